Background: an optimization exercise with open tools, aiming at small area. Do not read the settings as production practice.
At most, simulation tests tie the RTL to the original design; equivalence was not proved.
Order is by start time. A run may have started before the one above it ended, and the first run may already hold edits.
The series may have gaps, and a smaller design here may also do less where the tests do not look.
No functional check of the RTL was part of runs 2 to 6, 9 and 14.

`design/flow/design.v`:
```
package params_pkg;
  parameter int COEFF_WIDTH    = 16;  
  parameter int DATA_WIDTH     = 12;  
  parameter int OUTPUT_WIDTH   = 16;  
  parameter int PIPELINE_DEPTH = 5;   
  parameter int NUM_TAPS       = 16;  
  parameter int INPUT_FRAC     = 11;  
  parameter int COEFF_FRAC     = 14;  
  parameter int OUTPUT_FRAC    = 14;  
  parameter int ACC_WIDTH      = 32;  
  localparam int PROD_WIDTH = DATA_WIDTH + COEFF_WIDTH;  
  localparam int SHIFT_RIGHT = (INPUT_FRAC + COEFF_FRAC) - OUTPUT_FRAC;  
  typedef logic signed [DATA_WIDTH-1:0]    in_t;
  typedef logic signed [COEFF_WIDTH-1:0]  coeff_t;
  typedef logic signed [PROD_WIDTH-1:0]   prod_t;
  typedef logic signed [ACC_WIDTH-1:0]    acc_t;
  typedef logic signed [OUTPUT_WIDTH-1:0] out_t;
  localparam logic [NUM_TAPS*COEFF_WIDTH-1:0] COEFF_ROM = {
    -16'sd28,
    -16'sd1014,
    -16'sd1589,
    -16'sd1638,
    -16'sd1153,
    -16'sd261,
    16'sd790,
    16'sd1710,
    16'sd2177,
    16'sd2110,
    16'sd1594,
    16'sd845,
    16'sd184,
    -16'sd179,
    -16'sd226,
    -16'sd116
  };
endpackage
import params_pkg::*;
module algorithm_core (
  input  logic                 clk,
  input  logic                 rst_n,
  input  logic                 s_valid,
  output logic                 s_ready,
  input  params_pkg::in_t      s_data,
  output logic                 m_valid,
  input  logic                 m_ready,
  output params_pkg::out_t     m_data
);
  assign s_ready = 1'b1;
  logic signed [DATA_WIDTH-1:0] samples [0:NUM_TAPS-1];
  logic valid_pipe [0:PIPELINE_DEPTH];
  logic signed [PROD_WIDTH-1:0] prods_comb [0:NUM_TAPS-1];
  params_pkg::acc_t prod_ext_comb [0:NUM_TAPS-1];
  params_pkg::acc_t stage_prod_reg   [0:NUM_TAPS-1];  
  params_pkg::acc_t stage_sum8_reg   [0:8-1];        
  params_pkg::acc_t stage_sum4_reg   [0:4-1];        
  params_pkg::acc_t stage_sum2_reg   [0:2-1];        
  params_pkg::acc_t stage_final_reg;                 
  genvar i;
  generate
    for (i = 0; i < NUM_TAPS; i++) begin : PROD_COMB
      always_comb begin
        prods_comb[i] = $signed(samples[i]) * $signed(COEFF_ROM[i*COEFF_WIDTH +: COEFF_WIDTH]);
        prod_ext_comb[i] = $signed({{(ACC_WIDTH-PROD_WIDTH){prods_comb[i][PROD_WIDTH-1]}}, prods_comb[i]});
      end
    end
  endgenerate
  integer idx;
  always_ff @(posedge clk or negedge rst_n) begin
    if (!rst_n) begin
      for (idx = 0; idx < NUM_TAPS; idx = idx + 1) begin
        samples[idx] <= '0;
      end
      for (idx = 0; idx <= PIPELINE_DEPTH; idx = idx + 1) begin
        valid_pipe[idx] <= 1'b0;
      end
      for (idx = 0; idx < NUM_TAPS; idx = idx + 1) begin
        stage_prod_reg[idx] <= '0;
      end
      for (idx = 0; idx < 8; idx = idx + 1) begin
        stage_sum8_reg[idx] <= '0;
      end
      for (idx = 0; idx < 4; idx = idx + 1) begin
        stage_sum4_reg[idx] <= '0;
      end
      for (idx = 0; idx < 2; idx = idx + 1) begin
        stage_sum2_reg[idx] <= '0;
      end
      stage_final_reg <= '0;
    end else begin
      if (s_valid && s_ready) begin
        for (idx = NUM_TAPS-1; idx >= 1; idx = idx - 1) begin
          samples[idx] <= samples[idx-1];
        end
        samples[0] <= s_data;
      end
      valid_pipe[0] <= s_valid & s_ready;
      for (idx = 0; idx < PIPELINE_DEPTH; idx = idx + 1) begin
        valid_pipe[idx+1] <= valid_pipe[idx];
      end
      for (idx = 0; idx < NUM_TAPS; idx = idx + 1) begin
        stage_prod_reg[idx] <= prod_ext_comb[idx];
      end
      for (idx = 0; idx < 8; idx = idx + 1) begin
        stage_sum8_reg[idx] <= stage_prod_reg[2*idx] + stage_prod_reg[2*idx + 1];
      end
      for (idx = 0; idx < 4; idx = idx + 1) begin
        stage_sum4_reg[idx] <= stage_sum8_reg[2*idx] + stage_sum8_reg[2*idx + 1];
      end
      for (idx = 0; idx < 2; idx = idx + 1) begin
        stage_sum2_reg[idx] <= stage_sum4_reg[2*idx] + stage_sum4_reg[2*idx + 1];
      end
      stage_final_reg <= stage_sum2_reg[0] + stage_sum2_reg[1];
    end
  end
  logic signed [ACC_WIDTH-1:0] shifted_acc;
  always_comb begin
    if (SHIFT_RIGHT >= 0)
      shifted_acc = $signed(stage_final_reg) >>> SHIFT_RIGHT;
    else
      shifted_acc = $signed(stage_final_reg) <<< (-SHIFT_RIGHT);
  end
  assign m_data  = params_pkg::out_t'(shifted_acc[OUTPUT_WIDTH-1:0]);
  assign m_valid = valid_pipe[PIPELINE_DEPTH];
endmodule
import params_pkg::*;
module algorithm_top (
  input  logic                 clk,
  input  logic                 rst_n,
  input  logic                 s_valid,
  output logic                 s_ready,
  input  params_pkg::in_t      s_data,
  output logic                 m_valid,
  input  logic                 m_ready,
  output params_pkg::out_t     m_data
);
  algorithm_core u_core (
    .clk      (clk),
    .rst_n    (rst_n),
    .s_valid  (s_valid),
    .s_ready  (s_ready),
    .s_data   (s_data),
    .m_valid  (m_valid),
    .m_ready  (m_ready),
    .m_data   (m_data)
  );
endmodule
```
`design/flow/run.sh`:
```
#!/bin/bash
# synth_recipe.tcl (not shown) runs the flow's synth.tcl, then flattens the netlist and writes it again
# the make line also repeats each setting of config.mk as NAME=value (left out here)
make -C /OpenROAD-flow-scripts/flow DESIGN_CONFIG=/design/flow/config.mk WORK_HOME=/design/flow/orfs CLKGATE_MAP_FILE= SYNTH_SCRIPT=/design/flow/synth_recipe.tcl finish
```
`design/flow/config.mk`:
```
export PLATFORM = sky130hd
export DESIGN_NAME = algorithm_top
export DESIGN_NICKNAME = algorithm_top
export VERILOG_FILES = /design/flow/design.v
export SDC_FILE = /design/flow/constraint.sdc
export NUM_CORES = 4
export LEC_CHECK = 0
export CAP_MARGIN = 20
export CORE_MARGIN = 2
export CORE_UTILIZATION = 40
export SLEW_MARGIN = 20
```
`design/flow/constraint.sdc`:
```
create_clock -name core_clock -period 6.0 [get_ports {clk}]
set_input_delay 1.2000 -clock core_clock [delete_from_list [all_inputs] [get_ports {clk}]]
set_output_delay 1.2000 -clock core_clock [all_outputs]
set_load 0.01 [all_outputs]
```
==> impl_metrics.toml, run 1 <==
[route]
initialDrtViolationCount = 2177
wl_um = 170000
drc = 0
ant_nets = 0
num_vias = 51100
vias_per_cell = 4.99
post_drt_wl_per_cell_um = 16.6
dr.pass1.iters = 7

[global_routing]
antenna_found_initial = 12
grt_pass1_wl_um = 278000
grt.overflow.total = 0
grt_start_max_net_pins = 158
track_usage_pct = 17.6
grt_pass1_vias = 52600

[clock_network]
clockBufferDepth = 3
cts_root_buf = "clkbuf_16"
worstSkewPairLatency_ps = 760
numClockSinks = 909
cts_resized = 0
hold_buffers = 0
cts_setup_buffers = 0
numCtsBuffers = 107
cts_tree = "done"
htreeDepth = 3
path_clk_slew_ps = 60

[layout]
multi_input_area_um2 = 48900
ff_latch_area_um2 = 22700
stdcell_count = 10200
fin_nets = 9570
drive_gt1_share_pct = 4.45
layout_common_cells = "ha_1, inv_1, dfrtp_1, fa_1, xnor2_1"
fill_cells = 18200
largest_reg_flops = 348
syn2layout_area_growth_pct = 9.70
final_common_cell = "ha_1"
stdcell_area_um2 = 84500

[yosys]
seq_area_frac_synth_pct = 29.5
synthesis.area_um2 = 77100
synth_top_area_share_pct = 29.5
post-synth-top-area-cell = "dfrtp_1"
yosys-top-cells-area = "dfrtp_1, ha_1, fa_1, inv_1, xnor2_1"
syn_area_per_cell_um2 = 10.3
synthArstFlopShare_pct = 100
yosysWarnings = 9
ys_types = 90
ys_ff_latch = 909
synth_edf_count = 0
synth_top_flop_cell = "dfrtp_1"
synth_cells = 7508
syn_nets = 9467

[sta]
skew_ps = 53.2
grt_setup_unrepaired = "false"
setup_tns_ps = 0
tightestPinTransition_ps = 932
maxSlewHeadroom_pct = 37.9
drv_slew = 0
setup_violations = 0
timing.final.crit_share_pct = 91.5
hold_violations = 0
min_period_ps = 5490
fmax_ghz = 0.182

[place]
dp_hpwl_um = 137000
place_area_um2 = 80600
finalWeightedCongestion = 0.872
portBuffers = 31
dp_cells = 10000

[die]
std_cell_rows = 161
ios = 34
initial_core_util_pct = 40.1
fp.dieH_um = 443
die_w_um = 443
die_area_um2 = 196000
fp.coreArea_um2 = 192000

[worst_setup_path]
critical_path_required_ps = 6700
cp-start-kind = "flip-flop"
critPathMaxFanout = 6
path_class = "flip-flop to flip-flop"
critPathArrivalTime_ps = 6190
cp-end-kind = "flip-flop"

[min_path]
hold_path_class = "flip-flop to flip-flop"

[flow_run]
maxCapViolCount = 0

[run_status]
outcome = "complete, no violations"
==> through the flow <==
| stage | hold WS, ps | worst slack (ps) | util [%] |
|---|---|---|---|
| 2_1_floorplan | 331 | 813 | - |
| 3_3_place_gp | 332 | 520 | 42.0 |
| 3_5_place_dp | 335 | 515 | 42.0 |
| 4_1_cts | 344 | 492 | 44.0 |
| 5_1_grt | 349 | 213 | 44.0 |
| 6_report | 344 | 507 | 44.0 |
==> Yosys cell counts (69+ instances only) <==
cell type / number
ha_1: 1374
inv_1: 1372
nor2b_1: 81
fa_1: 569
dfrtp_1: 909
xnor2_1: 434
o21bai_1: 80
nor2_1: 294
xor2_1: 152
nor3_1: 96
nand3_1: 99
a21o_1: 191
o21ai_0: 318
a21oi_1: 392
mux2_2: 69
nand2_1: 347
==> layout make-up <==
class                           count  share of cell area (%)
Multi-Input combinational cell   5159                    57.9
Inverter                         1372                    6.09
Sequential cell                   909                    26.9
Antenna cell                        3                 0.00888
Clock inverter                     56                    1.06
Tap cell                         2526                    3.74
Timing Repair Buffer               62                   0.758
Clock buffer                      143                    3.59
==> routing by layer <==
metal  global-route usage, %  vias up  wire (µm)
li1                        -    25200          -
met1                    23.7    25100      79400
met2                    29.9      544      82000
met3                    1.97      202       4420
met4                    4.82        0       4430
met5                       0        -          0
==> worst paths after layout <==
kind	startpoint	end	slack [ps]	cells past startpoint
setup / recovery	u_core.samples[10][6]	u_core.stage_prod_reg[10][21]	510	18
hold / removal	u_core.valid_pipe[3]	u_core.valid_pipe[4]	340	0
setup reg to reg	u_core.samples[10][6]	u_core.stage_prod_reg[10][21]	510	18
hold reg to reg	u_core.valid_pipe[3]	u_core.valid_pipe[4]	340	0
max in group asynchronous	rst_n	u_core.stage_prod_reg[12][9]	4160	2
min in group asynchronous	rst_n	u_core.stage_prod_reg[0][16]	490	1
==> worst max-delay path, stage by stage, from the launching register on <==
cell,delay (ps)
dfrtp_1,460
inv_1,200
fa_1,570
inv_1,60
fa_1,550
fa_1,430
fa_1,490
inv_1,50
fa_1,470
inv_1,40
ha_1,320
a21o_1,180
a21o_1,180
a21o_1,180
and3_1,170
a221o_1,280
o41a_1,380
nor4b_1,280
a211o_1,140
==> kinds of logic after synthesis <==
family | Yosys count | synth area share (%)
buf+inv | 1440 | 7.02
compound gates | 1403 | 11.6
other cells | 1 | 0.00487
mux | 80 | 1.15
fa+ha+maj | 1943 | 37.1
simple gates | 1146 | 6.98
xor+xnor | 586 | 6.66
flops | 909 | 29.5
Power of run 1 is left out: the tool's default activity adds up to more than one toggle a clock period on the data nets, which glitch-free logic cannot reach.
--- run 2: outline of the changes from run 1 ---
design/flow/design.v: 146 -> 1664 lines; modules unchanged: 0
  algorithm_core: edited, 87 -> 1607 lines, shown in part
  algorithm_top: edited, 21 -> 21 lines
  code outside the modules changed too, not shown
==> module algorithm_core, changes in run 2, first 47 of 1690 lines <==
@@ -1,87 +1,1607 @@
 module algorithm_core (
-  input  logic                 clk,
-  input  logic                 rst_n,
-  input  logic                 s_valid,
-  output logic                 s_ready,
-  input  params_pkg::in_t      s_data,
-  output logic                 m_valid,
-  input  logic                 m_ready,
-  output params_pkg::out_t     m_data
+  input  logic        clk,
+  input  logic        rst_n,
+  input  logic        s_valid,
+  output logic        s_ready,
+  input  logic [11:0] s_data,
+  output logic        m_valid,
+  input  logic        m_ready,
+  output logic [15:0] m_data
 );
   assign s_ready = 1'b1;
-  logic signed [DATA_WIDTH-1:0] samples [0:NUM_TAPS-1];
-  logic valid_pipe [0:PIPELINE_DEPTH];
-  logic signed [PROD_WIDTH-1:0] prods_comb [0:NUM_TAPS-1];
-  params_pkg::acc_t prod_ext_comb [0:NUM_TAPS-1];
-  params_pkg::acc_t stage_prod_reg   [0:NUM_TAPS-1];  
-  params_pkg::acc_t stage_sum8_reg   [0:8-1];        
-  params_pkg::acc_t stage_sum4_reg   [0:4-1];        
-  params_pkg::acc_t stage_sum2_reg   [0:2-1];        
-  params_pkg::acc_t stage_final_reg;                 
-  genvar i;
-  generate
-    for (i = 0; i < NUM_TAPS; i++) begin : PROD_COMB
-      always_comb begin
-        prods_comb[i] = $signed(samples[i]) * $signed(COEFF_ROM[i*COEFF_WIDTH +: COEFF_WIDTH]);
-        prod_ext_comb[i] = $signed({{(ACC_WIDTH-PROD_WIDTH){prods_comb[i][PROD_WIDTH-1]}}, prods_comb[i]});
-      end
-    end
-  endgenerate
-  integer idx;
-  always_ff @(posedge clk or negedge rst_n) begin
-    if (!rst_n) begin
-      for (idx = 0; idx < NUM_TAPS; idx = idx + 1) begin
-        samples[idx] <= '0;
-      end
-      for (idx = 0; idx <= PIPELINE_DEPTH; idx = idx + 1) begin
-        valid_pipe[idx] <= 1'b0;
-      end
==> module algorithm_top as of run 2 <==
module algorithm_top (
  input  logic        clk,
  input  logic        rst_n,
  input  logic        s_valid,
  output logic        s_ready,
  input  logic [11:0] s_data,
  output logic        m_valid,
  input  logic        m_ready,
  output logic [15:0] m_data
);
  algorithm_core u_core (
    .clk      (clk),
    .rst_n    (rst_n),
    .s_valid  (s_valid),
    .s_ready  (s_ready),
    .s_data   (s_data),
    .m_valid  (m_valid),
    .m_ready  (m_ready),
    .m_data   (m_data)
  );
endmodule
==> impl_metrics.toml, run 2 <==
[yosys]
synth_edf_count = 12
synthMuxAreaShare_pct = 0
synth_cells = 2307
synth_top_family_by_area = "adder cells"
syn_area_per_cell_um2 = 10.8
yosysWarnings = 1
yosys-top-cells-area = "fa_1, dfxtp_1, inv_1, o22ai_1, nand2_1"
yosysMostFrequentCell = "inv_1"
synthArstFlopShare_pct = 1.42
synth_top_flop_cell = "dfxtp_1"
seq_area_frac_synth_pct = 17.6
post-synth-top-area-cell = "fa_1"
yosys.area_share.simple_pct = 2.88
syn_nets = 3074
ys_ff_latch = 211
ys_types = 25
synth_top_area_share_pct = 59.1
synthTopCellsByCount = "inv_1, fa_1, dfxtp_1, nand2_1, o22ai_1"
synthesis.area_um2 = 24800
synthAdderAreaFrac_pct = 60.0
synth_compound_area_share_pct = 4.45
synthXorXnorAreaFrac_pct = 0

[place]
dp_hpwl_um = 81000
portBuffers = 31
finalWeightedCongestion = 1.05

[clock_network]
numClockSinks = 211
htreeDepth = 1
cts_tree = "done"
worstSkewPairLatency_ps = 610
clockBufferDepth = 3
numCtsBuffers = 30
cts_root_buf = "clkbuf_16"
path_clk_slew_ps = 60

[worst_setup_path]
cp-start-kind = "flip-flop"
rr_startpoint = "u_core.h2[5]"
crit_buf_inv = 13
cp-end-kind = "flip-flop"
cp_common_cell = "fa_2"
r2r_cells = 39
path_class = "flip-flop to flip-flop"
critical-path-top-delay-family = "adder cells"
critical_path_required_ps = 6500
critPathArrivalTime_ps = 10280
r2r_slack_ps = -3770
critPathSlowestCell = "fa_1"
reg2reg_to = "u_core.y_q[14]"
cpPeakStageDelay_ps = 560
critPathMaxFanout = 3

[flow_run]
maxCapViolCount = 0

[die]
fp.dieH_um = 253
fp.coreArea_um2 = 61500
die_w_um = 253
initial_core_util_pct = 40.4
std_cell_rows = 91
ios = 34
die_area_um2 = 64100

[global_routing]
antenna_found_initial = 0
grt_pass1_vias = 19300
grt_pass1_wl_um = 133000
track_usage_pct = 30.4
grt.overflow.total = 0
grt_start_max_net_pins = 133

[min_path]
min_to = "u_core.v2_q"
hold_path_class = "flip-flop to flip-flop"
holdCritStartpoint = "u_core.v1_q"
hold_depth = 0

[sta]
min_period_ps = 9770
setup_slack_ps = -3770
maxSlewHeadroom_pct = 26.0
setup_tns_ps = -33220
skew_ps = 22.4
fmax_ghz = 0.102
tightestPinTransition_ps = 1110
hold_violations = 0
grt_setup_unrepaired = "true"
drv_slew = 0
setup_violations = 15
timing.final.crit_share_pct = 163

[layout]
drive_gt1_share_pct = 21.7
diodes = 0
fill_cells = 5702
fin_nets = 3465
largest_reg_flops = 16
final_common_cell = "inv_1"
syn2layout_area_growth_pct = 21.2
layout_common_cells = "inv_1, fa_1, buf_4, nand2_1, dfxtp_1"

[route]
post_drt_wl_per_cell_um = 25.9
top_layer_used = "met4"
ant_nets = 0
vias_per_cell = 4.81
initialDrtViolationCount = 1462
wl_met3_um = 7270
wl_met1_um = 35400
num_vias = 16900
wl_um = 91100
drc = 0
met2WireLength_um = 41900
dr.pass1.iters = 6

[run_status]
violations = "negative setup slack"
outcome = "failed layout checks"
-- run 2: kinds of logic (layout without fill, tap and decap cells) --
group	count (synthesis)	count (layout)
buffers and inverters	970	1385
adders and majority gates	752	752
DFF	211	211
AOI/OAI and AO/OA	188	188
and+or+nand+nor	185	185
other	1	1
-- run 2: worst max path at each step --
stage | start | to | slack [ps] | depth (start not counted)
floorplan | u_core.h4[2] | u_core.y_q[14] | -3330 | 39
global placement | u_core.h0[2] | u_core.y_q[14] | -3990 | 38
detailed placement | u_core.h0[2] | u_core.y_q[14] | -4000 | 38
CTS | u_core.h13[8] | u_core.y_q[14] | -3860 | 38
global route | u_core.h4[1] | u_core.y_q[14] | -4070 | 39
finish | u_core.h2[5] | u_core.y_q[14] | -3770 | 39
-- run 2: final cells by class --
type / instances / area (µm²) / area share, %
multi-input cells: 1126 / 16900 / 56.3
flip-flops and latches: 211 / 4470 / 14.8
clock buffers: 44 / 875 / 2.91
repair buffers: 414 / 3270 / 10.9
well taps: 790 / 988 / 3.28
inverters: 915 / 3440 / 11.4
clock inverters: 12 / 104 / 0.345
-- run 2: through the flow --
step                      setup WS [ps]  util [%]  cell area (µm²)  hold WS (ps)  instances
after floorplan                   -3330         -            25000           331       2307
after global placement            -3990      47.0            28900           334       3449
after detailed placement          -4000      47.0            28900           336       3449
after CTS                         -3860      48.8            30000           351       3508
after global routing              -4070      48.9            30100           364       3512
final                             -3770      48.9            30100           344       3512
-- run 2: timing repair --
item,4_1_cts,5_1_grt
setup endpoints to repair,15,15
setup buffers,3,5
resized for setup,54,30
hold buffers,0,0
pin swaps,15,11
-- run 2: metal layers --
metal,up-vias,GRT usage (%)
li1,7143,-
met2,680,48.2
met1,8866,39.9
met3,187,4.70
met5,-,0
met4,0,17.2
Power of run 2 is left out for the same reason.
==> run 3, diff against run 2 <==
==> design/flow/flow/run.sh (new file) <==
#!/bin/bash
set -e
bash standard.sh > standard.log 2>&1
==> design/flow/standard.sh (new file) <==
#!/bin/bash
# synth_recipe.tcl (not shown) runs the flow's synth.tcl, then flattens the netlist and writes it again
# the make line also repeats each setting of config.mk as NAME=value (left out here)
make -C /OpenROAD-flow-scripts/flow DESIGN_CONFIG=/design/flow/config.mk WORK_HOME=/design/flow/orfs CLKGATE_MAP_FILE= SYNTH_SCRIPT=/design/flow/synth_recipe.tcl "${@:-finish}"
removed: design/flow/run.sh
==> impl_metrics.toml, run 3 <==
[run_status]
outcome = "failed layout checks"
violations = "negative setup slack"

[yosys]
ys_types = 25
yosys-top-cells-area = "fa_1, dfxtp_1, inv_1, o22ai_1, nand2_1"
synthesis.area_um2 = 24800
syn_nets = 3074
syn_area_per_cell_um2 = 10.8
synth_top_flop_cell = "dfxtp_1"
synth_cells = 2307
seq_area_frac_synth_pct = 17.6
post-synth-top-area-cell = "fa_1"
synth_edf_count = 12
yosysWarnings = 1
yosysMostFrequentCell = "inv_1"
synthTopCellsByCount = "inv_1, fa_1, dfxtp_1, nand2_1, o22ai_1"
synth_top_area_share_pct = 59.1
synthArstFlopShare_pct = 1.42
ys_ff_latch = 211

[die]
fp.coreArea_um2 = 61500
die_w_um = 253
std_cell_rows = 91
die_area_um2 = 64100
fp.dieH_um = 253
ios = 34
initial_core_util_pct = 40.4

[route]
dr.pass1.iters = 6
ant_nets = 0
post_drt_wl_per_cell_um = 25.9
drc = 0
wl_um = 91100
initialDrtViolationCount = 1462
vias_per_cell = 4.81
num_vias = 16900

[worst_setup_path]
critPathArrivalTime_ps = 10280
critPathSlowestCell = "fa_1"
cp-end-kind = "flip-flop"
cp-start-kind = "flip-flop"
critical_path_required_ps = 6500
r2r_slack_ps = -3770
cpPeakStageDelay_ps = 560
cp_common_cell = "fa_2"
r2r_cells = 39
reg2reg_to = "u_core.y_q[14]"
critPathMaxFanout = 3
rr_startpoint = "u_core.h2[5]"
path_class = "flip-flop to flip-flop"

[layout]
largest_reg_flops = 16
drive_gt1_share_pct = 21.7
final_common_cell = "inv_1"
layout_common_cells = "inv_1, fa_1, buf_4, nand2_1, dfxtp_1"
diodes = 0
syn2layout_area_growth_pct = 21.2
fin_nets = 3465

[sta]
drv_slew = 0
grt_setup_unrepaired = "true"
hold_ws_ps = 344
fmax_ghz = 0.102
setup_violations = 15
timing.final.crit_share_pct = 163
maxSlewHeadroom_pct = 26.0
tightestPinTransition_ps = 1110
hold_violations = 0
setup_slack_ps = -3770
skew_ps = 22.4
min_period_ps = 9770

[global_routing]
track_usage_pct = 30.4
antenna_found_initial = 0
grt_start_max_net_pins = 133
grt_pass1_wl_um = 133000
grt.overflow.total = 0
grt_pass1_vias = 19300

[min_path]
min_to = "u_core.v2_q"
hold_path_class = "flip-flop to flip-flop"
hold_depth = 0
holdCritStartpoint = "u_core.v1_q"

[flow_run]
maxCapViolCount = 0

[place]
finalWeightedCongestion = 1.05
dp_hpwl_um = 81000
portBuffers = 31

[clock_network]
cts_root_buf = "clkbuf_16"
numClockSinks = 211
clockBufferDepth = 3
cts_tree = "done"
worstSkewPairLatency_ps = 610
htreeDepth = 1
path_clk_slew_ps = 60
numCtsBuffers = 30
-- run 3: worst max-delay path by stage --
stage               slack (ps)  cells after the start           from              to
finish                   -3770                     39   u_core.h2[5]  u_core.y_q[14]
global route             -4070                     39   u_core.h4[1]  u_core.y_q[14]
CTS                      -3860                     38  u_core.h13[8]  u_core.y_q[14]
detailed placement       -4000                     38   u_core.h0[2]  u_core.y_q[14]
global placement         -3990                     38   u_core.h0[2]  u_core.y_q[14]
floorplan                -3330                     39   u_core.h4[2]  u_core.y_q[14]
-- run 3: cells by family after synthesis --
family                     count (synthesis)  share of synthesized area, %
DFF                                      211                          17.6
buffers and inverters                    970                          15.0
and+or+nand+nor                          185                          2.88
other                                      1                        0.0151
AOI/OAI and AO/OA                        188                          4.45
adders and majority gates                752                          60.0
-- run 3: worst max-delay path, delay by kind of cell, from the launching register on --
kind                       cells  cell delay [ps]
and+or+nand+nor                1              230
adders and majority gates     24             8150
AOI/OAI and AO/OA              1              130
buffers and inverters         13              750
DFF                            1              370
-- run 3: cell type report --
| class | instances | area, µm² |
|---|---|---|
| timing repair buffer | 414 | 3270 |
| multi-input combinational | 1126 | 16900 |
| inverter | 915 | 3440 |
| fill | 5702 | 31400 |
| clock buffer | 44 | 875 |
| sequential | 211 | 4470 |
| tap | 790 | 988 |
| clock inverter | 12 | 104 |
-- run 3: metrics by stage --
step	setup WS [ps]	util, %	setup TNS [ps]	instance area, µm²	std cells
floorplan	-3330	-	-27160	25000	2307
global placement	-3990	47.0	-35510	28900	3449
detailed placement	-4000	47.0	-36080	28900	3449
CTS	-3860	48.8	-34190	30000	3508
global route	-4070	48.9	-36420	30100	3512
finish	-3770	48.9	-33220	30100	3512
-- run 3: repair_timing --
action | CTS | global route
resized for setup | 54 | 30
hold endpoints to repair | 0 | 0
hold buffers | 0 | 0
setup buffers | 3 | 5
pin swaps | 15 | 11
setup endpoints to repair | 15 | 15
-- run 3: layer usage --
metal	up-vias	wire [µm]	global-route usage, %
li1	7143	-	-
met1	8866	35400	39.9
met2	680	41900	48.2
met3	187	7270	4.70
met4	0	6500	17.2
met5	-	0	0
Power of run 3 is left out for the same reason.
## Run 4: large edit since run 3, in outline
design/flow/design.v: 1664 -> 1710 lines; modules unchanged: 1
  algorithm_core: edited, 1607 -> 1653 lines, shown in part
==> module algorithm_core, changes in run 4, first 37 of 2836 lines <==
@@ -58,126 +58,126 @@
   wire c4 = (h2[0] & h4[0]) | (h2[0] & h7[0]) | (h4[0] & h7[0]);
   wire s5 = h13[0] ^ s1 ^ ~s3;
   wire c6 = (h13[0] & s1) | (h13[0] & ~s3) | (s1 & ~s3);
-  wire s7 = 1'b0 ^ h1[0] ^ ~h2[1];
-  wire c8 = (1'b0 & h1[0]) | (1'b0 & ~h2[1]) | (h1[0] & ~h2[1]);
-  wire s9 = h4[1] ^ h5[0] ^ h7[1];
-  wire c10 = (h4[1] & h5[0]) | (h4[1] & h7[1]) | (h5[0] & h7[1]);
-  wire s11 = h6[0] ^ h8[0] ^ h9[0];
-  wire c12 = (h6[0] & h8[0]) | (h6[0] & h9[0]) | (h8[0] & h9[0]);
-  wire s13 = h10[1] ^ h11[1] ^ h13[1];
-  wire c14 = (h10[1] & h11[1]) | (h10[1] & h13[1]) | (h11[1] & h13[1]);
-  wire s15 = h12[0] ^ h14[0] ^ c4;
-  wire c16 = (h12[0] & h14[0]) | (h12[0] & c4) | (h14[0] & c4);
-  wire s17 = c2 ^ s7 ^ s11;
-  wire c18 = (c2 & s7) | (c2 & s11) | (s7 & s11);
-  wire s19 = s9 ^ ~s13 ^ s15;
-  wire c20 = (s9 & ~s13) | (s9 & s15) | (~s13 & s15);
-  wire s21 = c6 ^ s17 ^ ~s19;
-  wire c22 = (c6 & s17) | (c6 & ~s19) | (s17 & ~s19);
+  wire s7 = 1'b0 ^ h1[0] ^ h6[0];
+  wire c8 = (1'b0 & h1[0]) | (1'b0 & h6[0]) | (h1[0] & h6[0]);
+  wire s9 = h2[1] ^ h4[1] ^ h5[0];
+  wire c10 = (h2[1] & h4[1]) | (h2[1] & h5[0]) | (h4[1] & h5[0]);
+  wire s11 = h7[1] ^ h12[0] ^ h14[0];
+  wire c12 = (h7[1] & h12[0]) | (h7[1] & h14[0]) | (h12[0] & h14[0]);
+  wire s13 = h8[0] ^ h9[0] ^ h10[1];
+  wire c14 = (h8[0] & h9[0]) | (h8[0] & h10[1]) | (h9[0] & h10[1]);
+  wire s15 = h11[1] ^ h13[1] ^ c2;
+  wire c16 = (h11[1] & h13[1]) | (h11[1] & c2) | (h13[1] & c2);
+  wire s17 = c4 ^ s9 ^ s11;
+  wire c18 = (c4 & s9) | (c4 & s11) | (s9 & s11);
+  wire s19 = s7 ^ s13 ^ s15;
+  wire c20 = (s7 & s13) | (s7 & s15) | (s13 & s15);
+  wire s21 = c6 ^ ~s17 ^ s19;
+  wire c22 = (c6 & ~s17) | (c6 & s19) | (~s17 & s19);
   wire s23 = 1'b0 ^ h0[0] ^ h1[1];
removed: design/flow/flow/run.sh
removed: design/flow/standard.sh
==> design/flow/run.sh (new file) <==
#!/bin/bash
# synth_recipe.tcl (not shown) runs the flow's synth.tcl, then flattens the netlist and writes it again
# the make line also repeats each setting of config.mk as NAME=value (left out here)
make -C /OpenROAD-flow-scripts/flow DESIGN_CONFIG=/design/flow/config.mk WORK_HOME=/design/flow/orfs CLKGATE_MAP_FILE= SYNTH_SCRIPT=/design/flow/synth_recipe.tcl finish
==> impl_metrics.toml, run 4 <==
[run_status]
outcome = "failed layout checks"
violations = "negative setup slack"

[die]
std_cell_rows = 92
ios = 34
die_area_um2 = 65200
initial_core_util_pct = 40.3
fp.dieH_um = 255
fp.coreArea_um2 = 62700
die_w_um = 255

[worst_setup_path]
critical_path_required_ps = 6490
path_class = "flip-flop to flip-flop"
cp_common_cell = "fa_1"
r2r_slack_ps = -300
cp-start-kind = "flip-flop"
crit_chain = "fa_1, inv_1, fa_1, fa_1, fa_1, fa_1, fa_1, inv_2, fa_1, fa_2, fa_2, nand4b_1, a21oi_2, o31a_1, ha_2, inv_2, fa_1"
worstSetupEndpoint = "u_core.s871_q"
critPathMaxFanout = 3
r2r_cells = 17
cp-startpoint = "u_core.h13[4]"
rr_startpoint = "u_core.h13[4]"
critPathArrivalTime_ps = 6790
cp-end-kind = "flip-flop"
reg2reg_to = "u_core.s871_q"
critPathSlowestCell = "dfxtp_1"
cpPeakStageDelay_ps = 580

[place]
finalWeightedCongestion = 1.03
portBuffers = 31
place_area_um2 = 28700
dp_hpwl_um = 77500
dp_cells = 3481

[clock_network]
cts_tree = "done"
path_clk_slew_ps = 60
numCtsBuffers = 30
hold_buffers = 0
clockBufferDepth = 3
numClockSinks = 219
worstSkewPairLatency_ps = 620
cts_root_buf = "clkbuf_16"
htreeDepth = 1

[yosys]
synth_cells = 2368
synth_top_flop_cell = "dfxtp_1"
syn_nets = 3135
ys_types = 24
synthArstFlopShare_pct = 1.37
seq_area_frac_synth_pct = 17.9
post-synth-top-area-cell = "fa_1"
yosys-top-cells-area = "fa_1, dfxtp_1, inv_1, o22ai_1, nand2_1"
ys_ff_latch = 219
syn_area_per_cell_um2 = 10.7
yosysWarnings = 1
synthTopCellsByCount = "inv_1, fa_1, dfxtp_1, nand2_1, o22ai_1"
synth_top_area_share_pct = 58.1
synth_edf_count = 12
synthesis.area_um2 = 25300
yosysMostFrequentCell = "inv_1"

[layout]
syn2layout_area_growth_pct = 18.8
final_common_cell = "inv_1"
layout_common_cells = "inv_1, fa_1, buf_4, nand2_1, o22ai_1"
multi_input_area_um2 = 17000
drive_gt1_share_pct = 18.7
diodes = 0
fin_nets = 3440
stdcell_count = 3543
ff_latch_area_um2 = 4600
stdcell_area_um2 = 30000
fill_cells = 5862

[sta]
grt_setup_unrepaired = "true"
tightestPinTransition_ps = 1040
hold_violations = 0
timing.final.crit_share_pct = 105
skew_ps = 19.7
setup_violations = 3
drv_slew = 0
min_period_ps = 6300
fmax_ghz = 0.159
setup_tns_ps = -576
maxSlewHeadroom_pct = 30.7
hold_ws_ps = 346
setup_slack_ps = -296

[route]
post_drt_wl_per_cell_um = 25.0
wl_met1_um = 33900
dr.pass1.iters = 8
ant_nets = 0
top_layer_used = "met5"
num_vias = 17100
met2WireLength_um = 41500
wl_um = 88400
wl_met3_um = 7380
drc = 0
initialDrtViolationCount = 1589
vias_per_cell = 4.82

[global_routing]
grt_start_max_net_pins = 182
grt_pass1_vias = 19200
antenna_found_initial = 1
track_usage_pct = 29.0
grt.overflow.total = 0
grt_pass1_wl_um = 130000

[min_path]
holdCritStartpoint = "u_core.v1_q"
hold_path_class = "flip-flop to flip-flop"

[flow_run]
maxCapViolCount = 0
==> run 4: cell types whose count changed after synthesis, moves of 5 or more <==
cell / change
o22ai_1: +54
dfxtp_1: +8
o21ai_0: -49
inv_1: +38
buf_4: +8
buf_6: -5
buf_2: +7
o21ai_1: -7
==> run 4: kinds of logic (layout without fill, tap and decap cells) <==
| kind of cell | count (synthesis) | in the layout | share of synthesized area (%) |
|---|---|---|---|
| AOI/OAI and AO/OA | 185 | 185 | 4.60 |
| DFF | 219 | 219 | 17.9 |
| adders and majority gates | 753 | 753 | 59.1 |
| and+or+nand+nor | 188 | 188 | 2.84 |
| other | 1 | 1 | 0.0148 |
| buffers and inverters | 1022 | 1351 | 15.6 |
==> run 4: repair_timing <==
action,in CTS,in global routing
gates resized for setup,60,63
endpoints found under the setup margin,10,9
pin swaps,28,40
buffers inserted,3,3
==> run 4: critical path: cells and delay by family (launching register included) <==
kind | cells | cell delay, ps
adders and majority gates | 11 | 4970
DFF | 1 | 580
AOI/OAI and AO/OA | 2 | 310
buffers and inverters | 3 | 170
and+or+nand+nor | 1 | 140
==> run 4: how the worst min path moves through the flow <==
stage,to,slack (ps),cells after the start
after floorplan,u_core.v2_q,330,0
after global placement,u_core.v2_q,340,0
after detailed placement,u_core.v2_q,340,0
after CTS,u_core.v2_q,350,0
after global routing,u_core.v2_q,370,0
final,u_core.v2_q,350,0
==> run 4: cell type report <==
type | count | share of cell area, %
clock buffers | 39 | 2.75
inverters | 953 | 11.9
well taps | 846 | 3.53
clock inverters | 17 | 0.625
multi-input cells | 1127 | 56.7
flip-flops and latches | 219 | 15.3
repair buffers | 342 | 9.13
==> run 4: stage by stage <==
step / util (%) / setup slack [ps]
after floorplan: - / 10.5
after global placement: 45.8 / -438
after detailed placement: 45.8 / -436
after CTS: 47.6 / -312
after global routing: 47.8 / -429
final: 47.8 / -296
==> run 4: metal layers <==
layer  vias up  track usage (%)
met2       728             46.5
met1      8977             37.6
li1       7168                -
met4         2             15.1
met5         -                0
met3       196             5.58
Power of run 4 is left out for the same reason.
==> run 5, diff against run 4 <==
==> design/flow/flow/run.sh (new file) <==
#!/bin/bash
# Own layout flow: the standard synthesis, then a netlist clean-up that removes
# inverters around full adders (flow/netopt.py), then the standard layout steps.
set -euo pipefail
HERE=$(pwd)
R=$HERE/orfs/results/sky130hd/algorithm_top/base
bash standard.sh synth > synth_std.log 2>&1
cp $R/1_2_yosys.v $HERE/1_2_yosys.std.v
python3 flow/netopt.py $HERE/1_2_yosys.std.v $R/1_2_yosys.v > netopt.log 2>&1
rm -f $R/1_synth.odb $R/1_synth.sdc
bash standard.sh synth > synth_odb.log 2>&1
bash standard.sh > layout.log 2>&1
==> design/flow/flow/netopt.py (new file) <==
#!/usr/bin/env python3
"""Post-synthesis netlist clean-up for a yosys-written flat sky130hd netlist.

Full adders are self-dual: FA(~a,~b,~c) = ~FA(a,b,c) on both outputs.  Synthesis
leaves many inverters around the fa cells; this script chooses, for each fa cell,
whether to run it on the true or the complemented signals so that the number of
inverters needed is smallest, then rebuilds the inverters (at most one per signal).
Registers and ports are not touched."""
import re, sys, random
from collections import defaultdict

SA_STEPS = 3000000
INV = re.compile(r'sky130_fd_sc_hd__(inv|clkinv)_\d+$')
FA = re.compile(r'sky130_fd_sc_hd__fa_\d+$')
OUTPINS = {'X', 'Y', 'Q', 'Q_N', 'SUM', 'COUT', 'HI', 'LO'}

def parse(path):
    txt = open(path).read()
    m = re.search(r'^(.*?\);\n)(.*?)\nendmodule', txt, re.S)
    header, body = m.group(1), m.group(2)
    decls, cells, others = [], [], []
    # split body into statements ending in ';'
    for st in re.finditer(r'\s*(.*?;)', body, re.S):
        s = st.group(1).strip()
        if not s: continue
        if re.match(r'(input|output|inout|wire)\b', s):
            decls.append(s)
            continue
        mm = re.match(r'(sky130_fd_sc_hd__\w+)\s+(\\\S+\s|\S+)\s*\((.*)\)\s*;$', s, re.S)
        if mm:
            pins = {}
            for p in re.finditer(r'\.(\w+)\(\s*((?:\\\S+\s)|[^()\s]+)\s*\)', mm.group(3)):
                pins[p.group(1)] = p.group(2).strip()
            cells.append([mm.group(1), mm.group(2).strip(), pins])
        else:
            others.append(s)
    return header, decls, cells, others

def main(inp, outp, seed=1):
    header, decls, cells, others = parse(inp)
    if others:
        print("netopt: unhandled statements, leaving netlist unchanged:", others[:3], file=sys.stderr)
        open(outp, 'w').write(open(inp).read()); return
    driver = {}
    for ci, (t, n, pins) in enumerate(cells):
        for p, net in pins.items():
            if p in OUTPINS: driver[net] = (ci, p)
    # resolve inverter chains: net -> (base net, parity)
    base = {}
    def res(net):
        if net in base: return base[net]
        d = driver.get(net)
        if d and INV.match(cells[d[0]][0]):
            b, p = res(cells[d[0]][2]['A'])
            base[net] = (b, p ^ 1)
        else:
            base[net] = (net, 0)
        return base[net]
    ports_out = set()
    for s in decls:
        mm = re.match(r'output\s+(\[(\d+):(\d+)\]\s+)?(\S+);', s)
        if mm:
            if mm.group(1):
                for i in range(int(mm.group(3)), int(mm.group(2)) + 1): ports_out.add(f"{mm.group(4)}[{i}]")
            else: ports_out.add(mm.group(4))
    fa_ids = [ci for ci, c in enumerate(cells) if FA.match(c[0])]
    isfa = set(fa_ids)
    # consumers: list of (cell, pin, base, parity)
    uses = defaultdict(list)   # base -> list of (ci, pin, parity)
    for ci, (t, n, pins) in enumerate(cells):
        if INV.match(t): continue
        for p, net in pins.items():
            if p in OUTPINS: continue
            b, par = res(net)
            uses[b].append((ci, p, par))
    # output ports fed by inverters are consumers too
    port_use = {}
    for pn in ports_out:
        b, par = res(pn)
        if b != pn:
            uses[b].append((None, pn, par))
    # frozen fa: outputs that are ports
    frozen = set()
    for ci in fa_ids:
        for p in ('SUM', 'COUT'):
            if cells[ci][2].get(p) in ports_out: frozen.add(ci)
    flip = defaultdict(int)
    def dflip(b):
        d = driver.get(b)
        return flip[d[0]] if d and d[0] in isfa else 0
    def cost_base(b):
        fd = dflip(b)
        need = False
        for (ci, p, par) in uses[b]:
            fc = flip[ci] if ci in isfa else 0
            if fd ^ par ^ fc: return 1
        return 0
    # bases touching each fa
    touch = defaultdict(set)
    for b, us in uses.items():
        d = driver.get(b)
        if d and d[0] in isfa: touch[d[0]].add(b)
        for (ci, p, par) in us:
            if ci in isfa: touch[ci].add(b)
    def total():
        return sum(cost_base(b) for b in uses)
    c0 = total()
    rng = random.Random(seed)
    improved = True; it = 0
    while improved and it < 50:
        improved = False; it += 1
        order = fa_ids[:]; rng.shuffle(order)
        for ci in order:
            if ci in frozen: continue
            bs = touch[ci]
            before = sum(cost_base(b) for b in bs)
            flip[ci] ^= 1
            after = sum(cost_base(b) for b in bs)
            if after < before: improved = True
            elif after == before and rng.random() < 0.3: pass
            else: flip[ci] ^= 1
    # simulated annealing on top of the greedy result
    import math
    cur = total()
    best = cur; bestflip = dict(flip)
    movable = [ci for ci in fa_ids if ci not in frozen]
    steps = SA_STEPS
    for k in range(steps):
        T = 2.0 * (1 - k / steps) + 0.05
        ci = rng.choice(movable)
        bs = touch[ci]
        before = sum(cost_base(b) for b in bs)
        flip[ci] ^= 1
        after = sum(cost_base(b) for b in bs)
        dlt = after - before
        if dlt <= 0 or rng.random() < math.exp(-dlt / T):
            cur += dlt
            if cur < best: best = cur; bestflip = dict(flip)
        else:
            flip[ci] ^= 1
    flip.clear(); flip.update(bestflip)
    c1 = total()
    # rebuild
    new_cells = []
    invnet = {}
    extra_wires = []
    cnt = [0]
    def inverted(b):
        if b not in invnet:
            cnt[0] += 1
            nn = f"_netopt_inv{cnt[0]}_"
            extra_wires.append(nn)
            new_cells.append(['sky130_fd_sc_hd__inv_1', f"_netopt_i{cnt[0]}_", {'A': b, 'Y': nn}])
            invnet[b] = nn
        return invnet[b]
    for ci, (t, n, pins) in enumerate(cells):
        if INV.match(t):
            # keep inverters that drive an output port directly (rebuilt below)
            continue
        fc = flip[ci] if ci in isfa else 0
        np_ = {}
        for p, net in pins.items():
            if p in OUTPINS:
                np_[p] = net; continue
            b, par = res(net)
            if dflip(b) ^ par ^ fc: np_[p] = inverted(b)
            else: np_[p] = b
        new_cells.append([t, n, np_])
    # output ports that were driven by inverters
    for pn in ports_out:
        b, par = res(pn)
        if b == pn: continue
        if dflip(b) ^ par:
            cnt[0] += 1
            new_cells.append(['sky130_fd_sc_hd__inv_1', f"_netopt_i{cnt[0]}_", {'A': b, 'Y': pn}])
        else:
            cnt[0] += 1
            new_cells.append(['sky130_fd_sc_hd__buf_1', f"_netopt_b{cnt[0]}_", {'A': b, 'X': pn}])
    ninv_old = sum(1 for c in cells if INV.match(c[0]))
    ninv_new = sum(1 for c in new_cells if INV.match(c[0]))
    print(f"netopt: fa={len(fa_ids)} flipped={sum(flip[c] for c in fa_ids)} cost {c0}->{c1} inverters {ninv_old}->{ninv_new}", file=sys.stderr)
    used = set()
    for t, n, pins in new_cells:
        used.update(pins.values())
    out = [header.rstrip('\n')]
    for s in decls:
        mm = re.match(r'wire\s+(\[\d+:\d+\]\s+)?(\\\S+\s|\S+)\s*;', s)
        if mm and not mm.group(1):
            nm = mm.group(2).strip()
            if nm not in used and nm not in ports_out: continue
        out.append("  " + s)
    for w in extra_wires: out.append(f"  wire {w};")
    for t, n, pins in new_cells:
        pl = ",\n".join(f"    .{p}({v}{' ' if v.startswith(chr(92)) else ''})" for p, v in pins.items())
        nn = n + (' ' if n.startswith('\\') else '')
        out.append(f"  {t} {nn} (\n{pl}\n  );")
    out.append("endmodule")
    open(outp, 'w').write("\n".join(out) + "\n")

if __name__ == "__main__":
    main(sys.argv[1], sys.argv[2])
==> design/flow/standard.sh (new file) <==
#!/bin/bash
# synth_recipe.tcl (not shown) runs the flow's synth.tcl, then flattens the netlist and writes it again
# the make line also repeats each setting of config.mk as NAME=value (left out here)
make -C /OpenROAD-flow-scripts/flow DESIGN_CONFIG=/design/flow/config.mk WORK_HOME=/design/flow/orfs CLKGATE_MAP_FILE= SYNTH_SCRIPT=/design/flow/synth_recipe.tcl "${@:-finish}"
removed: design/flow/run.sh
==> impl_metrics.toml, run 5 <==
[worst_setup_path]
cp-start-kind = "flip-flop"
cp-end-kind = "flip-flop"
critPathMaxFanout = 4
critPathArrivalTime_ps = 6740
rr_startpoint = "u_core.h4[5]"
path_class = "flip-flop to flip-flop"
cp-startpoint = "u_core.h4[5]"
critical_path_required_ps = 6520
r2r_slack_ps = -220

[global_routing]
antenna_found_initial = 0
grt_pass1_wl_um = 117000
track_usage_pct = 28.8
use_met3_pct = 6.33
grt_start_max_net_pins = 151
grt_util_met1_pct = 36.7
met2_usage_pct = 44.0
grt_most_used_layer = "met2"
grt.overflow.total = 0
grt_pass1_vias = 16800

[sta]
timing.final.crit_share_pct = 104
min_period_ps = 6220
hold_violations = 0
setup_violations = 2
tightestPinTransition_ps = 1110
maxSlewHeadroom_pct = 26.1
setup_slack_ps = -222
fmax_ghz = 0.161
drv_slew = 0
skew_ps = 18.1
grt_setup_unrepaired = "true"

[clock_network]
path_clk_slew_ps = 60
numClockSinks = 219
cts_root_buf = "clkbuf_16"
hold_buffers = 0
htreeDepth = 1
cts_tree = "done"
numCtsBuffers = 28
clockBufferDepth = 3
worstSkewPairLatency_ps = 580

[layout]
fin_util_pct = 49.3
syn2layout_area_growth_pct = 22.3
diodes = 0
drive_gt1_share_pct = 29.6
layout_common_cells = "fa_1, buf_4, inv_1, nand2_1, o22ai_1"
fin_nets = 2782
final_common_cell = "fa_1"
stdcell_area_um2 = 27700

[die]
ios = 34
die_area_um2 = 58500
fp.coreArea_um2 = 56200
initial_core_util_pct = 40.3
die_w_um = 242
std_cell_rows = 87
fp.dieH_um = 242

[route]
ant_nets = 0
dr.pass1.iters = 8
drc = 0
vias_per_cell = 5.26
num_vias = 14700
initialDrtViolationCount = 1490
post_drt_wl_per_cell_um = 29.1
wl_um = 81200

[place]
pre_cts_ws_ps = -644
place_area_um2 = 26400
portBuffers = 31
dp_hpwl_um = 71600
finalWeightedCongestion = 1.11

[yosys]
synth_cells = 1672
syn_nets = 2439
synthesis.area_um2 = 22600
syn_area_per_cell_um2 = 13.5
yosysWarnings = 1

[min_path]
hold_path_class = "flip-flop to flip-flop"
holdCritStartpoint = "u_core.v1_q"

[run_status]
violations = "negative setup slack"
outcome = "failed layout checks"

[flow_run]
maxCapViolCount = 0
run 5: metal layers:
metal,part of all wire (%),routed length (µm),vias up
met5,0.15,122,-
met4,8.5,6940,2
met3,9.7,7880,230
met2,46,37100,806
met1,36,29200,7812
li1,-,-,5853
run 5: final cells by class:
type,count,area (µm²)
clock buffer,40,837
fill,4997,28500
timing repair buffer,384,3100
inverter,255,962
multi-input combinational,1127,17100
tap,756,946
sequential,219,4600
clock inverter,12,124
run 5: path summary, 6_finish.rpt:
kind	endpoint	cells after the start
setup / recovery	u_core.s871_q	16
max in group asynchronous	u_core.clr_q	1
setup reg to reg	u_core.s871_q	16
hold reg to reg	u_core.v2_q	0
hold / removal	u_core.v2_q	0
min in group asynchronous	u_core.v2_q	1
run 5: repair_timing:
item                                    CTS  global route
pin swaps                                32            15
gates resized for setup                 105            38
gates cloned                              0             0
setup buffers                             4             3
endpoints found under the setup margin   10             7
run 5: critical path: stages (launching register included):
cell and delay, ps:
dfxtp_2 390, buf_4 200, fa_1 470, fa_1 500, fa_1 580, fa_1 450, fa_1 500, fa_1 520
fa_1 430, fa_2 360, fa_2 580, nand4b_1 130, a21oi_2 130, o31a_1 250, ha_4 170, fa_1 420
inv_1 70
run 5: stage by stage:
stage,cells,hold slack (ps),setup TNS (ps)
2_1_floorplan,1672,331,0
3_3_place_gp,2734,339,-2330
3_5_place_dp,2734,341,-2330
4_1_cts,2790,354,-375
5_1_grt,2793,365,-787
6_report,2793,352,-402
Power of run 5 is left out for the same reason.
==> run 6, diff against run 5 <==
--- a/design/flow/config.mk
+++ b/design/flow/config.mk
@@ -8,4 +8,5 @@
 export CAP_MARGIN = 20
 export CORE_MARGIN = 2
 export CORE_UTILIZATION = 40
+export GPL_TIMING_DRIVEN = 0
 export SLEW_MARGIN = 20
==> impl_metrics.toml, run 6 <==
[die]
fp.dieH_um = 242
ios = 34
die_w_um = 242
die_area_um2 = 58500
fp.coreArea_um2 = 56200
initial_core_util_pct = 40.3
std_cell_rows = 87

[worst_setup_path]
cpPeakStageDelay_ps = 620
r2r_cells = 15
cp_common_cell = "fa_1"
critical_path_required_ps = 6560
reg2reg_to = "u_core.s871_q"
cp-startpoint = "u_core.h7[1]"
worstSetupEndpoint = "u_core.s871_q"
r2r_slack_ps = -490
critPathMaxFanout = 4
critPathArrivalTime_ps = 7050
cp-end-kind = "flip-flop"
rr_startpoint = "u_core.h7[1]"
cp-start-kind = "flip-flop"
path_class = "flip-flop to flip-flop"
critPathSlowestCell = "dfxtp_1"
crit_chain = "fa_1, fa_1, fa_1, fa_1, fa_1, fa_1, fa_1, fa_2, fa_2, nand4b_1, a21oi_1, o31a_2, ha_4, fa_1, inv_1"

[global_routing]
grt.overflow.total = 0
grt_pass1_wl_um = 158000
antenna_found_initial = 6
grt_pass1_vias = 16700
track_usage_pct = 42.0
grt_start_max_net_pins = 16

[clock_network]
cts_tree = "done"
cts_root_buf = "clkbuf_16"
clockBufferDepth = 3
htreeDepth = 1
path_clk_slew_ps = 70
numClockSinks = 219
numCtsBuffers = 29
worstSkewPairLatency_ps = 610

[sta]
setup_violations = 4
fmax_ghz = 0.154
grt_setup_unrepaired = "true"
timing.final.crit_share_pct = 108
drv_slew = 0
min_period_ps = 6490
setup_slack_ps = -486
tightestPinTransition_ps = 1300
setup_tns_ps = -980
hold_violations = 0
maxSlewHeadroom_pct = 13.4
skew_ps = 15.0

[place]
portBuffers = 31
pre_cts_ws_ps = -1250
finalWeightedCongestion = 1.06
dp_hpwl_um = 98900

[run_status]
outcome = "failed layout checks"
violations = "negative setup slack"

[route]
initialDrtViolationCount = 2157
wl_met3_um = 13200
drc = 0
num_vias = 15600
vias_per_cell = 5.93
wl_met1_um = 45400
ant_nets = 0
met2WireLength_um = 53400
post_drt_wl_per_cell_um = 45.8
top_layer_used = "met5"
wl_um = 121000
dr.pass1.iters = 6

[yosys]
syn_area_per_cell_um2 = 13.5
synth_cells = 1672
synthesis.area_um2 = 22600
yosysWarnings = 1
syn_nets = 2439

[layout]
drive_gt1_share_pct = 28.0
fill_cells = 5097
multi_input_area_um2 = 17100
final_common_cell = "fa_1"
fin_util_pct = 47.5
ff_latch_area_um2 = 4790
layout_common_cells = "fa_1, nand2_1, o22ai_1, inv_1, buf_4"
syn2layout_area_growth_pct = 17.8
fin_nets = 2621

[flow_run]
maxCapViolCount = 0

[min_path]
hold_path_class = "flip-flop to flip-flop"
hold_depth = 0
holdCritStartpoint = "u_core.v1_q"
[run 6: per-layer routing]
layer  up-vias  global-route usage, %
met1      8573                   55.1
met4         6                   22.8
met2      1170                   63.6
met3       327                   12.0
met5         -                      0
li1       5535                      -
[run 6: what timing repair did]
| item | 4_1_cts | 5_1_grt |
|---|---|---|
| setup buffers | 105 | 15 |
| hold buffers | 0 | 0 |
| pin swaps | 25 | 26 |
| endpoints found under the hold margin | 0 | 0 |
| endpoints found under the setup margin | 14 | 7 |
| resized for setup | 262 | 52 |
[run 6: layout make-up]
| class | instances | share of cell area [%] |
|---|---|---|
| Sequential cell | 219 | 18.0 |
| Multi-Input combinational cell | 1127 | 64.2 |
| Clock buffer | 42 | 3.13 |
| Tap cell | 756 | 3.54 |
| Buffer | 71 | 1.37 |
| Inverter | 255 | 4.32 |
| Timing Repair Buffer | 151 | 4.97 |
| Antenna cell | 2 | 0.0188 |
| Clock inverter | 11 | 0.474 |
[run 6: metrics by stage]
stage                     hold slack (ps)  instance area, µm²  std cells
after floorplan                       331               22700       1672
after global placement                334               24000       2459
after detailed placement              343               24000       2459
after CTS                             358               26400       2617
after global routing                  369               26700       2632
final                                 351               26700       2634
[run 6: worst min path at each step]
stage / to / slack [ps]
6_report: u_core.v2_q / 350
2_1_floorplan: u_core.v2_q / 330
4_1_cts: u_core.v2_q / 360
3_5_place_dp: u_core.v2_q / 340
3_3_place_gp: u_core.v2_q / 330
5_1_grt: u_core.v2_q / 370
[run 6: critical path, delay by kind of cell, from the launching register on]
kind	cells	cell delay [ps]
adders and majority gates	11	5150
DFF	1	620
AOI/OAI and AO/OA	2	450
and+or+nand+nor	1	130
buffers and inverters	1	60
Power of run 6 is left out for the same reason.
==> run 7: too many edits to list; what changed since run 6 <==
design/flow/design.v: 1710 -> 1750 lines; modules unchanged: 1
  algorithm_core: edited, 1653 -> 1693 lines, shown in part
==> module algorithm_core, changes in run 7, first 76 of 2246 lines <==
@@ -52,6 +52,68 @@
     h14 <= ({12{ld}} & h13) | ({12{hld}} & h14);
     h15 <= ({12{ld}} & h14) | ({12{hld}} & h15);
   end
+  logic c638_q;
+  logic s753_q;
+  logic c754_q;
+  logic s867_q;
+  logic c868_q;
+  logic s973_q;
+  logic c974_q;
+  logic s1069_q;
+  logic c1070_q;
+  logic s1155_q;
+  logic c1156_q;
+  logic s1233_q;
+  logic c1234_q;
+  logic s1301_q;
+  logic c1302_q;
+  logic s1357_q;
+  logic c1358_q;
+  logic s1403_q;
+  logic c1404_q;
+  logic s1439_q;
+  logic c1440_q;
+  logic s1467_q;
+  logic c1468_q;
+  logic s1487_q;
+  logic c1488_q;
+  logic s1495_q;
+  logic c1496_q;
+  logic s1499_q;
+  logic c1498_q;
+  logic c1500_q;
+  always_ff @(posedge clk) begin
+    c638_q <= c638;
+    s753_q <= s753;
+    c754_q <= c754;
+    s867_q <= s867;
+    c868_q <= c868;
+    s973_q <= s973;
+    c974_q <= c974;
+    s1069_q <= s1069;
+    c1070_q <= c1070;
+    s1155_q <= s1155;
+    c1156_q <= c1156;
+    s1233_q <= s1233;
+    c1234_q <= c1234;
+    s1301_q <= s1301;
+    c1302_q <= c1302;
+    s1357_q <= s1357;
+    c1358_q <= c1358;
+    s1403_q <= s1403;
+    c1404_q <= c1404;
+    s1439_q <= s1439;
+    c1440_q <= c1440;
+    s1467_q <= s1467;
+    c1468_q <= c1468;
+    s1487_q <= s1487;
+    c1488_q <= c1488;
+    s1495_q <= s1495;
+    c1496_q <= c1496;
+    s1499_q <= s1499;
+    c1498_q <= c1498;
+    c1500_q <= c1500;
+  end
   wire s1 = 1'b0 ^ h10[0] ^ h11[0];
   wire c2 = (1'b0 & h10[0]) | (1'b0 & h11[0]) | (h10[0] & h11[0]);
   wire s3 = h2[0] ^ h4[0] ^ h7[0];
@@ -70,10 +132,10 @@
   wire c16 = (h11[1] & h13[1]) | (h11[1] & c2) | (h13[1] & c2);
   wire s17 = c4 ^ s9 ^ s11;
   wire c18 = (c4 & s9) | (c4 & s11) | (s9 & s11);
-  wire s19 = s7 ^ s13 ^ s15;
-  wire c20 = (s7 & s13) | (s7 & s15) | (s13 & s15);
-  wire s21 = c6 ^ ~s17 ^ s19;
--- a/design/flow/flow/netopt.py
+++ b/design/flow/flow/netopt.py
@@ -18,7 +18,7 @@
     txt = open(path).read()
     m = re.search(r'^(.*?\);\n)(.*?)\nendmodule', txt, re.S)
     header, body = m.group(1), m.group(2)
-    decls, cells, others = [], [], []
+    decls, cells, others, assigns = [], [], [], []
     # split body into statements ending in ';'
     for st in re.finditer(r'\s*(.*?;)', body, re.S):
         s = st.group(1).strip()
@@ -33,11 +33,15 @@
                 pins[p.group(1)] = p.group(2).strip()
             cells.append([mm.group(1), mm.group(2).strip(), pins])
         else:
-            others.append(s)
-    return header, decls, cells, others
+            ma = re.match(r'assign\s+(\\\S+\s|[^=\s]+)\s*=\s*(\\\S+\s|[^;\s]+)\s*;$', s)
+            if ma:
+                assigns.append([ma.group(1).strip(), ma.group(2).strip()])
+            else:
+                others.append(s)
+    return header, decls, cells, others, assigns
 
 def main(inp, outp, seed=1):
-    header, decls, cells, others = parse(inp)
+    header, decls, cells, others, assigns = parse(inp)
     if others:
         print("netopt: unhandled statements, leaving netlist unchanged:", others[:3], file=sys.stderr)
         open(outp, 'w').write(open(inp).read()); return
@@ -79,8 +83,15 @@
         b, par = res(pn)
         if b != pn:
             uses[b].append((None, pn, par))
-    # frozen fa: outputs that are ports
+    for a_ in assigns:
+        b, par = res(a_[1])
+        uses[b].append((None, 'assign', par))
+    # frozen fa: outputs that are ports or assign sources
     frozen = set()
+    for a_ in assigns:
+        b, par = res(a_[1])
+        d = driver.get(b)
+        if d and d[0] in isfa: frozen.add(d[0])
     for ci in fa_ids:
         for p in ('SUM', 'COUT'):
             if cells[ci][2].get(p) in ports_out: frozen.add(ci)
@@ -176,12 +187,19 @@
         else:
             cnt[0] += 1
             new_cells.append(['sky130_fd_sc_hd__buf_1', f"_netopt_b{cnt[0]}_", {'A': b, 'X': pn}])
+    new_assigns = []
+    for lhs, rhs in assigns:
+        b, par = res(rhs)
+        if dflip(b) ^ par: new_assigns.append((lhs, inverted(b)))
+        else: new_assigns.append((lhs, b))
     ninv_old = sum(1 for c in cells if INV.match(c[0]))
     ninv_new = sum(1 for c in new_cells if INV.match(c[0]))
     print(f"netopt: fa={len(fa_ids)} flipped={sum(flip[c] for c in fa_ids)} cost {c0}->{c1} inverters {ninv_old}->{ninv_new}", file=sys.stderr)
     used = set()
     for t, n, pins in new_cells:
         used.update(pins.values())
+    for lhs, rhs in new_assigns:
+        used.add(lhs); used.add(rhs)
     out = [header.rstrip('\n')]
     for s in decls:
         mm = re.match(r'wire\s+(\[\d+:\d+\]\s+)?(\\\S+\s|\S+)\s*;', s)
@@ -194,6 +212,8 @@
         pl = ",\n".join(f"    .{p}({v}{' ' if v.startswith(chr(92)) else ''})" for p, v in pins.items())
         nn = n + (' ' if n.startswith('\\') else '')
         out.append(f"  {t} {nn} (\n{pl}\n  );")
+    for lhs, rhs in new_assigns:
+        out.append(f"  assign {lhs}{' ' if lhs.startswith(chr(92)) else ''} = {rhs}{' ' if rhs.startswith(chr(92)) else ''};")
     out.append("endmodule")
     open(outp, 'w').write("\n".join(out) + "\n")
 
==> impl_metrics.toml, run 7 <==
[global_routing]
grt_pass1_wl_um = 156000
antenna_found_initial = 2
track_usage_pct = 40.9
grt.overflow.total = 0
grt_pass1_vias = 16600
grt_start_max_net_pins = 17

[clock_network]
htreeDepth = 1
hold_buffers = 0
cts_root_buf = "clkbuf_16"
path_clk_slew_ps = 60
numClockSinks = 225
cts_tree = "done"
numCtsBuffers = 30
worstSkewPairLatency_ps = 630
clockBufferDepth = 3

[place]
portBuffers = 31
place_area_um2 = 24200
dp_cells = 2496
finalWeightedCongestion = 1.06
pre_cts_ws_ps = -846
dp_hpwl_um = 98500

[worst_setup_path]
cpPeakStageDelay_ps = 590
cp-start-kind = "flip-flop"
crit_chain = "inv_1, fa_1, fa_1, fa_1, fa_1, fa_1, fa_1, fa_1, fa_1, fa_2, inv_1, o211ai_1, a21oi_4"
crit_buf_inv = 2
cp-end-kind = "flip-flop"
path_class = "flip-flop to flip-flop"
critPathMaxFanout = 4
critical_path_required_ps = 6500
r2r_slack_ps = 70
critical-path-top-delay-family = "adder cells"
critPathSlowestCell = "fa_1"
cp_common_cell = "fa_1"
critPathArrivalTime_ps = 6430

[route]
dr.pass1.iters = 5
initialDrtViolationCount = 1931
drc = 0
ant_nets = 0
num_vias = 15400
vias_per_cell = 5.88
post_drt_wl_per_cell_um = 45.1
wl_um = 118000

[sta]
tightestPinTransition_ps = 1310
fmax_ghz = 0.169
drv_slew = 0
hold_violations = 0
timing.final.crit_share_pct = 98.8
maxSlewHeadroom_pct = 12.8
setup_tns_ps = 0
setup_slack_ps = 70.1
min_period_ps = 5930
setup_violations = 0
skew_ps = 27.0
grt_setup_unrepaired = "false"

[yosys]
syn_area_per_cell_um2 = 13.5
synth_cells = 1709
synthesis.area_um2 = 23000
syn_nets = 2481
yosysWarnings = 1

[die]
die_w_um = 244
die_area_um2 = 59400
fp.coreArea_um2 = 56600
fp.dieH_um = 244
initial_core_util_pct = 40.6
std_cell_rows = 87
ios = 34

[layout]
drive_gt1_share_pct = 14.0
diodes = 0
final_common_cell = "fa_1"
stdcell_count = 2612
syn2layout_area_growth_pct = 13.5
fin_nets = 2605
layout_common_cells = "fa_1, inv_1, nand2_1, o22ai_1, dfxtp_1"
stdcell_area_um2 = 26100

[min_path]
hold_path_class = "flip-flop to flip-flop"

[run_status]
outcome = "complete, no violations"

[flow_run]
maxCapViolCount = 0
run 7: timing repair:
item	4_1_cts	5_1_grt
gates resized for setup	107	50
endpoints found under the setup margin	8	6
pin swaps	0	4
buffers inserted	39	22
run 7: per-stage QoR:
step                hold slack (ps)  util [%]
floorplan                       331         -
global placement                334      42.8
detailed placement              337      42.8
CTS                             350      45.6
global route                    355      46.1
finish                          347      46.1
run 7: area by class of cell:
cell class,instances,area (µm²)
fillers,5229,30500
multi-input cells,1163,17100
flip-flops and latches,225,4810
inverters,247,1040
well taps,756,946
clock buffers,43,881
repair buffers,92,793
plain buffers,74,337
clock inverters,12,143
run 7: routing by layer:
layer  wire (µm)  GRT usage, %  up-vias  share of wire, %
met5          12             0        -             0.010
met4        8980          24.4        2               7.6
met2       51000          59.6      986                43
met3       12200          11.0      270                10
met1       45700          55.1     8537                39
li1            -             -     5560                 -
run 7: path summary, 6_finish.rpt:
path                                from            end  cells past startpoint
hold / removal               u_core.v1_q    u_core.v2_q                      0
setup / recovery           u_core.h12[5]  u_core.c638_q                     13
min in group asynchronous          rst_n    u_core.v1_q                      1
max in group asynchronous          rst_n   u_core.clr_q                      1
hold reg to reg              u_core.v1_q    u_core.v2_q                      0
setup reg to reg           u_core.h12[5]  u_core.c638_q                     13
Power of run 7 is left out for the same reason.
==> run 8, diff against run 7 <==
==> design/flow/flow/run.sh (replaced) <==
#!/bin/bash
# Own layout flow: the standard synthesis, then a netlist clean-up (flow/netopt.py:
# history-register input muxes as a22o cells, fewer inverters around full adders),
# then the standard layout steps with a leaner clock tree.
set -euo pipefail
HERE=$(pwd)
R=$HERE/orfs/results/sky130hd/algorithm_top/base
CTS="CTS_ARGS=-sink_clustering_enable -repair_clock_nets -dont_use_dummy_load -sink_clustering_size 20 -sink_clustering_max_diameter 40 -buf_list sky130_fd_sc_hd__clkbuf_8 -root_buf sky130_fd_sc_hd__clkbuf_16"
bash standard.sh synth > synth_std.log 2>&1
cp $R/1_2_yosys.v $HERE/1_2_yosys.std.v
python3 flow/netopt.py $HERE/1_2_yosys.std.v $R/1_2_yosys.v > netopt.log 2>&1
rm -f $R/1_synth.odb $R/1_synth.sdc
bash standard.sh synth > synth_odb.log 2>&1
bash standard.sh "$CTS" finish > layout.log 2>&1
--- a/design/flow/flow/netopt.py
+++ b/design/flow/flow/netopt.py
@@ -40,11 +40,78 @@
                 others.append(s)
     return header, decls, cells, others, assigns
 
+HMUX = True
+FLOP = re.compile(r'sky130_fd_sc_hd__(dfxtp|dfrtp|dfstp|edfxtp|dfxbp|dfrbp|dfsbp|sdf\w*|df\w*)_\d+$')
+
+def hmux(cells):
+    """Rebuild the input logic of history registers h1..h15 as a22o(ld, prev, hld, self)."""
+    byname = {n: ci for ci, (t, n, p) in enumerate(cells)}
+    hq = {}
+    for ci, (t, n, p) in enumerate(cells):
+        m = re.match(r'\\u_core\.h(\d+)\[(\d+)\]\$_DFF_P_$', n)
+        if m and t.startswith('sky130_fd_sc_hd__dfxtp'):
+            hq[(int(m.group(1)), int(m.group(2)))] = ci
+    clr = [ci for ci, (t, n, p) in enumerate(cells) if n.startswith('\\u_core.clr_q$')]
+    if len(hq) != 15 * 12 or len(clr) != 1:
+        print(f"netopt: hmux pattern not found ({len(hq)} regs, {len(clr)} clr), skipped", file=sys.stderr)
+        return cells
+    clrq = cells[clr[0]][2]['Q']
+    for i in range(16):
+        for j in range(12):
+            if i >= 1 and (i, j) not in hq: return cells
+    qn = {k: cells[ci][2]['Q'] for k, ci in hq.items()}
+    h0 = {}
+    for ci, (t, n, p) in enumerate(cells):
+        m = re.match(r'\\u_core\.h0\[(\d+)\]\$', n)
+        if m: h0[int(m.group(1))] = p['Q']
+    if len(h0) != 12:
+        print("netopt: h0 not found, hmux skipped", file=sys.stderr); return cells
+    for j in range(12): qn[(0, j)] = h0[j]
+    new = [list(c) for c in cells]
+    new.append(['sky130_fd_sc_hd__nor2b_1', '_hm_ld_', {'A': clrq, 'B_N': 's_valid', 'Y': '_hm_ld_n_'}])
+    new.append(['sky130_fd_sc_hd__inv_1', '_hm_hld_', {'A': 's_valid', 'Y': '_hm_hld_n_'}])
+    for (i, j), ci in hq.items():
+        d = f"_hm_d_{i}_{j}_"
+        new[ci][2] = dict(new[ci][2]); new[ci][2]['D'] = d
+        new.append(['sky130_fd_sc_hd__a22o_1', f"_hm_m_{i}_{j}_", {'A1': '_hm_ld_n_', 'A2': qn[(i - 1, j)], 'B1': '_hm_hld_n_', 'B2': qn[(i, j)], 'X': d}])
+    # dead-code elimination of combinational cells
+    ports = PORTS_OUT
+    while True:
+        used = set(ports)
+        for t, n, p in new:
+            for k, v in p.items():
+                if k not in OUTPINS: used.add(v)
+        keep = []
+        removed = 0
+        for c in new:
+            t, n, p = c
+            outs = [v for k, v in p.items() if k in OUTPINS]
+            if not FLOP.match(t) and outs and not any(o in used for o in outs) and not t.startswith('sky130_fd_sc_hd__conb'):
+                removed += 1; continue
+            keep.append(c)
+        new = keep
+        if not removed: break
+    print(f"netopt: hmux rebuilt {len(hq)} register inputs; cells {len(cells)} -> {len(new)}", file=sys.stderr)
+    return new
+
+PORTS_OUT = set()
+
 def main(inp, outp, seed=1):
     header, decls, cells, others, assigns = parse(inp)
     if others:
         print("netopt: unhandled statements, leaving netlist unchanged:", others[:3], file=sys.stderr)
         open(outp, 'w').write(open(inp).read()); return
+    global PORTS_OUT
+    po = set()
+    for s_ in decls:
+        mm = re.match(r'output\s+(\[(\d+):(\d+)\]\s+)?(\S+);', s_)
+        if mm:
+            if mm.group(1):
+                for i in range(int(mm.group(3)), int(mm.group(2)) + 1): po.add(f"{mm.group(4)}[{i}]")
+            else: po.add(mm.group(4))
+    PORTS_OUT = po | set(a_[1] for a_ in assigns)
+    if HMUX:
+        cells = hmux(cells)
     driver = {}
     for ci, (t, n, pins) in enumerate(cells):
         for p, net in pins.items():
==> impl_metrics.toml, run 8 <==
[run_status]
outcome = "complete, no violations"

[layout]
drive_gt1_share_pct = 8.55
stdcell_area_um2 = 24400
fill_cells = 4999
layout_common_cells = "fa_1, a22o_1, inv_1, dfxtp_1, dfxtp_2"
syn2layout_area_growth_pct = 9.44
diodes = 0
final_common_cell = "fa_1"
fin_nets = 2247

[worst_setup_path]
cp-startpoint = "u_core.h5[6]"
cp-end-kind = "flip-flop"
critPathMaxFanout = 7
path_class = "flip-flop to flip-flop"
critical_path_required_ps = 6380
cp-start-kind = "flip-flop"
critPathArrivalTime_ps = 6280
rr_startpoint = "u_core.h5[6]"

[sta]
tightestPinTransition_ps = 938
fmax_ghz = 0.170
drv_slew = 0
grt_setup_unrepaired = "false"
setup_violations = 0
hold_violations = 0
setup_slack_ps = 102
hold_ws_ps = 355
skew_ps = 68.4
maxSlewHeadroom_pct = 37.2
timing.final.crit_share_pct = 98.3
min_period_ps = 5900
setup_tns_ps = 0

[yosys]
syn_nets = 2167
syn_area_per_cell_um2 = 16.0
synthesis.area_um2 = 22300
synth_cells = 1395
yosysWarnings = 1

[die]
ios = 34
std_cell_rows = 86
fp.coreArea_um2 = 55100
initial_core_util_pct = 40.4
die_area_um2 = 57600
fp.dieH_um = 240
die_w_um = 240

[min_path]
hold_path_class = "flip-flop to flip-flop"
holdCritStartpoint = "u_core.v1_q"

[place]
portBuffers = 31
finalWeightedCongestion = 1.01
pre_cts_ws_ps = -200
place_area_um2 = 23700
dp_hpwl_um = 59900

[global_routing]
grt.overflow.total = 0
track_usage_pct = 27.3
grt_start_max_net_pins = 126
antenna_found_initial = 0
grt_pass1_wl_um = 105000
grt_pass1_vias = 14200

[clock_network]
worstSkewPairLatency_ps = 560
cts_tree = "done"
cts_root_buf = "clkbuf_16"
clockBufferDepth = 3
htreeDepth = 2
path_clk_slew_ps = 80
numClockSinks = 225
numCtsBuffers = 41

[route]
num_vias = 12500
vias_per_cell = 5.61
dr.pass1.iters = 5
drc = 0
ant_nets = 0
wl_um = 73700
initialDrtViolationCount = 1165
post_drt_wl_per_cell_um = 33.2

[flow_run]
maxCapViolCount = 0
run 8: changes by cell type in the layout (fill, tap and decap cells not counted), moves of 30 or more:
cell,before,now
o22ai_1,180,0
clkbuf_8,6,36
clkinvlp_4,33,0
nand2_1,185,5
clkbuf_1,60,4
buf_4,72,13
a22o_1,0,180
inv_1,216,167
run 8: stage by stage:
step | util [%] | cells
3_5_place_dp | 42.9 | 2180
5_1_grt | 44.2 | 2221
3_3_place_gp | 42.7 | 2174
2_1_floorplan | - | 1395
6_report | 44.2 | 2221
4_1_cts | 44.1 | 2221
run 8: path summary, 6_finish.rpt:
path,endpoint,slack [ps],cells past startpoint
max,u_core.s753_q,100,10
min,u_core.v2_q,350,0
max reg2reg,u_core.s753_q,100,10
min reg2reg,u_core.v2_q,350,0
max in group asynchronous,u_core.clr_q,4920,1
min in group asynchronous,u_core.v2_q,870,1
run 8: critical path: stages, from the launching register on:
cell	delay, ps
dfxtp_1	810
fa_1	550
fa_1	560
fa_1	440
fa_1	510
fa_1	590
fa_1	460
fa_1	470
fa_1	440
fa_1	430
fa_1	470
run 8: layer usage:
metal	up-vias	wire [µm]	track usage, %
met5	-	0	0
met3	184	5280	4.88
li1	4622	-	-
met1	7088	27400	35.0
met4	0	4390	14.2
met2	573	36700	44.8
run 8: repair_timing:
action,4_1_cts,5_1_grt
hold endpoints to repair,0,0
endpoints found under the setup margin,6,6
setup buffers,0,0
hold buffers,0,0
gates resized for setup,26,35
run 8: cell type report:
class,instances,area [µm²],area share (%)
Timing Repair Buffer,37,445,1.83
Buffer,18,124,0.508
Multi-Input combinational cell,984,16900,69.3
Sequential cell,225,4710,19.4
Tap cell,748,936,3.84
Clock buffer,41,621,2.55
Inverter,168,638,2.62
Power of run 8 is left out for the same reason.
==> run 9: too many edits to list; what changed since run 8 <==
design/flow/design.v: 1750 -> 1750 lines; modules unchanged: 1
  algorithm_core: edited, 1693 -> 1693 lines, shown in part
==> module algorithm_core, changes in run 9, first 52 of 1622 lines <==
@@ -62,7 +62,7 @@
   logic s1069_q;
   logic c1070_q;
   logic s1155_q;
-  logic c1156_q;
+  logic s1231_q;
   logic s1233_q;
   logic c1234_q;
   logic s1301_q;
@@ -93,7 +93,7 @@
     s1069_q <= s1069;
     c1070_q <= c1070;
     s1155_q <= s1155;
-    c1156_q <= c1156;
+    s1231_q <= s1231;
     s1233_q <= s1233;
     c1234_q <= c1234;
     s1301_q <= s1301;
@@ -156,14 +156,14 @@
   wire c40 = (s23 & s27) | (s23 & s31) | (s27 & s31);
   wire s41 = s25 ^ s29 ^ ~s33;
   wire c42 = (s25 & s29) | (s25 & ~s33) | (s29 & ~s33);
-  wire s43 = c16 ^ ~c18 ^ s35;
-  wire c44 = (c16 & ~c18) | (c16 & s35) | (~c18 & s35);
-  wire s45 = s37 ^ ~s39 ^ s41;
-  wire c46 = (s37 & ~s39) | (s37 & s41) | (~s39 & s41);
-  wire s47 = c20 ^ s43 ^ ~s45;
-  wire c48 = (c20 & s43) | (c20 & ~s45) | (s43 & ~s45);
-  wire s49 = c22 ^ s47;
-  wire c50 = ~(c22 | s47);
+  wire s43 = c16 ^ s35 ^ s39;
+  wire c44 = (c16 & s35) | (c16 & s39) | (s35 & s39);
+  wire s45 = c18 ^ s37 ^ s41;
+  wire c46 = (c18 & s37) | (c18 & s41) | (s37 & s41);
+  wire s47 = c20 ^ s43 ^ c22;
+  wire c48 = (c20 & s43) | (c20 & c22) | (s43 & c22);
+  wire s49 = s45 ^ s47;
+  wire c50 = s45 & ~s47;
   wire s51 = 1'b0 ^ h0[1] ^ h1[2];
   wire c52 = (1'b0 & h0[1]) | (1'b0 & h1[2]) | (h0[1] & h1[2]);
   wire s53 = h2[3] ^ h4[3] ^ h5[2];
@@ -198,10 +198,10 @@
   wire c82 = (s71 & s73) | (s71 & ~s75) | (s73 & ~s75);
   wire s83 = c44 ^ ~c46 ^ s77;
   wire c84 = (c44 & ~c46) | (c44 & s77) | (~c46 & s77);
-  wire s85 = s81 ^ c48 ^ s83;
-  wire c86 = (s81 & c48) | (s81 & s83) | (c48 & s83);
-  wire s87 = s79 ^ c50 ^ ~s85;
-  wire c88 = (s79 & c50) | (s79 & ~s85) | (c50 & ~s85);
+  wire s85 = ~s79 ^ s81 ^ s83;
+  wire c86 = (~s79 & s81) | (~s79 & s83) | (s81 & s83);
+  wire s87 = c48 ^ s85 ^ ~c50;
--- a/design/flow/flow/run.sh
+++ b/design/flow/flow/run.sh
@@ -5,7 +5,7 @@
 set -euo pipefail
 HERE=$(pwd)
 R=$HERE/orfs/results/sky130hd/algorithm_top/base
-CTS="CTS_ARGS=-sink_clustering_enable -repair_clock_nets -dont_use_dummy_load -sink_clustering_size 20 -sink_clustering_max_diameter 40 -buf_list sky130_fd_sc_hd__clkbuf_8 -root_buf sky130_fd_sc_hd__clkbuf_16"
+CTS="CTS_ARGS=-sink_clustering_enable -repair_clock_nets -dont_use_dummy_load -sink_clustering_size 16 -sink_clustering_max_diameter 60 -buf_list sky130_fd_sc_hd__clkbuf_8 -root_buf sky130_fd_sc_hd__clkbuf_16"
 bash standard.sh synth > synth_std.log 2>&1
 cp $R/1_2_yosys.v $HERE/1_2_yosys.std.v
 python3 flow/netopt.py $HERE/1_2_yosys.std.v $R/1_2_yosys.v > netopt.log 2>&1
==> impl_metrics.toml, run 9 <==
[layout]
drive_gt1_share_pct = 10.6
fin_nets = 2161
final_common_cell = "fa_1"
layout_common_cells = "fa_1, a22o_1, dfxtp_1, inv_1, dfxtp_2"
syn2layout_area_growth_pct = 9.16
diodes = 0
stdcell_count = 2087
fin_util_pct = 44.3

[global_routing]
grt.overflow.total = 0
grt_pass1_wl_um = 102000
antenna_found_initial = 0
grt_start_max_net_pins = 92
track_usage_pct = 26.5
grt_pass1_vias = 13900

[worst_setup_path]
critPathArrivalTime_ps = 6210
cpPeakStageDelay_ps = 620
critPathSlowestCell = "fa_1"
critical-path-top-delay-family = "adder cells"
path_class = "flip-flop to flip-flop"
critical_path_required_ps = 6370
cp_common_cell = "fa_1"
crit_buf_inv = 1
cp-end-kind = "flip-flop"
critPathMaxFanout = 7
cp-start-kind = "flip-flop"
crit_chain = "fa_1, fa_1, fa_1, fa_1, fa_1, fa_1, fa_1, fa_2, fa_2, fa_1, inv_1, fa_1"

[sta]
hold_violations = 0
fmax_ghz = 0.171
setup_slack_ps = 163
setup_violations = 0
setup_tns_ps = 0
skew_ps = 60.7
min_period_ps = 5840
timing.final.crit_share_pct = 97.3
tightestPinTransition_ps = 872
drv_slew = 0
maxSlewHeadroom_pct = 41.7

[yosys]
yosysWarnings = 1
syn_nets = 2085
synthesis.area_um2 = 21900
syn_area_per_cell_um2 = 16.6
synth_cells = 1317

[route]
num_vias = 12100
vias_per_cell = 5.79
ant_nets = 0
dr.pass1.iters = 5
post_drt_wl_per_cell_um = 33.7
drc = 0
wl_um = 70400
initialDrtViolationCount = 1196

[die]
std_cell_rows = 85
fp.dieH_um = 238
initial_core_util_pct = 40.5
ios = 34
die_area_um2 = 56600
fp.coreArea_um2 = 54000
die_w_um = 238

[clock_network]
numClockSinks = 225
worstSkewPairLatency_ps = 530
cts_tree = "done"
numCtsBuffers = 26
clockBufferDepth = 3
cts_root_buf = "clkbuf_16"
path_clk_slew_ps = 100
hold_buffers = 0
htreeDepth = 1

[place]
finalWeightedCongestion = 0.975
dp_hpwl_um = 56200
pre_cts_ws_ps = -500
dp_cells = 2051
portBuffers = 31

[flow_run]
maxCapViolCount = 0

[run_status]
outcome = "complete, no violations"

[min_path]
hold_path_class = "flip-flop to flip-flop"
==> run 9: cell count changes in the layout (fill, tap and decap cells not counted), sizes merged, moves of 3 or more <==
cell / previous run / this run
fa: 731 / 723
buf: 20 / 31
nand2: 5 / 2
clkbuf: 45 / 30
inv: 168 / 87
o21a: 0 / 3
ha: 25 / 29
xor2: 1 / 4
==> run 9: stage by stage <==
stage                     area (µm²)  hold slack, ps
after floorplan                21900             331
after global placement         23100             338
after detailed placement       23300             350
after CTS                      23800             385
after global routing           23900             399
final                          23900             380
==> run 9: layout make-up <==
class,instances,area [µm²]
plain buffers,18,113
clock buffers,26,392
fillers,4833,30100
inverters,87,334
multi-input cells,987,16900
flip-flops and latches,225,4790
well taps,696,871
repair buffers,48,553
==> run 9: worst paths after layout <==
kind	depth (start not counted)	endpoint	slack (ps)	from
worst max-delay path	12	u_core.s753_q	160	u_core.h9[1]
worst min-delay path	0	u_core.v2_q	380	u_core.v1_q
worst max register to register	12	u_core.s753_q	160	u_core.h9[1]
worst min register to register	0	u_core.v2_q	380	u_core.v1_q
max in group asynchronous	1	u_core.clr_q	4920	rst_n
min in group asynchronous	1	u_core.v2_q	820	rst_n
==> run 9: timing repair <==
| action | 4_1_cts | 5_1_grt |
|---|---|---|
| setup buffers | 1 | 9 |
| gates resized for setup | 90 | 18 |
| endpoints found under the setup margin | 14 | 4 |
| pin swaps | 4 | 3 |
==> run 9: worst register-to-register path, cell delays in order (launching register included) <==
cell and delay (ps):
dfxtp_2 610, fa_1 520, fa_1 490, fa_1 400, fa_1 440, fa_1 490, fa_1 620, fa_1 470
fa_2 360, fa_2 370, fa_1 410, inv_1 80, fa_1 410
==> run 9: per-layer routing <==
layer | wire [µm] | track usage (%) | part of all wire, %
met2 | 34000 | 42.3 | 48
met4 | 4650 | 13.6 | 6.6
met3 | 5370 | 4.47 | 7.6
met1 | 26300 | 35.2 | 37
met5 | 0 | 0 | 0
Power of run 9 is left out for the same reason.
## Run 10: large edit since run 9, in outline
design/flow/design.v: 1750 -> 1758 lines; modules unchanged: 1
  algorithm_core: edited, 1693 -> 1701 lines, shown in part
==> module algorithm_core, changes in run 10, first 91 of 2628 lines <==
@@ -52,67 +52,71 @@
     h14 <= ({12{ld}} & h13) | ({12{hld}} & h14);
     h15 <= ({12{ld}} & h14) | ({12{hld}} & h15);
   end
-  logic c638_q;
-  logic s753_q;
-  logic c754_q;
-  logic s867_q;
-  logic c868_q;
-  logic s973_q;
-  logic c974_q;
-  logic s1069_q;
-  logic c1070_q;
-  logic s1155_q;
+  logic c530_q;
+  logic s635_q;
+  logic c636_q;
+  logic s751_q;
+  logic c752_q;
+  logic s865_q;
+  logic c866_q;
+  logic s971_q;
+  logic c972_q;
+  logic s1067_q;
+  logic s1151_q;
+  logic s1153_q;
+  logic c1154_q;
   logic s1231_q;
-  logic s1233_q;
-  logic c1234_q;
-  logic s1301_q;
-  logic c1302_q;
-  logic s1357_q;
-  logic c1358_q;
-  logic s1403_q;
-  logic c1404_q;
-  logic s1439_q;
-  logic c1440_q;
-  logic s1467_q;
-  logic c1468_q;
-  logic s1487_q;
-  logic c1488_q;
-  logic s1495_q;
+  logic c1232_q;
+  logic s1299_q;
+  logic c1300_q;
+  logic s1355_q;
+  logic c1356_q;
+  logic s1401_q;
+  logic c1402_q;
+  logic s1437_q;
+  logic c1438_q;
+  logic s1465_q;
+  logic c1466_q;
+  logic s1485_q;
+  logic c1486_q;
+  logic s1493_q;
+  logic c1494_q;
+  logic s1497_q;
   logic c1496_q;
-  logic s1499_q;
   logic c1498_q;
-  logic c1500_q;
   always_ff @(posedge clk) begin
-    c638_q <= c638;
-    s753_q <= s753;
-    c754_q <= c754;
-    s867_q <= s867;
-    c868_q <= c868;
-    s973_q <= s973;
-    c974_q <= c974;
-    s1069_q <= s1069;
-    c1070_q <= c1070;
-    s1155_q <= s1155;
+    c530_q <= c530;
+    s635_q <= s635;
+    c636_q <= c636;
+    s751_q <= s751;
+    c752_q <= c752;
+    s865_q <= s865;
+    c866_q <= c866;
+    s971_q <= s971;
+    c972_q <= c972;
+    s1067_q <= s1067;
+    s1151_q <= s1151;
+    s1153_q <= s1153;
+    c1154_q <= c1154;
     s1231_q <= s1231;
-    s1233_q <= s1233;
-    c1234_q <= c1234;
-    s1301_q <= s1301;
==> impl_metrics.toml, run 10 <==
[worst_setup_path]
cp_num_cells = 11
crit_chain = "fa_1, fa_1, fa_1, fa_1, fa_1, fa_1, fa_1, fa_1, inv_1, fa_1, fa_1"
critPathArrivalTime_ps = 6330
critPathSlowestCell = "dfxtp_1"
critical_path_required_ps = 6390
cp_common_cell = "fa_1"
worstSetupEndpoint = "u_core.s1299_q"
critPathMaxFanout = 6
r2r_cells = 11
path_class = "flip-flop to flip-flop"
crit_buf_inv = 1
cp-startpoint = "u_core.h12[4]"
cpPeakStageDelay_ps = 740
rr_startpoint = "u_core.h12[4]"
cp-end-kind = "flip-flop"
reg2reg_to = "u_core.s1299_q"
cp-start-kind = "flip-flop"
r2r_slack_ps = 60
critical-path-top-delay-family = "adder cells"

[yosys]
synthesis.area_um2 = 22000
yosysWarnings = 1
syn_area_per_cell_um2 = 16.7
syn_nets = 2088
synth_cells = 1317

[global_routing]
grt_most_used_layer = "met2"
grt_util_met1_pct = 32.3
use_met3_pct = 8.13
grt_pass1_wl_um = 100000
grt_start_max_net_pins = 114
track_usage_pct = 26.0
met2_usage_pct = 41.0
antenna_found_initial = 1
grt_pass1_vias = 14000
grt.overflow.total = 0

[route]
drc = 0
wl_um = 69200
ant_nets = 0
dr.pass1.iters = 5
post_drt_wl_per_cell_um = 33.3
vias_per_cell = 5.76
initialDrtViolationCount = 1074
num_vias = 12000

[sta]
hold_violations = 0
skew_ps = 76.6
drv_slew = 0
min_period_ps = 5940
setup_violations = 0
tightestPinTransition_ps = 899
grt_setup_unrepaired = "false"
fmax_ghz = 0.168
maxSlewHeadroom_pct = 39.9
hold_ws_ps = 376
timing.final.crit_share_pct = 98.9

[place]
dp_hpwl_um = 55600
portBuffers = 31
finalWeightedCongestion = 0.992

[die]
fp.coreArea_um2 = 54100
die_area_um2 = 56900
initial_core_util_pct = 40.6
std_cell_rows = 85
ios = 34
die_w_um = 239
fp.dieH_um = 239

[run_status]
outcome = "complete, no violations"

[flow_run]
maxCapViolCount = 0

[clock_network]
cts_tree = "done"
numClockSinks = 227
worstSkewPairLatency_ps = 550
htreeDepth = 1
clockBufferDepth = 3
path_clk_slew_ps = 100
numCtsBuffers = 26
cts_root_buf = "clkbuf_16"

[layout]
syn2layout_area_growth_pct = 8.32
fin_nets = 2155
diodes = 0
layout_common_cells = "fa_1, a22o_1, dfxtp_1, inv_1, dfxtp_2"
final_common_cell = "fa_1"
drive_gt1_share_pct = 7.24

[min_path]
hold_path_class = "flip-flop to flip-flop"
run 10: worst min path at each step:
stage	end	depth (start not counted)	startpoint	slack (ps)
3_5_place_dp	u_core.v2_q	0	u_core.v1_q	360
5_1_grt	u_core.v2_q	0	u_core.v1_q	380
2_1_floorplan	u_core.v2_q	0	u_core.v1_q	330
3_3_place_gp	u_core.v2_q	0	u_core.v1_q	340
6_report	u_core.v2_q	0	u_core.v1_q	380
4_1_cts	u_core.v2_q	0	u_core.v1_q	380
run 10: area by class of cell:
cell class                 count  area (µm²)
inverter                      80         308
buffer                        20         131
multi-input combinational    990       16900
sequential                   227        4740
timing repair buffer          39         480
clock buffer                  26         392
fill                        4793       30300
tap                          696         871
run 10: stage by stage:
stage	TNS (ps)	worst slack (ps)	std cells	util (%)	area (µm²)
finish	0	63.3	2078	44.0	23800
global route	0	0.421	2078	44.0	23800
CTS	0	12.0	2078	43.9	23800
detailed placement	-195	-77.0	2051	43.2	23400
global placement	-407160	-2290	2044	42.8	23200
floorplan	0	599	1317	-	22000
run 10: per-layer routing:
metal / routed length (µm) / part of all wire [%] / up-vias
li1: - / - / 4456
met1: 24800 / 36 / 6709
met2: 32900 / 48 / 612
met3: 6950 / 10 / 187
met4: 4550 / 6.6 / 2
met5: 16 / 0.023 / -
run 10: timing repair:
action / in CTS / in global routing
hold endpoints to repair: 0 / 0
setup buffers: 1 / 0
gates resized for setup: 16 / 32
pin swaps: 0 / 0
hold buffers: 0 / 0
endpoints found under the setup margin: 8 / 14
Power of run 10 is left out for the same reason.
==> run 11, diff against run 10 <==
==> design/flow/flow/run.sh (replaced) <==
#!/bin/bash
# Own layout flow: the standard synthesis, then a netlist clean-up (flow/netopt.py:
# history-register input muxes as a22o cells, fewer inverters around full adders),
# then the standard layout steps with a leaner clock tree.
set -euo pipefail
HERE=$(pwd)
R=$HERE/orfs/results/sky130hd/algorithm_top/base
CTS="CTS_ARGS=-sink_clustering_enable -repair_clock_nets -dont_use_dummy_load -sink_clustering_size 10 -sink_clustering_max_diameter 50 -buf_list sky130_fd_sc_hd__clkbuf_4 -root_buf sky130_fd_sc_hd__clkbuf_16"
bash standard.sh synth > synth_std.log 2>&1
cp $R/1_2_yosys.v $HERE/1_2_yosys.std.v
python3 flow/netopt.py $HERE/1_2_yosys.std.v $R/1_2_yosys.v > netopt.log 2>&1
rm -f $R/1_synth.odb $R/1_synth.sdc
bash standard.sh synth > synth_odb.log 2>&1
bash standard.sh "$CTS" "BUFFER_PORTS_ARGS=-buffer_cell sky130_fd_sc_hd__buf_1" finish > layout.log 2>&1
--- a/design/flow/flow/netopt.py
+++ b/design/flow/flow/netopt.py
@@ -68,12 +68,15 @@
         print("netopt: h0 not found, hmux skipped", file=sys.stderr); return cells
     for j in range(12): qn[(0, j)] = h0[j]
     new = [list(c) for c in cells]
-    new.append(['sky130_fd_sc_hd__nor2b_1', '_hm_ld_', {'A': clrq, 'B_N': 's_valid', 'Y': '_hm_ld_n_'}])
-    new.append(['sky130_fd_sc_hd__inv_1', '_hm_hld_', {'A': 's_valid', 'Y': '_hm_hld_n_'}])
+    # one load/hold control pair per register stage (12 loads each) instead of two
+    # nets with 180 loads that placement would have to buffer
+    for i in range(1, 16):
+        new.append(['sky130_fd_sc_hd__nor2b_1', f'_hm_ld{i}_', {'A': clrq, 'B_N': 's_valid', 'Y': f'_hm_ld{i}_n_'}])
+        new.append(['sky130_fd_sc_hd__inv_1', f'_hm_hld{i}_', {'A': 's_valid', 'Y': f'_hm_hld{i}_n_'}])
     for (i, j), ci in hq.items():
         d = f"_hm_d_{i}_{j}_"
         new[ci][2] = dict(new[ci][2]); new[ci][2]['D'] = d
-        new.append(['sky130_fd_sc_hd__a22o_1', f"_hm_m_{i}_{j}_", {'A1': '_hm_ld_n_', 'A2': qn[(i - 1, j)], 'B1': '_hm_hld_n_', 'B2': qn[(i, j)], 'X': d}])
+        new.append(['sky130_fd_sc_hd__a22o_1', f"_hm_m_{i}_{j}_", {'A1': f'_hm_ld{i}_n_', 'A2': qn[(i - 1, j)], 'B1': f'_hm_hld{i}_n_', 'B2': qn[(i, j)], 'X': d}])
     # dead-code elimination of combinational cells
     ports = PORTS_OUT
     while True:
@@ -94,6 +97,29 @@
     print(f"netopt: hmux rebuilt {len(hq)} register inputs; cells {len(cells)} -> {len(new)}", file=sys.stderr)
     return new
 
+UNBUF = True
+BUF = re.compile(r'sky130_fd_sc_hd__(buf|clkbuf)_\d+$')
+
+def unbuffer(cells):
+    """Remove the buffers synthesis inserted (placement repairs fanout itself)."""
+    alias = {}
+    keep = []
+    for c in cells:
+        t, n, p = c
+        if BUF.match(t) and p.get('X') not in PORTS_OUT:
+            alias[p['X']] = p['A']
+        else:
+            keep.append(c)
+    def r(net):
+        seen = 0
+        while net in alias and seen < 100: net = alias[net]; seen += 1
+        return net
+    out = []
+    for t, n, p in keep:
+        out.append([t, n, {k: (v if k in OUTPINS else r(v)) for k, v in p.items()}])
+    print(f"netopt: removed {len(alias)} buffers", file=sys.stderr)
+    return out
+
 PORTS_OUT = set()
 
 def main(inp, outp, seed=1):
@@ -112,6 +138,8 @@
     PORTS_OUT = po | set(a_[1] for a_ in assigns)
     if HMUX:
         cells = hmux(cells)
+    if UNBUF:
+        cells = unbuffer(cells)
     driver = {}
     for ci, (t, n, pins) in enumerate(cells):
         for p, net in pins.items():
@@ -121,7 +149,7 @@
     def res(net):
         if net in base: return base[net]
         d = driver.get(net)
-        if d and INV.match(cells[d[0]][0]):
+        if d and INV.match(cells[d[0]][0]) and not cells[d[0]][1].startswith('_hm_'):
             b, p = res(cells[d[0]][2]['A'])
             base[net] = (b, p ^ 1)
         else:
@@ -139,7 +167,7 @@
     # consumers: list of (cell, pin, base, parity)
     uses = defaultdict(list)   # base -> list of (ci, pin, parity)
     for ci, (t, n, pins) in enumerate(cells):
-        if INV.match(t): continue
+        if INV.match(t) and not n.startswith('_hm_'): continue
         for p, net in pins.items():
             if p in OUTPINS: continue
             b, par = res(net)
@@ -232,8 +260,8 @@
             invnet[b] = nn
         return invnet[b]
     for ci, (t, n, pins) in enumerate(cells):
-        if INV.match(t):
-            # keep inverters that drive an output port directly (rebuilt below)
+        if INV.match(t) and not n.startswith('_hm_'):
+            # inverters are rebuilt below, at most one per signal
             continue
         fc = flip[ci] if ci in isfa else 0
         np_ = {}
==> impl_metrics.toml, run 11 <==
[route]
num_vias = 12500
post_drt_wl_per_cell_um = 35.4
dr.pass1.iters = 6
vias_per_cell = 5.93
wl_um = 74600
initialDrtViolationCount = 1402
drc = 0
ant_nets = 0

[worst_setup_path]
cpPeakStageDelay_ps = 650
critPathMaxFanout = 4
path_class = "flip-flop to flip-flop"
critPathArrivalTime_ps = 6240
critPathSlowestCell = "fa_1"
cp-end-kind = "flip-flop"
crit_buf_inv = 1
cp-start-kind = "flip-flop"
cp_common_cell = "fa_1"
crit_chain = "fa_1, fa_1, fa_1, fa_1, fa_1, fa_1, fa_1, fa_1, fa_1, inv_1, fa_1, fa_1"
critical_path_required_ps = 6380
critical-path-top-delay-family = "adder cells"

[clock_network]
numClockSinks = 227
cts_setup_buffers = 0
clockBufferDepth = 3
hold_buffers = 0
worstSkewPairLatency_ps = 540
cts_root_buf = "clkbuf_16"
path_clk_slew_ps = 110
htreeDepth = 2
cts_tree = "done"
numCtsBuffers = 35

[global_routing]
grt_pass1_vias = 14400
grt.overflow.total = 0
grt_start_max_net_pins = 35
antenna_found_initial = 0
grt_pass1_wl_um = 107000
track_usage_pct = 28.0

[sta]
setup_tns_ps = 0
grt_setup_unrepaired = "false"
tightestPinTransition_ps = 1050
maxSlewHeadroom_pct = 30.1
setup_violations = 0
fmax_ghz = 0.170
hold_violations = 0
skew_ps = 63.0
timing.final.crit_share_pct = 97.8
drv_slew = 0
min_period_ps = 5870
hold_ws_ps = 365

[die]
die_area_um2 = 57200
fp.dieH_um = 239
die_w_um = 239
initial_core_util_pct = 40.3
ios = 34
fp.coreArea_um2 = 54900
std_cell_rows = 86

[layout]
fill_cells = 4929
drive_gt1_share_pct = 8.81
layout_common_cells = "fa_1, a22o_1, dfxtp_1, inv_1, dfxtp_2"
stdcell_count = 2111
final_common_cell = "fa_1"
diodes = 0
fin_nets = 2180
stdcell_area_um2 = 23600
syn2layout_area_growth_pct = 6.62

[place]
place_area_um2 = 23100
portBuffers = 31
dp_cells = 2076
dp_hpwl_um = 59800
finalWeightedCongestion = 0.988

[yosys]
syn_nets = 2111
yosysWarnings = 1
synthesis.area_um2 = 22100
synth_cells = 1340
syn_area_per_cell_um2 = 16.5

[flow_run]
maxCapViolCount = 0

[run_status]
outcome = "complete, no violations"

[min_path]
hold_path_class = "flip-flop to flip-flop"
## run 11: cell types whose count changed in the layout (fill, tap and decap cells not counted), sizes merged
cell	before	now
buf	24	47
inv	80	93
clkinvlp	0	1
clkbuf	30	35
nor2b	3	17
clkdlybuf4s50	31	0
## run 11: metal layers
metal | vias to the layer above | global-route usage, % | wire [µm]
li1 | 4545 | - | -
met5 | - | 0 | 0
met3 | 240 | 7.44 | 7580
met2 | 770 | 42.5 | 34300
met4 | 0 | 17.6 | 5870
met1 | 6956 | 35.9 | 26900
## run 11: through the flow
step,setup WS (ps),utilization (%)
CTS,5.15,42.8
global route,3.66,43.0
global placement,-80.7,42.1
floorplan,599,-
finish,133,43.0
detailed placement,-88.3,42.2
## run 11: worst register-to-register path, stage by stage (launching register included)
cell and delay [ps]:
edfxtp_1 630, fa_1 500, fa_1 460, fa_1 460
fa_1 470, fa_1 390, fa_1 460, fa_1 390
fa_1 390, fa_1 650, inv_1 90, fa_1 380
fa_1 430
## run 11: area by class of cell
class	instances	area, µm²	area share (%)
multi-input combinational	1004	17000	72.0
sequential	227	4760	20.2
tap	704	881	3.74
inverter	94	357	1.51
clock buffer	35	350	1.49
timing repair buffer	32	138	0.584
buffer	15	105	0.446
## run 11: timing repair
action / 4_1_cts / 5_1_grt
pin swaps: 0 / 0
gates resized for setup: 25 / 44
setup endpoints to repair: 7 / 10
## run 11: path summary, 6_finish.rpt
check / startpoint / to / slack (ps) / depth (start not counted)
max in group asynchronous: rst_n / u_core.clr_q / 5320 / 1
max: u_core.h0[5] / u_core.s1299_q / 130 / 12
min in group asynchronous: rst_n / u_core.v1_q / 450 / 1
min reg2reg: u_core.v1_q / u_core.v2_q / 370 / 0
min: u_core.v1_q / u_core.v2_q / 370 / 0
max reg2reg: u_core.h0[5] / u_core.s1299_q / 130 / 12
Power of run 11 is left out for the same reason.
==> run 12, diff against run 11 <==
--- a/design/flow/flow/run.sh
+++ b/design/flow/flow/run.sh
@@ -5,7 +5,7 @@
 set -euo pipefail
 HERE=$(pwd)
 R=$HERE/orfs/results/sky130hd/algorithm_top/base
-CTS="CTS_ARGS=-sink_clustering_enable -repair_clock_nets -dont_use_dummy_load -sink_clustering_size 10 -sink_clustering_max_diameter 50 -buf_list sky130_fd_sc_hd__clkbuf_4 -root_buf sky130_fd_sc_hd__clkbuf_16"
+CTS="CTS_ARGS=-sink_clustering_enable -repair_clock_nets -dont_use_dummy_load -sink_clustering_size 16 -sink_clustering_max_diameter 60 -buf_list sky130_fd_sc_hd__clkbuf_8 -root_buf sky130_fd_sc_hd__clkbuf_16"
 bash standard.sh synth > synth_std.log 2>&1
 cp $R/1_2_yosys.v $HERE/1_2_yosys.std.v
 python3 flow/netopt.py $HERE/1_2_yosys.std.v $R/1_2_yosys.v > netopt.log 2>&1
==> impl_metrics.toml, run 12 <==
[run_status]
outcome = "complete, no violations"

[die]
fp.dieH_um = 239
std_cell_rows = 86
initial_core_util_pct = 40.3
ios = 34
die_w_um = 239
fp.coreArea_um2 = 54900
die_area_um2 = 57200

[clock_network]
cts_root_buf = "clkbuf_16"
hold_buffers = 0
clockBufferDepth = 3
cts_setup_buffers = 0
cts_tree = "done"
numClockSinks = 227
numCtsBuffers = 27
worstSkewPairLatency_ps = 560
path_clk_slew_ps = 100
htreeDepth = 1

[layout]
fin_nets = 2173
drive_gt1_share_pct = 7.64
syn2layout_area_growth_pct = 6.87
stdcell_area_um2 = 23600
layout_common_cells = "fa_1, a22o_1, dfxtp_1, inv_1, dfxtp_2"
final_common_cell = "fa_1"
fin_util_pct = 43.1

[route]
dr.pass1.iters = 5
wl_um = 74300
num_vias = 12400
ant_nets = 0
drc = 0
post_drt_wl_per_cell_um = 35.3
initialDrtViolationCount = 1247
vias_per_cell = 5.91

[place]
dp_hpwl_um = 60200
place_area_um2 = 23100
portBuffers = 31
finalWeightedCongestion = 1.00

[worst_setup_path]
r2r_slack_ps = 90
critical_path_required_ps = 6380
cp-start-kind = "flip-flop"
critPathMaxFanout = 7
cp-end-kind = "flip-flop"
path_class = "flip-flop to flip-flop"
critPathArrivalTime_ps = 6290

[global_routing]
grt.overflow.total = 0
grt_pass1_vias = 14600
antenna_found_initial = 0
track_usage_pct = 27.8
grt_start_max_net_pins = 26
grt_pass1_wl_um = 107000

[sta]
fmax_ghz = 0.169
hold_violations = 0
timing.final.crit_share_pct = 98.5
drv_slew = 0
maxSlewHeadroom_pct = 25.5
skew_ps = 78.6
tightestPinTransition_ps = 1110
setup_violations = 0
min_period_ps = 5910

[flow_run]
maxCapViolCount = 0

[yosys]
synthesis.area_um2 = 22100
yosysWarnings = 1
syn_area_per_cell_um2 = 16.5
synth_cells = 1340
syn_nets = 2111

[min_path]
hold_path_class = "flip-flop to flip-flop"
run 12: cell type report:
type / instances / area (µm²)
fill: 4961 / 31200
multi-input combinational: 1004 / 17000
sequential: 227 / 4750
tap: 704 / 881
clock buffer: 27 / 405
inverter: 94 / 353
timing repair buffer: 33 / 153
buffer: 15 / 105
antenna: 1 / 2.50
run 12: worst paths after layout:
path                          startpoint        endpoint  cells after the start
max in group asynchronous          rst_n    u_core.clr_q                      1
hold / removal               u_core.v1_q     u_core.v2_q                      0
setup / recovery           u_core.h12[9]  u_core.s1299_q                     12
setup reg to reg           u_core.h12[9]  u_core.s1299_q                     12
hold reg to reg              u_core.v1_q     u_core.v2_q                      0
min in group asynchronous          rst_n     u_core.v2_q                      1
run 12: per-layer routing:
layer / wire length [µm] / up-vias / track usage [%]
met5: 0 / - / 0
met4: 5300 / 0 / 16.0
met3: 7790 / 221 / 7.97
met2: 34100 / 751 / 42.8
met1: 27100 / 6972 / 35.4
li1: - / 4503 / -
run 12: timing repair:
| action | in CTS | in global routing |
|---|---|---|
| endpoints found under the hold margin | 0 | 0 |
| gates cloned | 0 | 0 |
| resized for setup | 20 | 39 |
| endpoints found under the setup margin | 9 | 14 |
run 12: critical path, stage by stage (launching register included):
cell and delay [ps]:
dfxtp_1 770, fa_1 560, fa_1 410, fa_1 400, fa_1 440, fa_1 400, fa_1 450, fa_1 390
fa_1 380, fa_1 650, inv_1 90, fa_1 380, fa_1 430
run 12: per-stage QoR:
step	hold slack, ps	cells	setup TNS (ps)	worst slack (ps)
4_1_cts	376	2103	0	0.804
5_1_grt	387	2104	-0.313	-0.313
6_report	369	2105	0	92.8
3_5_place_dp	341	2076	-159	-64.7
2_1_floorplan	331	1340	0	599
3_3_place_gp	336	2075	-168	-73.2
Power of run 12 is left out for the same reason.
==> run 13: too many edits to list; what changed since run 12 <==
design/flow/design.v: 1758 -> 1761 lines; modules unchanged: 1
  algorithm_core: edited, 1701 -> 1704 lines, shown in part
==> module algorithm_core, changes in run 13, first 73 of 2381 lines <==
@@ -9,7 +9,7 @@
   output logic [15:0] m_data
 );
   assign s_ready = 1'b1;
-  logic clr_q, v1_q, v2_q;
+  logic clr_q, v0_q, v1_q;
   logic [11:0] h0;
   logic [11:0] h1;
   logic [11:0] h2;
@@ -26,16 +26,16 @@
   logic [11:0] h13;
   logic [11:0] h14;
   logic [11:0] h15;
-  wire ld  = s_valid & ~clr_q;
-  wire hld = ~s_valid;
+  wire ld  = v0_q;
+  wire hld = ~(v0_q | clr_q);
   always_ff @(posedge clk or negedge rst_n)
     if (!rst_n) clr_q <= 1'b1;
-    else if (s_valid) clr_q <= 1'b0;
+    else if (v0_q) clr_q <= 1'b0;
   always_ff @(posedge clk or negedge rst_n)
-    if (!rst_n) begin v1_q <= 1'b0; v2_q <= 1'b0; end
-    else begin v1_q <= s_valid; v2_q <= v1_q; end
+    if (!rst_n) begin v0_q <= 1'b0; v1_q <= 1'b0; end
+    else begin v0_q <= s_valid; v1_q <= v0_q; end
   always_ff @(posedge clk) begin
-    h0 <= s_valid ? s_data : h0;
+    h0 <= s_data;
     h1 <= ({12{ld}} & h0) | ({12{hld}} & h1);
     h2 <= ({12{ld}} & h1) | ({12{hld}} & h2);
     h3 <= ({12{ld}} & h2) | ({12{hld}} & h3);
@@ -52,71 +52,75 @@
     h14 <= ({12{ld}} & h13) | ({12{hld}} & h14);
     h15 <= ({12{ld}} & h14) | ({12{hld}} & h15);
   end
-  logic c530_q;
-  logic s635_q;
-  logic c636_q;
-  logic s751_q;
-  logic c752_q;
-  logic s865_q;
-  logic c866_q;
-  logic s971_q;
-  logic c972_q;
-  logic s1067_q;
+  logic c430_q;
+  logic s527_q;
+  logic c528_q;
+  logic s633_q;
+  logic s747_q;
+  logic s749_q;
+  logic c750_q;
+  logic s863_q;
+  logic c864_q;
+  logic s969_q;
+  logic c970_q;
+  logic s1065_q;
+  logic c1066_q;
   logic s1151_q;
-  logic s1153_q;
-  logic c1154_q;
-  logic s1231_q;
-  logic c1232_q;
-  logic s1299_q;
-  logic c1300_q;
-  logic s1355_q;
-  logic c1356_q;
-  logic s1401_q;
-  logic c1402_q;
-  logic s1437_q;
-  logic c1438_q;
-  logic s1465_q;
--- a/design/flow/flow/netopt.py
+++ b/design/flow/flow/netopt.py
@@ -49,13 +49,15 @@
     hq = {}
     for ci, (t, n, p) in enumerate(cells):
         m = re.match(r'\\u_core\.h(\d+)\[(\d+)\]\$_DFF_P_$', n)
-        if m and t.startswith('sky130_fd_sc_hd__dfxtp'):
+        if m and t.startswith('sky130_fd_sc_hd__dfxtp') and int(m.group(1)) >= 1:
             hq[(int(m.group(1)), int(m.group(2)))] = ci
     clr = [ci for ci, (t, n, p) in enumerate(cells) if n.startswith('\\u_core.clr_q$')]
     if len(hq) != 15 * 12 or len(clr) != 1:
         print(f"netopt: hmux pattern not found ({len(hq)} regs, {len(clr)} clr), skipped", file=sys.stderr)
         return cells
     clrq = cells[clr[0]][2]['Q']
+    v0 = [ci for ci, (t, n, p) in enumerate(cells) if n.startswith('\\u_core.v0_q$')]
+    v0q = cells[v0[0]][2]['Q'] if len(v0) == 1 else None
     for i in range(16):
         for j in range(12):
             if i >= 1 and (i, j) not in hq: return cells
@@ -71,8 +73,13 @@
     # one load/hold control pair per register stage (12 loads each) instead of two
     # nets with 180 loads that placement would have to buffer
     for i in range(1, 16):
-        new.append(['sky130_fd_sc_hd__nor2b_1', f'_hm_ld{i}_', {'A': clrq, 'B_N': 's_valid', 'Y': f'_hm_ld{i}_n_'}])
-        new.append(['sky130_fd_sc_hd__inv_1', f'_hm_hld{i}_', {'A': 's_valid', 'Y': f'_hm_hld{i}_n_'}])
+        if v0q is not None:
+            # shift one cycle after acceptance: load = v0, hold = ~(v0 | clr)
+            new.append(['sky130_fd_sc_hd__buf_1', f'_hm_ld{i}_', {'A': v0q, 'X': f'_hm_ld{i}_n_'}])
+            new.append(['sky130_fd_sc_hd__nor2_1', f'_hm_hld{i}_', {'A': v0q, 'B': clrq, 'Y': f'_hm_hld{i}_n_'}])
+        else:
+            new.append(['sky130_fd_sc_hd__nor2b_1', f'_hm_ld{i}_', {'A': clrq, 'B_N': 's_valid', 'Y': f'_hm_ld{i}_n_'}])
+            new.append(['sky130_fd_sc_hd__inv_1', f'_hm_hld{i}_', {'A': 's_valid', 'Y': f'_hm_hld{i}_n_'}])
     for (i, j), ci in hq.items():
         d = f"_hm_d_{i}_{j}_"
         new[ci][2] = dict(new[ci][2]); new[ci][2]['D'] = d
@@ -106,7 +113,7 @@
     keep = []
     for c in cells:
         t, n, p = c
-        if BUF.match(t) and p.get('X') not in PORTS_OUT:
+        if BUF.match(t) and p.get('X') not in PORTS_OUT and not n.startswith('_hm_'):
             alias[p['X']] = p['A']
         else:
             keep.append(c)
==> impl_metrics.toml, run 13 <==
[run_status]
outcome = "complete, no violations"

[flow_run]
maxCapViolCount = 0

[worst_setup_path]
crit_chain = "fa_1, fa_1, fa_1, fa_1, fa_1, fa_1, fa_1, fa_1, fa_1, fa_1"
critical_path_required_ps = 6400
cp_common_cell = "fa_1"
cpPeakStageDelay_ps = 870
critical-path-top-delay-family = "adder cells"
cp-end-kind = "flip-flop"
crit_buf_inv = 0
r2r_slack_ps = 110
reg2reg_to = "u_core.s1297_q"
cp-start-kind = "flip-flop"
critPathSlowestCell = "dfxtp_1"
rr_startpoint = "u_core.h12[4]"
r2r_cells = 10
critPathMaxFanout = 6
path_class = "flip-flop to flip-flop"
critPathArrivalTime_ps = 6290

[place]
finalWeightedCongestion = 1.05
dp_cells = 2064
place_area_um2 = 23000
dp_hpwl_um = 62200
portBuffers = 31

[die]
ios = 34
std_cell_rows = 85
fp.dieH_um = 238
initial_core_util_pct = 40.7
die_w_um = 238
die_area_um2 = 56800
fp.coreArea_um2 = 54000

[route]
wl_um = 76500
vias_per_cell = 5.96
initialDrtViolationCount = 1468
post_drt_wl_per_cell_um = 36.5
num_vias = 12500
drc = 0
ant_nets = 0
dr.pass1.iters = 5

[layout]
layout_common_cells = "fa_1, dfxtp_1, a22o_1, inv_1, buf_1"
stdcell_count = 2093
fill_cells = 4876
drive_gt1_share_pct = 3.94
fin_nets = 2172
multi_input_area_um2 = 16900
syn2layout_area_growth_pct = 6.47
final_common_cell = "fa_1"
ff_latch_area_um2 = 4610
diodes = 0
stdcell_area_um2 = 23400

[global_routing]
grt_pass1_vias = 14600
grt_pass1_wl_um = 111000
antenna_found_initial = 0
track_usage_pct = 28.8
grt.overflow.total = 0
grt_start_max_net_pins = 33

[sta]
maxSlewHeadroom_pct = 25.7
fmax_ghz = 0.170
grt_setup_unrepaired = "false"
drv_slew = 0
setup_tns_ps = 0
min_period_ps = 5890
tightestPinTransition_ps = 1110
timing.final.crit_share_pct = 98.2
skew_ps = 58.0
setup_violations = 0
hold_violations = 0

[yosys]
syn_nets = 2110
yosysWarnings = 1
syn_area_per_cell_um2 = 16.4
synth_cells = 1337
synthesis.area_um2 = 22000

[clock_network]
cts_tree = "done"
htreeDepth = 1
numCtsBuffers = 26
path_clk_slew_ps = 90
numClockSinks = 229
hold_buffers = 0
worstSkewPairLatency_ps = 540
clockBufferDepth = 3
cts_root_buf = "clkbuf_16"

[min_path]
hold_path_class = "input port to async pin"
==> run 13: layout make-up <==
class | instances | share of cell area, %
Buffer | 31 | 0.706
Clock buffer | 26 | 1.67
Inverter | 80 | 1.30
Sequential cell | 229 | 19.7
Tap cell | 696 | 3.72
Timing Repair Buffer | 34 | 0.593
Multi-Input combinational cell | 997 | 72.3
==> run 13: worst max-delay path by stage <==
stage | end | startpoint | slack [ps] | depth (start not counted)
after floorplan | u_core.s1297_q | u_core.h4[3] | 850 | 10
after global placement | u_core.s863_q | u_core.h4[4] | 50 | 10
after detailed placement | u_core.s863_q | u_core.h4[4] | 70 | 10
after CTS | m_data[13] | u_core.s527_q | 40 | 14
after global routing | u_core.s1297_q | u_core.h12[7] | 20 | 10
final | u_core.s1297_q | u_core.h12[4] | 110 | 10
==> run 13: per-layer routing <==
layer | routed length [µm] | vias to the layer above | GRT usage (%)
li1 | - | 4484 | -
met1 | 28900 | 7032 | 37.8
met2 | 35300 | 745 | 44.6
met3 | 7520 | 223 | 7.20
met4 | 4770 | 0 | 14.6
met5 | 0 | - | 0
==> run 13: repair_timing <==
item	4_1_cts	5_1_grt
setup endpoints to repair	4	5
buffers inserted	2	1
gates resized for setup	1	5
==> run 13: per-stage QoR <==
step	setup slack, ps	hold WS (ps)	utilization, %
3_5_place_dp	69.3	538	42.5
3_3_place_gp	45.8	523	42.5
4_1_cts	43.0	463	43.3
6_report	110	488	43.3
2_1_floorplan	849	504	-
5_1_grt	22.0	489	43.3
Power of run 13 is left out for the same reason.
==> run 14: too many edits to list; what changed since run 13 <==
design/flow/design.v: 1761 -> 1754 lines; modules unchanged: 1
  algorithm_core: edited, 1704 -> 1697 lines, shown in part
==> module algorithm_core, changes in run 14, first 92 of 2430 lines <==
@@ -52,75 +52,71 @@
     h14 <= ({12{ld}} & h13) | ({12{hld}} & h14);
     h15 <= ({12{ld}} & h14) | ({12{hld}} & h15);
   end
-  logic c430_q;
-  logic s527_q;
-  logic c528_q;
-  logic s633_q;
-  logic s747_q;
-  logic s749_q;
-  logic c750_q;
-  logic s863_q;
-  logic c864_q;
-  logic s969_q;
-  logic c970_q;
-  logic s1065_q;
-  logic c1066_q;
-  logic s1151_q;
-  logic c1152_q;
+  logic c530_q;
+  logic s635_q;
+  logic c636_q;
+  logic s751_q;
+  logic c752_q;
+  logic s865_q;
+  logic c866_q;
+  logic s971_q;
+  logic c972_q;
+  logic s1067_q;
+  logic c1068_q;
+  logic s1153_q;
   logic s1229_q;
-  logic c1230_q;
-  logic s1297_q;
-  logic c1298_q;
-  logic s1353_q;
-  logic c1354_q;
-  logic s1399_q;
-  logic c1400_q;
-  logic s1435_q;
-  logic c1436_q;
-  logic s1463_q;
-  logic c1464_q;
-  logic s1483_q;
-  logic c1484_q;
-  logic s1491_q;
-  logic c1492_q;
-  logic s1495_q;
+  logic s1231_q;
+  logic c1232_q;
+  logic s1299_q;
+  logic c1300_q;
+  logic s1355_q;
+  logic c1356_q;
+  logic s1401_q;
+  logic c1402_q;
+  logic s1437_q;
+  logic c1438_q;
+  logic s1465_q;
+  logic c1466_q;
+  logic s1485_q;
+  logic c1486_q;
+  logic s1493_q;
   logic c1494_q;
+  logic s1497_q;
   logic c1496_q;
+  logic c1498_q;
   always_ff @(posedge clk) begin
-    c430_q <= c430;
-    s527_q <= s527;
-    c528_q <= c528;
-    s633_q <= s633;
-    s747_q <= s747;
-    s749_q <= s749;
-    c750_q <= c750;
-    s863_q <= s863;
-    c864_q <= c864;
-    s969_q <= s969;
-    c970_q <= c970;
-    s1065_q <= s1065;
-    c1066_q <= c1066;
-    s1151_q <= s1151;
-    c1152_q <= c1152;
+    c530_q <= c530;
+    s635_q <= s635;
+    c636_q <= c636;
+    s751_q <= s751;
+    c752_q <= c752;
+    s865_q <= s865;
+    c866_q <= c866;
+    s971_q <= s971;
+    c972_q <= c972;
==> impl_metrics.toml, run 14 <==
[sta]
grt_setup_unrepaired = "true"
timing.final.crit_share_pct = 98.1
fmax_ghz = 0.170
skew_ps = 77.4
setup_tns_ps = 0
min_period_ps = 5890
drv_slew = 0
setup_violations = 0
maxSlewHeadroom_pct = 23.4
hold_violations = 0
tightestPinTransition_ps = 1150

[route]
vias_per_cell = 5.96
wl_um = 75900
num_vias = 12600
dr.pass1.iters = 5
initialDrtViolationCount = 1330
post_drt_wl_per_cell_um = 36.0
ant_nets = 0
drc = 0

[global_routing]
grt_pass1_wl_um = 109000
track_usage_pct = 28.4
antenna_found_initial = 0
grt_start_max_net_pins = 33
grt_pass1_vias = 14500
grt.overflow.total = 0

[worst_setup_path]
critPathMaxFanout = 8
cp-start-kind = "flip-flop"
rr_startpoint = "u_core.h13[8]"
path_class = "flip-flop to flip-flop"
cp-startpoint = "u_core.h13[8]"
critPathArrivalTime_ps = 6280
critical_path_required_ps = 6390
cp-end-kind = "flip-flop"

[layout]
drive_gt1_share_pct = 6.52
fin_nets = 2184
syn2layout_area_growth_pct = 6.98
stdcell_area_um2 = 23500
layout_common_cells = "fa_1, dfxtp_1, a22o_1, inv_1, buf_1"
diodes = 0
final_common_cell = "fa_1"

[clock_network]
cts_tree = "done"
hold_buffers = 0
numCtsBuffers = 27
htreeDepth = 1
clockBufferDepth = 3
cts_root_buf = "clkbuf_16"
path_clk_slew_ps = 90
numClockSinks = 227
worstSkewPairLatency_ps = 550

[place]
portBuffers = 31
finalWeightedCongestion = 1.02
dp_hpwl_um = 61800
place_area_um2 = 23000

[die]
die_w_um = 238
die_area_um2 = 56800
initial_core_util_pct = 40.7
ios = 34
std_cell_rows = 85
fp.dieH_um = 238
fp.coreArea_um2 = 54000

[flow_run]
maxCapViolCount = 0

[yosys]
syn_area_per_cell_um2 = 16.4
synth_cells = 1343
synthesis.area_um2 = 22000
yosysWarnings = 1
syn_nets = 2115

[min_path]
hold_path_class = "input port to async pin"

[run_status]
outcome = "complete, no violations"
## run 14: cell count changes in the layout (fill, tap and decap cells not counted), moves of 3 or more
cell / before / now
fa_2: 1 / 4
dfxtp_1: 222 / 195
inv_1: 79 / 92
buf_4: 16 / 20
fa_1: 730 / 727
nand2_1: 3 / 6
dfxtp_2: 4 / 25
dfxtp_4: 0 / 4
## run 14: worst max-delay path: stages (launching register included)
cell	delay, ps
dfxtp_1	1010
fa_1	570
fa_1	490
fa_1	480
fa_1	480
fa_1	450
fa_1	510
fa_1	440
fa_1	480
fa_1	410
fa_1	430
## run 14: through the flow
step                      cells  hold WS (ps)  setup slack (ps)  utilization (%)
after detailed placement   2071           537              -332             42.5
after CTS                  2101           508              18.4             43.3
final                      2106           521               111             43.5
after global placement     2070           527              -355             42.5
after global routing       2106           526             -7.81             43.5
after floorplan            1343           504               622                -
## run 14: layer usage
layer	track usage, %	up-vias	share of wire, %
met2	43.6	789	45
met4	14.8	0	6.8
met3	6.86	250	9.9
met1	37.8	7026	38
met5	0	-	0
li1	-	4495	-
## run 14: worst paths after layout
| kind | endpoint | slack (ps) | cells past startpoint |
|---|---|---|---|
| worst min-delay path | u_core.v1_q | 520 | 1 |
| worst max-delay path | u_core.s1299_q | 110 | 10 |
| worst max register to register | u_core.s1299_q | 110 | 10 |
| min in group core_clock | u_core.h15[2] | 560 | 1 |
| max in group asynchronous | u_core.clr_q | 5260 | 1 |
| worst min register to register | u_core.h15[2] | 560 | 1 |
## run 14: final cells by class
class | instances | area [µm²]
Buffer | 28 | 150
Clock buffer | 27 | 405
Fill cell | 4824 | 30500
Inverter | 92 | 345
Multi-Input combinational cell | 996 | 16900
Sequential cell | 227 | 4610
Tap cell | 696 | 871
Timing Repair Buffer | 40 | 188
## run 14: repair_timing
item                                    4_1_cts  5_1_grt
setup buffers                                 3        5
gates resized for setup                      11       27
gates cloned                                  0        0
endpoints found under the setup margin        7        7
hold endpoints to repair                      0        0
pin swaps                                     1        1
Power of run 14 is left out for the same reason.
==> run 15, diff against run 14 <==
==> design/flow/design.v: back to that of run 13 <==
--- a/design/flow/flow/run.sh
+++ b/design/flow/flow/run.sh
@@ -5,7 +5,7 @@
 set -euo pipefail
 HERE=$(pwd)
 R=$HERE/orfs/results/sky130hd/algorithm_top/base
-CTS="CTS_ARGS=-sink_clustering_enable -repair_clock_nets -dont_use_dummy_load -sink_clustering_size 16 -sink_clustering_max_diameter 60 -buf_list sky130_fd_sc_hd__clkbuf_8 -root_buf sky130_fd_sc_hd__clkbuf_16"
+CTS="CTS_ARGS=-sink_clustering_enable -repair_clock_nets -dont_use_dummy_load -sink_clustering_size 20 -sink_clustering_max_diameter 60 -buf_list sky130_fd_sc_hd__clkbuf_8 -root_buf sky130_fd_sc_hd__clkbuf_16"
 bash standard.sh synth > synth_std.log 2>&1
 cp $R/1_2_yosys.v $HERE/1_2_yosys.std.v
 python3 flow/netopt.py $HERE/1_2_yosys.std.v $R/1_2_yosys.v > netopt.log 2>&1
--- a/design/flow/flow/netopt.py
+++ b/design/flow/flow/netopt.py
@@ -123,6 +123,8 @@
         return net
     out = []
     for t, n, p in keep:
+        if BUF.match(t) and p.get('X') in PORTS_OUT:
+            t = 'sky130_fd_sc_hd__buf_1'   # port buffers of their own come later
         out.append([t, n, {k: (v if k in OUTPINS else r(v)) for k, v in p.items()}])
     print(f"netopt: removed {len(alias)} buffers", file=sys.stderr)
     return out
==> impl_metrics.toml, run 15 <==
[layout]
final_common_cell = "fa_1"
diodes = 0
stdcell_count = 2094
fin_util_pct = 43.3
drive_gt1_share_pct = 3.93
fin_nets = 2173
syn2layout_area_growth_pct = 6.57
layout_common_cells = "fa_1, dfxtp_1, a22o_1, inv_1, buf_1"

[clock_network]
htreeDepth = 1
cts_tree = "done"
numCtsBuffers = 24
hold_buffers = 0
cts_root_buf = "clkbuf_16"
path_clk_slew_ps = 120
worstSkewPairLatency_ps = 560
clockBufferDepth = 3
numClockSinks = 229

[route]
drc = 0
ant_nets = 0
wl_um = 76300
dr.pass1.iters = 6
num_vias = 12500
initialDrtViolationCount = 1372
post_drt_wl_per_cell_um = 36.5
vias_per_cell = 5.98

[global_routing]
grt_pass1_vias = 14700
antenna_found_initial = 0
grt.overflow.total = 0
track_usage_pct = 28.5
grt_pass1_wl_um = 110000
grt_start_max_net_pins = 33

[sta]
grt_setup_unrepaired = "false"
fmax_ghz = 0.169
skew_ps = 78.3
hold_violations = 0
drv_slew = 0
maxSlewHeadroom_pct = 25.4
setup_violations = 0
timing.final.crit_share_pct = 98.6
tightestPinTransition_ps = 1120
min_period_ps = 5910
setup_tns_ps = 0

[flow_run]
maxCapViolCount = 0

[place]
dp_cells = 2065
finalWeightedCongestion = 0.998
dp_hpwl_um = 62200
portBuffers = 31

[yosys]
yosysWarnings = 1
synth_cells = 1337
synthesis.area_um2 = 21900
syn_area_per_cell_um2 = 16.4
syn_nets = 2110

[worst_setup_path]
r2r_cells = 10
critPathArrivalTime_ps = 6330
cp-start-kind = "flip-flop"
path_class = "flip-flop to flip-flop"
critical_path_required_ps = 6410
critPathMaxFanout = 8
cp-end-kind = "flip-flop"
rr_startpoint = "u_core.h13[7]"
cp-startpoint = "u_core.h13[7]"

[run_status]
outcome = "complete, no violations"

[die]
fp.coreArea_um2 = 54000
fp.dieH_um = 238
std_cell_rows = 85
die_w_um = 238
ios = 34
initial_core_util_pct = 40.6
die_area_um2 = 56700

[min_path]
hold_path_class = "input port to async pin"
## run 15: metrics by stage
| stage | hold slack (ps) | worst slack (ps) | cell area, µm² |
|---|---|---|---|
| after floorplan | 504 | 849 | 21900 |
| after global placement | 526 | 88.9 | 22900 |
| after detailed placement | 536 | 66.3 | 22900 |
| after CTS | 469 | 50.7 | 23300 |
| after global routing | 498 | 9.61 | 23400 |
| final | 494 | 85.8 | 23400 |
## run 15: path summary, 6_finish.rpt
check                           endpoint  slack, ps
setup / recovery           u_core.s863_q         90
hold / removal               u_core.v1_q        490
setup reg to reg           u_core.s863_q         90
hold reg to reg            u_core.h15[2]        550
max in group asynchronous   u_core.clr_q       5280
min in group core_clock    u_core.h15[2]        550
## run 15: metal layers
| layer | GRT usage (%) | wire [µm] | share of wire (%) |
|---|---|---|---|
| met2 | 44.5 | 35300 | 46 |
| met4 | 14.0 | 4750 | 6.2 |
| met3 | 6.84 | 8100 | 11 |
| met1 | 37.7 | 28200 | 37 |
| met5 | 0 | 0 | 0 |
## run 15: area by class of cell
class | instances | area (µm²)
flip-flops and latches | 229 | 4620
plain buffers | 31 | 116
clock buffers | 24 | 364
repair buffers | 37 | 165
fillers | 4841 | 30700
well taps | 696 | 871
multi-input cells | 997 | 16900
inverters | 80 | 304
## run 15: critical path, stage by stage, from the launching register on
cell and delay, ps:
dfxtp_1 1080, fa_1 580, fa_1 510, fa_1 430, fa_1 400, fa_1 490, fa_1 430, fa_1 490
fa_1 450, fa_1 440, fa_1 450
## run 15: timing repair
item	in CTS	in global routing
resized for setup	2	17
hold endpoints to repair	0	0
buffers inserted	1	4
setup endpoints to repair	3	9
Power of run 15 is left out for the same reason.
==> run 16, diff against run 15 <==
--- a/design/flow/flow/run.sh
+++ b/design/flow/flow/run.sh
@@ -5,7 +5,7 @@
 set -euo pipefail
 HERE=$(pwd)
 R=$HERE/orfs/results/sky130hd/algorithm_top/base
-CTS="CTS_ARGS=-sink_clustering_enable -repair_clock_nets -dont_use_dummy_load -sink_clustering_size 20 -sink_clustering_max_diameter 60 -buf_list sky130_fd_sc_hd__clkbuf_8 -root_buf sky130_fd_sc_hd__clkbuf_16"
+CTS="CTS_ARGS=-sink_clustering_enable -repair_clock_nets -dont_use_dummy_load -sink_clustering_size 16 -sink_clustering_max_diameter 60 -buf_list sky130_fd_sc_hd__clkbuf_8 -root_buf sky130_fd_sc_hd__clkbuf_16"
 bash standard.sh synth > synth_std.log 2>&1
 cp $R/1_2_yosys.v $HERE/1_2_yosys.std.v
 python3 flow/netopt.py $HERE/1_2_yosys.std.v $R/1_2_yosys.v > netopt.log 2>&1
==> impl_metrics.toml, run 16 <==
[sta]
hold_violations = 0
maxSlewHeadroom_pct = 28.0
setup_slack_ps = 62.3
skew_ps = 62.9
timing.final.crit_share_pct = 99.0
setup_violations = 0
drv_slew = 0
fmax_ghz = 0.168
hold_ws_ps = 483
tightestPinTransition_ps = 1080
setup_tns_ps = 0
min_period_ps = 5940
grt_setup_unrepaired = "false"

[die]
fp.coreArea_um2 = 54000
fp.dieH_um = 238
die_area_um2 = 56700
std_cell_rows = 85
initial_core_util_pct = 40.6
die_w_um = 238
ios = 34

[global_routing]
grt_pass1_vias = 14500
grt.overflow.total = 0
track_usage_pct = 28.4
grt_start_max_net_pins = 33
grt_pass1_wl_um = 109000
antenna_found_initial = 0

[yosys]
synth_cells = 1337
syn_area_per_cell_um2 = 16.4
syn_nets = 2110
yosysWarnings = 1
synthesis.area_um2 = 21900

[worst_setup_path]
cp-start-kind = "flip-flop"
r2r_cells = 10
critical_path_required_ps = 6400
critPathArrivalTime_ps = 6330
critPathMaxFanout = 8
cp-end-kind = "flip-flop"
path_class = "flip-flop to flip-flop"

[clock_network]
worstSkewPairLatency_ps = 550
path_clk_slew_ps = 80
numCtsBuffers = 27
cts_tree = "done"
htreeDepth = 1
clockBufferDepth = 3
numClockSinks = 229
cts_root_buf = "clkbuf_16"

[run_status]
outcome = "complete, no violations"

[route]
vias_per_cell = 5.96
post_drt_wl_per_cell_um = 36.3
wl_um = 76100
dr.pass1.iters = 5
num_vias = 12500
ant_nets = 0
initialDrtViolationCount = 1370
drc = 0

[layout]
fill_cells = 4838
multi_input_area_um2 = 16900
drive_gt1_share_pct = 3.92
diodes = 0
layout_common_cells = "fa_1, dfxtp_1, a22o_1, inv_1, buf_1"
final_common_cell = "fa_1"
ff_latch_area_um2 = 4610
syn2layout_area_growth_pct = 6.83
fin_nets = 2178

[place]
dp_hpwl_um = 62000
portBuffers = 31
finalWeightedCongestion = 1.05
pre_cts_ws_ps = 63.3

[min_path]
hold_path_class = "input port to async pin"

[flow_run]
maxCapViolCount = 0
-- run 16: per-stage QoR --
stage	util [%]	area (µm²)	cells
2_1_floorplan	-	21900	1337
3_3_place_gp	42.4	22900	2064
3_5_place_dp	42.4	22900	2064
4_1_cts	43.2	23300	2092
5_1_grt	43.4	23400	2099
6_report	43.4	23400	2099
-- run 16: layer usage --
metal,vias up,GRT usage [%],wire length [µm]
li1,4493,-,-
met1,6978,37.4,28700
met2,790,44.1,35100
met3,249,6.72,7260
met4,0,15.1,5070
met5,-,0,0
-- run 16: layout make-up --
type	count	area share, %
well taps	696	3.72
repair buffers	39	0.785
clock buffers	27	1.73
inverters	80	1.30
multi-input cells	997	72.3
flip-flops and latches	229	19.7
plain buffers	31	0.497
-- run 16: final timing paths --
kind | start | end | slack [ps]
worst max-delay path | u_core.h13[9] | u_core.s1297_q | 60
worst min-delay path | rst_n | u_core.v1_q | 480
worst max register to register | u_core.h13[9] | u_core.s1297_q | 60
worst min register to register | u_core.h15[2] | u_core.h15[2] | 560
max in group asynchronous | rst_n | u_core.clr_q | 5290
min in group core_clock | u_core.h15[2] | u_core.h15[2] | 560
-- run 16: worst max-delay path: stages (launching register included) --
cell	delay, ps
dfxtp_1	1010
fa_1	600
fa_1	490
fa_1	410
fa_1	480
fa_1	460
fa_1	530
fa_1	440
fa_1	470
fa_1	430
fa_1	470
-- run 16: what timing repair did --
action	4_1_cts	5_1_grt
buffers inserted	1	5
hold buffers	0	0
hold endpoints to repair	0	0
endpoints found under the setup margin	3	5
gates resized for setup	3	11
Power of run 16 is left out for the same reason.
==> run 17, diff against run 16 <==
--- a/design/flow/flow/netopt.py
+++ b/design/flow/flow/netopt.py
@@ -122,10 +122,26 @@
         while net in alias and seen < 100: net = alias[net]; seen += 1
         return net
     out = []
-    for t, n, p in keep:
+    # buffers between an internal cell output and an output port: drive the port
+    # net from the cell itself (placement adds its own port buffers)
+    drv = {}
+    for ci, (t, n, p) in enumerate(keep):
+        for k, v in p.items():
+            if k in OUTPINS: drv[v] = ci
+    rename = {}
+    portbufs = []
+    for ci, (t, n, p) in enumerate(keep):
         if BUF.match(t) and p.get('X') in PORTS_OUT:
-            t = 'sky130_fd_sc_hd__buf_1'   # port buffers of their own come later
-        out.append([t, n, {k: (v if k in OUTPINS else r(v)) for k, v in p.items()}])
+            a_ = r(p['A'])
+            if a_ in drv and a_ not in PORTS_OUT and a_ not in rename and not keep[drv[a_]][1].startswith('_hm_') \
+                    and not FLOP.match(keep[drv[a_]][0]) and 'conb' not in keep[drv[a_]][0]:
+                rename[a_] = p['X']; portbufs.append(ci); continue
+    for ci, (t, n, p) in enumerate(keep):
+        if ci in portbufs: continue
+        if BUF.match(t) and p.get('X') in PORTS_OUT:
+            t = 'sky130_fd_sc_hd__buf_1'
+        out.append([t, n, {k: rename.get(v if k in OUTPINS else r(v), v if k in OUTPINS else r(v)) for k, v in p.items()}])
+    print(f"netopt: {len(portbufs)} output-port buffers removed", file=sys.stderr)
     print(f"netopt: removed {len(alias)} buffers", file=sys.stderr)
     return out
 
==> impl_metrics.toml, run 17 <==
[worst_setup_path]
cp-end-kind = "flip-flop"
rr_startpoint = "u_core.h13[9]"
critical_path_required_ps = 6410
r2r_slack_ps = 100
cp-start-kind = "flip-flop"
cp-startpoint = "u_core.h13[9]"
critPathMaxFanout = 8
path_class = "flip-flop to flip-flop"
critPathArrivalTime_ps = 6310
r2r_cells = 10
reg2reg_to = "u_core.s1297_q"

[global_routing]
track_usage_pct = 28.4
antenna_found_initial = 0
grt.overflow.total = 0
grt_pass1_vias = 14800
grt_pass1_wl_um = 109000
grt_start_max_net_pins = 33

[place]
finalWeightedCongestion = 1.03
portBuffers = 31
pre_cts_ws_ps = 54.3
dp_hpwl_um = 62000

[sta]
hold_violations = 0
tightestPinTransition_ps = 1170
setup_violations = 0
setup_tns_ps = 0
grt_setup_unrepaired = "false"
skew_ps = 70.0
maxSlewHeadroom_pct = 21.6
setup_slack_ps = 102
timing.final.crit_share_pct = 98.3
drv_slew = 0
fmax_ghz = 0.170
min_period_ps = 5900

[yosys]
synthesis.area_um2 = 21900
synth_cells = 1326
syn_area_per_cell_um2 = 16.5
yosysWarnings = 1
syn_nets = 2099

[clock_network]
cts_tree = "done"
htreeDepth = 1
clockBufferDepth = 3
cts_root_buf = "clkbuf_16"
hold_buffers = 0
numCtsBuffers = 25
path_clk_slew_ps = 100
worstSkewPairLatency_ps = 560
numClockSinks = 229

[layout]
diodes = 0
final_common_cell = "fa_1"
layout_common_cells = "fa_1, dfxtp_1, a22o_1, inv_1, buf_1"
fin_nets = 2162
drive_gt1_share_pct = 3.24
syn2layout_area_growth_pct = 6.54

[die]
fp.coreArea_um2 = 53900
ios = 34
die_w_um = 238
initial_core_util_pct = 40.6
fp.dieH_um = 238
std_cell_rows = 85
die_area_um2 = 56600

[route]
num_vias = 12500
drc = 0
wl_um = 75500
ant_nets = 0
vias_per_cell = 6.00
dr.pass1.iters = 5
post_drt_wl_per_cell_um = 36.3
initialDrtViolationCount = 1339

[run_status]
outcome = "complete, no violations"

[min_path]
hold_path_class = "input port to async pin"

[flow_run]
maxCapViolCount = 0
run 17: worst max-delay path by stage:
stage / end
after CTS: u_core.s863_q
final: u_core.s1297_q
after floorplan: u_core.s1297_q
after global routing: u_core.s1297_q
after detailed placement: u_core.s863_q
after global placement: u_core.s863_q
run 17: layout make-up:
class | count | area [µm²]
fillers | 4804 | 30600
multi-input cells | 997 | 16900
flip-flops and latches | 229 | 4610
well taps | 696 | 871
clock buffers | 25 | 378
inverters | 80 | 304
repair buffers | 36 | 154
plain buffers | 20 | 75.1
run 17: critical path, stage by stage (launching register included):
cell and delay (ps):
dfxtp_1 950, fa_1 600, fa_1 510, fa_1 410, fa_1 480, fa_1 460, fa_1 480, fa_1 470
fa_1 500, fa_1 420, fa_1 460
run 17: layer usage:
metal	routed length, µm	up-vias	global-route usage (%)	share of wire [%]
li1	-	4444	-	-
met1	28200	7006	36.6	37
met2	34500	790	44.0	46
met3	7730	255	7.50	10
met4	5200	0	15.5	6.9
met5	0	-	0	0
run 17: through the flow:
step	hold slack [ps]	instance area, µm²	utilization [%]	instances
global placement	533	22900	42.4	2053
global route	470	23300	43.2	2083
CTS	456	23300	43.2	2079
finish	475	23300	43.2	2083
floorplan	504	21900	-	1326
detailed placement	550	22900	42.4	2053
run 17: what timing repair did:
item	CTS	global route
gates resized for setup	2	7
buffers inserted	1	4
setup endpoints to repair	3	8
Power of run 17 is left out for the same reason.
==> run 18, diff against run 17 <==
--- a/design/flow/config.mk
+++ b/design/flow/config.mk
@@ -7,6 +7,6 @@
 export LEC_CHECK = 0
 export CAP_MARGIN = 20
 export CORE_MARGIN = 2
-export CORE_UTILIZATION = 40
+export CORE_UTILIZATION = 70
 export GPL_TIMING_DRIVEN = 0
 export SLEW_MARGIN = 20
==> impl_metrics.toml, run 18 <==
[run_status]
outcome = "complete, no violations"

[sta]
maxSlewHeadroom_pct = 27.1
tightestPinTransition_ps = 1090
min_period_ps = 5920
setup_violations = 0
fmax_ghz = 0.169
setup_tns_ps = 0
grt_setup_unrepaired = "false"
skew_ps = 89.6
drv_slew = 0
hold_ws_ps = 444
hold_violations = 0
timing.final.crit_share_pct = 98.6

[route]
dr.pass1.iters = 7
vias_per_cell = 7.27
wl_met3_um = 10700
top_layer_used = "met4"
wl_met1_um = 22200
met2WireLength_um = 32700
post_drt_wl_per_cell_um = 40.8
initialDrtViolationCount = 1561
num_vias = 13000
drc = 0
wl_um = 72700
ant_nets = 0

[global_routing]
grt.overflow.total = 0
track_usage_pct = 48.1
antenna_found_initial = 1
grt_pass1_wl_um = 106000
grt_pass1_vias = 15000
grt_start_max_net_pins = 33

[yosys]
synthesis.area_um2 = 21900
syn_nets = 2099
synth_cells = 1326
yosysWarnings = 1
syn_area_per_cell_um2 = 16.5

[clock_network]
numCtsBuffers = 24
numClockSinks = 229
path_clk_slew_ps = 90
hold_buffers = 0
htreeDepth = 1
cts_root_buf = "clkbuf_16"
cts_tree = "done"
clockBufferDepth = 3
worstSkewPairLatency_ps = 540

[worst_setup_path]
critPathMaxFanout = 8
critPathArrivalTime_ps = 6300
critical_path_required_ps = 6380
cp-end-kind = "flip-flop"
path_class = "flip-flop to flip-flop"
cp-start-kind = "flip-flop"
r2r_slack_ps = 80

[place]
dp_cells = 1753
portBuffers = 31
finalWeightedCongestion = 1.07
dp_hpwl_um = 60300
place_area_um2 = 22500

[die]
fp.coreArea_um2 = 30700
die_area_um2 = 32700
std_cell_rows = 64
fp.dieH_um = 181
initial_core_util_pct = 71.4
ios = 34
die_w_um = 181

[layout]
syn2layout_area_growth_pct = 4.78
final_common_cell = "fa_1"
stdcell_area_um2 = 22900
fin_nets = 2161
stdcell_count = 1783
fill_cells = 1901
layout_common_cells = "fa_1, dfxtp_1, a22o_1, inv_1, buf_1"
drive_gt1_share_pct = 2.81

[min_path]
hold_path_class = "input port to async pin"

[flow_run]
maxCapViolCount = 0
run 18: cell count changes in the layout (fill, tap and decap cells not counted), sizes merged:
cell	previous run	this run
diode	0	1
clkbuf	25	24
run 18: what timing repair did:
item,in CTS,in global routing
buffers inserted,0,5
resized for setup,2,4
gates cloned,0,0
endpoints found under the setup margin,3,5
run 18: final cells by class:
| type | instances | area [µm²] | share of cell area, % |
|---|---|---|---|
| multi-input cells | 997 | 16900 | 73.8 |
| flip-flops and latches | 229 | 4600 | 20.1 |
| well taps | 396 | 495 | 2.16 |
| clock buffers | 24 | 364 | 1.59 |
| inverters | 80 | 304 | 1.33 |
| repair buffers | 36 | 154 | 0.671 |
| plain buffers | 20 | 75.1 | 0.327 |
| diodes | 1 | 2.50 | 0.0109 |
run 18: stage by stage:
step	setup WS [ps]	util, %
floorplan	849	-
global placement	111	73.4
detailed placement	134	73.4
CTS	50.4	74.6
global route	1.79	74.8
finish	82.6	74.8
run 18: final timing paths:
kind                                    start              to  depth (start not counted)
worst max-delay path            u_core.h13[9]  u_core.s1065_q                         11
worst min-delay path                    rst_n     u_core.v1_q                          1
worst max register to register  u_core.h13[9]  u_core.s1065_q                         11
worst min register to register  u_core.h15[0]   u_core.h15[0]                          1
max in group asynchronous               rst_n    u_core.clr_q                          1
min in group core_clock         u_core.h15[0]   u_core.h15[0]                          1
run 18: metal layers:
| metal | global-route usage (%) | up-vias |
|---|---|---|
| li1 | - | 4442 |
| met1 | 59.1 | 6936 |
| met2 | 70.8 | 1178 |
| met3 | 19.6 | 402 |
| met4 | 32.7 | 0 |
| met5 | 0 | - |
run 18: worst max-delay path, cell delays in order (launching register included):
cell and delay [ps]:
dfxtp_1 930, fa_1 580, fa_1 530, fa_1 550
fa_1 400, fa_1 440, fa_1 410, fa_1 470
fa_1 410, fa_1 510, inv_1 50, fa_1 470
Power of run 18 is left out for the same reason.
==> run 19, diff against run 18 <==
--- a/design/flow/config.mk
+++ b/design/flow/config.mk
@@ -7,6 +7,6 @@
 export LEC_CHECK = 0
 export CAP_MARGIN = 20
 export CORE_MARGIN = 2
-export CORE_UTILIZATION = 70
+export CORE_UTILIZATION = 60
 export GPL_TIMING_DRIVEN = 0
 export SLEW_MARGIN = 20
==> impl_metrics.toml, run 19 <==
[worst_setup_path]
path_class = "flip-flop to flip-flop"
critical-path-top-delay-family = "adder cells"
crit_chain = "fa_1, fa_1, fa_1, fa_1, fa_1, fa_1, fa_1, fa_1, fa_1, fa_1"
crit_buf_inv = 0
cpPeakStageDelay_ps = 980
cp-start-kind = "flip-flop"
cp_common_cell = "fa_1"
critical_path_required_ps = 6400
cp-end-kind = "flip-flop"
critPathSlowestCell = "dfxtp_1"
critPathMaxFanout = 8
critPathArrivalTime_ps = 6290

[clock_network]
worstSkewPairLatency_ps = 530
clockBufferDepth = 3
cts_root_buf = "clkbuf_16"
hold_buffers = 0
cts_tree = "done"
numClockSinks = 229
numCtsBuffers = 24
path_clk_slew_ps = 90
htreeDepth = 1

[yosys]
synthesis.area_um2 = 21900
yosysWarnings = 1
synth_cells = 1326
syn_area_per_cell_um2 = 16.5
syn_nets = 2099

[min_path]
hold_path_class = "input port to async pin"

[die]
fp.coreArea_um2 = 35700
std_cell_rows = 69
fp.dieH_um = 195
initial_core_util_pct = 61.2
ios = 34
die_w_um = 195
die_area_um2 = 38000

[sta]
skew_ps = 62.2
hold_violations = 0
drv_slew = 0
setup_tns_ps = 0
min_period_ps = 5890
setup_violations = 0
maxSlewHeadroom_pct = 30.5
tightestPinTransition_ps = 1040
timing.final.crit_share_pct = 98.2
fmax_ghz = 0.170
grt_setup_unrepaired = "false"
setup_slack_ps = 108

[layout]
final_common_cell = "fa_1"
layout_common_cells = "fa_1, dfxtp_1, a22o_1, inv_1, buf_1"
syn2layout_area_growth_pct = 5.02
fin_nets = 2157
drive_gt1_share_pct = 2.68
fill_cells = 2652

[route]
dr.pass1.iters = 5
post_drt_wl_per_cell_um = 39.9
drc = 0
wl_um = 73600
num_vias = 12600
initialDrtViolationCount = 1243
ant_nets = 0
vias_per_cell = 6.81

[place]
dp_hpwl_um = 61000
portBuffers = 31
pre_cts_ws_ps = 85.1
finalWeightedCongestion = 1.02

[global_routing]
grt_start_max_net_pins = 18
antenna_found_initial = 1
track_usage_pct = 41.6
grt_pass1_vias = 14600
grt_pass1_wl_um = 106000
grt.overflow.total = 0

[flow_run]
maxCapViolCount = 0

[run_status]
outcome = "complete, no violations"
## run 19: metal layers
| layer | routed length, µm | vias to the layer above | track usage, % |
|---|---|---|---|
| li1 | - | 4443 | - |
| met1 | 25400 | 6955 | 53.6 |
| met2 | 33800 | 865 | 63.3 |
| met3 | 8390 | 291 | 11.7 |
| met4 | 6010 | 0 | 26.5 |
| met5 | 0 | - | 0 |
## run 19: path summary, 6_finish.rpt
path | cells past startpoint | from | slack, ps | to
worst max-delay path | 10 | u_core.h13[6] | 110 | u_core.s863_q
min in group core_clock | 1 | u_core.h15[0] | 550 | u_core.h15[0]
worst min-delay path | 1 | rst_n | 450 | u_core.v0_q
max in group asynchronous | 1 | rst_n | 5330 | u_core.clr_q
worst max register to register | 10 | u_core.h13[6] | 110 | u_core.s863_q
worst min register to register | 1 | u_core.h15[0] | 550 | u_core.h15[0]
## run 19: timing repair
action / CTS / global route
gates resized for setup: 1 / 7
buffers inserted: 0 / 0
pin swaps: 0 / 0
endpoints found under the setup margin: 1 / 8
## run 19: cell type report
class	count	area, µm²	share of cell area [%]
Sequential cell	229	4610	20.0
Antenna cell	1	2.50	0.0109
Timing Repair Buffer	32	131	0.572
Clock buffer	24	364	1.58
Tap cell	461	577	2.51
Multi-Input combinational cell	997	16900	73.6
Inverter	80	304	1.32
Buffer	20	75.1	0.327
## run 19: worst register-to-register path, delay by kind of cell, from the launching register on
| family | cells | cell delay, ps |
|---|---|---|
| flops | 1 | 980 |
| fa+ha+maj | 10 | 4780 |
## run 19: metrics by stage
| stage | util, % | cell area [µm²] | hold WS (ps) | cells |
|---|---|---|---|---|
| finish | 64.3 | 23000 | 445 | 1844 |
| global route | 64.3 | 23000 | 446 | 1843 |
| CTS | 64.3 | 23000 | 439 | 1843 |
| detailed placement | 63.2 | 22600 | 537 | 1819 |
| global placement | 63.2 | 22600 | 526 | 1818 |
| floorplan | - | 21900 | 504 | 1326 |
Power of run 19 is left out for the same reason.
==> run 20, diff against run 19 <==
--- a/design/flow/flow/netopt.py
+++ b/design/flow/flow/netopt.py
@@ -41,6 +41,7 @@
     return header, decls, cells, others, assigns
 
 HMUX = True
+HM_GROUP = 2
 FLOP = re.compile(r'sky130_fd_sc_hd__(dfxtp|dfrtp|dfstp|edfxtp|dfxbp|dfrbp|dfsbp|sdf\w*|df\w*)_\d+$')
 
 def hmux(cells):
@@ -72,7 +73,7 @@
     new = [list(c) for c in cells]
     # one load/hold control pair per register stage (12 loads each) instead of two
     # nets with 180 loads that placement would have to buffer
-    for i in range(1, 16):
+    for i in range(1, 16, HM_GROUP):
         if v0q is not None:
             # shift one cycle after acceptance: load = v0, hold = ~(v0 | clr)
             new.append(['sky130_fd_sc_hd__buf_1', f'_hm_ld{i}_', {'A': v0q, 'X': f'_hm_ld{i}_n_'}])
@@ -82,8 +83,9 @@
             new.append(['sky130_fd_sc_hd__inv_1', f'_hm_hld{i}_', {'A': 's_valid', 'Y': f'_hm_hld{i}_n_'}])
     for (i, j), ci in hq.items():
         d = f"_hm_d_{i}_{j}_"
+        gi = HM_GROUP * ((i - 1) // HM_GROUP) + 1
         new[ci][2] = dict(new[ci][2]); new[ci][2]['D'] = d
-        new.append(['sky130_fd_sc_hd__a22o_1', f"_hm_m_{i}_{j}_", {'A1': f'_hm_ld{i}_n_', 'A2': qn[(i - 1, j)], 'B1': f'_hm_hld{i}_n_', 'B2': qn[(i, j)], 'X': d}])
+        new.append(['sky130_fd_sc_hd__a22o_1', f"_hm_m_{i}_{j}_", {'A1': f'_hm_ld{gi}_n_', 'A2': qn[(i - 1, j)], 'B1': f'_hm_hld{gi}_n_', 'B2': qn[(i, j)], 'X': d}])
     # dead-code elimination of combinational cells
     ports = PORTS_OUT
     while True:
==> impl_metrics.toml, run 20 <==
[run_status]
outcome = "complete, no violations"

[worst_setup_path]
critPathMaxFanout = 8
critPathArrivalTime_ps = 6290
critical_path_required_ps = 6380
crit_chain = "fa_1, fa_1, fa_1, fa_1, fa_1, fa_1, fa_1, inv_1, fa_1, fa_1, fa_1"
cpPeakStageDelay_ps = 860
crit_buf_inv = 1
critPathSlowestCell = "dfxtp_1"
cp-end-kind = "flip-flop"
path_class = "flip-flop to flip-flop"
cp_common_cell = "fa_1"
r2r_slack_ps = 100
cp-start-kind = "flip-flop"
critical-path-top-delay-family = "adder cells"

[clock_network]
htreeDepth = 1
clockBufferDepth = 3
worstSkewPairLatency_ps = 540
numClockSinks = 229
numCtsBuffers = 23
path_clk_slew_ps = 100
cts_root_buf = "clkbuf_16"
cts_tree = "done"

[yosys]
yosysWarnings = 1
syn_area_per_cell_um2 = 16.6
synthesis.area_um2 = 21800
syn_nets = 2085
synth_cells = 1312

[global_routing]
antenna_found_initial = 0
grt.overflow.total = 0
track_usage_pct = 42.4
grt_start_max_net_pins = 25
grt_pass1_vias = 14500
grt_pass1_wl_um = 107000

[layout]
drive_gt1_share_pct = 4.58
diodes = 0
layout_common_cells = "fa_1, dfxtp_1, a22o_1, inv_1, buf_1"
final_common_cell = "fa_1"
stdcell_count = 1836
fin_nets = 2150
syn2layout_area_growth_pct = 5.73

[route]
ant_nets = 0
drc = 0
vias_per_cell = 6.84
wl_um = 74900
initialDrtViolationCount = 1244
post_drt_wl_per_cell_um = 40.8
dr.pass1.iters = 5
num_vias = 12600

[place]
dp_cells = 1811
finalWeightedCongestion = 1.08
portBuffers = 31
dp_hpwl_um = 61300

[sta]
setup_tns_ps = 0
fmax_ghz = 0.169
drv_slew = 0
hold_violations = 0
tightestPinTransition_ps = 1000
maxSlewHeadroom_pct = 32.9
setup_violations = 0
hold_ws_ps = 458
timing.final.crit_share_pct = 98.4
min_period_ps = 5900
grt_setup_unrepaired = "false"
skew_ps = 83.2

[min_path]
hold_path_class = "input port to async pin"

[die]
std_cell_rows = 69
initial_core_util_pct = 61.1
die_area_um2 = 37900
ios = 34
fp.dieH_um = 195
die_w_um = 195
fp.coreArea_um2 = 35700

[flow_run]
maxCapViolCount = 0
==> run 20: stage by stage <==
stage	cell area, µm²	setup slack [ps]	utilization [%]
final	23100	96.9	64.6
after global routing	23100	9.59	64.6
after CTS	23000	21.1	64.5
after detailed placement	22700	35.7	63.5
after global placement	22500	55.6	63.0
after floorplan	21800	849	-
==> run 20: repair_timing <==
action | CTS | global route
endpoints found under the setup margin | 1 | 11
setup buffers | 0 | 2
endpoints found under the hold margin | 0 | 0
pin swaps | 0 | 0
hold buffers | 0 | 0
resized for setup | 1 | 12
==> run 20: path summary, 6_finish.rpt <==
path | from | endpoint | depth (start not counted)
worst max register to register | u_core.h4[8] | u_core.s1297_q | 11
worst max-delay path | u_core.h4[8] | u_core.s1297_q | 11
worst min register to register | u_core.h15[2] | u_core.h15[2] | 1
min in group core_clock | u_core.h15[2] | u_core.h15[2] | 1
worst min-delay path | rst_n | u_core.v0_q | 1
max in group asynchronous | rst_n | u_core.clr_q | 1
==> run 20: per-layer routing <==
| metal | global-route usage (%) | up-vias | share of wire [%] |
|---|---|---|---|
| met2 | 63.8 | 826 | 46 |
| met4 | 24.7 | 0 | 7.6 |
| met1 | 56.8 | 7060 | 36 |
| li1 | - | 4414 | - |
| met3 | 11.3 | 255 | 11 |
| met5 | 0 | - | 0 |
==> run 20: cell type report <==
type / instances / area [µm²]
clock buffers: 23 / 350
fillers: 2700 / 12700
well taps: 461 / 577
flip-flops and latches: 229 / 4610
plain buffers: 13 / 57.6
inverters: 80 / 304
repair buffers: 40 / 258
multi-input cells: 990 / 16900
Power of run 20 is left out for the same reason.
==> run 21, diff against run 20 <==
--- a/design/flow/design.v
+++ b/design/flow/design.v
@@ -90,9 +90,8 @@
   end
   logic c430_q;
   logic s527_q;
-  logic c528_q;
   logic s633_q;
-  logic s747_q;
+  logic c634_q;
   logic s749_q;
   logic c750_q;
   logic s863_q;
@@ -110,7 +109,6 @@
   logic s1353_q;
   logic c1354_q;
   logic s1399_q;
-  logic c1400_q;
   logic s1435_q;
   logic c1436_q;
   logic s1463_q;
@@ -118,16 +116,14 @@
   logic s1483_q;
   logic c1484_q;
   logic s1491_q;
-  logic c1492_q;
   logic s1495_q;
   logic c1494_q;
   logic c1496_q;
   always_ff @(posedge clk) begin
     c430_q <= c430;
     s527_q <= s527;
-    c528_q <= c528;
     s633_q <= s633;
-    s747_q <= s747;
+    c634_q <= c634;
     s749_q <= s749;
     c750_q <= c750;
     s863_q <= s863;
@@ -145,7 +141,6 @@
     s1353_q <= s1353;
     c1354_q <= c1354;
     s1399_q <= s1399;
-    c1400_q <= c1400;
     s1435_q <= s1435;
     c1436_q <= c1436;
     s1463_q <= s1463;
@@ -153,7 +148,6 @@
     s1483_q <= s1483;
     c1484_q <= c1484;
     s1491_q <= s1491;
-    c1492_q <= c1492;
     s1495_q <= s1495;
     c1494_q <= c1494;
     c1496_q <= c1496;
@@ -540,50 +534,50 @@
   wire c380 = (c276 & c280) | (c276 & c288) | (c280 & c288);
   wire s381 = c278 ^ c282 ^ c284;
   wire c382 = (c278 & c282) | (c278 & c284) | (c282 & c284);
-  wire s383 = c286 ^ c290 ^ s341;
-  wire c384 = (c286 & c290) | (c286 & s341) | (c290 & s341);
-  wire s385 = c292 ^ s343 ^ s347;
-  wire c386 = (c292 & s343) | (c292 & s347) | (s343 & s347);
-  wire s387 = s345 ^ s349 ^ s353;
-  wire c388 = (s345 & s349) | (s345 & s353) | (s349 & s353);
-  wire s389 = s351 ^ s355 ^ s357;
-  wire c390 = (s351 & s355) | (s351 & s357) | (s355 & s357);
-  wire s391 = s359 ^ s361 ^ s363;
-  wire c392 = (s359 & s361) | (s359 & s363) | (s361 & s363);
-  wire s393 = s365 ^ s369 ^ s371;
-  wire c394 = (s365 & s369) | (s365 & s371) | (s369 & s371);
-  wire s395 = s367 ^ s373 ^ c296;
-  wire c396 = (s367 & s373) | (s367 & c296) | (s373 & c296);
-  wire s397 = c294 ^ c300 ^ c302;
-  wire c398 = (c294 & c300) | (c294 & c302) | (c300 & c302);
-  wire s399 = c298 ^ c304 ^ c308;
-  wire c400 = (c298 & c304) | (c298 & c308) | (c304 & c308);
-  wire s401 = c306 ^ c310 ^ s375;
-  wire c402 = (c306 & c310) | (c306 & s375) | (c310 & s375);
-  wire s403 = s377 ^ s379 ^ s385;
-  wire c404 = (s377 & s379) | (s377 & s385) | (s379 & s385);
-  wire s405 = s381 ^ s383 ^ s387;
-  wire c406 = (s381 & s383) | (s381 & s387) | (s383 & s387);
-  wire s407 = s389 ^ c312 ^ c316;
-  wire c408 = (s389 & c312) | (s389 & c316) | (c312 & c316);
-  wire s409 = s391 ^ s393 ^ c314;
-  wire c410 = (s391 & s393) | (s391 & c314) | (s393 & c314);
-  wire s411 = c318 ^ c322 ^ s397;
-  wire c412 = (c318 & c322) | (c318 & s397) | (c322 & s397);
-  wire s413 = s395 ^ c320 ^ s399;
-  wire c414 = (s395 & c320) | (s395 & s399) | (c320 & s399);
-  wire s415 = s401 ^ s405 ^ c324;
-  wire c416 = (s401 & s405) | (s401 & c324) | (s405 & c324);
-  wire s417 = s403 ^ c326 ^ s407;
-  wire c418 = (s403 & c326) | (s403 & s407) | (c326 & s407);
-  wire s419 = s409 ^ c328 ^ s411;
-  wire c420 = (s409 & c328) | (s409 & s411) | (c328 & s411);
-  wire s421 = s413 ^ c330 ^ s417;
-  wire c422 = (s413 & c330) | (s413 & s417) | (c330 & s417);
-  wire s423 = c332 ^ s415 ^ s419;
-  wire c424 = (c332 & s415) | (c332 & s419) | (s415 & s419);
-  wire s425 = c334 ^ ~c336 ^ s421;
-  wire c426 = (c334 & ~c336) | (c334 & s421) | (~c336 & s421);
+  wire s383 = c286 ^ c290 ^ ~c292;
+  wire c384 = (c286 & c290) | (c286 & ~c292) | (c290 & ~c292);
+  wire s385 = s341 ^ s345 ^ s349;
+  wire c386 = (s341 & s345) | (s341 & s349) | (s345 & s349);
+  wire s387 = s343 ^ s347 ^ s351;
+  wire c388 = (s343 & s347) | (s343 & s351) | (s347 & s351);
+  wire s389 = s353 ^ s359 ^ s361;
+  wire c390 = (s353 & s359) | (s353 & s361) | (s359 & s361);
+  wire s391 = s355 ^ s357 ^ s367;
+  wire c392 = (s355 & s357) | (s355 & s367) | (s357 & s367);
+  wire s393 = s363 ^ s365 ^ s369;
+  wire c394 = (s363 & s365) | (s363 & s369) | (s365 & s369);
+  wire s395 = s371 ^ c294 ^ c300;
+  wire c396 = (s371 & c294) | (s371 & c300) | (c294 & c300);
+  wire s397 = s373 ^ c296 ^ c298;
+  wire c398 = (s373 & c296) | (s373 & c298) | (c296 & c298);
+  wire s399 = c302 ^ c306 ^ c310;
+  wire c400 = (c302 & c306) | (c302 & c310) | (c306 & c310);
+  wire s401 = c304 ^ c308 ^ s377;
+  wire c402 = (c304 & c308) | (c304 & s377) | (c308 & s377);
+  wire s403 = s375 ^ s381 ^ s383;
+  wire c404 = (s375 & s381) | (s375 & s383) | (s381 & s383);
+  wire s405 = s379 ^ s387 ^ s391;
+  wire c406 = (s379 & s387) | (s379 & s391) | (s387 & s391);
+  wire s407 = s385 ^ s389 ^ s393;
+  wire c408 = (s385 & s389) | (s385 & s393) | (s389 & s393);
+  wire s409 = c312 ^ c316 ^ s397;
+  wire c410 = (c312 & c316) | (c312 & s397) | (c316 & s397);
+  wire s411 = c314 ^ c318 ^ s395;
+  wire c412 = (c314 & c318) | (c314 & s395) | (c318 & s395);
+  wire s413 = c322 ^ s399 ^ s403;
+  wire c414 = (c322 & s399) | (c322 & s403) | (s399 & s403);
+  wire s415 = c320 ^ s401 ^ s405;
+  wire c416 = (c320 & s401) | (c320 & s405) | (s401 & s405);
+  wire s417 = s407 ^ c324 ^ s411;
+  wire c418 = (s407 & c324) | (s407 & s411) | (c324 & s411);
+  wire s419 = c326 ^ s409 ^ ~c328;
+  wire c420 = (c326 & s409) | (c326 & ~c328) | (s409 & ~c328);
+  wire s421 = ~s413 ^ s415 ^ c330;
+  wire c422 = (~s413 & s415) | (~s413 & c330) | (s415 & c330);
+  wire s423 = c332 ^ s417 ^ ~s419;
+  wire c424 = (c332 & s417) | (c332 & ~s419) | (s417 & ~s419);
+  wire s425 = s421 ^ c334 ^ ~c336;
+  wire c426 = (s421 & c334) | (s421 & ~c336) | (c334 & ~c336);
   wire s427 = s423 ^ c338 ^ ~s425;
   wire c428 = (s423 & c338) | (s423 & ~s425) | (c338 & ~s425);
   wire s429 = s427 ^ c340;
@@ -650,38 +644,38 @@
   wire c490 = (s459 & s463) | (s459 & s465) | (s463 & s465);
   wire s491 = c376 ^ c382 ^ c384;
   wire c492 = (c376 & c382) | (c376 & c384) | (c382 & c384);
-  wire s493 = c378 ^ c380 ^ c386;
-  wire c494 = (c378 & c380) | (c378 & c386) | (c380 & c386);
-  wire s495 = c388 ^ c392 ^ c394;
-  wire c496 = (c388 & c392) | (c388 & c394) | (c392 & c394);
-  wire s497 = c390 ^ s469 ^ s473;
-  wire c498 = (c390 & s469) | (c390 & s473) | (s469 & s473);
+  wire s493 = c378 ^ c380 ^ c388;
+  wire c494 = (c378 & c380) | (c378 & c388) | (c380 & c388);
+  wire s495 = c386 ^ c390 ^ c394;
+  wire c496 = (c386 & c390) | (c386 & c394) | (c390 & c394);
+  wire s497 = c392 ^ s469 ^ s473;
+  wire c498 = (c392 & s469) | (c392 & s473) | (s469 & s473);
   wire s499 = s467 ^ s471 ^ s475;
   wire c500 = (s467 & s471) | (s467 & s475) | (s471 & s475);
   wire s501 = s477 ^ s481 ^ s485;
   wire c502 = (s477 & s481) | (s477 & s485) | (s481 & s485);
   wire s503 = s479 ^ s483 ^ s489;
   wire c504 = (s479 & s483) | (s479 & s489) | (s483 & s489);
-  wire s505 = s487 ^ c398 ^ c402;
-  wire c506 = (s487 & c398) | (s487 & c402) | (c398 & c402);
-  wire s507 = c396 ^ c400 ^ c404;
-  wire c508 = (c396 & c400) | (c396 & c404) | (c400 & c404);
-  wire s509 = c406 ^ s491 ^ s495;
-  wire c510 = (c406 & s491) | (c406 & s495) | (s491 & s495);
+  wire s505 = s487 ^ c396 ^ c400;
+  wire c506 = (s487 & c396) | (s487 & c400) | (c396 & c400);
+  wire s507 = c398 ^ c402 ^ c406;
+  wire c508 = (c398 & c402) | (c398 & c406) | (c402 & c406);
+  wire s509 = c404 ^ s491 ^ c408;
+  wire c510 = (c404 & s491) | (c404 & c408) | (s491 & c408);
   wire s511 = s493 ^ s497 ^ s503;
   wire c512 = (s493 & s497) | (s493 & s503) | (s497 & s503);
-  wire s513 = s499 ^ s501 ^ c410;
-  wire c514 = (s499 & s501) | (s499 & c410) | (s501 & c410);
-  wire s515 = c408 ^ c414 ^ s507;
-  wire c516 = (c408 & c414) | (c408 & s507) | (c414 & s507);
-  wire s517 = c412 ^ s505 ^ s509;
-  wire c518 = (c412 & s505) | (c412 & s509) | (s505 & s509);
-  wire s519 = c416 ^ s513 ^ c420;
-  wire c520 = (c416 & s513) | (c416 & c420) | (s513 & c420);
-  wire s521 = s511 ^ c418 ^ s515;
-  wire c522 = (s511 & c418) | (s511 & s515) | (c418 & s515);
-  wire s523 = s517 ^ c424 ^ s519;
-  wire c524 = (s517 & c424) | (s517 & s519) | (c424 & s519);
+  wire s513 = s495 ^ s499 ^ s501;
+  wire c514 = (s495 & s499) | (s495 & s501) | (s499 & s501);
+  wire s515 = c412 ^ c414 ^ s505;
+  wire c516 = (c412 & c414) | (c412 & s505) | (c414 & s505);
+  wire s517 = c410 ^ c416 ^ s507;
+  wire c518 = (c410 & c416) | (c410 & s507) | (c416 & s507);
+  wire s519 = s509 ^ s513 ^ c418;
+  wire c520 = (s509 & s513) | (s509 & c418) | (s513 & c418);
+  wire s521 = s511 ^ c420 ^ s517;
+  wire c522 = (s511 & c420) | (s511 & s517) | (c420 & s517);
+  wire s523 = s515 ^ s519 ^ c424;
+  wire c524 = (s515 & s519) | (s515 & c424) | (s519 & c424);
   wire s525 = c422 ^ s521 ^ c426;
   wire c526 = (c422 & s521) | (c422 & c426) | (s521 & c426);
   wire s527 = s523 ^ c428 ^ ~s525;
@@ -774,24 +768,24 @@
   wire c614 = (c502 & s597) | (c502 & s599) | (s597 & s599);
   wire s615 = c504 ^ s595 ^ s601;
   wire c616 = (c504 & s595) | (c504 & s601) | (s595 & s601);
-  wire s617 = s603 ^ c506 ^ c510;
-  wire c618 = (s603 & c506) | (s603 & c510) | (c506 & c510);
+  wire s617 = s603 ^ c506 ^ s607;
+  wire c618 = (s603 & c506) | (s603 & s607) | (c506 & s607);
   wire s619 = s605 ^ c508 ^ s609;
   wire c620 = (s605 & c508) | (s605 & s609) | (c508 & s609);
-  wire s621 = s607 ^ s611 ^ s613;
-  wire c622 = (s607 & s611) | (s607 & s613) | (s611 & s613);
-  wire s623 = c512 ^ s615 ^ c516;
-  wire c624 = (c512 & s615) | (c512 & c516) | (s615 & c516);
-  wire s625 = c514 ^ c518 ^ s617;
-  wire c626 = (c514 & c518) | (c514 & s617) | (c518 & s617);
-  wire s627 = s619 ^ c522 ^ s623;
-  wire c628 = (s619 & c522) | (s619 & s623) | (c522 & s623);
-  wire s629 = s621 ^ c520 ^ s625;
-  wire c630 = (s621 & c520) | (s621 & s625) | (c520 & s625);
-  wire s631 = c524 ^ ~s627 ^ s629;
-  wire c632 = (c524 & ~s627) | (c524 & s629) | (~s627 & s629);
-  wire s633 = c526 ^ s631;
-  wire c634 = c526 & ~s631;
+  wire s621 = c510 ^ s611 ^ c514;
+  wire c622 = (c510 & s611) | (c510 & c514) | (s611 & c514);
+  wire s623 = s613 ^ c516 ^ s617;
+  wire c624 = (s613 & c516) | (s613 & s617) | (c516 & s617);
+  wire s625 = c512 ^ s615 ^ c518;
+  wire c626 = (c512 & s615) | (c512 & c518) | (s615 & c518);
+  wire s627 = s621 ^ c520 ^ s623;
+  wire c628 = (s621 & c520) | (s621 & s623) | (c520 & s623);
+  wire s629 = s619 ^ c522 ^ s625;
+  wire c630 = (s619 & c522) | (s619 & s625) | (c522 & s625);
+  wire s631 = c524 ^ s627 ^ ~s629;
+  wire c632 = (c524 & s627) | (c524 & ~s629) | (s627 & ~s629);
+  wire s633 = ~c526 ^ s631 ^ c528;
+  wire c634 = (~c526 & s631) | (~c526 & c528) | (s631 & c528);
   wire s635 = h0[9] ^ h0[4] ^ h1[10];
   wire c636 = (h0[9] & h0[4]) | (h0[9] & h1[10]) | (h0[4] & h1[10]);
   wire s637 = h0[7] ^ h1[6] ^ h2[7];
@@ -900,14 +894,14 @@
   wire c740 = (c618 & c622) | (c618 & s733) | (c622 & s733);
   wire s741 = c620 ^ s731 ^ s735;
   wire c742 = (c620 & s731) | (c620 & s735) | (s731 & s735);
-  wire s743 = s737 ^ c626 ^ s739;
-  wire c744 = (s737 & c626) | (s737 & s739) | (c626 & s739);
-  wire s745 = c624 ^ s741 ^ c628;
-  wire c746 = (c624 & s741) | (c624 & c628) | (s741 & c628);
-  wire s747 = c630 ^ s743 ^ c632;
-  wire c748 = (c630 & s743) | (c630 & c632) | (s743 & c632);
-  wire s749 = s745 ^ c634;
-  wire c750 = s745 & c634;
+  wire s743 = s737 ^ c624 ^ s739;
+  wire c744 = (s737 & c624) | (s737 & s739) | (c624 & s739);
+  wire s745 = c626 ^ s741 ^ c630;
+  wire c746 = (c626 & s741) | (c626 & c630) | (s741 & c630);
+  wire s747 = c628 ^ s743 ^ c632;
+  wire c748 = (c628 & s743) | (c628 & c632) | (s743 & c632);
+  wire s749 = s745 ^ s747;
+  wire c750 = s745 & ~s747;
   wire s751 = h0[10] ^ h0[5] ^ h1[4];
   wire c752 = (h0[10] & h0[5]) | (h0[10] & h1[4]) | (h0[5] & h1[4]);
   wire s753 = h0[8] ^ h1[11] ^ h1[7];
@@ -1572,28 +1566,28 @@
   wire c1412 = (h14[10] & c1358) | (h14[10] & c1366) | (c1358 & c1366);
   wire s1413 = c1362 ^ c1364 ^ s1403;
   wire c1414 = (c1362 & c1364) | (c1362 & s1403) | (c1364 & s1403);
-  wire s1415 = s1401 ^ ~s1405 ^ s1407;
-  wire c1416 = (s1401 & ~s1405) | (s1401 & s1407) | (~s1405 & s1407);
-  wire s1417 = c1368 ^ c1372 ^ c1376;
-  wire c1418 = (c1368 & c1372) | (c1368 & c1376) | (c1372 & c1376);
-  wire s1419 = c1370 ^ c1374 ^ s1411;
-  wire c1420 = (c1370 & c1374) | (c1370 & s1411) | (c1374 & s1411);
-  wire s1421 = s1409 ^ s1413 ^ ~s1415;
-  wire c1422 = (s1409 & s1413) | (s1409 & ~s1415) | (s1413 & ~s1415);
-  wire s1423 = c1378 ^ c1382 ^ s1417;
-  wire c1424 = (c1378 & c1382) | (c1378 & s1417) | (c1382 & s1417);
-  wire s1425 = c1380 ^ s1419 ^ c1384;
-  wire c1426 = (c1380 & s1419) | (c1380 & c1384) | (s1419 & c1384);
-  wire s1427 = s1421 ^ c1386 ^ s1423;
-  wire c1428 = (s1421 & c1386) | (s1421 & s1423) | (c1386 & s1423);
+  wire s1415 = s1401 ^ s1407 ^ c1370;
+  wire c1416 = (s1401 & s1407) | (s1401 & c1370) | (s1407 & c1370);
+  wire s1417 = s1405 ^ c1368 ^ c1372;
+  wire c1418 = (s1405 & c1368) | (s1405 & c1372) | (c1368 & c1372);
+  wire s1419 = c1376 ^ s1409 ^ s1413;
+  wire c1420 = (c1376 & s1409) | (c1376 & s1413) | (s1409 & s1413);
+  wire s1421 = c1374 ^ s1411 ^ c1380;
+  wire c1422 = (c1374 & s1411) | (c1374 & c1380) | (s1411 & c1380);
+  wire s1423 = c1378 ^ s1417 ^ c1382;
+  wire c1424 = (c1378 & s1417) | (c1378 & c1382) | (s1417 & c1382);
+  wire s1425 = s1415 ^ c1384 ^ s1421;
+  wire c1426 = (s1415 & c1384) | (s1415 & s1421) | (c1384 & s1421);
+  wire s1427 = s1419 ^ c1386 ^ s1423;
+  wire c1428 = (s1419 & c1386) | (s1419 & s1423) | (c1386 & s1423);
   wire s1429 = c1388 ^ s1425 ^ c1392;
   wire c1430 = (c1388 & s1425) | (c1388 & c1392) | (s1425 & c1392);
   wire s1431 = c1390 ^ s1427 ^ c1394;
   wire c1432 = (c1390 & s1427) | (c1390 & c1394) | (s1427 & c1394);
   wire s1433 = c1396 ^ s1429 ^ ~c1398;
   wire c1434 = (c1396 & s1429) | (c1396 & ~c1398) | (s1429 & ~c1398);
-  wire s1435 = s1431 ^ s1433;
-  wire c1436 = s1431 & ~s1433;
+  wire s1435 = ~s1431 ^ s1433 ^ c1400;
+  wire c1436 = (~s1431 & s1433) | (~s1431 & c1400) | (s1433 & c1400);
   wire s1437 = 1'b0 ^ h4[11] ^ h9[11];
   wire c1438 = (1'b0 & h4[11]) | (1'b0 & h9[11]) | (h4[11] & h9[11]);
   wire s1439 = h5[10] ^ h6[10] ^ h7[10];
@@ -1608,14 +1602,14 @@
   wire c1448 = (c1408 & s1437) | (c1408 & c1412) | (s1437 & c1412);
   wire s1449 = s1441 ^ c1410 ^ c1414;
   wire c1450 = (s1441 & c1410) | (s1441 & c1414) | (c1410 & c1414);
-  wire s1451 = c1416 ^ s1443 ^ c1420;
-  wire c1452 = (c1416 & s1443) | (c1416 & c1420) | (s1443 & c1420);
-  wire s1453 = s1445 ^ c1418 ^ c1422;
-  wire c1454 = (s1445 & c1418) | (s1445 & c1422) | (c1418 & c1422);
+  wire s1451 = s1443 ^ c1416 ^ s1447;
+  wire c1452 = (s1443 & c1416) | (s1443 & s1447) | (c1416 & s1447);
+  wire s1453 = s1445 ^ c1418 ^ c1420;
+  wire c1454 = (s1445 & c1418) | (s1445 & c1420) | (c1418 & c1420);
   wire s1455 = s1449 ^ c1424 ^ s1453;
   wire c1456 = (s1449 & c1424) | (s1449 & s1453) | (c1424 & s1453);
-  wire s1457 = s1447 ^ s1451 ^ c1426;
-  wire c1458 = (s1447 & s1451) | (s1447 & c1426) | (s1451 & c1426);
+  wire s1457 = c1422 ^ s1451 ^ c1426;
+  wire c1458 = (c1422 & s1451) | (c1422 & c1426) | (s1451 & c1426);
   wire s1459 = c1428 ^ s1455 ^ ~s1457;
   wire c1460 = (c1428 & s1455) | (c1428 & ~s1457) | (s1455 & ~s1457);
   wire s1461 = ~c1430 ^ s1459 ^ c1432;
@@ -1652,14 +1646,14 @@
   wire c1492 = (c1480 & ~s1489) | (c1480 & c1482) | (~s1489 & c1482);
   wire s1493 = 1'b0 ^ c1486 ^ c1488;
   wire c1494 = (1'b0 & c1486) | (1'b0 & c1488) | (c1486 & c1488);
-  wire s1495 = s1493 ^ c1490;
-  wire c1496 = ~(s1493 | c1490);
+  wire s1495 = s1493 ^ c1490 ^ ~c1492;
+  wire c1496 = (s1493 & c1490) | (s1493 & ~c1492) | (c1490 & ~c1492);
   wire s1497 = c430_q ^ s527_q;
   wire c1498 = c430_q & ~s527_q;
-  wire s1499 = c528_q ^ s633_q ^ ~c1498;
-  wire c1500 = (c528_q & s633_q) | (c528_q & ~c1498) | (s633_q & ~c1498);
-  wire s1501 = s747_q ^ ~s749_q ^ c1500;
-  wire c1502 = (s747_q & ~s749_q) | (s747_q & c1500) | (~s749_q & c1500);
+  wire s1499 = s633_q ^ c1498;
+  wire c1500 = c1498 & ~s633_q;
+  wire s1501 = c634_q ^ s749_q ^ ~c1500;
+  wire c1502 = (c634_q & s749_q) | (c634_q & ~c1500) | (s749_q & ~c1500);
   wire s1503 = ~c750_q ^ s863_q ^ c1502;
   wire c1504 = (~c750_q & s863_q) | (~c750_q & c1502) | (s863_q & c1502);
   wire s1505 = c864_q ^ s969_q ^ c1504;
@@ -1692,34 +1686,32 @@
   wire m1532 = ~c1508 ? ~s1525 : ~s1515;
   wire m1533 = ~c1508 ? ~s1527 : ~s1517;
   wire m1534 = ~c1508 ? ~c1528 : ~c1518;
-  wire s1535 = c1400_q ^ s1435_q;
-  wire c1536 = ~(c1400_q | s1435_q);
-  wire s1537 = c1436_q ^ ~s1463_q ^ c1536;
-  wire c1538 = (c1436_q & ~s1463_q) | (c1436_q & c1536) | (~s1463_q & c1536);
-  wire s1539 = c1464_q ^ s1483_q ^ c1538;
-  wire c1540 = (c1464_q & s1483_q) | (c1464_q & c1538) | (s1483_q & c1538);
-  wire s1541 = c1484_q ^ s1491_q ^ c1540;
-  wire c1542 = (c1484_q & s1491_q) | (c1484_q & c1540) | (s1491_q & c1540);
-  wire s1543 = c1492_q ^ s1495_q ^ c1542;
-  wire c1544 = (c1492_q & s1495_q) | (c1492_q & c1542) | (s1495_q & c1542);
-  wire s1545 = ~c1494_q ^ c1496_q ^ c1544;
-  wire s1546 = c1400_q ^ s1435_q ^ 1'b0;
-  wire c1547 = (c1400_q & s1435_q) | (c1400_q & 1'b0) | (s1435_q & 1'b0);
-  wire s1548 = ~c1436_q ^ s1463_q ^ c1547;
-  wire c1549 = (~c1436_q & s1463_q) | (~c1436_q & c1547) | (s1463_q & c1547);
-  wire s1550 = c1464_q ^ s1483_q ^ ~c1549;
-  wire c1551 = (c1464_q & s1483_q) | (c1464_q & ~c1549) | (s1483_q & ~c1549);
-  wire s1552 = c1484_q ^ s1491_q ^ c1551;
-  wire c1553 = (c1484_q & s1491_q) | (c1484_q & c1551) | (s1491_q & c1551);
-  wire s1554 = c1492_q ^ s1495_q ^ c1553;
-  wire c1555 = (c1492_q & s1495_q) | (c1492_q & c1553) | (s1495_q & c1553);
-  wire s1556 = ~c1494_q ^ c1496_q ^ c1555;
-  wire m1557 = m1534 ? ~s1546 : s1535;
-  wire m1558 = m1534 ? ~s1548 : s1537;
-  wire m1559 = m1534 ? s1550 : s1539;
-  wire m1560 = m1534 ? s1552 : s1541;
-  wire m1561 = m1534 ? s1554 : s1543;
-  wire m1562 = m1534 ? s1556 : s1545;
+  wire s1535 = c1436_q ^ s1463_q;
+  wire c1536 = ~(c1436_q | s1463_q);
+  wire s1537 = c1464_q ^ s1483_q ^ c1536;
+  wire c1538 = (c1464_q & s1483_q) | (c1464_q & c1536) | (s1483_q & c1536);
+  wire s1539 = c1484_q ^ s1491_q ^ c1538;
+  wire c1540 = (c1484_q & s1491_q) | (c1484_q & c1538) | (s1491_q & c1538);
+  wire s1541 = s1495_q ^ c1540;
+  wire c1542 = c1540 & ~s1495_q;
+  wire s1543 = c1494_q ^ c1496_q ^ ~c1542;
+  wire s1544 = s1435_q ^ 1'b0;
+  wire c1545 = ~(s1435_q | 1'b0);
+  wire s1546 = c1436_q ^ s1463_q ^ ~c1545;
+  wire c1547 = (c1436_q & s1463_q) | (c1436_q & ~c1545) | (s1463_q & ~c1545);
+  wire s1548 = c1464_q ^ s1483_q ^ ~c1547;
+  wire c1549 = (c1464_q & s1483_q) | (c1464_q & ~c1547) | (s1483_q & ~c1547);
+  wire s1550 = c1484_q ^ s1491_q ^ c1549;
+  wire c1551 = (c1484_q & s1491_q) | (c1484_q & c1549) | (s1491_q & c1549);
+  wire s1552 = s1495_q ^ c1551;
+  wire c1553 = c1551 & ~s1495_q;
+  wire s1554 = c1494_q ^ c1496_q ^ ~c1553;
+  wire m1555 = m1534 ? s1544 : ~s1435_q;
+  wire m1556 = m1534 ? ~s1546 : s1535;
+  wire m1557 = m1534 ? s1548 : s1537;
+  wire m1558 = m1534 ? s1550 : s1539;
+  wire m1559 = m1534 ? ~s1552 : ~s1541;
+  wire m1560 = m1534 ? ~s1554 : ~s1543;
   assign m_data[0] = ~s1501;
   assign m_data[1] = ~s1503;
   assign m_data[2] = ~s1505;
@@ -1729,12 +1721,12 @@
   assign m_data[6] = m1531;
   assign m_data[7] = m1532;
   assign m_data[8] = m1533;
-  assign m_data[9] = m1557;
-  assign m_data[10] = m1558;
-  assign m_data[11] = m1559;
-  assign m_data[12] = m1560;
-  assign m_data[13] = m1561;
-  assign m_data[14] = m1562;
+  assign m_data[9] = m1555;
+  assign m_data[10] = m1556;
+  assign m_data[11] = m1557;
+  assign m_data[12] = m1558;
+  assign m_data[13] = m1559;
+  assign m_data[14] = m1560;
   assign m_data[15] = m_data[14];
   assign m_valid = v1_q;
 endmodule
--- a/design/flow/flow/netopt.py
+++ b/design/flow/flow/netopt.py
@@ -41,7 +41,7 @@
     return header, decls, cells, others, assigns
 
 HMUX = True
-HM_GROUP = 2
+HM_GROUP = 1
 FLOP = re.compile(r'sky130_fd_sc_hd__(dfxtp|dfrtp|dfstp|edfxtp|dfxbp|dfrbp|dfsbp|sdf\w*|df\w*)_\d+$')
 
 def hmux(cells):
==> impl_metrics.toml, run 21 <==
[layout]
final_common_cell = "fa_1"
fin_util_pct = 64.2
fill_cells = 2657
syn2layout_area_growth_pct = 4.97
stdcell_count = 1830
fin_nets = 2142
layout_common_cells = "fa_1, dfxtp_1, a22o_1, inv_1, buf_1"
drive_gt1_share_pct = 2.78

[sta]
timing.final.crit_share_pct = 98.3
fmax_ghz = 0.169
tightestPinTransition_ps = 1070
min_period_ps = 5900
maxSlewHeadroom_pct = 28.7
setup_tns_ps = 0
skew_ps = 67.3
grt_setup_unrepaired = "false"
hold_violations = 0
drv_slew = 0
setup_violations = 0

[clock_network]
numCtsBuffers = 23
cts_setup_buffers = 0
path_clk_slew_ps = 90
worstSkewPairLatency_ps = 530
clockBufferDepth = 3
cts_tree = "done"
htreeDepth = 1
cts_root_buf = "clkbuf_16"
numClockSinks = 226

[worst_setup_path]
crit_buf_inv = 2
path_class = "flip-flop to flip-flop"
cp-start-kind = "flip-flop"
cp-end-kind = "flip-flop"
critical-path-top-delay-family = "adder cells"
cp_common_cell = "fa_1"
critPathArrivalTime_ps = 6260
critical_path_required_ps = 6360
critPathSlowestCell = "dfxtp_1"
crit_chain = "inv_1, fa_1, fa_1, fa_1, fa_1, fa_1, fa_1, fa_1, fa_1, fa_1, inv_1, fa_1"
critPathMaxFanout = 8
cpPeakStageDelay_ps = 930

[route]
ant_nets = 0
drc = 0
vias_per_cell = 6.77
initialDrtViolationCount = 1136
wl_um = 73300
post_drt_wl_per_cell_um = 40.0
num_vias = 12400
dr.pass1.iters = 5

[place]
dp_cells = 1806
finalWeightedCongestion = 1.03
dp_hpwl_um = 60200
portBuffers = 31

[flow_run]
maxCapViolCount = 0

[global_routing]
grt_pass1_wl_um = 106000
track_usage_pct = 41.9
grt.overflow.total = 0
antenna_found_initial = 1
grt_start_max_net_pins = 18
grt_pass1_vias = 14500

[yosys]
syn_nets = 2085
yosysWarnings = 1
synthesis.area_um2 = 21800
syn_area_per_cell_um2 = 16.6
synth_cells = 1313

[run_status]
outcome = "complete, no violations"

[die]
die_area_um2 = 37900
fp.coreArea_um2 = 35700
die_w_um = 195
ios = 34
std_cell_rows = 69
initial_core_util_pct = 61.2
fp.dieH_um = 195

[min_path]
hold_path_class = "input port to async pin"
[run 21: cell types whose count changed in the layout (fill, tap and decap cells not counted), moves of 3 or more]
| cell | delta |
|---|---|
| buf_1 | +13 |
| buf_8 | -4 |
| clkbuf_2 | -5 |
| dfxtp_2 | -4 |
| ha_1 | -3 |
| nor2_1 | +10 |
| nor2_2 | -5 |
[run 21: area by class of cell]
class / count / area [µm²] / share of cell area [%]
flip-flops and latches: 226 / 4550 / 19.9
diodes: 1 / 2.50 / 0.0109
inverters: 79 / 297 / 1.30
clock buffers: 23 / 350 / 1.53
plain buffers: 19 / 71.3 / 0.312
repair buffers: 32 / 144 / 0.629
well taps: 461 / 577 / 2.52
multi-input cells: 989 / 16900 / 73.8
[run 21: metal layers]
layer	wire (µm)	global-route usage, %	vias to the layer above
met2	34500	65.5	836
met5	0	0	-
met1	25100	53.8	6872
li1	-	-	4383
met3	7530	9.94	307
met4	6080	26.2	0
[run 21: repair_timing]
item / CTS / global route
hold buffers: 0 / 0
endpoints found under the setup margin: 0 / 6
gates resized for setup: 0 / 6
[run 21: path summary, 6_finish.rpt]
check / from / end / slack, ps / cells after the start
worst min register to register: u_core.h15[0] / u_core.h15[0] / 570 / 1
max in group asynchronous: rst_n / u_core.clr_q / 5330 / 1
worst max register to register: u_core.h13[3] / u_core.s1151_q / 100 / 12
worst min-delay path: rst_n / u_core.v0_q / 450 / 1
min in group core_clock: u_core.h15[0] / u_core.h15[0] / 570 / 1
worst max-delay path: u_core.h13[3] / u_core.s1151_q / 100 / 12
[run 21: metrics by stage]
| stage | area (µm²) | worst slack [ps] | hold WS (ps) |
|---|---|---|---|
| final | 22900 | 99.0 | 447 |
| after global routing | 22900 | 17.3 | 460 |
| after CTS | 22900 | 95.8 | 441 |
| after detailed placement | 22500 | 105 | 551 |
| after global placement | 22500 | 88.7 | 541 |
| after floorplan | 21800 | 849 | 504 |
Power of run 21 is left out for the same reason.
==> run 22, diff against run 21 <==
--- a/design/flow/config.mk
+++ b/design/flow/config.mk
@@ -9,4 +9,5 @@
 export CORE_MARGIN = 2
 export CORE_UTILIZATION = 60
 export GPL_TIMING_DRIVEN = 0
+export SETUP_SLACK_MARGIN = 0.1
 export SLEW_MARGIN = 20
==> impl_metrics.toml, run 22 <==
[run_status]
outcome = "complete, no violations"

[clock_network]
path_clk_slew_ps = 100
clockBufferDepth = 3
worstSkewPairLatency_ps = 540
cts_setup_buffers = 0
hold_buffers = 0
cts_root_buf = "clkbuf_16"
cts_tree = "done"
htreeDepth = 1
numCtsBuffers = 23
numClockSinks = 226

[sta]
timing.final.crit_share_pct = 97.8
setup_tns_ps = 0
min_period_ps = 5870
maxSlewHeadroom_pct = 29.6
setup_violations = 0
skew_ps = 67.0
hold_ws_ps = 442
grt_setup_unrepaired = "true"
tightestPinTransition_ps = 1050
drv_slew = 0
hold_violations = 0
fmax_ghz = 0.170

[place]
place_area_um2 = 22500
dp_cells = 1806
finalWeightedCongestion = 1.03
dp_hpwl_um = 60200
portBuffers = 31

[layout]
stdcell_area_um2 = 22900
fin_nets = 2142
syn2layout_area_growth_pct = 5.04
stdcell_count = 1830
drive_gt1_share_pct = 3.73
layout_common_cells = "fa_1, dfxtp_1, a22o_1, inv_1, buf_1"
final_common_cell = "fa_1"

[route]
drc = 0
post_drt_wl_per_cell_um = 40.0
num_vias = 12400
vias_per_cell = 6.80
dr.pass1.iters = 5
wl_um = 73200
ant_nets = 0
initialDrtViolationCount = 1216

[global_routing]
antenna_found_initial = 1
grt_pass1_wl_um = 106000
track_usage_pct = 41.9
grt_start_max_net_pins = 18
grt.overflow.total = 0
grt_pass1_vias = 14500

[worst_setup_path]
path_class = "flip-flop to flip-flop"
cp-startpoint = "u_core.h4[0]"
cp-start-kind = "flip-flop"
r2r_cells = 11
rr_startpoint = "u_core.h4[0]"
cpPeakStageDelay_ps = 890
r2r_slack_ps = 130
critical_path_required_ps = 6360
critPathSlowestCell = "dfxtp_1"
cp_common_cell = "fa_1"
cp-end-kind = "flip-flop"
critPathMaxFanout = 8
crit_chain = "fa_1, fa_1, fa_1, fa_1, fa_1, fa_1, fa_1, fa_1, fa_1, inv_1, fa_1"
critPathArrivalTime_ps = 6230

[die]
fp.dieH_um = 195
std_cell_rows = 69
die_w_um = 195
initial_core_util_pct = 61.2
die_area_um2 = 37900
ios = 34
fp.coreArea_um2 = 35700

[yosys]
synth_cells = 1313
synthesis.area_um2 = 21800
syn_area_per_cell_um2 = 16.6
syn_nets = 2085
yosysWarnings = 1

[min_path]
hold_path_class = "input port to async pin"

[flow_run]
maxCapViolCount = 0
run 22: changes by cell type in the layout (fill, tap and decap cells not counted):
cell / previous run / this run
dfxtp_2: 6 / 19
dfxtp_1: 217 / 204
run 22: final cells by class:
| class | count | area (µm²) |
|---|---|---|
| buffer | 19 | 71.3 |
| tap | 461 | 577 |
| fill | 2658 | 12800 |
| inverter | 79 | 297 |
| timing repair buffer | 32 | 144 |
| clock buffer | 23 | 350 |
| antenna | 1 | 2.50 |
| multi-input combinational | 989 | 16900 |
| sequential | 226 | 4560 |
run 22: per-layer routing:
layer | GRT usage, % | part of all wire [%] | routed length [µm] | vias to the layer above
met2 | 65.5 | 47 | 34400 | 860
met4 | 26.2 | 8.3 | 6090 | 0
li1 | - | - | - | 4388
met5 | 0 | 0 | 0 | -
met1 | 53.8 | 34 | 25000 | 6892
met3 | 9.94 | 11 | 7720 | 296
run 22: worst paths after layout:
check,endpoint
worst max-delay path,u_core.s1151_q
worst min-delay path,u_core.v0_q
worst max register to register,u_core.s1151_q
worst min register to register,u_core.h15[0]
max in group asynchronous,u_core.clr_q
min in group core_clock,u_core.h15[0]
run 22: worst max-delay path: cells and delay by family, from the launching register on:
kind | cells | cell delay (ps)
flip-flops | 1 | 890
buffers and inverters | 1 | 50
adder cells (fa/ha/maj) | 10 | 4780
run 22: timing repair:
item,4_1_cts,5_1_grt
resized for setup,1,18
setup endpoints to repair,1,13
pin swaps,0,0
cloned,0,0
endpoints found under the hold margin,0,0
run 22: stage by stage:
stage          util (%)  setup slack (ps)
2_1_floorplan         -               849
3_3_place_gp       63.1              88.7
3_5_place_dp       63.2               105
4_1_cts            64.2               110
5_1_grt            64.2              81.0
6_report           64.2               132
Power of run 22 is left out for the same reason.
==> run 23, diff against run 22 <==
--- a/design/flow/config.mk
+++ b/design/flow/config.mk
@@ -9,5 +9,5 @@
 export CORE_MARGIN = 2
 export CORE_UTILIZATION = 60
 export GPL_TIMING_DRIVEN = 0
-export SETUP_SLACK_MARGIN = 0.1
+export SETUP_SLACK_MARGIN = 0.2
 export SLEW_MARGIN = 20
==> impl_metrics.toml, run 23 <==
[clock_network]
cts_setup_buffers = 0
path_clk_slew_ps = 90
clockBufferDepth = 3
numCtsBuffers = 23
hold_buffers = 0
numClockSinks = 226
cts_root_buf = "clkbuf_16"
cts_tree = "done"
htreeDepth = 1
worstSkewPairLatency_ps = 530

[die]
std_cell_rows = 69
fp.dieH_um = 195
fp.coreArea_um2 = 35700
ios = 34
die_area_um2 = 37900
initial_core_util_pct = 61.2
die_w_um = 195

[sta]
maxSlewHeadroom_pct = 29.9
setup_tns_ps = 0
hold_violations = 0
fmax_ghz = 0.174
setup_violations = 0
setup_slack_ps = 240
min_period_ps = 5760
skew_ps = 62.3
tightestPinTransition_ps = 1050
timing.final.crit_share_pct = 96.0
grt_setup_unrepaired = "true"
drv_slew = 0

[layout]
layout_common_cells = "fa_1, a22o_1, dfxtp_1, inv_1, buf_1"
syn2layout_area_growth_pct = 5.14
drive_gt1_share_pct = 5.77
diodes = 0
fin_nets = 2142
final_common_cell = "fa_1"
fill_cells = 2692

[route]
num_vias = 12500
ant_nets = 0
post_drt_wl_per_cell_um = 40.4
wl_um = 74000
initialDrtViolationCount = 1321
vias_per_cell = 6.81
drc = 0
dr.pass1.iters = 5

[global_routing]
grt_pass1_wl_um = 108000
grt.overflow.total = 0
grt_pass1_vias = 14700
grt_start_max_net_pins = 33
antenna_found_initial = 0
track_usage_pct = 42.5

[worst_setup_path]
rr_startpoint = "u_core.h9[5]"
critPathMaxFanout = 7
r2r_cells = 11
r2r_slack_ps = 240
cp-end-kind = "flip-flop"
worstSetupEndpoint = "u_core.s1065_q"
path_class = "flip-flop to flip-flop"
reg2reg_to = "u_core.s1065_q"
critical_path_required_ps = 6390
cp-start-kind = "flip-flop"
critPathArrivalTime_ps = 6150
cp-startpoint = "u_core.h9[5]"

[min_path]
hold_path_class = "input port to async pin"

[place]
pre_cts_ws_ps = 63.7
dp_hpwl_um = 60400
finalWeightedCongestion = 1.07
portBuffers = 31

[yosys]
synthesis.area_um2 = 21800
yosysWarnings = 1
syn_nets = 2085
syn_area_per_cell_um2 = 16.6
synth_cells = 1313

[run_status]
outcome = "complete, no violations"

[flow_run]
maxCapViolCount = 0
[run 23: worst min-delay path by stage]
stage / from / slack, ps / to / cells after the start
3_5_place_dp: u_core.h15[2] / 550 / u_core.h15[2] / 1
3_3_place_gp: u_core.h15[2] / 550 / u_core.h15[2] / 1
6_report: rst_n / 460 / u_core.v1_q / 1
4_1_cts: rst_n / 440 / u_core.v1_q / 1
5_1_grt: rst_n / 460 / u_core.v1_q / 1
2_1_floorplan: u_core.h15[4] / 500 / u_core.h15[4] / 1
[run 23: area by class of cell]
cell class                 count  area [µm²]  share of cell area (%)
multi-input combinational    989       16900                    73.7
sequential                   226        4600                    20.1
timing repair buffer          32         131                   0.573
clock buffer                  23         350                    1.53
inverter                      79         297                    1.29
tap                          461         577                    2.52
buffer                        19        71.3                   0.311
[run 23: critical path, stage by stage, from the launching register on]
cell and delay [ps]:
dfxtp_1 890, fa_1 570, fa_1 410, fa_1 440, fa_1 490, fa_1 440
fa_1 390, fa_1 470, fa_1 400, fa_1 540, inv_1 70, fa_1 480
[run 23: timing repair]
action / in CTS / in global routing
endpoints found under the setup margin: 12 / 13
pin swaps: 0 / 0
gates resized for setup: 11 / 35
[run 23: stage by stage]
| step | instances | hold WS, ps | instance area [µm²] | util, % |
|---|---|---|---|---|
| 6_report | 1829 | 455 | 22900 | 64.3 |
| 5_1_grt | 1829 | 458 | 22900 | 64.3 |
| 4_1_cts | 1829 | 439 | 22900 | 64.2 |
| 3_5_place_dp | 1806 | 555 | 22500 | 63.1 |
| 3_3_place_gp | 1805 | 554 | 22500 | 63.1 |
| 2_1_floorplan | 1313 | 504 | 21800 | - |
[run 23: routing by layer]
metal	GRT usage, %	part of all wire (%)	wire length, µm	up-vias
li1	-	-	-	4404
met1	54.8	35	25900	6913
met2	65.1	46	34000	797
met3	9.28	9.5	7050	348
met4	30.1	9.5	7040	0
met5	0	0	0	-
Power of run 23 is left out for the same reason.
==> run 24, diff against run 23 <==
--- a/design/flow/flow/run.sh
+++ b/design/flow/flow/run.sh
@@ -5,7 +5,7 @@
 set -euo pipefail
 HERE=$(pwd)
 R=$HERE/orfs/results/sky130hd/algorithm_top/base
-CTS="CTS_ARGS=-sink_clustering_enable -repair_clock_nets -dont_use_dummy_load -sink_clustering_size 16 -sink_clustering_max_diameter 60 -buf_list sky130_fd_sc_hd__clkbuf_8 -root_buf sky130_fd_sc_hd__clkbuf_16"
+CTS="CTS_ARGS=-sink_clustering_enable -repair_clock_nets -dont_use_dummy_load -sink_clustering_size 8 -sink_clustering_max_diameter 40 -buf_list sky130_fd_sc_hd__clkbuf_4 -root_buf sky130_fd_sc_hd__clkbuf_16"
 bash standard.sh synth > synth_std.log 2>&1
 cp $R/1_2_yosys.v $HERE/1_2_yosys.std.v
 python3 flow/netopt.py $HERE/1_2_yosys.std.v $R/1_2_yosys.v > netopt.log 2>&1
==> impl_metrics.toml, run 24 <==
[run_status]
outcome = "complete, no violations"

[sta]
drv_slew = 0
grt_setup_unrepaired = "true"
hold_violations = 0
setup_violations = 0
maxSlewHeadroom_pct = 31.2
timing.final.crit_share_pct = 95.5
skew_ps = 76.0
fmax_ghz = 0.174
setup_tns_ps = 0
min_period_ps = 5730
tightestPinTransition_ps = 1030

[route]
dr.pass1.iters = 5
ant_nets = 0
drc = 0
post_drt_wl_per_cell_um = 40.1
vias_per_cell = 6.76
wl_um = 74100
initialDrtViolationCount = 1237
num_vias = 12500

[worst_setup_path]
cp-end-kind = "flip-flop"
critPathArrivalTime_ps = 6120
path_class = "flip-flop to flip-flop"
cp-start-kind = "flip-flop"
critical_path_required_ps = 6390
critPathMaxFanout = 5

[global_routing]
grt.overflow.total = 0
grt_util_met1_pct = 54.5
met2_usage_pct = 65.3
antenna_found_initial = 0
use_met3_pct = 10.3
grt_most_used_layer = "met2"
grt_start_max_net_pins = 33
grt_pass1_wl_um = 108000
track_usage_pct = 42.7
grt_pass1_vias = 14700

[yosys]
synth_cells = 1313
yosysWarnings = 1
syn_area_per_cell_um2 = 16.6
syn_nets = 2085
synthesis.area_um2 = 21800

[clock_network]
path_clk_slew_ps = 90
cts_root_buf = "clkbuf_16"
clockBufferDepth = 3
numCtsBuffers = 41
htreeDepth = 2
cts_setup_buffers = 0
worstSkewPairLatency_ps = 530
cts_tree = "done"
numClockSinks = 226

[layout]
multi_input_area_um2 = 16900
fin_nets = 2160
fill_cells = 2714
layout_common_cells = "fa_1, a22o_1, dfxtp_1, inv_1, buf_1"
diodes = 0
drive_gt1_share_pct = 7.14
final_common_cell = "fa_1"
ff_latch_area_um2 = 4600
syn2layout_area_growth_pct = 5.35

[place]
finalWeightedCongestion = 1.07
dp_hpwl_um = 60400
portBuffers = 31

[min_path]
hold_path_class = "input port to async pin"

[flow_run]
maxCapViolCount = 0

[die]
die_w_um = 195
std_cell_rows = 69
ios = 34
fp.dieH_um = 195
fp.coreArea_um2 = 35700
die_area_um2 = 37900
initial_core_util_pct = 61.2
==> run 24: path summary, 6_finish.rpt <==
| check | end | start | cells past startpoint | slack (ps) |
|---|---|---|---|---|
| max in group asynchronous | u_core.clr_q | rst_n | 1 | 5310 |
| min | u_core.v1_q | rst_n | 1 | 460 |
| max reg2reg | u_core.s1065_q | u_core.h10[8] | 11 | 270 |
| min reg2reg | u_core.h15[0] | u_core.h15[0] | 1 | 570 |
| max | u_core.s1065_q | u_core.h10[8] | 11 | 270 |
| min in group core_clock | u_core.h15[0] | u_core.h15[0] | 1 | 570 |
==> run 24: critical path, cell delays in order (launching register included) <==
cell,delay [ps]
dfxtp_1,810
fa_1,570
fa_1,480
fa_1,410
fa_1,490
fa_1,440
fa_1,390
fa_1,470
fa_1,400
fa_1,550
inv_1,80
fa_1,490
==> run 24: through the flow <==
step / utilization (%) / hold WS [ps] / worst slack (ps) / instance area [µm²] / instances
floorplan: - / 504 / 849 / 21800 / 1313
detailed placement: 63.1 / 555 / 63.7 / 22500 / 1806
global placement: 63.1 / 554 / 76.6 / 22500 / 1805
finish: 64.4 / 462 / 268 / 23000 / 1847
global route: 64.4 / 464 / 184 / 23000 / 1847
CTS: 64.3 / 448 / 101 / 22900 / 1847
==> run 24: routing by layer <==
layer	up-vias	part of all wire, %
met5	-	0
li1	4451	-
met3	329	9.8
met1	6910	35
met4	0	9.1
met2	795	46
==> run 24: cell type report <==
cell class | count | area share (%)
well taps | 461 | 2.51
repair buffers | 32 | 0.572
inverters | 79 | 1.29
multi-input cells | 989 | 73.6
clock buffers | 41 | 1.72
flip-flops and latches | 226 | 20.0
plain buffers | 19 | 0.310
==> run 24: repair_timing <==
action | 4_1_cts | 5_1_grt
gates cloned | 0 | 0
resized for setup | 11 | 37
setup endpoints to repair | 12 | 13
hold buffers | 0 | 0
Power of run 24 is left out for the same reason.
==> run 25, diff against run 24 <==
--- a/design/flow/design.v
+++ b/design/flow/design.v
@@ -1670,63 +1670,62 @@
   wire c1516 = (c1298_q & s1353_q) | (c1298_q & c1514) | (s1353_q & c1514);
   wire s1517 = c1354_q ^ s1399_q ^ c1516;
   wire c1518 = (c1354_q & s1399_q) | (c1354_q & c1516) | (s1399_q & c1516);
-  wire s1519 = ~c1066_q ^ s1151_q ^ 1'b0;
-  wire c1520 = (~c1066_q & s1151_q) | (~c1066_q & 1'b0) | (s1151_q & 1'b0);
-  wire s1521 = c1152_q ^ s1229_q ^ c1520;
-  wire c1522 = (c1152_q & s1229_q) | (c1152_q & c1520) | (s1229_q & c1520);
-  wire s1523 = ~c1230_q ^ s1297_q ^ c1522;
-  wire c1524 = (~c1230_q & s1297_q) | (~c1230_q & c1522) | (s1297_q & c1522);
-  wire s1525 = c1298_q ^ s1353_q ^ c1524;
-  wire c1526 = (c1298_q & s1353_q) | (c1298_q & c1524) | (s1353_q & c1524);
-  wire s1527 = c1354_q ^ s1399_q ^ c1526;
-  wire c1528 = (c1354_q & s1399_q) | (c1354_q & c1526) | (s1399_q & c1526);
-  wire m1529 = ~c1508 ? ~s1519 : ~s1509;
-  wire m1530 = ~c1508 ? ~s1521 : ~s1511;
-  wire m1531 = ~c1508 ? ~s1523 : ~s1513;
-  wire m1532 = ~c1508 ? ~s1525 : ~s1515;
-  wire m1533 = ~c1508 ? ~s1527 : ~s1517;
-  wire m1534 = ~c1508 ? ~c1528 : ~c1518;
-  wire s1535 = c1436_q ^ s1463_q;
-  wire c1536 = ~(c1436_q | s1463_q);
-  wire s1537 = c1464_q ^ s1483_q ^ c1536;
-  wire c1538 = (c1464_q & s1483_q) | (c1464_q & c1536) | (s1483_q & c1536);
-  wire s1539 = c1484_q ^ s1491_q ^ c1538;
-  wire c1540 = (c1484_q & s1491_q) | (c1484_q & c1538) | (s1491_q & c1538);
-  wire s1541 = s1495_q ^ c1540;
-  wire c1542 = c1540 & ~s1495_q;
-  wire s1543 = c1494_q ^ c1496_q ^ ~c1542;
-  wire s1544 = s1435_q ^ 1'b0;
-  wire c1545 = ~(s1435_q | 1'b0);
-  wire s1546 = c1436_q ^ s1463_q ^ ~c1545;
-  wire c1547 = (c1436_q & s1463_q) | (c1436_q & ~c1545) | (s1463_q & ~c1545);
-  wire s1548 = c1464_q ^ s1483_q ^ ~c1547;
-  wire c1549 = (c1464_q & s1483_q) | (c1464_q & ~c1547) | (s1483_q & ~c1547);
-  wire s1550 = c1484_q ^ s1491_q ^ c1549;
-  wire c1551 = (c1484_q & s1491_q) | (c1484_q & c1549) | (s1491_q & c1549);
-  wire s1552 = s1495_q ^ c1551;
-  wire c1553 = c1551 & ~s1495_q;
-  wire s1554 = c1494_q ^ c1496_q ^ ~c1553;
-  wire m1555 = m1534 ? s1544 : ~s1435_q;
-  wire m1556 = m1534 ? ~s1546 : s1535;
-  wire m1557 = m1534 ? s1548 : s1537;
-  wire m1558 = m1534 ? s1550 : s1539;
-  wire m1559 = m1534 ? ~s1552 : ~s1541;
-  wire m1560 = m1534 ? ~s1554 : ~s1543;
+  wire o1519 = ~s1509 ^ ~c1508;
+  wire p1520 = ~s1509;
+  wire f1521 = ~c1508 & p1520;
+  wire o1522 = ~s1511 ^ f1521;
+  wire p1523 = p1520 & ~s1511;
+  wire f1524 = ~c1508 & p1523;
+  wire o1525 = ~s1513 ^ f1524;
+  wire p1526 = p1523 & ~s1513;
+  wire f1527 = ~c1508 & p1526;
+  wire o1528 = ~s1515 ^ f1527;
+  wire p1529 = p1526 & ~s1515;
+  wire f1530 = ~c1508 & p1529;
+  wire o1531 = ~s1517 ^ f1530;
+  wire p1532 = p1529 & ~s1517;
+  wire k1533 = ~c1518 | (~c1508 & p1532);
+  wire s1534 = c1436_q ^ s1463_q;
+  wire c1535 = ~(c1436_q | s1463_q);
+  wire s1536 = c1464_q ^ s1483_q ^ c1535;
+  wire c1537 = (c1464_q & s1483_q) | (c1464_q & c1535) | (s1483_q & c1535);
+  wire s1538 = c1484_q ^ s1491_q ^ c1537;
+  wire c1539 = (c1484_q & s1491_q) | (c1484_q & c1537) | (s1491_q & c1537);
+  wire s1540 = s1495_q ^ c1539;
+  wire c1541 = c1539 & ~s1495_q;
+  wire s1542 = c1494_q ^ c1496_q ^ ~c1541;
+  wire o1543 = ~s1435_q ^ k1533;
+  wire p1544 = ~s1435_q;
+  wire f1545 = k1533 & p1544;
+  wire o1546 = s1534 ^ f1545;
+  wire p1547 = p1544 & s1534;
+  wire f1548 = k1533 & p1547;
+  wire o1549 = s1536 ^ f1548;
+  wire p1550 = p1547 & s1536;
+  wire f1551 = k1533 & p1550;
+  wire o1552 = s1538 ^ f1551;
+  wire p1553 = p1550 & s1538;
+  wire f1554 = k1533 & p1553;
+  wire o1555 = ~s1540 ^ f1554;
+  wire p1556 = p1553 & ~s1540;
+  wire f1557 = k1533 & p1556;
+  wire o1558 = ~s1542 ^ f1557;
+  wire p1559 = p1556 & ~s1542;
   assign m_data[0] = ~s1501;
   assign m_data[1] = ~s1503;
   assign m_data[2] = ~s1505;
   assign m_data[3] = ~s1507;
-  assign m_data[4] = m1529;
-  assign m_data[5] = m1530;
-  assign m_data[6] = m1531;
-  assign m_data[7] = m1532;
-  assign m_data[8] = m1533;
-  assign m_data[9] = m1555;
-  assign m_data[10] = m1556;
-  assign m_data[11] = m1557;
-  assign m_data[12] = m1558;
-  assign m_data[13] = m1559;
-  assign m_data[14] = m1560;
+  assign m_data[4] = o1519;
+  assign m_data[5] = o1522;
+  assign m_data[6] = o1525;
+  assign m_data[7] = o1528;
+  assign m_data[8] = o1531;
+  assign m_data[9] = o1543;
+  assign m_data[10] = o1546;
+  assign m_data[11] = o1549;
+  assign m_data[12] = o1552;
+  assign m_data[13] = o1555;
+  assign m_data[14] = o1558;
   assign m_data[15] = m_data[14];
   assign m_valid = v1_q;
 endmodule
--- a/design/flow/flow/run.sh
+++ b/design/flow/flow/run.sh
@@ -5,7 +5,7 @@
 set -euo pipefail
 HERE=$(pwd)
 R=$HERE/orfs/results/sky130hd/algorithm_top/base
-CTS="CTS_ARGS=-sink_clustering_enable -repair_clock_nets -dont_use_dummy_load -sink_clustering_size 8 -sink_clustering_max_diameter 40 -buf_list sky130_fd_sc_hd__clkbuf_4 -root_buf sky130_fd_sc_hd__clkbuf_16"
+CTS="CTS_ARGS=-sink_clustering_enable -repair_clock_nets -dont_use_dummy_load -sink_clustering_size 16 -sink_clustering_max_diameter 60 -buf_list sky130_fd_sc_hd__clkbuf_8 -root_buf sky130_fd_sc_hd__clkbuf_16"
 bash standard.sh synth > synth_std.log 2>&1
 cp $R/1_2_yosys.v $HERE/1_2_yosys.std.v
 python3 flow/netopt.py $HERE/1_2_yosys.std.v $R/1_2_yosys.v > netopt.log 2>&1
==> impl_metrics.toml, run 25 <==
[clock_network]
cts_setup_buffers = 0
cts_resized = 21
cts_root_buf = "clkbuf_16"
htreeDepth = 1
path_clk_slew_ps = 90
numCtsBuffers = 28
clockBufferDepth = 3
numClockSinks = 226
worstSkewPairLatency_ps = 550
hold_buffers = 0
cts_tree = "done"

[worst_setup_path]
cp-start-kind = "flip-flop"
r2r_cells = 10
critPathMaxFanout = 7
critical_path_required_ps = 6360
rr_startpoint = "u_core.h9[1]"
path_class = "flip-flop to flip-flop"
reg2reg_to = "u_core.s633_q"
cp-end-kind = "flip-flop"
r2r_slack_ps = 320
critPathArrivalTime_ps = 6040

[global_routing]
grt_start_max_net_pins = 33
grt.overflow.total = 0
grt_pass1_wl_um = 107000
track_usage_pct = 42.1
grt_pass1_vias = 14500
antenna_found_initial = 0

[place]
dp_hpwl_um = 60900
portBuffers = 31
finalWeightedCongestion = 1.05
pre_cts_ws_ps = 12.3

[sta]
tightestPinTransition_ps = 1030
timing.final.crit_share_pct = 94.7
hold_violations = 0
fmax_ghz = 0.176
setup_violations = 0
setup_slack_ps = 315
skew_ps = 68.2
min_period_ps = 5680
drv_slew = 0
maxSlewHeadroom_pct = 31.3
grt_setup_unrepaired = "true"
setup_tns_ps = 0

[route]
dr.pass1.iters = 5
drc = 0
initialDrtViolationCount = 1330
ant_nets = 0
post_drt_wl_per_cell_um = 40.4
num_vias = 12400
wl_um = 73700
vias_per_cell = 6.79

[die]
fp.dieH_um = 194
initial_core_util_pct = 61.0
fp.coreArea_um2 = 35600
std_cell_rows = 69
die_area_um2 = 37700
ios = 34
die_w_um = 194

[layout]
final_common_cell = "fa_1"
layout_common_cells = "fa_1, a22o_1, dfxtp_1, inv_1, dfxtp_2"
diodes = 0
fill_cells = 2642
syn2layout_area_growth_pct = 5.53
fin_nets = 2134
drive_gt1_share_pct = 7.18
ff_latch_area_um2 = 4630
multi_input_area_um2 = 16800

[run_status]
outcome = "complete, no violations"

[yosys]
syn_nets = 2073
syn_area_per_cell_um2 = 16.6
synth_cells = 1306
yosysWarnings = 1
synthesis.area_um2 = 21700

[min_path]
hold_path_class = "input port to async pin"

[flow_run]
maxCapViolCount = 0
[run 25: final cells by class]
cell class	instances	area share, %
repair buffers	31	0.508
multi-input cells	981	73.3
flip-flops and latches	226	20.2
inverters	80	1.31
well taps	461	2.52
clock buffers	28	1.83
plain buffers	19	0.312
[run 25: metrics by stage]
step | hold WS [ps] | utilization (%) | std cells | area, µm²
after detailed placement | 532 | 62.9 | 1798 | 22400
after floorplan | 504 | - | 1306 | 21700
after global routing | 425 | 64.4 | 1826 | 22900
after global placement | 530 | 62.9 | 1798 | 22400
final | 429 | 64.4 | 1826 | 22900
after CTS | 407 | 64.2 | 1826 | 22800
[run 25: worst max-delay path by stage]
stage / from / end / cells after the start
floorplan: u_core.h4[6] / u_core.s633_q / 13
global placement: u_core.h4[5] / u_core.s863_q / 10
detailed placement: u_core.h4[5] / u_core.s863_q / 10
CTS: u_core.h4[8] / u_core.s1297_q / 11
global route: u_core.h6[2] / u_core.s633_q / 10
finish: u_core.h9[1] / u_core.s633_q / 10
[run 25: metal layers]
metal	global-route usage [%]	part of all wire, %
met1	56.2	35
met5	0	0
met2	64.3	47
met3	8.82	9.7
met4	26.5	8.3
[run 25: critical path: stages (launching register included)]
cell and delay [ps]:
dfxtp_1 810, fa_1 550, fa_1 400, fa_1 460
fa_1 560, fa_1 450, fa_1 460, fa_1 480
fa_1 440, fa_1 430, fa_1 430
Power of run 25 is left out for the same reason.
==> run 26, diff against run 25 <==
--- a/design/flow/flow/run.sh
+++ b/design/flow/flow/run.sh
@@ -5,7 +5,7 @@
 set -euo pipefail
 HERE=$(pwd)
 R=$HERE/orfs/results/sky130hd/algorithm_top/base
-CTS="CTS_ARGS=-sink_clustering_enable -repair_clock_nets -dont_use_dummy_load -sink_clustering_size 16 -sink_clustering_max_diameter 60 -buf_list sky130_fd_sc_hd__clkbuf_8 -root_buf sky130_fd_sc_hd__clkbuf_16"
+CTS="CTS_ARGS=-sink_clustering_enable -repair_clock_nets -dont_use_dummy_load -sink_clustering_size 22 -sink_clustering_max_diameter 60 -buf_list sky130_fd_sc_hd__clkbuf_16 -root_buf sky130_fd_sc_hd__clkbuf_16"
 bash standard.sh synth > synth_std.log 2>&1
 cp $R/1_2_yosys.v $HERE/1_2_yosys.std.v
 python3 flow/netopt.py $HERE/1_2_yosys.std.v $R/1_2_yosys.v > netopt.log 2>&1
==> impl_metrics.toml, run 26 <==
[die]
fp.coreArea_um2 = 35600
ios = 34
std_cell_rows = 69
fp.dieH_um = 194
initial_core_util_pct = 61.0
die_w_um = 194
die_area_um2 = 37700

[flow_run]
maxCapViolCount = 0

[yosys]
syn_nets = 2073
yosysWarnings = 1
synth_cells = 1306
syn_area_per_cell_um2 = 16.6
synthesis.area_um2 = 21700

[sta]
setup_violations = 0
fmax_ghz = 0.175
skew_ps = 56.5
min_period_ps = 5710
setup_slack_ps = 286
hold_ws_ps = 414
timing.final.crit_share_pct = 95.2
setup_tns_ps = 0
grt_setup_unrepaired = "true"
maxSlewHeadroom_pct = 31.4
drv_slew = 0
hold_violations = 0
tightestPinTransition_ps = 1020

[worst_setup_path]
critPathArrivalTime_ps = 6150
critPathMaxFanout = 7
cp-end-kind = "flip-flop"
r2r_cells = 11
cp_common_cell = "fa_1"
critical-path-top-delay-family = "adder cells"
crit_chain = "fa_1, fa_1, fa_1, fa_1, fa_1, fa_1, fa_1, inv_1, fa_1, fa_1, fa_1"
r2r_slack_ps = 290
rr_startpoint = "u_core.h9[7]"
critical_path_required_ps = 6430
reg2reg_to = "u_core.s1297_q"
cp-start-kind = "flip-flop"
path_class = "flip-flop to flip-flop"
cpPeakStageDelay_ps = 880
crit_buf_inv = 1
critPathSlowestCell = "dfxtp_1"

[clock_network]
htreeDepth = 1
path_clk_slew_ps = 80
cts_tree = "done"
numClockSinks = 226
cts_root_buf = "clkbuf_16"
numCtsBuffers = 25
worstSkewPairLatency_ps = 570
clockBufferDepth = 3

[layout]
fin_nets = 2131
layout_common_cells = "fa_1, a22o_1, dfxtp_1, inv_1, dfxtp_2"
syn2layout_area_growth_pct = 6.41
final_common_cell = "fa_1"
diodes = 0
drive_gt1_share_pct = 6.31
fill_cells = 2620

[global_routing]
grt_start_max_net_pins = 33
antenna_found_initial = 0
track_usage_pct = 42.1
grt.overflow.total = 0
grt_pass1_vias = 14400
grt_pass1_wl_um = 107000

[min_path]
hold_path_class = "input port to async pin"

[route]
ant_nets = 0
post_drt_wl_per_cell_um = 40.5
num_vias = 12500
vias_per_cell = 6.83
wl_um = 73900
drc = 0
dr.pass1.iters = 5
initialDrtViolationCount = 1384

[place]
dp_hpwl_um = 60900
pre_cts_ws_ps = 12.3
finalWeightedCongestion = 1.05
portBuffers = 31

[run_status]
outcome = "complete, no violations"
-- run 26: worst max path at each step --
stage                  startpoint  cells after the start              to
floorplan            u_core.h4[6]                     13   u_core.s633_q
global placement     u_core.h4[5]                     10   u_core.s863_q
detailed placement   u_core.h4[5]                     10   u_core.s863_q
CTS                 u_core.h8[10]                     10  u_core.s1297_q
global route         u_core.h6[2]                     10   u_core.s633_q
finish               u_core.h9[7]                     11  u_core.s1297_q
-- run 26: per-layer routing --
layer,vias to the layer above,track usage (%),wire (µm)
li1,4378,-,-
met3,278,8.45,7320
met5,-,0,0
met1,6929,56.2,26000
met4,0,26.4,6400
met2,874,64.6,34200
-- run 26: worst reg2reg max path: stages (launching register included) --
cell,delay (ps)
dfxtp_1,880
fa_1,580
fa_1,510
fa_1,420
fa_1,430
fa_1,480
fa_1,430
fa_1,490
inv_1,50
fa_1,450
fa_1,410
fa_1,450
-- run 26: area by class of cell --
class                           count  area (µm²)  area share, %
Sequential cell                   226        4610           20.0
Buffer                             19        71.3          0.309
Timing Repair Buffer               31         116          0.504
Multi-Input combinational cell    981       16800           72.7
Clock buffer                       25         626           2.71
Tap cell                          461         577           2.50
Inverter                           80         300           1.30
-- run 26: stage by stage --
step	instances	util, %	instance area (µm²)
finish	1823	64.9	23100
floorplan	1306	-	21700
CTS	1823	64.8	23000
global placement	1798	62.9	22400
global route	1823	64.9	23100
detailed placement	1798	62.9	22400
-- run 26: timing repair --
item / 4_1_cts / 5_1_grt
buffers inserted: 0 / 0
cloned: 0 / 0
hold endpoints to repair: 0 / 0
setup endpoints to repair: 13 / 15
resized for setup: 20 / 34
hold buffers: 0 / 0
Power of run 26 is left out for the same reason.

afterwards: timing with drivers on the ports:
The flow's constraints put no driver on any port. The routed layouts listed below were extracted and timed again, unchanged, in two steps. Step 1 (the two cells are an assumption about what drives the block):
set clk [get_ports {clk}]
set_driving_cell -lib_cell sky130_fd_sc_hd__clkbuf_16 $clk
set_driving_cell -lib_cell sky130_fd_sc_hd__buf_2 [delete_from_list [all_inputs] $clk]
Step 2 moves the port delays by t, midway between the first and last clock arrival at a register: inputs arrive t later, outputs are due t later. That takes back most of the time a late clock gives input paths. Three values: no drivers, after step 1, after step 2; two values: the first two.
run | t, ns | setup WS [ns] | worst hold slack (ns) | worst setup path after step 2 | worst data-port slew with drivers (ns)
run 1 | 0.811 | 0.507 / 0.507 / 0.507 | 0.344 / 0.344 / 0.344 | register to register | 0.05
run 2 | 0.657 | -3.774 / -3.774 / -3.774 | 0.344 / 0.344 / 0.344 | register to register | 0.05
run 3 | 0.657 | -3.774 / -3.774 / -3.774 | 0.344 / 0.344 / 0.344 | register to register | 0.05
run 4 | 0.666 | -0.296 / -0.296 / -0.296 | 0.346 / 0.346 / 0.346 | register to register | 0.05
run 5 | 0.629 | -0.222 / -0.222 / -0.222 | 0.352 / 0.352 / 0.352 | register to register | 0.05
run 6 | 0.667 | -0.486 / -0.486 / -0.486 | 0.351 / 0.351 / 0.351 | register to register | 0.07
run 7 | 0.677 | 0.070 / 0.070 / 0.070 | 0.347 / 0.347 / 0.347 | register to register | 0.05
run 8 | 0.575 | 0.102 / 0.102 / 0.102 | 0.355 / 0.355 / 0.355 | register to register | 0.03
run 9 | 0.561 | 0.163 / 0.163 / 0.163 | 0.380 / 0.380 / 0.380 | register to register | 0.03
run 10 | 0.567 | 0.063 / 0.063 / 0.063 | 0.376 / 0.376 / 0.376 | register to register | 0.03
run 11 | 0.566 | 0.133 / 0.133 / 0.133 | 0.365 / 0.365 / 0.365 | register to register | 0.03
run 12 | 0.575 | 0.093 / 0.093 / 0.093 | 0.369 / 0.369 / 0.369 | register to register | 0.03
run 13 | 0.572 | 0.110 / 0.110 / 0.110 | 0.488 / 0.457 / 0.557 | register to register | 0.03
run 14 | 0.563 | 0.111 / 0.111 / 0.111 | 0.521 / 0.490 / 0.560 | register to register | 0.03
run 15 | 0.574 | 0.086 / 0.086 / 0.086 | 0.494 / 0.461 / 0.551 | register to register | 0.03
run 16 | 0.580 | 0.062 / 0.062 / 0.062 | 0.483 / 0.451 / 0.564 | register to register | 0.03
run 17 | 0.569 | 0.102 / 0.102 / 0.102 | 0.475 / 0.443 / 0.572 | register to register | 0.03
run 18 | 0.555 | 0.083 / 0.083 / 0.083 | 0.444 / 0.411 / 0.568 | register to register | 0.03
run 19 | 0.557 | 0.108 / 0.108 / 0.108 | 0.445 / 0.416 / 0.551 | register to register | 0.03
run 20 | 0.556 | 0.097 / 0.097 / 0.097 | 0.458 / 0.428 / 0.559 | register to register | 0.03
run 21 | 0.557 | 0.099 / 0.099 / 0.099 | 0.447 / 0.418 / 0.567 | register to register | 0.03
run 22 | 0.559 | 0.132 / 0.132 / 0.132 | 0.442 / 0.414 / 0.567 | register to register | 0.03
run 23 | 0.552 | 0.240 / 0.240 / 0.240 | 0.455 / 0.434 / 0.581 | register to register | 0.04
run 24 | 0.551 | 0.268 / 0.268 / 0.268 | 0.462 / 0.436 / 0.571 | register to register | 0.03
run 25 | 0.577 | 0.315 / 0.315 / 0.315 | 0.429 / 0.400 / 0.548 | register to register | 0.03
run 26 | 0.600 | 0.286 / 0.286 / 0.286 | 0.414 / 0.390 / 0.551 | register to register | 0.03
